What follows belongs to an exercise in optimizing a design on an open flow for small area; a production flow would make more cautious choices.
At most, simulation tests tie the RTL to the original design; equivalence was not proved.
The runs stand in the order in which they began. Some may have run side by side, so a run need not build on the results above it, and the first need not be the original design.
The series may have gaps, and a smaller design here may also do less where the tests do not look.
No functional check of the RTL was part of runs 16 to 18 and 22.
The flow treats the clock pin as an ideal source. Dropping or thinning the clock tree relies on that and would not hold on a real chip.
Power figures rest on the tool's default switching activity, not on a simulated workload.

**flow/design.v**
```verilog
`timescale 1ns / 1ps
module adc_12bit #(
    parameter ADC_BITS = 12,
    parameter V_REF_MV = 2500,      
    parameter CONV_CYCLES = 12      
)(
    input  wire                    clk,
    input  wire                    rst_n,
    input  wire signed [15:0]      analog_in_mv,   
    input  wire                    start_conv,     
    output reg  signed [ADC_BITS-1:0] digital_out,
    output reg                        valid_out,
    output reg                        busy
);
    localparam MAX_CODE = (1 << ADC_BITS) - 1;   
    localparam HALF_RANGE = (1 << (ADC_BITS - 1));   
    reg [3:0] conv_counter;   
    reg [2:0] adc_state;
    reg signed [15:0] voltage_latched;
    localparam IDLE        = 3'b000;
    localparam SAMPLE      = 3'b001;
    localparam HOLD        = 3'b010;
    localparam CONVERT     = 3'b011;
    localparam QUANTIZE    = 3'b100;
    localparam OUTPUT      = 3'b101;
    always @(posedge clk or negedge rst_n) begin
        if (!rst_n) begin
            adc_state      <= IDLE;
            digital_out    <= {ADC_BITS{1'b0}};
            valid_out      <= 1'b0;
            busy           <= 1'b0;
            conv_counter   <= 4'b0;
            voltage_latched <= 16'b0;
        end else begin
            case (adc_state)
                IDLE: begin
                    valid_out    <= 1'b0;
                    busy         <= 1'b0;
                    conv_counter <= 4'b0;
                    if (start_conv) begin
                        busy      <= 1'b1;
                        adc_state <= SAMPLE;
                    end
                end
                SAMPLE: begin
                    voltage_latched <= analog_in_mv;
                    adc_state       <= HOLD;
                end
                HOLD: begin
                    adc_state <= CONVERT;
                end
                CONVERT: begin
                    if (conv_counter < CONV_CYCLES) begin
                        conv_counter <= conv_counter + 1'b1;
                    end else begin
                        adc_state    <= QUANTIZE;
                        conv_counter <= 4'b0;
                    end
                end
                QUANTIZE: begin
                    if (voltage_latched > V_REF_MV) begin
                        digital_out <= HALF_RANGE - 1;   
                    end else if (voltage_latched < -V_REF_MV) begin
                        digital_out <= -HALF_RANGE;      
                    end else begin
                        digital_out <= (voltage_latched * HALF_RANGE) / V_REF_MV;
                    end
                    adc_state <= OUTPUT;
                end
                OUTPUT: begin
                    valid_out <= 1'b1;
                    busy      <= 1'b0;
                    adc_state <= IDLE;
                end
                default: begin
                    adc_state <= IDLE;
                end
            endcase
        end
    end
endmodule
```
**flow/run.sh**
```bash
#!/bin/bash
# synth_recipe.tcl (not shown) runs the flow's synth.tcl, then flattens the netlist and writes it again
# the make line also repeats each setting of config.mk as NAME=value (left out here)
make -C /OpenROAD-flow-scripts/flow DESIGN_CONFIG=/design/flow/config.mk WORK_HOME=/design/flow/orfs CLKGATE_MAP_FILE= SYNTH_SCRIPT=/design/flow/synth_recipe.tcl finish
```
**flow/config.mk**
```make
export PLATFORM = sky130hd
export DESIGN_NAME = adc_12bit
export DESIGN_NICKNAME = adc_12bit
export VERILOG_FILES = /design/flow/design.v
export SDC_FILE = /design/flow/constraint.sdc
export NUM_CORES = 4
export LEC_CHECK = 0
export CAP_MARGIN = 20
export CORE_MARGIN = 2
export CORE_UTILIZATION = 40
export SLEW_MARGIN = 20
```
**flow/constraint.sdc**
```tcl
create_clock -name core_clock -period 20.0 [get_ports {clk}]
set_input_delay 4.0000 -clock core_clock [delete_from_list [all_inputs] [get_ports {clk}]]
set_output_delay 4.0000 -clock core_clock [all_outputs]
set_load 0.01 [all_outputs]
```
==> results of run 1 <==
-- sequential cells by signal (all words and copies together), names as in the netlist --
| register | count |
|---|---|
| voltage_latched | 16 |
| digital_out | 12 |
| conv_counter | 4 |
| adc_state | 3 |
| busy | 1 |
| valid_out | 1 |
-- layout make-up --
type / instances / area, sq um
tap: 330 / 413
sequential: 37 / 926
inverter: 28 / 110
clock buffer: 5 / 125
timing repair buffer: 126 / 1030
multi-input combinational: 1235 / 9210
fill: 2509 / 13200
clock inverter: 3 / 21.3
-- cell families after synthesis --
group | Yosys count
AOI/OAI and AO/OA | 575
and+or+nand+nor | 508
xor gates and xnor gates | 86
buffers and inverters | 84
muxes | 47
DFF | 37
adders and majority gates | 18
-- timing repair --
item,in CTS,in global routing
buffers inserted,4,23
endpoints found under the setup margin,9,12
cloned,0,1
pin swaps,2,20
gates resized for setup,9,66
-- cell usage in the layout, fill, tap and decap left out, types with 11 or more instances in the layout --
| cell type | instances |
|---|---|
| clkdlybuf4s50_1 | 31 |
| a21oi_1 | 83 |
| mux2_2 | 21 |
| a21o_1 | 22 |
| o211ai_1 | 28 |
| and3_1 | 14 |
| xnor2_1 | 57 |
| a211oi_1 | 21 |
| nand3_1 | 61 |
| nand2_1 | 112 |
| mux2i_1 | 20 |
| nor4_1 | 15 |
| or4_1 | 13 |
| o31ai_1 | 12 |
| o21ai_0 | 78 |
| a22oi_1 | 11 |
| nor2_1 | 98 |
| o22ai_1 | 15 |
| nor3_1 | 48 |
| xor2_1 | 17 |
| a31oi_1 | 34 |
| nand4_1 | 18 |
| and2_1 | 17 |
| or3_1 | 16 |
| ha_1 | 15 |
| inv_1 | 20 |
| buf_4 | 93 |
| dfrtp_1 | 37 |
| o21ai_1 | 26 |
-- through the flow --
stage	TNS (ns)	hold slack (ns)	utilization, %	instances
after floorplan	0	0.493	-	1355
after global placement	0	0.478	44.2	1728
after detailed placement	-2.32	0.510	44.2	1728
after CTS	0	0.522	45.1	1740
after global routing	-0.0934	0.534	47.3	1764
final	0	0.513	47.3	1764
-- worst paths after layout --
path,startpoint,endpoint,depth (start not counted)
min in group asynchronous,rst_n,valid_out,1
max in group asynchronous,rst_n,voltage_latched[2],1
worst max-delay path,voltage_latched[11],digital_out[10],82
worst min register to register,digital_out[1],digital_out[1],1
worst max register to register,voltage_latched[11],digital_out[10],82
worst min-delay path,digital_out[1],digital_out[1],1
-- metal layers --
metal | up-vias | part of all wire, %
met5 | - | 0
met4 | 0 | 1.9
met3 | 60 | 5.8
met2 | 502 | 47
met1 | 5671 | 45
li1 | 5597 | -
==> results by group, run 1 <==
Placed design
  • Placed cell areas: 11,100 sq um
  • Buffers on Ports: 32
  • Pre-CTS WS: -0.559 ns
  • HPWL after detailed placement: 27,500 um
  • Placer Congestion: 0.969

Cells and area
  • Finished Cell Area: 11,800 sq um
  • Ant. Diodes: 0
  • Layout net count: 1,469
  • Area Overhead vs Synth: 16.9%
  • Fraction of layout cells with a size suffix above 1: 20.4%

CTS
  • Num CTS Buffers: 5
  • Clock transition at path regs: 0.06 ns
  • H-tree depth: 2
  • TritonCTS clock tree: done
  • CTS sink count: 37
  • CTS root buffer: clkbuf_16
  • Cts hold-fix bufs: 0
  • Clock latency on the worst-skew pair: 0.28 ns
  • Clock Tree Buf Depth: 2

Route
  • DR vias/cell: 6.71
  • DR DRC count: 0
  • Vias: 11,800
  • WL/cell: 20.3 um
  • Final WL: 35,900 um
  • Antenna Violating Nets Remaining: 0
  • Initial DRC count: 1,335
  • Pre-antenna DRT Iters: 6

Global routing
  • Gr ovfl total: 0
  • GRT Util Overall: 25.6%
  • Global-route wire length before repair: 57,100 um
  • GR Util met2: 43.3%
  • Gr busiest metal: met2
  • Largest net degree at the start of global routing: 38
  • Met1 Track Usage GR: 35.9%
  • Met3 Track Usage GR: 1.22%
  • Number of global-route vias before repair: 10,700
  • Antenna violations before repair: 0

Floorplanning
  • Io pins: 33
  • Num rows: 58
  • Die width: 163 um
  • Die Y: 163 um
  • Starting density of the core: 40.5%
  • Die area: 26,600 sq um
  • CORE AREA: 25,000 sq um

Worst setup path
  • FF-to-FF setup slack: 1.04 ns
  • Critical path's largest stage delay: 0.64 ns
  • Worst Setup Start Kind: flop
  • Critical path arrival: 19.09 ns
  • Top delay family on crit path: compound AO/OA/AOI/OAI gates
  • Crit Path Category: reg -> reg
  • Crit end category: flop
  • WP buf/inv: 8
  • Crit-path most repeated cell: ha_1
  • Critical path data required time: 20.13 ns
  • Slowest CP cell: or4b_1
  • Crit path max fanout: 14

STA
  • Tmin final: 18.96 ns
  • Final hold vios: 0
  • F_max: 52.7 MHz
  • Max-slew violation count: 0
  • Fin crit share: 94.8%
  • Worst slew margin relative to its limit: 38.2%
  • Final setup fails: 0
  • Tightest Pin Transition: 0.921 ns
  • Worst Skew: 0.00727 ns
  • Setup ws final: 1.04 ns

Synth
  • Seq cells post-synth: 37
  • Area share of fa/ha/maj cells after synthesis: 2.20%
  • Sequential fraction of the synthesis area: 9.14%
  • XOR/XNOR Fraction of Synth Area: 7.87%
  • Synth Area in Simple Gates: 27.2%
  • Most frequent cells after synthesis: nand2_1, nor2_1, a21oi_1, o21ai_0, nand3_1
  • Largest family of logic cells by synthesized area: compound AO/OA/AOI/OAI gates
  • Synthesized area: 10,100 sq um
  • Number of synthesized flops with an enable pin: 0
  • Largest cells by area after synthesis: dfrtp_1, xnor2_1, a21oi_1
  • Syn Nets: 1,391
  • Yosys top cell by area: dfrtp_1
  • Yosys cell types: 141
  • Mux cell area share after synthesis: 4.98%
  • Async SR Flop Fraction: 100%
  • Mapped Cells: 1,355
  • YS warnings: 1
  • Avg Inst Size Synth: 7.48 sq um
  • Synth top area share: 9.14%
  • Top FF cell, synth: dfrtp_1
  • Most common cell in the netlist: nand2_1
  • Post-synthesis compound-gate area fraction: 44.3%

Job
  • Max-cap violation count: 0

Run status
  • Status: timing/DRC/antenna clean

Hold path
  • Tightest Hold Check Type: reg -> reg
Power of run 1 is not shown: default switching activity piles up to over one toggle a cycle in this logic, so the estimate is an artifact.
==> run 2: changes to the inputs <==
==> flow/design.v (replaced) <==
`timescale 1ns / 1ps
module adc_12bit #(
    parameter ADC_BITS = 12,
    parameter V_REF_MV = 2500,
    parameter CONV_CYCLES = 12
)(
    input  wire                    clk,
    input  wire                    rst_n,
    input  wire signed [15:0]      analog_in_mv,
    input  wire                    start_conv,
    output reg  signed [ADC_BITS-1:0] digital_out,
    output reg                        valid_out,
    output reg                        busy
);
    reg [4:0]  cnt;     
    reg [9:0]  rem;     
    reg [11:0] quo;     
    wire signed [15:0] v = analog_in_mv;
    wire pos_ovf = (v > 16'sd2500);
    wire neg_ovf = (v < -16'sd2500);
    wire neg     = v[15];
    wire [12:0] w = pos_ovf ? 13'd2499 :
                    neg_ovf ? 13'd2501 :
                    neg     ? (v[12:0] + 13'd5001) : v[12:0];
    wire [10:0] t  = {rem, quo[11]};
    wire [10:0] d  = t - 11'd625;
    wire        ge = ~d[10];
    wire load    = (cnt == 5'd0);
    wire quant   = (cnt == 5'd15);
    wire last    = (cnt == 5'd16);
    always @(posedge clk) begin
        cnt <= busy ? cnt + 5'd1 : 5'd0;
        if (load) begin
            rem <= {2'b00, w[12:5]};
            quo <= {w[4:0], 2'b00, neg, neg, neg, 2'b00};
        end else begin
            rem <= ge ? d[9:0] : t[9:0];
            quo <= {quo[10:0], ge};
        end
    end
    always @(posedge clk or negedge rst_n) begin
        if (!rst_n) begin
            digital_out <= {ADC_BITS{1'b0}};
            valid_out   <= 1'b0;
            busy        <= 1'b0;
        end else begin
            valid_out <= busy & last;
            busy      <= busy ? ~last : start_conv;
            if (busy & quant)
                digital_out <= quo;
        end
    end
endmodule
==> results by group, run 2 <==
Synth
  • Most common cell in the netlist: dfxtp_1
  • Seq cells post-synth: 41 (+11%)
  • Synth top area share: 26.7% (+18 points)
  • Yosys cell types: 50 (-65%)
  • Async SR Flop Fraction: 34.1% (-66 points)
  • Avg Inst Size Synth: 9.51 sq um (+27%)
  • Synthesized area: 2030 sq um (-80%)
  • Most frequent cells after synthesis: dfxtp_1, nand2_1, nor2_1, dfrtp_1
  • Sequential fraction of the synthesis area: 44.0% (+35 points)
  • Largest cells by area after synthesis: dfxtp_1, dfrtp_1, mux2_1
  • Mapped Cells: 213 (-84%)
  • Yosys top cell by area: dfxtp_1
  • Number of synthesized flops with an enable pin: 0 (unchanged)
  • Top FF cell, synth: dfxtp_1
  • YS warnings: 1 (unchanged)
  • Syn Nets: 238 (-83%)

Cells and area
  • Multi-input gate area: 1080 sq um (-88%)
  • Most common cell after layout, fill and taps aside: clkdlybuf4s50_1
  • Fraction of layout cells with a size suffix above 1: 6.88% (-14 points)
  • Layout net count: 271 (-82%)
  • Storage cell area: 891 sq um (-3.8%)
  • Largest regs: digital_out x12, quo x12, rem x10
  • Most frequent cells in the layout: clkdlybuf4s50_1, dfxtp_1, nand2_1
  • Area Overhead vs Synth: 23.3%
  • Ant. Diodes: 0 (unchanged)
  • Filler instances: 482 (-81%)

Worst setup path
  • Crit end category: flop
  • Critical path's largest stage delay: 0.55 ns (-0.09 ns)
  • Critical path data required time: 20.18 ns (+0.05 ns)
  • WP buf/inv: 1 (-7)
  • Crit Path Category: in -> reg
  • Reg-to-Reg Start: quo[11]
  • Worst Setup Start Kind: primary input
  • FF-to-FF End: rem[3]
  • FF-to-FF setup slack: 17.72 ns (+16.68 ns)
  • Crit path cell chain: clkdlybuf4s50_1 > or4_1 > o311a_1 > nor3_4 > o21ai_2 > o32a_2
  • Critical path arrival: 6.06 ns (-13.03 ns)
  • Crit path max fanout: 7 (-7)
  • Worst R2R Path Depth: 7 (-91%)
  • Slowest CP cell: or4_1
  • Top delay family on crit path: simple AND/OR/NAND/NOR gates

Floorplanning
  • Die area: 5650 sq um (-79%)
  • CORE AREA: 4820 sq um (-81%)
  • Die Y: 75.2 um (-54%)
  • Io pins: 33 (unchanged)
  • Die width: 75.2 um (-54%)
  • Num rows: 25 (-57%)
  • Starting density of the core: 42.1% (+1.6 points)

Route
  • Final WL: 4140 um (-88%)
  • Antenna Violating Nets Remaining: 0 (unchanged)
  • Vias: 1,615 (-86%)
  • Initial DRC count: 58 (-96%)
  • DR DRC count: 0 (unchanged)
  • Pre-antenna DRT Iters: 4 (-2)
  • WL/cell: 13.2 um (-35%)
  • DR vias/cell: 5.14 (-23%)

STA
  • Final hold vios: 0 (unchanged)
  • Post-Route Setup TNS: 0 ns (unchanged)
  • Tightest Pin Transition: 0.664 ns (-0.256 ns)
  • RSZ-0062 raised after global routing: no
  • Tmin final: 5.88 ns (-13.08 ns)
  • F_max: 170 MHz (+220%)
  • Worst slew margin relative to its limit: 55.5% (+17 points)
  • Setup ws final: 14.12 ns (+13.08 ns)
  • Max-slew violation count: 0 (unchanged)
  • Final setup fails: 0 (unchanged)
  • Fin crit share: 29.4% (-65 points)
  • Worst Skew: 0.00384 ns (-0.00342 ns)

Placed design
  • Pre-CTS WS: 13.80 ns (+14.36 ns)
  • Placer Congestion: 0.895 (-7.6%)
  • HPWL after detailed placement: 3090 um (-89%)
  • Buffers on Ports: 32 (unchanged)

Hold path
  • Hold Crit Depth: 2 (+1)
  • Tightest Hold Check Type: reg -> reg
  • Hold wc startpoint: quo[3]
  • Hold EP: quo[4]

Global routing
  • Global-route wire length before repair: 7030 um (-88%)
  • Gr ovfl total: 0 (unchanged)
  • GRT Util Overall: 16.6% (-9.0 points)
  • Antenna violations before repair: 0 (unchanged)
  • Largest net degree at the start of global routing: 18 (-53%)
  • Number of global-route vias before repair: 1,511 (-86%)

CTS
  • # resized after CTS: 0 (-9)
  • Clock latency on the worst-skew pair: 0.29 ns (about the same)
  • Num CTS Buffers: 5 (unchanged)
  • TritonCTS clock tree: done
  • Post-CTS setup buffer count: 0 (-4)
  • CTS sink count: 41 (+11%)
  • Cts hold-fix bufs: 0 (unchanged)
  • Clock Tree Buf Depth: 2 (unchanged)
  • Clock transition at path regs: 0.08 ns (+0.02 ns)
  • H-tree depth: 2 (unchanged)
  • CTS root buffer: clkbuf_8

Power
  • Power per standard cell area: 143 nW/um^2
  • Peak VDD IR: 58.5 uV
  • Leakage: 0.00103 uW

Run status
  • Status: timing/DRC/antenna clean

Job
  • Max-cap violation count: 0 (unchanged)
-- run 2: layout make-up --
type	instances	share of cell area, %
clock buffer	5	2.75
multi-input combinational	157	43.4
clock inverter	3	0.701
tap	67	3.36
inverter	9	1.35
timing repair buffer	32	12.8
sequential	41	35.7
-- run 2: kinds of logic after synthesis --
family,synth area share [%]
buf+inv,2.90
simple gates,21.9
compound gates,13.5
fa+ha+maj,3.71
mux,7.16
xor+xnor,6.92
flops,44.0
-- run 2: power by group --
| part | switching, uW | internal (uW) | leakage, uW |
|---|---|---|---|
| Sequential | 29.1 | 124 | 0.000405 |
| Combinational | 71.5 | 80.8 | 0.000579 |
| Clock | 28.7 | 24.1 | 0.0000439 |
| Total | 129 | 229 | 0.00103 |
-- run 2: through the flow --
| stage | util (%) | cell area [sq um] | instances | total power [uW] | hold slack, ns |
|---|---|---|---|---|---|
| after floorplan | - | 2030 | 213 | 255 | 0.417 |
| after global placement | 49.9 | 2400 | 306 | 304 | 0.436 |
| after detailed placement | 49.9 | 2400 | 306 | 307 | 0.434 |
| after CTS | 51.7 | 2490 | 314 | 361 | 0.446 |
| after global routing | 51.9 | 2500 | 314 | 390 | 0.462 |
| final | 51.9 | 2500 | 314 | 358 | 0.442 |
-- run 2: worst max path at each step --
| stage | start | end | slack [ns] | cells after the start |
|---|---|---|---|---|
| finish | analog_in_mv[10] | rem[3] | 14.12 | 6 |
| global placement | analog_in_mv[10] | rem[3] | 13.82 | 6 |
| floorplan | analog_in_mv[10] | rem[3] | 14.47 | 5 |
| global route | analog_in_mv[10] | rem[3] | 14.03 | 6 |
| detailed placement | analog_in_mv[10] | rem[3] | 13.80 | 6 |
| CTS | analog_in_mv[10] | rem[3] | 14.12 | 6 |
-- run 2: layer usage --
layer	share of wire, %	GRT usage (%)	vias to the layer above
li1	-	-	834
met1	49	23.3	732
met2	45	25.0	45
met3	4.4	4.02	4
met4	1.2	5.85	0
met5	0	0	-
-- run 2: worst register-to-register path, delay by kind of cell (launching register included) --
| kind | cells | cell delay (ns) |
|---|---|---|
| adder cells (fa/ha/maj) | 1 | 0.18 |
| flip-flops | 1 | 0.33 |
| buffers and inverters | 1 | 0.12 |
| AND/OR/NAND/NOR | 2 | 0.45 |
| XOR/XNOR | 1 | 0.55 |
| AO/OA/AOI/OAI | 2 | 0.55 |
==> run 3: changes to the inputs <==
--- a/flow/design.v
+++ b/flow/design.v
@@ -13,5 +13,5 @@
     output reg                        busy
 );
-    reg [4:0]  cnt;     
+    reg [4:0]  cnt;
     reg [9:0]  rem;     
     reg [11:0] quo;     
@@ -26,9 +26,9 @@
     wire [10:0] d  = t - 11'd625;
     wire        ge = ~d[10];
-    wire load    = (cnt == 5'd0);
-    wire quant   = (cnt == 5'd15);
-    wire last    = (cnt == 5'd16);
+    wire load    = ~cnt[0] & ~cnt[1] & ~cnt[2];    
+    wire quant   = ~cnt[1] &  cnt[2] &  cnt[4];    
+    wire last    = ~cnt[0] & ~cnt[2] &  cnt[3];    
     always @(posedge clk) begin
-        cnt <= busy ? cnt + 5'd1 : 5'd0;
+        cnt <= busy ? {cnt[3:0], ~(cnt[4] ^ cnt[1])} : 5'd0;
         if (load) begin
             rem <= {2'b00, w[12:5]};
--- a/flow/config.mk
+++ b/flow/config.mk
@@ -8,4 +8,5 @@
 export CAP_MARGIN = 20
 export CORE_MARGIN = 2
-export CORE_UTILIZATION = 40
+export CORE_UTILIZATION = 70
+export CTS_BUF_LIST = sky130_fd_sc_hd__clkbuf_4
 export SLEW_MARGIN = 20
==> results by group, run 3 <==
Floorplanning
  • Num rows: 19 (-24%)
  • Die area: 3190 sq um (-44%)
  • CORE AREA: 2690 sq um (-44%)
  • Die width: 56.5 um (-25%)
  • Starting density of the core: 71.7% (+30 points)
  • Io pins: 33 (unchanged)
  • Die Y: 56.5 um (-25%)

Power
  • Peak VDD IR: 134 uV (+130%)
  • Power per standard cell area: 155 nW/um^2 (+8.1%)
  • Clock power frac: 11.6% (-3.2 points)
  • Leakage: 0.000926 uW (-9.9%)
  • Net Sw Frac: 38.4% (+2.3 points)
  • Reg power frac: 43.7% (+1.0 points)
  • Gate power share: 44.7% (+2.2 points)
  • Design internal power: 220 uW (-3.5%)
  • Switching power: 137 uW (+6.3%)
  • Tot Pwr: 358 uW (about the same)

Cells and area
  • Largest regs: digital_out x12, quo x12, rem x10
  • Fraction of layout cells with a size suffix above 1: 4.78% (-2.1 points)
  • Most frequent cells in the layout: clkdlybuf4s50_1, dfxtp_1, nand2_1
  • Fin cells: 261 (-17%)
  • Area Overhead vs Synth: 20.0%
  • Most common cell after layout, fill and taps aside: clkdlybuf4s50_1
  • Ant. Diodes: 0 (unchanged)
  • Layout net count: 251 (-7.4%)

Route
  • Routed length on met3: 224 um (+22%)
  • WL/cell: 17.4 um (+32%)
  • Final WL: 4550 um (+10%)
  • Vias: 1,633 (+1.1%)
  • Top Metal Used: met4
  • DR DRC count: 0 (unchanged)
  • Pre-antenna DRT Iters: 5 (+1)
  • Post-Route M1 WL: 1850 um (-9.0%)
  • DR WL met2: 2350 um (+26%)
  • Antenna Violating Nets Remaining: 0 (unchanged)
  • DR vias/cell: 6.26 (+22%)
  • Initial DRC count: 110 (+90%)

Worst setup path
  • Crit end category: flop
  • Critical path arrival: 6.14 ns (+0.08 ns)
  • Setup crit end: rem[1]
  • Critical path's largest stage delay: 0.56 ns (about the same)
  • FF-to-FF setup slack: 17.34 ns (-0.38 ns)
  • Reg-to-Reg Start: quo[11]
  • Critical path data required time: 20.26 ns (+0.08 ns)
  • Critical path depth: 6 (unchanged)
  • Slowest CP cell: or4_1
  • Crit path max fanout: 10 (+3)
  • WP buf/inv: 1 (unchanged)
  • Top delay family on crit path: compound AO/OA/AOI/OAI gates
  • Worst Setup SP: analog_in_mv[10]
  • Crit path cell chain: clkdlybuf4s50_1 > or4_1 > o311a_1 > nor3_4 > a21oi_2 > o22a_1
  • Worst Setup Start Kind: primary input
  • FF-to-FF End: rem[3]
  • Crit Path Category: in -> reg
  • Worst R2R Path Depth: 7 (unchanged)

CTS
  • Clock transition at path regs: 0.12 ns (+0.04 ns)
  • Post-CTS setup buffer count: 0 (unchanged)
  • CTS sink count: 41 (unchanged)
  • # resized after CTS: 0 (unchanged)
  • H-tree depth: 2 (unchanged)
  • CTS root buffer: clkbuf_4
  • Clock latency on the worst-skew pair: 0.35 ns (+0.06 ns)
  • TritonCTS clock tree: done
  • Clock Tree Buf Depth: 2 (unchanged)
  • Cts hold-fix bufs: 0 (unchanged)
  • Num CTS Buffers: 5 (unchanged)

STA
  • Max-slew violation count: 0 (unchanged)
  • RSZ-0062 raised after global routing: no
  • Tightest Pin Transition: 1.07 ns (+0.403 ns)
  • Tmin final: 5.88 ns (-0.00140 ns)
  • Final hold vios: 0 (unchanged)
  • Post-Route Setup TNS: 0 ns (unchanged)
  • Final setup fails: 0 (unchanged)
  • Fin crit share: 29.4% (about the same)
  • Worst Skew: 0.0123 ns (+0.00842 ns)
  • F_max: 170 MHz (about the same)
  • Worst slew margin relative to its limit: 28.3% (-27 points)

Synth
  • Syn Nets: 220 (-7.6%)
  • Avg Inst Size Synth: 9.73 sq um (+2.3%)
  • Yosys top cell by area: dfxtp_1
  • Largest cells by area after synthesis: dfxtp_1, dfrtp_1, mux2_1
  • Yosys cell types: 43 (-14%)
  • Sequential fraction of the synthesis area: 46.2% (+2.3 points)
  • Async SR Flop Fraction: 34.1% (unchanged)
  • Most frequent cells after synthesis: dfxtp_1, nand2_1, dfrtp_1, xnor2_1, mux2_1
  • Synthesized area: 1930 sq um (-4.9%)
  • Number of synthesized flops with an enable pin: 0 (unchanged)
  • Mapped Cells: 198 (-7.0%)
  • Most common cell in the netlist: dfxtp_1
  • Top FF cell, synth: dfxtp_1
  • Synth top area share: 28.1% (+1.4 points)
  • Seq cells post-synth: 41 (unchanged)
  • YS warnings: 1 (unchanged)

Global routing
  • Global-route wire length before repair: 7400 um (+5.3%)
  • GRT Util Overall: 31.0% (+14 points)
  • Number of global-route vias before repair: 1,588 (+5.1%)
  • Gr ovfl total: 0 (unchanged)
  • Largest net degree at the start of global routing: 16 (-2)
  • Antenna violations before repair: 0 (unchanged)

Placed design
  • HPWL after detailed placement: 3440 um (+11%)
  • Buffers on Ports: 32 (unchanged)
  • # placed instances: 253 (-17%)
  • Placer Congestion: 0.857 (-4.2%)

Job
  • Max-cap violation count: 0 (unchanged)

Run status
  • Status: timing/DRC/antenna clean

Hold path
  • Tightest Hold Check Type: reg -> reg
  • Hold Crit Depth: 2 (unchanged)
run 3: logic make-up (layout without fill, tap and decap cells):
| group | count (synthesis) | after routing | share of synthesized area (%) |
|---|---|---|---|
| flip-flops | 41 | 41 | 46.2 |
| XOR/XNOR | 17 | 17 | 7.73 |
| adder cells (fa/ha/maj) | 3 | 3 | 1.95 |
| AND/OR/NAND/NOR | 65 | 65 | 18.7 |
| AO/OA/AOI/OAI | 45 | 45 | 15.5 |
| buffers and inverters | 15 | 47 | 2.92 |
| multiplexers | 12 | 12 | 6.95 |
run 3: cell type report:
type / instances / area [sq um]
Clock buffer: 7 / 52.6
Clock inverter: 1 / 3.75
Fill cell: 149 / 374
Inverter: 7 / 26.3
Multi-Input combinational cell: 142 / 980
Sequential cell: 41 / 891
Tap cell: 31 / 38.8
Timing Repair Buffer: 32 / 320
run 3: power by group through the flow:
stage	Clock [uW]	Sequential (uW)	Combinational, uW
6_report	41.6	156	160
5_1_grt	45.4	160	175
4_1_cts	42.8	155	159
3_5_place_dp	0	157	158
2_1_floorplan	0	152	103
3_3_place_gp	0	152	146
run 3: through the flow:
| step | utilization, % | area (sq um) | setup WS [ns] | hold WS (ns) |
|---|---|---|---|---|
| after floorplan | - | 1930 | 14.44 | 0.417 |
| after global placement | 84.0 | 2260 | 13.83 | 0.431 |
| after detailed placement | 84.0 | 2260 | 13.76 | 0.439 |
| after CTS | 86.1 | 2310 | 14.16 | 0.467 |
| after global routing | 86.1 | 2310 | 14.06 | 0.482 |
| final | 86.1 | 2310 | 14.12 | 0.469 |
run 3: per-layer routing:
layer  global-route usage [%]  vias to the layer above
met4                     15.0                        0
met5                        0                        -
met1                     36.2                      783
met2                     53.0                       63
li1                         -                      776
met3                     7.60                       11
run 3: worst min path at each step:
stage | end | startpoint | slack (ns)
2_1_floorplan | quo[2] | quo[1] | 0.42
3_3_place_gp | quo[3] | quo[2] | 0.43
3_5_place_dp | quo[3] | quo[2] | 0.44
4_1_cts | quo[4] | quo[3] | 0.47
5_1_grt | quo[10] | quo[9] | 0.48
6_report | quo[4] | quo[3] | 0.47
run 3: worst min-delay path, stage by stage, from the launching register on:
cell and delay, ns:
dfxtp_1 0.33, nand2_1 0.06, nand2_1 0.05
==> run 4: changes to the inputs <==
--- a/flow/config.mk
+++ b/flow/config.mk
@@ -8,5 +8,7 @@
 export CAP_MARGIN = 20
 export CORE_MARGIN = 2
-export CORE_UTILIZATION = 70
-export CTS_BUF_LIST = sky130_fd_sc_hd__clkbuf_4
+export CORE_UTILIZATION = 80
+export CTS_BUF_LIST = sky130_fd_sc_hd__clkbuf_8
+export CTS_CLUSTER_DIAMETER = 100
+export CTS_CLUSTER_SIZE = 50
 export SLEW_MARGIN = 20
==> results by group, run 4 <==
Floorplanning
  • Die Y: 53.1 um (-6.0%)
  • Io pins: 33 (unchanged)
  • Starting density of the core: 85.5% (+14 points)
  • Num rows: 17 (-2)
  • Die width: 53.1 um (-6.0%)

Placed design
  • Buffers on Ports: 32 (unchanged)

Synth
  • Avg Inst Size Synth: 9.73 sq um (unchanged)
  • Largest cells by area after synthesis: dfxtp_1, dfrtp_1, mux2_1
  • Seq cells post-synth: 41 (unchanged)
  • Sequential fraction of the synthesis area: 46.2% (unchanged)
  • Yosys cell types: 43 (unchanged)
  • Most frequent cells after synthesis: dfxtp_1, nand2_1, dfrtp_1, xnor2_1, mux2_1
  • Synthesized area: 1930 sq um (unchanged)
  • Yosys top cell by area: dfxtp_1
  • Most common cell in the netlist: dfxtp_1
  • Top FF cell, synth: dfxtp_1
  • Syn Nets: 220 (unchanged)
  • Async SR Flop Fraction: 34.1% (unchanged)
  • Number of synthesized flops with an enable pin: 0 (unchanged)
  • Mapped Cells: 198 (unchanged)
  • Synth top area share: 28.1% (unchanged)
  • YS warnings: 1 (unchanged)

Run status
  • Err: [ERROR GPL-0301] Utilization 108.109 % exceeds 100%.
  • Halt Stage: global placement (3_3_place_gp)
  • Status: aborted with a tool error
==> run 4: cell counts after synthesis <==
No cell type changed its count.
==> run 4: logic make-up after synthesis <==
kind of cell    Yosys count  synth area share (%)
simple gates             65                  18.7
compound gates           45                  15.5
flops                    41                  46.2
xor+xnor                 17                  7.73
buf+inv                  15                  2.92
mux                      12                  6.95
fa+ha+maj                 3                  1.95
==> run 5: changes to the inputs <==
==> flow/flow/run.sh (new file) <==
#!/bin/bash
set -euo pipefail
W=$(pwd)
F=$W/flow
cp standard.sh standard.sh.orig
# synthesis script: the standard flow's, with the ABC override sourced first
awk -v ov="$F/abc_override.tcl" 'NR==1{print; print "source " ov; next} {print}' synth_recipe.tcl > my_synth.tcl
sed "s#$W/synth_recipe.tcl#$W/my_synth.tcl#g" standard.sh > my_standard.sh
export MY_ABC_SCRIPT=$F/area.abc
export BUFFER_PORTS_ARGS="-buffer_cell sky130_fd_sc_hd__buf_1"
export CTS_ARGS="-sink_clustering_enable -repair_clock_nets -dont_use_dummy_load -buf_list sky130_fd_sc_hd__clkbuf_8 -sink_clustering_size 50 -sink_clustering_max_diameter 200"
bash my_standard.sh > make_flow.log 2>&1
==> flow/flow/abc_override.tcl (new file) <==
# Map the combinational logic with an area-oriented ABC script (flow/area.abc)
# instead of ORFS's speed script. Flip-flops are mapped before ABC runs, so the
# registers are the standard synthesis's.
proc abc {args} {
  set i [lsearch -exact $args -script]
  if {$i >= 0 && [info exists ::env(MY_ABC_SCRIPT)]} {
    lset args [expr {$i + 1}] $::env(MY_ABC_SCRIPT)
  }
  yosys abc {*}$args
}
==> flow/flow/area.abc (new file) <==
&get -n
&st
&syn2
&dch -f
&nf -R 1000 -p
&st
&syn2
&dch -f
&nf -R 1000 -p
&put
==> flow/standard.sh (new file) <==
#!/bin/bash
# synth_recipe.tcl (not shown) runs the flow's synth.tcl, then flattens the netlist and writes it again
# the make line also repeats each setting of config.mk as NAME=value (left out here)
make -C /OpenROAD-flow-scripts/flow DESIGN_CONFIG=/design/flow/config.mk WORK_HOME=/design/flow/orfs CLKGATE_MAP_FILE= SYNTH_SCRIPT=/design/flow/synth_recipe.tcl "${@:-finish}"
--- a/flow/config.mk
+++ b/flow/config.mk
@@ -8,7 +8,4 @@
 export CAP_MARGIN = 20
 export CORE_MARGIN = 2
-export CORE_UTILIZATION = 80
-export CTS_BUF_LIST = sky130_fd_sc_hd__clkbuf_8
-export CTS_CLUSTER_DIAMETER = 100
-export CTS_CLUSTER_SIZE = 50
+export CORE_UTILIZATION = 85
 export SLEW_MARGIN = 20
removed: flow/run.sh
==> results by group, run 5 <==
Run status
  • Status: aborted with a tool error
  • Halt Stage: global placement (3_3_place_gp)
  • Err: [ERROR GPL-0301] Utilization 104.359 % exceeds 100%.

Synth
  • Yosys top cell by area: dfxtp_1
  • Most frequent cells after synthesis: dfxtp_1, nand2_1, dfrtp_1
  • Most common cell in the netlist: dfxtp_1
  • Avg Inst Size Synth: 9.64 sq um (-0.94%)
  • Mapped Cells: 186 (-6.1%)
  • Async SR Flop Fraction: 34.1% (unchanged)
  • YS warnings: 1 (unchanged)
  • Number of synthesized flops with an enable pin: 0 (unchanged)
  • Top FF cell, synth: dfxtp_1
  • Synthesized area: 1790 sq um (-6.9%)
  • Largest cells by area after synthesis: dfxtp_1, dfrtp_1, mux2_1
  • Sequential fraction of the synthesis area: 49.7% (+3.5 points)
  • Yosys cell types: 30 (-30%)
  • Seq cells post-synth: 41 (unchanged)
  • Synth top area share: 30.1% (+2.1 points)
  • Syn Nets: 208 (-5.5%)

Floorplanning
  • Die width: 49.9 um (-5.9%)
  • Num rows: 16 (-1)
  • Io pins: 33 (unchanged)
  • Starting density of the core: 90.5% (+5.0 points)
  • Die Y: 49.9 um (-5.9%)

Placed design
  • Buffers on Ports: 32 (unchanged)
-- run 5: cell count changes after synthesis, sizes merged, moves of 3 or more --
cell / delta
xor2: +8
clkbuf: -7
inv: -7
xnor2: -7
clkinv: +6
nand2: +6
a31oi: -5
o211ai: -4
or3: -4
a21oi: +3
nand3: +3
-- run 5: cells by family after synthesis --
family,after synthesis,synth area share [%]
adder cells (fa/ha/maj),3,2.09
multiplexers,11,6.91
flip-flops,41,49.7
buffers and inverters,6,1.26
XOR/XNOR,18,8.79
AND/OR/NAND/NOR,68,18.3
AO/OA/AOI/OAI,39,13.0
==> run 6: changes to the inputs <==
--- a/flow/config.mk
+++ b/flow/config.mk
@@ -8,4 +8,4 @@
 export CAP_MARGIN = 20
 export CORE_MARGIN = 2
-export CORE_UTILIZATION = 85
+export CORE_UTILIZATION = 72
 export SLEW_MARGIN = 20
==> results by group, run 6 <==
Run status
  • Status: timing/DRC/antenna clean

Worst setup path
  • Critical path data required time: 20.14 ns
  • Crit Path Category: in -> reg
  • Crit end category: flop
  • Critical path arrival: 5.48 ns
  • Worst R2R Path Depth: 11
  • Crit path max fanout: 5
  • Worst Setup Start Kind: primary input

Floorplanning
  • CORE AREA: 2410 sq um
  • Starting density of the core: 74.4% (-16 points)
  • Num rows: 18 (+2)
  • Die width: 53.9 um (+8.0%)
  • Die Y: 53.9 um (+8.0%)
  • Die area: 2910 sq um
  • Io pins: 33 (unchanged)

CTS
  • Cts hold-fix bufs: 0
  • CTS root buffer: clkbuf_8
  • Clock latency on the worst-skew pair: 0.29 ns
  • Num CTS Buffers: 5
  • CTS sink count: 41
  • TritonCTS clock tree: done
  • Post-CTS setup buffer count: 0
  • Clock Tree Buf Depth: 2
  • H-tree depth: 2
  • # resized after CTS: 0
  • Clock transition at path regs: 0.07 ns

Synth
  • Synth Area in Simple Gates: 18.3% (unchanged)
  • Most common cell in the netlist: dfxtp_1
  • Seq cells post-synth: 41 (unchanged)
  • Mux cell area share after synthesis: 6.91% (unchanged)
  • Most frequent cells after synthesis: dfxtp_1, nand2_1, dfrtp_1
  • Mapped Cells: 186 (unchanged)
  • Yosys cell types: 30 (unchanged)
  • Synthesized area: 1790 sq um (unchanged)
  • YS warnings: 1 (unchanged)
  • Post-synthesis compound-gate area fraction: 13.0% (unchanged)
  • XOR/XNOR Fraction of Synth Area: 8.79% (unchanged)
  • Sequential fraction of the synthesis area: 49.7% (unchanged)
  • Avg Inst Size Synth: 9.64 sq um (unchanged)
  • Yosys top cell by area: dfxtp_1
  • Top FF cell, synth: dfxtp_1
  • Async SR Flop Fraction: 34.1% (unchanged)
  • Synth top area share: 30.1% (unchanged)
  • Largest family of logic cells by synthesized area: simple AND/OR/NAND/NOR gates
  • Largest cells by area after synthesis: dfxtp_1, dfrtp_1, mux2_1
  • Number of synthesized flops with an enable pin: 0 (unchanged)
  • Syn Nets: 208 (unchanged)
  • Area share of fa/ha/maj cells after synthesis: 2.09% (unchanged)

Cells and area
  • Finished Cell Area: 2030 sq um
  • Most frequent cells in the layout: buf_1, dfxtp_1, nand2_1
  • Ant. Diodes: 0
  • Filler instances: 151
  • Area Overhead vs Synth: 13.0%
  • Final Util: 84.1%
  • Most common cell after layout, fill and taps aside: buf_1
  • Layout net count: 248
  • Largest regs: digital_out x12, quo x12, rem x10
  • Fraction of layout cells with a size suffix above 1: 2.68%

Route
  • DR DRC count: 0
  • Final WL: 3650 um
  • Initial DRC count: 33
  • Antenna Violating Nets Remaining: 0
  • Vias: 1,490
  • DR vias/cell: 5.87
  • WL/cell: 14.4 um
  • Pre-antenna DRT Iters: 4

Global routing
  • GRT Util Overall: 28.7%
  • Number of global-route vias before repair: 1,358
  • Global-route wire length before repair: 5820 um
  • Largest net degree at the start of global routing: 18
  • Antenna violations before repair: 0
  • Gr ovfl total: 0

STA
  • RSZ-0062 raised after global routing: no
  • Fin crit share: 26.7%
  • Post-Route Setup TNS: 0 ns
  • Final hold vios: 0
  • Max-slew violation count: 0
  • Worst Skew: 0.00889 ns
  • Tightest Pin Transition: 0.746 ns
  • Tmin final: 5.33 ns
  • Final setup fails: 0
  • F_max: 188 MHz
  • Worst slew margin relative to its limit: 50.1%

Hold path
  • Tightest Hold Check Type: reg -> reg
  • Hold Crit Depth: 1

Placed design
  • HPWL after detailed placement: 2690 um
  • Buffers on Ports: 32 (unchanged)
  • Placed cell areas: 1960 sq um
  • Placer Congestion: 0.864

Power
  • Power per standard cell area: 162 nW/um^2
  • Peak VDD IR: 154 uV
  • Leakage: 0.000834 uW

Job
  • Max-cap violation count: 0
==> run 6: cell counts after synthesis <==
No cell type changed its count.
==> run 6: cells by family after synthesis <==
group                    count (synthesis)
multiplexers                            11
AND/OR/NAND/NOR                         68
flip-flops                              41
adder cells (fa/ha/maj)                  3
XOR/XNOR                                18
AO/OA/AOI/OAI                           39
buffers and inverters                    6
==> run 6: routing by layer <==
layer / global-route usage [%] / wire length (um) / vias up
met5: 0 / 0 / -
met1: 33.5 / 1520 / 700
met2: 50.4 / 1910 / 49
met4: 8.55 / 33 / 0
li1: - / - / 735
met3: 8.61 / 184 / 6
==> run 6: path summary, 6_finish.rpt <==
check,from,end,slack (ns)
max,analog_in_mv[0],rem[6],14.67
min,rem[8],rem[9],0.46
max reg2reg,quo[11],rem[6],17.30
min reg2reg,rem[8],rem[9],0.46
max in group asynchronous,rst_n,digital_out[7],15.79
min in group asynchronous,rst_n,digital_out[4],3.74
==> run 6: cell type report <==
class	instances	area (sq um)	share of cell area, %
Tap cell	30	37.5	1.85
Clock buffer	5	68.8	3.40
Multi-Input combinational cell	139	880	43.4
Sequential cell	41	891	44.0
Inverter	6	22.5	1.11
Timing Repair Buffer	33	128	6.30
==> run 6: power by group <==
part	internal, uW	switching [uW]
combinational	56.4	74.3
clock	22.4	24.2
sequential	124	27.0
total	203	126
==> run 6: worst max-delay path: stages <==
cell	delay, ns
buf_1	0.14
clkinv_1	0.08
ha_1	0.14
nand2b_1	0.09
a21oi_1	0.06
o31ai_1	0.22
a21o_1	0.17
nand2_1	0.09
a21oi_1	0.34
a22oi_1	0.14
==> run 6: through the flow <==
stage | setup slack, ns | std cells | total power, uW | hold WS, ns
after floorplan | 14.76 | 186 | 240 | 0.416
after global placement | 14.53 | 249 | 269 | 0.428
after detailed placement | 14.39 | 249 | 280 | 0.440
after CTS | 14.68 | 254 | 329 | 0.454
after global routing | 14.49 | 254 | 355 | 0.465
final | 14.67 | 254 | 328 | 0.455
==> run 7: changes to the inputs <==
--- a/flow/flow/run.sh
+++ b/flow/flow/run.sh
@@ -1,3 +1,7 @@
 #!/bin/bash
+# Own layout flow: the standard ORFS flow with three changes:
+#  - synthesis maps logic with an area-oriented ABC script (flow/area.abc),
+#  - port buffers are sky130_fd_sc_hd__buf_1 (one per input/output port, as usual),
+#  - the clock tree uses clkbuf_4 buffers and no dummy loads.
 set -euo pipefail
 W=$(pwd)
@@ -9,4 +13,4 @@
 export MY_ABC_SCRIPT=$F/area.abc
 export BUFFER_PORTS_ARGS="-buffer_cell sky130_fd_sc_hd__buf_1"
-export CTS_ARGS="-sink_clustering_enable -repair_clock_nets -dont_use_dummy_load -buf_list sky130_fd_sc_hd__clkbuf_8 -sink_clustering_size 50 -sink_clustering_max_diameter 200"
+export CTS_ARGS="-sink_clustering_enable -repair_clock_nets -dont_use_dummy_load -buf_list sky130_fd_sc_hd__clkbuf_4"
 bash my_standard.sh > make_flow.log 2>&1
--- a/flow/config.mk
+++ b/flow/config.mk
@@ -7,5 +7,5 @@
 export LEC_CHECK = 0
 export CAP_MARGIN = 20
-export CORE_MARGIN = 2
-export CORE_UTILIZATION = 72
+export CORE_AREA = 2 2 60 60
+export DIE_AREA = 0 0 62 62
 export SLEW_MARGIN = 20
==> results by group, run 7 <==
Run status
  • Status: timing/DRC/antenna clean

Cells and area
  • Final Util: 61.4% (-23 points)
  • Ant. Diodes: 0 (unchanged)
  • Largest regs: digital_out x12, quo x12, rem x10
  • Layout net count: 248 (unchanged)
  • Fraction of layout cells with a size suffix above 1: 2.68% (unchanged)
  • Fin cells: 270 (+6.3%)
  • Area Overhead vs Synth: 12.4%
  • Most frequent cells in the layout: buf_1, dfxtp_1, nand2_1
  • Most common cell after layout, fill and taps aside: buf_1

Synth
  • Syn Nets: 208 (unchanged)
  • Most common cell in the netlist: dfxtp_1
  • Number of synthesized flops with an enable pin: 0 (unchanged)
  • Seq cells post-synth: 41 (unchanged)
  • Async SR Flop Fraction: 34.1% (unchanged)
  • Most frequent cells after synthesis: dfxtp_1, nand2_1, dfrtp_1
  • Avg Inst Size Synth: 9.64 sq um (unchanged)
  • Sequential fraction of the synthesis area: 49.7% (unchanged)
  • Synthesized area: 1790 sq um (unchanged)
  • Top FF cell, synth: dfxtp_1
  • Largest cells by area after synthesis: dfxtp_1, dfrtp_1, mux2_1
  • YS warnings: 1 (unchanged)
  • Mapped Cells: 186 (unchanged)
  • Synth top area share: 30.1% (unchanged)
  • Yosys cell types: 30 (unchanged)
  • Yosys top cell by area: dfxtp_1

CTS
  • Clock latency on the worst-skew pair: 0.34 ns (+0.05 ns)
  • TritonCTS clock tree: done
  • Clock transition at path regs: 0.11 ns (+0.04 ns)
  • CTS sink count: 41 (unchanged)
  • Cts hold-fix bufs: 0 (unchanged)
  • Clock Tree Buf Depth: 2 (unchanged)
  • Post-CTS setup buffer count: 0 (unchanged)
  • Num CTS Buffers: 5 (unchanged)
  • H-tree depth: 2 (unchanged)
  • CTS root buffer: clkbuf_4
  • # resized after CTS: 0 (unchanged)

Hold path
  • Tightest Hold Check Type: reg -> reg
  • Hold wc startpoint: quo[0]

Route
  • Vias: 1,465 (-1.7%)
  • DR DRC count: 0 (unchanged)
  • Final WL: 3440 um (-5.8%)
  • Antenna Violating Nets Remaining: 0 (unchanged)
  • WL/cell: 12.7 um (-11%)
  • DR vias/cell: 5.43 (-7.5%)
  • Pre-antenna DRT Iters: 4 (unchanged)
  • Initial DRC count: 50 (+52%)

Worst setup path
  • Crit Path Category: in -> reg
  • Crit path cell chain: buf_1 > clkinv_1 > ha_1 > nand2b_1 > a21oi_1 > o31ai_1 > a21o_1 > nand2_1 > a21oi_1 > a22oi_1
  • Worst Setup Start Kind: primary input
  • Crit end category: flop
  • Worst Setup SP: analog_in_mv[0]
  • Critical path's largest stage delay: 0.33 ns (about the same)
  • FF-to-FF setup slack: 17.30 ns (about the same)
  • Crit path max fanout: 5 (unchanged)
  • Crit-path most repeated cell: a21oi_1
  • Critical path data required time: 20.20 ns (+0.06 ns)
  • Top delay family on crit path: compound AO/OA/AOI/OAI gates
  • Critical path arrival: 5.43 ns (-0.05 ns)
  • Slowest CP cell: a21oi_1
  • WP buf/inv: 2 (unchanged)
  • Reg-to-Reg Start: quo[11]

Placed design
  • Pre-CTS WS: 14.41 ns (+0.0263 ns)
  • # placed instances: 265 (+6.4%)
  • Placer Congestion: 0.808 (-6.5%)
  • HPWL after detailed placement: 2650 um (-1.5%)
  • Buffers on Ports: 32 (unchanged)

STA
  • Final setup fails: 0 (unchanged)
  • Setup ws final: 14.77 ns (+0.0971 ns)
  • Post-Route Setup TNS: 0 ns (unchanged)
  • Worst Skew: 0.0212 ns (+0.0123 ns)
  • Tightest Pin Transition: 0.736 ns (-0.00944 ns)
  • Worst slew margin relative to its limit: 50.7% (+0.63 points)
  • F_max: 191 MHz (+1.9%)
  • Max-slew violation count: 0 (unchanged)
  • Tmin final: 5.23 ns (-0.0971 ns)
  • Final hold vios: 0 (unchanged)
  • RSZ-0062 raised after global routing: no
  • Fin crit share: 26.2% (-0.49 points)

Global routing
  • GRT Util Overall: 19.9% (-8.9 points)
  • Largest net degree at the start of global routing: 18 (unchanged)
  • Met1 Track Usage GR: 23.8% (-9.7 points)
  • Number of global-route vias before repair: 1,281 (-5.7%)
  • Met3 Track Usage GR: 6.63% (-2.0 points)
  • GR Util met2: 33.2% (-17 points)
  • Gr busiest metal: met2
  • Gr ovfl total: 0 (unchanged)
  • Antenna violations before repair: 0 (unchanged)
  • Global-route wire length before repair: 5490 um (-5.8%)

Floorplanning
  • Die Y: 62 um (+15%)
  • Num rows: 21 (+3)
  • Starting density of the core: 54.6% (-20 points)
  • Io pins: 33 (unchanged)
  • Die width: 62 um (+15%)
  • CORE AREA: 3280 sq um (+36%)
  • Die area: 3840 sq um (+32%)

Power
  • Peak VDD IR: 76.4 uV (-50%)
  • Tot Pwr: 311 uW (-5.3%)
  • Leakage: 0.000821 uW (-1.6%)
  • Power per standard cell area: 154 nW/um^2 (-4.8%)

Job
  • Max-cap violation count: 0 (unchanged)
-- run 7: cell count changes in the layout (fill, tap and decap cells not counted) --
cell      change
clkbuf_4      +5
clkbuf_8      -5
-- run 7: path summary, 6_finish.rpt --
| check | cells after the start | endpoint |
|---|---|---|
| max | 10 | rem[6] |
| min | 1 | quo[1] |
| max reg2reg | 10 | rem[3] |
| min reg2reg | 1 | quo[1] |
| max in group asynchronous | 1 | digital_out[8] |
| min in group asynchronous | 1 | digital_out[4] |
-- run 7: per-layer routing --
metal / share of wire, % / vias to the layer above
li1: - / 736
met1: 45 / 668
met2: 47 / 53
met3: 6.1 / 8
met4: 2.1 / 0
met5: 0 / -
-- run 7: area by class of cell --
cell class,instances,area [sq um]
inverters,6,22.5
fillers,301,1270
repair buffers,33,128
well taps,46,57.6
flip-flops and latches,41,891
multi-input cells,139,880
clock buffers,5,37.5
-- run 7: stage by stage --
step | instance area [sq um] | hold slack [ns]
2_1_floorplan | 1790 | 0.416
3_5_place_dp | 1980 | 0.436
5_1_grt | 2020 | 0.479
4_1_cts | 2020 | 0.448
3_3_place_gp | 1980 | 0.427
6_report | 2020 | 0.438
-- run 7: kinds of logic (layout without fill, tap and decap cells) --
group                      count (synthesis)  after routing  synth area share, %
and+or+nand+nor                           68             68                 18.3
DFF                                       41             41                 49.7
AOI/OAI and AO/OA                         39             39                 13.0
xor gates and xnor gates                  18             18                 8.79
muxes                                     11             11                 6.91
buffers and inverters                      6             44                 1.26
adders and majority gates                  3              3                 2.09
-- run 7: power breakdown --
| group | leakage (uW) | internal, uW | switching (uW) |
|---|---|---|---|
| sequential | 0.000403 | 124 | 25.7 |
| combinational | 0.000395 | 56.3 | 70.8 |
| clock | 0.0000230 | 11.8 | 22.7 |
| total | 0.000821 | 192 | 119 |
==> run 8: changes to the inputs <==
--- a/flow/design.v
+++ b/flow/design.v
@@ -15,26 +15,27 @@
     reg [4:0]  cnt;
     reg [9:0]  rem;     
-    reg [11:0] quo;     
+    reg [10:0] quo;     
     wire signed [15:0] v = analog_in_mv;
     wire pos_ovf = (v > 16'sd2500);
     wire neg_ovf = (v < -16'sd2500);
     wire neg     = v[15];
-    wire [12:0] w = pos_ovf ? 13'd2499 :
-                    neg_ovf ? 13'd2501 :
-                    neg     ? (v[12:0] + 13'd5001) : v[12:0];
-    wire [10:0] t  = {rem, quo[11]};
-    wire [10:0] d  = t - 11'd625;
-    wire        ge = ~d[10];
+    wire [12:0] wn = v[12:0] + 13'd5000 + {12'd0, neg};
+    wire [12:0] w  = (pos_ovf | neg_ovf) ? {10'd937, neg, ~neg, ~neg} : wn;
     wire load    = ~cnt[0] & ~cnt[1] & ~cnt[2];    
     wire quant   = ~cnt[1] &  cnt[2] &  cnt[4];    
     wire last    = ~cnt[0] & ~cnt[2] &  cnt[3];    
+    wire late    =  cnt[2] &  cnt[3] &  cnt[4];    
+    wire        b  = quo[10] & ~late;
+    wire [10:0] t  = {rem, b};
+    wire [10:0] d  = t - 11'd625;
+    wire        ge = ~d[10];
     always @(posedge clk) begin
         cnt <= busy ? {cnt[3:0], ~(cnt[4] ^ cnt[1])} : 5'd0;
         if (load) begin
-            rem <= {2'b00, w[12:5]};
-            quo <= {w[4:0], 2'b00, neg, neg, neg, 2'b00};
+            rem <= {3'b000, w[12:6]};
+            quo <= {w[5:0], 2'b00, neg, neg, neg};
         end else begin
             rem <= ge ? d[9:0] : t[9:0];
-            quo <= {quo[10:0], ge};
+            quo <= {quo[9:0], ge};
         end
     end
@@ -48,5 +49,5 @@
             busy      <= busy ? ~last : start_conv;
             if (busy & quant)
-                digital_out <= quo;
+                digital_out <= {quo, ge};
         end
     end
==> flow/flow/run.sh (replaced) <==
#!/bin/bash
# Own layout flow: the standard ORFS flow with these changes:
#  - synthesis maps the logic with area-oriented ABC scripts (flow/abc_*.abc):
#    each is tried (synthesis only) and the one giving the smallest
#    synthesized area is used for the layout,
#  - port buffers are sky130_fd_sc_hd__buf_1 (one per input/output port, as usual),
#  - the clock tree uses clkbuf_4 buffers and no dummy loads.
set -euo pipefail
W=$(pwd)
F=$W/flow
# synthesis script: the standard flow's, with the ABC override sourced first
awk -v ov="$F/abc_override.tcl" 'NR==1{print; print "source " ov; next} {print}' synth_recipe.tcl > my_synth.tcl
sed "s#$W/synth_recipe.tcl#$W/my_synth.tcl#g" standard.sh > my_standard.sh
export BUFFER_PORTS_ARGS="-buffer_cell sky130_fd_sc_hd__buf_1"
export CTS_ARGS="-sink_clustering_enable -repair_clock_nets -dont_use_dummy_load -buf_list sky130_fd_sc_hd__clkbuf_4"

# try each ABC script, synthesis only, each in an ORFS work folder of its own
names=()
for s in "$F"/abc_*.abc; do
  n=$(basename "$s" .abc)
  names+=("$n")
  sed "s#WORK_HOME=$W/orfs #WORK_HOME=$W/try_$n #" my_standard.sh > "try_$n.sh"
  (MY_ABC_SCRIPT="$s" bash "try_$n.sh" synth > "try_$n.log" 2>&1 || true) &
done
wait
best=""
best_area=""
for n in "${names[@]}"; do
  f=$(ls "$W"/try_"$n"/reports/*/adc_12bit/base/synth_stat.txt 2>/dev/null | head -1 || true)
  [[ -n "$f" ]] || continue
  a=$(awk '/Chip area/ {print $NF}' "$f" | tail -1)
  echo "$n $a" >> synth_tries.txt
  if [[ -z "$best" ]] || awk -v a="$a" -v b="$best_area" 'BEGIN{exit !(a < b)}'; then
    best=$n
    best_area=$a
  fi
done
echo "chosen: $best $best_area" >> synth_tries.txt
export MY_ABC_SCRIPT=$F/$best.abc
bash my_standard.sh > make_flow.log 2>&1
==> flow/flow/abc_a.abc (new file) <==
&get -n
&st
&syn2
&dch 
&nf -R 1000 -p
&st
&syn2
&dch 
&nf -R 1000 -p
&put
==> flow/flow/abc_b.abc (new file) <==
&get -n
&st
&syn3
&dch -f
&nf -R 1000 -p
&st
&syn3
&dch -f
&nf -R 1000 -p
&put
==> flow/flow/abc_c.abc (new file) <==
&get -n
&st
&syn3
&dch -f
&nf -R 1000 -p
&st
&syn3
&dch -f
&nf -R 1000 -p
&st
&syn3
&dch -f
&nf -R 1000 -p
&put
--- a/flow/config.mk
+++ b/flow/config.mk
@@ -9,3 +9,4 @@
 export CORE_AREA = 2 2 60 60
 export DIE_AREA = 0 0 62 62
+export PLACE_DENSITY = 0.85
 export SLEW_MARGIN = 20
removed: flow/flow/area.abc
==> results by group, run 8 <==
Cells and area
  • Multi-input gate area: 831 sq um (-5.5%)
  • Largest register by flop count: digital_out
  • Fraction of layout cells with a size suffix above 1: 2.88% (+0.21 points)
  • Largest register FFs: 12
  • Most frequent cells in the layout: buf_1, dfxtp_1, nor2_1
  • Most common cell after layout, fill and taps aside: buf_1
  • Area Overhead vs Synth: 13.0%
  • Filler instances: 292 (-3.0%)
  • Storage cell area: 871 sq um (-2.2%)
  • Layout net count: 232 (-6.5%)
  • Largest regs: digital_out x12, quo x11, rem x10
  • Ant. Diodes: 0 (unchanged)

Route
  • WL/cell: 13.3 um (+4.6%)
  • Pre-antenna DRT Iters: 4 (unchanged)
  • DR DRC count: 0 (unchanged)
  • Antenna Violating Nets Remaining: 0 (unchanged)
  • Vias: 1,348 (-8.0%)
  • DR vias/cell: 5.31 (-2.2%)
  • Final WL: 3380 um (-1.6%)
  • Initial DRC count: 86 (+72%)

Global routing
  • Global-route wire length before repair: 5400 um (-1.5%)
  • Number of global-route vias before repair: 1,250 (-2.4%)
  • Gr ovfl total: 0 (unchanged)
  • Antenna violations before repair: 0 (unchanged)
  • GRT Util Overall: 19.8% (-0.11 points)
  • Largest net degree at the start of global routing: 16 (-2)

STA
  • Post-Route Setup TNS: 0 ns (unchanged)
  • Tmin final: 5.52 ns (+0.285 ns)
  • Final hold vios: 0 (unchanged)
  • Hold_ws: 0.461 ns (+0.0228 ns)
  • Worst Skew: 0.0299 ns (+0.00876 ns)
  • Final setup fails: 0 (unchanged)
  • RSZ-0062 raised after global routing: no
  • Worst slew margin relative to its limit: 43.5% (-7.2 points)
  • F_max: 181 MHz (-5.2%)
  • Tightest Pin Transition: 0.844 ns (+0.108 ns)
  • Max-slew violation count: 0 (unchanged)
  • Fin crit share: 27.6% (+1.4 points)

Synth
  • Number of synthesized flops with an enable pin: 0 (unchanged)
  • YS warnings: 1 (unchanged)
  • Largest cells by area after synthesis: dfxtp_1, dfrtp_1, mux2_1
  • Sequential fraction of the synthesis area: 51.0% (+1.3 points)
  • Synth top area share: 30.5% (+0.31 points)
  • Most common cell in the netlist: dfxtp_1
  • Async SR Flop Fraction: 35.0% (+0.85 points)
  • Yosys top cell by area: dfxtp_1
  • Avg Inst Size Synth: 10.1 sq um (+4.3%)
  • Synthesized area: 1710 sq um (-4.7%)
  • Most frequent cells after synthesis: dfxtp_1, nor2_1, dfrtp_1, nand2_1, xnor2_1
  • Syn Nets: 192 (-7.7%)
  • Top FF cell, synth: dfxtp_1
  • Yosys cell types: 31 (+3.3%)
  • Seq cells post-synth: 40 (-2.4%)
  • Mapped Cells: 170 (-8.6%)

CTS
  • Post-CTS setup buffer count: 0 (unchanged)
  • CTS root buffer: clkbuf_4
  • H-tree depth: 2 (unchanged)
  • Clock latency on the worst-skew pair: 0.35 ns (about the same)
  • # resized after CTS: 0 (unchanged)
  • Num CTS Buffers: 5 (unchanged)
  • Clock Tree Buf Depth: 2 (unchanged)
  • Cts hold-fix bufs: 0 (unchanged)
  • TritonCTS clock tree: done
  • CTS sink count: 40 (-2.4%)
  • Clock transition at path regs: 0.09 ns (-0.02 ns)

Worst setup path
  • Critical path arrival: 5.71 ns (+0.28 ns)
  • Critical path's largest stage delay: 0.25 ns (-0.08 ns)
  • Crit path max fanout: 4 (-1)
  • Critical path data required time: 20.19 ns (about the same)
  • Crit path cell chain: buf_1 > ha_1 > ha_1 > a21oi_1 > nor2_1 > a21oi_1 > nand2b_1 > o211ai_1 > xnor2_1 > a22oi_1
  • Slowest CP cell: a21oi_1
  • Top delay family on crit path: compound AO/OA/AOI/OAI gates
  • WP buf/inv: 1 (-1)
  • Crit end category: flop
  • Worst Setup Start Kind: primary input
  • Crit Path Category: in -> reg

Floorplanning
  • Die width: 62 um (unchanged)
  • Num rows: 21 (unchanged)
  • Die area: 3840 sq um (unchanged)
  • Starting density of the core: 52.0% (-2.6 points)
  • CORE AREA: 3280 sq um (unchanged)
  • Io pins: 33 (unchanged)
  • Die Y: 62 um (unchanged)

Placed design
  • HPWL after detailed placement: 2570 um (-3.4%)
  • Placer Congestion: 0.814 (+0.72%)
  • Buffers on Ports: 32 (unchanged)

Power
  • Peak VDD IR: 78.2 uV (+2.3%)
  • Power per standard cell area: 160 nW/um^2 (+3.7%)
  • Leakage: 0.000767 uW (-6.6%)

Run status
  • Status: timing/DRC/antenna clean

Job
  • Max-cap violation count: 0 (unchanged)

Hold path
  • Tightest Hold Check Type: reg -> reg
[run 8: logic make-up after synthesis]
kind of cell | synth area share [%]
AO/OA/AOI/OAI | 13.4
XOR/XNOR | 9.22
adder cells (fa/ha/maj) | 2.20
buffers and inverters | 0.439
flip-flops | 51.0
multiplexers | 7.25
AND/OR/NAND/NOR | 16.5
[run 8: worst paths after layout]
path	start	endpoint	slack [ns]	cells after the start
worst max-delay path	analog_in_mv[15]	rem[6]	14.48	10
worst min-delay path	rem[8]	rem[9]	0.46	1
worst max register to register	cnt[4]	rem[6]	17.38	10
worst min register to register	rem[8]	rem[9]	0.46	1
max in group asynchronous	rst_n	digital_out[0]	15.80	1
min in group asynchronous	rst_n	digital_out[10]	3.68	1
[run 8: where the power goes]
part	total, uW	switching (uW)	internal (uW)
logic	128	70.5	57.2
clock network	35.0	23.3	11.8
registers	146	24.7	122
total	309	118	191
[run 8: layout make-up]
cell class | instances | area share (%)
clock buffer | 5 | 1.94
sequential | 40 | 45.1
timing repair buffer | 33 | 6.61
inverter | 2 | 0.389
multi-input combinational | 128 | 43.0
tap | 46 | 2.98
[run 8: worst register-to-register path, delay by kind of cell, from the launching register on]
| family | cells | cell delay (ns) |
|---|---|---|
| xor gates and xnor gates | 2 | 0.88 |
| and+or+nand+nor | 3 | 0.41 |
| DFF | 1 | 0.39 |
| adders and majority gates | 1 | 0.21 |
| AOI/OAI and AO/OA | 4 | 0.58 |
[run 8: stage by stage]
step                      util [%]  cell area (sq um)  instances  power (uW)  setup slack, ns
final                         58.8               1930        254         309            14.48
after global routing          58.8               1930        254         337            14.27
after CTS                     58.8               1930        254         311            14.49
after detailed placement      57.7               1890        249         276            14.14
after global placement        57.7               1890        249         269            14.16
after floorplan                  -               1710        170         237            14.48
[run 8: layer usage]
| metal | vias to the layer above | wire length [um] | share of wire, % | track usage, % |
|---|---|---|---|---|
| li1 | 680 | - | - | - |
| met1 | 626 | 1540 | 46 | 24.3 |
| met2 | 36 | 1610 | 48 | 32.6 |
| met3 | 6 | 170 | 5.0 | 6.00 |
| met4 | 0 | 59 | 1.7 | 7.60 |
| met5 | - | 0 | 0 | 0 |
==> run 9: changes to the inputs <==
--- a/flow/flow/run.sh
+++ b/flow/flow/run.sh
@@ -5,5 +5,8 @@
 #    synthesized area is used for the layout,
 #  - port buffers are sky130_fd_sc_hd__buf_1 (one per input/output port, as usual),
-#  - the clock tree uses clkbuf_4 buffers and no dummy loads.
+#  - synthesis leaves adders to ABC (no ORFS adder cell mapping),
+#  - the clock tree uses clkbuf_4 buffers and no dummy loads; after CTS a clock
+#    buffer whose sinks see a slow edge is swapped for the next size up
+#    (flow/post_cts.tcl).
 set -euo pipefail
 W=$(pwd)
@@ -13,4 +16,7 @@
 sed "s#$W/synth_recipe.tcl#$W/my_synth.tcl#g" standard.sh > my_standard.sh
 export BUFFER_PORTS_ARGS="-buffer_cell sky130_fd_sc_hd__buf_1"
+export ADDER_MAP_FILE=
+export POST_CTS_TCL=$F/post_cts.tcl
+export CLK_SLEW_UPSIZE_NS=0.115
 export CTS_ARGS="-sink_clustering_enable -repair_clock_nets -dont_use_dummy_load -buf_list sky130_fd_sc_hd__clkbuf_4"
 
==> flow/flow/post_cts.tcl (new file) <==
estimate_parasitics -placement
set db_ [ord::get_db]
set swapped 0
foreach inst [[ord::get_db_block] getInsts] {
  set m [[$inst getMaster] getName]
  if {![regexp {^sky130_fd_sc_hd__clkbuf_([0-9]+)$} $m -> size]} { continue }
  if {$size >= 16} { continue }
  set worst 0.0
  set onet [[$inst findITerm X] getNet]
  if {$onet eq "NULL"} { continue }
  foreach it [$onet getITerms] {
    if {[$it isOutputSignal]} { continue }
    set pin [get_pins -quiet "[[$it getInst] getName]/[[$it getMTerm] getName]"]
    if {$pin eq ""} { continue }
    set s [get_property $pin slew_max]
    if {$s > $worst} { set worst $s }
  }
  if {$worst > $::env(CLK_SLEW_UPSIZE_NS)} {
    set new sky130_fd_sc_hd__clkbuf_[expr {$size * 2}]
    puts "post_cts: [$inst getName] $m -> $new (sink slew [format %.4f $worst] ns)"
    $inst swapMaster [$db_ findMaster $new]
    incr swapped
  }
}
if {$swapped} {
  detailed_placement
  check_placement -verbose
  estimate_parasitics -placement
}
==> results by group, run 9 <==
Cells and area
  • Most common cell after layout, fill and taps aside: buf_1
  • Finished Cell Area: 1880 sq um (-2.7%)
  • Most frequent cells in the layout: buf_1, dfxtp_1, nor2_1, o21ai_0, dfrtp_1
  • Area Overhead vs Synth: 13.4%
  • Fraction of layout cells with a size suffix above 1: 2.46% (-0.42 points)
  • Largest regs: digital_out x12, quo x11, rem x10
  • Largest register FFs: 12 (unchanged)
  • Layout net count: 224 (-3.4%)
  • Ant. Diodes: 0 (unchanged)
  • Largest register by flop count: digital_out

Synth
  • Synth top area share: 31.4% (+0.94 points)
  • Synthesized area: 1660 sq um (-3.0%)
  • Seq cells post-synth: 40 (unchanged)
  • Async SR Flop Fraction: 35.0% (unchanged)
  • Number of synthesized flops with an enable pin: 0 (unchanged)
  • Synth Area in Simple Gates: 18.9% (+2.4 points)
  • Most common cell in the netlist: dfxtp_1
  • Largest cells by area after synthesis: dfxtp_1, dfrtp_1, mux2_1
  • Sequential fraction of the synthesis area: 52.5% (+1.6 points)
  • Mapped Cells: 166 (-2.4%)
  • Largest family of logic cells by synthesized area: simple AND/OR/NAND/NOR gates
  • XOR/XNOR Fraction of Synth Area: 6.87% (-2.4 points)
  • Yosys top cell by area: dfxtp_1
  • Avg Inst Size Synth: 9.99 sq um (-0.66%)
  • Mux cell area share after synthesis: 6.79% (-0.45 points)
  • Yosys cell types: 31 (unchanged)
  • Post-synthesis compound-gate area fraction: 14.2% (+0.79 points)
  • Most frequent cells after synthesis: dfxtp_1, nor2_1, o21ai_0, dfrtp_1, nand2_1
  • YS warnings: 1 (unchanged)
  • Top FF cell, synth: dfxtp_1
  • Area share of fa/ha/maj cells after synthesis: 0% (-2.2 points)
  • Syn Nets: 185 (-3.6%)

Worst setup path
  • Worst R2R Path Depth: 11 (+1)
  • Critical path data required time: 20.21 ns (+0.02 ns)
  • Slowest CP cell: o21ai_0
  • Crit end category: flop
  • Crit path cell chain: buf_1 > and3_1 > and2_0 > o21ai_0 > nand2b_1 > nand2b_1 > nor2b_1 > nand2b_1 > o21ai_0 > nand2b_1 > xnor2_1 > a22oi_1
  • Critical path depth: 12 (+2)
  • Critical path arrival: 6.27 ns (+0.56 ns)
  • Crit Path Category: in -> reg
  • Worst Setup Start Kind: primary input
  • Crit path max fanout: 6 (+2)
  • Top delay family on crit path: simple AND/OR/NAND/NOR gates
  • Crit-path most repeated cell: nand2b_1
  • WP buf/inv: 1 (unchanged)
  • Critical path's largest stage delay: 0.30 ns (+0.05 ns)

Floorplanning
  • Die width: 62 um (unchanged)
  • Num rows: 21 (unchanged)
  • Die Y: 62 um (unchanged)
  • Starting density of the core: 50.5% (-1.6 points)
  • Io pins: 33 (unchanged)
  • Die area: 3840 sq um (unchanged)
  • CORE AREA: 3280 sq um (unchanged)

Global routing
  • Largest net degree at the start of global routing: 21 (+5)
  • Antenna violations before repair: 0 (unchanged)
  • GRT Util Overall: 18.8% (-0.97 points)
  • Gr ovfl total: 0 (unchanged)
  • Global-route wire length before repair: 5110 um (-5.4%)
  • Number of global-route vias before repair: 1,173 (-6.2%)

STA
  • Worst slew margin relative to its limit: 41.8% (-1.7 points)
  • Tightest Pin Transition: 0.866 ns (+0.0216 ns)
  • Tmin final: 6.06 ns (+0.545 ns)
  • Max-slew violation count: 0 (unchanged)
  • Final setup fails: 0 (unchanged)
  • Final hold vios: 0 (unchanged)
  • Worst Skew: 0.0248 ns (-0.00516 ns)
  • RSZ-0062 raised after global routing: no
  • Post-Route Setup TNS: 0 ns (unchanged)
  • Fin crit share: 30.3% (+2.7 points)
  • F_max: 165 MHz (-9.0%)

Run status
  • Status: timing/DRC/antenna clean

Power
  • Peak VDD IR: 61.4 uV (-22%)
  • Leakage: 0.000741 uW (-3.4%)
  • Power per standard cell area: 160 nW/um^2 (-0.22%)

CTS
  • Clock latency on the worst-skew pair: 0.34 ns (about the same)
  • TritonCTS clock tree: done
  • Clock transition at path regs: 0.10 ns (about the same)
  • CTS sink count: 40 (unchanged)

Placed design
  • Placer Congestion: 0.771 (-5.3%)
  • Buffers on Ports: 32 (unchanged)
  • HPWL after detailed placement: 2540 um (-1.1%)
  • Placed cell areas: 1840 sq um (-3.1%)

Route
  • Initial DRC count: 75 (-13%)
  • DR DRC count: 0 (unchanged)
  • Final WL: 3370 um (-0.21%)
  • Vias: 1,338 (-0.74%)
  • DR vias/cell: 5.37 (+1.3%)
  • Pre-antenna DRT Iters: 4 (unchanged)
  • Antenna Violating Nets Remaining: 0 (unchanged)
  • WL/cell: 13.6 um (+1.8%)

Job
  • Max-cap violation count: 0 (unchanged)

Hold path
  • Tightest Hold Check Type: reg -> reg
  • Hold Crit Depth: 1 (unchanged)
-- run 9: changes by cell type in the layout (fill, tap and decap cells not counted), sizes merged, moves of 2 or more --
| cell | change |
|---|---|
| o21ai | +4 |
| a22oi | -2 |
| nand2 | -2 |
| nand2b | +4 |
| nand4 | -2 |
| xnor2 | -6 |
| a32o | +2 |
| ha | -3 |
| or3 | +4 |
| nor2b | +3 |
| a21oi | -4 |
| a32oi | +2 |
-- run 9: metrics by stage --
step	hold WS, ns	total power [uW]	setup WS [ns]	utilization, %	instances
after floorplan	0.408	227	14.04	-	166
after global placement	0.438	256	13.75	55.9	244
after detailed placement	0.440	264	13.63	55.9	244
after global routing	0.481	325	13.75	57.2	249
final	0.457	300	13.94	57.2	249
-- run 9: cells by family after synthesis --
family	after synthesis
compound gates	38
xor+xnor	13
buf+inv	3
flops	40
mux	10
simple gates	62
-- run 9: power breakdown --
| group | internal, uW | leakage [uW] | switching, uW |
|---|---|---|---|
| clock | 13.9 | 0.0000256 | 23.9 |
| combinational | 51.3 | 0.000323 | 63.9 |
| sequential | 122 | 0.000392 | 25.0 |
| total | 187 | 0.000741 | 113 |
-- run 9: path summary, 6_finish.rpt --
kind,end,slack (ns),start
hold reg to reg,digital_out[2],0.46,quo[1]
setup reg to reg,rem[3],16.98,cnt[2]
min in group asynchronous,digital_out[7],3.69,rst_n
hold / removal,digital_out[2],0.46,quo[1]
max in group asynchronous,digital_out[8],15.82,rst_n
setup / recovery,rem[6],13.94,analog_in_mv[15]
-- run 9: worst reg2reg max path, delay by kind of cell (launching register included) --
family,cells,cell delay [ns]
flip-flops,1,0.40
XOR/XNOR,2,0.34
AO/OA/AOI/OAI,2,0.34
AND/OR/NAND/NOR,7,1.83
-- run 9: metal layers --
layer	vias up	GRT usage, %	wire length [um]
met4	0	7.60	70
met5	-	0	0
li1	663	-	-
met1	631	22.2	1470
met2	36	31.7	1680
met3	8	5.80	159
-- run 9: area by class of cell --
class                   instances  area, sq um
repair buffers                 32          120
well taps                      46         57.6
flip-flops and latches         40          871
multi-input cells             123          776
clock buffers                   5         43.8
inverters                       3         11.3
fillers                       310         1410
==> run 10: changes to the inputs <==
--- a/flow/flow/run.sh
+++ b/flow/flow/run.sh
@@ -6,7 +6,8 @@
 #  - port buffers are sky130_fd_sc_hd__buf_1 (one per input/output port, as usual),
 #  - synthesis leaves adders to ABC (no ORFS adder cell mapping),
-#  - the clock tree uses clkbuf_4 buffers and no dummy loads; after CTS a clock
-#    buffer whose sinks see a slow edge is swapped for the next size up
-#    (flow/post_cts.tcl).
+#  - after CTS, the clock tree is replaced by a flat one (flow/clock_tree.tcl):
+#    the clock port drives two clkbuf_8 buffers, each driving the flip-flops
+#    of one placement cluster; a buffer whose sinks see a slow edge is swapped
+#    for the next size up.
 set -euo pipefail
 W=$(pwd)
@@ -17,6 +18,8 @@
 export BUFFER_PORTS_ARGS="-buffer_cell sky130_fd_sc_hd__buf_1"
 export ADDER_MAP_FILE=
-export POST_CTS_TCL=$F/post_cts.tcl
-export CLK_SLEW_UPSIZE_NS=0.115
+export POST_CTS_TCL=$F/clock_tree.tcl
+export NCLK=2
+export CLKBUF=sky130_fd_sc_hd__clkbuf_8
+export CLK_SLEW_UPSIZE_NS=0.122
 export CTS_ARGS="-sink_clustering_enable -repair_clock_nets -dont_use_dummy_load -buf_list sky130_fd_sc_hd__clkbuf_4"
 
==> flow/flow/clock_tree.tcl (new file) <==
# Replaces the clock tree that CTS built with a flat one: the clock port
# drives NCLK buffers (cell CLKBUF) directly, each driving the flip-flops of one
# placement cluster (k-means on the flip-flops' positions). A buffer whose
# sinks see a slow edge (estimated from placement) is swapped for the next
# size up. Then the placement is legalized.
set block [ord::get_db_block]
set db_ [ord::get_db]
set clknet [$block findNet clk]
set kinds {}
# 1. undo CTS: every flip-flop clock pin back on the port's net, CTS cells removed
set cts_insts {}
foreach inst [$block getInsts] {
  set m [[$inst getMaster] getName]
  if {[regexp {^sky130_fd_sc_hd__clk(buf|inv)_} $m] && [regexp {^(clkbuf_|clkload)} [$inst getName]]} {
    lappend cts_insts $inst
  }
}
set cts_nets {}
foreach inst $cts_insts {
  foreach it [$inst getITerms] {
    set n [$it getNet]
    if {$n ne "NULL" && [$n getName] ne "clk" && [$n getSigType] eq "CLOCK" || ($n ne "NULL" && [string match clknet* [$n getName]])} {
      if {[lsearch -exact $cts_nets $n] < 0} { lappend cts_nets $n }
    }
  }
}
foreach n $cts_nets {
  foreach it [$n getITerms] {
    set inst [$it getInst]
    if {[lsearch -exact $cts_insts $inst] >= 0} { continue }
    $it disconnect
    $it connect $clknet
  }
}
foreach inst $cts_insts { puts "clock_tree: removing [$inst getName] ([[$inst getMaster] getName])"; odb::dbInst_destroy $inst }
foreach n $cts_nets { if {[llength [$n getITerms]] == 0} { odb::dbNet_destroy $n } }

# 2. cluster the sinks
set sinks {}
foreach it [$clknet getITerms] {
  if {[$it isInputSignal]} {
    set inst [$it getInst]
    lassign [$inst getLocation] x y
    set m [$inst getMaster]
    lappend sinks [list "[$inst getName]/[[$it getMTerm] getName]" [expr {$x + [$m getWidth]/2}] [expr {$y + [$m getHeight]/2}]]
  }
}
set k $::env(NCLK)
set sorted [lsort -integer -index 1 $sinks]
set n [llength $sorted]
set cents {}
for {set i 0} {$i < $k} {incr i} { set s [lindex $sorted [expr {int(($i + 0.5) * $n / $k)}]]; lappend cents [list [lindex $s 1] [lindex $s 2]] }
for {set iter 0} {$iter < 50} {incr iter} {
  set groups {}
  for {set i 0} {$i < $k} {incr i} { lappend groups {} }
  foreach s $sinks {
    set best 0; set bd -1
    for {set i 0} {$i < $k} {incr i} {
      lassign [lindex $cents $i] cx cy
      set d [expr {abs([lindex $s 1]-$cx) + abs([lindex $s 2]-$cy)}]
      if {$bd < 0 || $d < $bd} { set bd $d; set best $i }
    }
    lset groups $best [concat [lindex $groups $best] [list $s]]
  }
  set new {}
  for {set i 0} {$i < $k} {incr i} {
    set g [lindex $groups $i]
    if {[llength $g] == 0} { lappend new [lindex $cents $i]; continue }
    set sx 0; set sy 0
    foreach s $g { incr sx [lindex $s 1]; incr sy [lindex $s 2] }
    lappend new [list [expr {$sx / [llength $g]}] [expr {$sy / [llength $g]}]]
  }
  set cents $new
}
# 3. one buffer per cluster
set dbu [$block getDbUnitsPerMicron]
set bufs {}
for {set i 0} {$i < $k} {incr i} {
  set g [lindex $groups $i]
  if {[llength $g] == 0} { continue }
  set pins {}
  foreach s $g { lappend pins [get_pins [lindex $s 0]] }
  lassign [lindex $cents $i] cx cy
  puts "clock_tree: cluster $i: [llength $g] sinks around ([expr {$cx/double($dbu)}], [expr {$cy/double($dbu)}])"
  insert_buffer -buffer_cell $::env(CLKBUF) -net clk -load_pins $pins -location [list [expr {$cx/double($dbu)}] [expr {$cy/double($dbu)}]] -buffer_name clkbuf_leaf_$i -net_name clknet_leaf_$i
  # the new buffer drives the first sink of the cluster
  lassign [split [lindex $g 0 0] /] iname pname
  set lnet [[[$block findInst $iname] findITerm $pname] getNet]
  $lnet setSigType CLOCK
  # a leaf net gets no non-default rule (insert_buffer copies the clock port net's)
  $lnet setNonDefaultRule NULL
  foreach it [$lnet getITerms] { if {[$it isOutputSignal]} { lappend bufs [$it getInst] } }
}
$clknet setSigType CLOCK
detailed_placement
# 4. upsize a buffer whose sinks see a slow edge
estimate_parasitics -placement
set swapped 0
foreach inst $bufs {
  set m [[$inst getMaster] getName]
  regexp {_([0-9]+)$} $m -> size
  if {$size >= 16} { continue }
  set worst 0.0
  foreach it [[[$inst findITerm X] getNet] getITerms] {
    if {[$it isOutputSignal]} { continue }
    set s [get_property [get_pins "[[$it getInst] getName]/[[$it getMTerm] getName]"] slew_max]
    if {$s > $worst} { set worst $s }
  }
  puts "clock_tree: [$inst getName] $m drives [expr {[llength [[[$inst findITerm X] getNet] getITerms]] - 1}] sinks, worst sink slew [format %.4f $worst] ns"
  if {$worst > $::env(CLK_SLEW_UPSIZE_NS)} {
    set new sky130_fd_sc_hd__clkbuf_[expr {$size * 2}]
    puts "clock_tree: [$inst getName] $m -> $new"
    $inst swapMaster [$db_ findMaster $new]
    incr swapped
  }
}
if {$swapped} { detailed_placement }
check_placement -verbose
estimate_parasitics -placement
removed: flow/flow/post_cts.tcl
==> results by group, run 10 <==
Floorplanning
  • Io pins: 33 (unchanged)
  • Die width: 62 um (unchanged)
  • Die area: 3840 sq um (unchanged)
  • Num rows: 21 (unchanged)
  • Starting density of the core: 50.5% (unchanged)
  • CORE AREA: 3280 sq um (unchanged)
  • Die Y: 62 um (unchanged)

Cells and area
  • Fin cells: 246 (-1.2%)
  • Layout net count: 221 (-1.3%)
  • Most frequent cells in the layout: buf_1, dfxtp_1, nor2_1, o21ai_0, dfrtp_1
  • Multi-input gate area: 776 sq um (unchanged)
  • Largest regs: digital_out x12, quo x11, rem x10
  • Filler instances: 313 (+0.97%)
  • Storage cell area: 871 sq um (unchanged)
  • Largest register FFs: 12 (unchanged)
  • Ant. Diodes: 0 (unchanged)
  • Largest register by flop count: digital_out
  • Most common cell after layout, fill and taps aside: buf_1
  • Area Overhead vs Synth: 12.4%
  • Fraction of layout cells with a size suffix above 1: 1.00% (-1.5 points)

Global routing
  • Number of global-route vias before repair: 1,165 (-0.68%)
  • GRT Util Overall: 17.4% (-1.4 points)
  • Gr ovfl total: 0 (unchanged)
  • Antenna violations before repair: 0 (unchanged)
  • Global-route wire length before repair: 5000 um (-2.3%)
  • Largest net degree at the start of global routing: 22 (+4.8%)

STA
  • Final setup fails: 0 (unchanged)
  • Post-Route Setup TNS: 0 ns (unchanged)
  • Worst Skew: 0.00985 ns (-0.0149 ns)
  • RSZ-0062 raised after global routing: no
  • Final hold vios: 0 (unchanged)
  • Setup ws final: 13.79 ns (-0.141 ns)
  • Worst slew margin relative to its limit: 44.0% (+2.1 points)
  • Fin crit share: 31.0% (+0.71 points)
  • Max-slew violation count: 0 (unchanged)
  • F_max: 161 MHz (-2.3%)
  • Tightest Pin Transition: 0.834 ns (-0.0317 ns)
  • Tmin final: 6.21 ns (+0.141 ns)

Route
  • Pre-antenna DRT Iters: 4 (unchanged)
  • WL/cell: 13.2 um (-2.9%)
  • Initial DRC count: 56 (-25%)
  • Vias: 1,325 (-0.97%)
  • Post-Route M1 WL: 1410 um (-4.0%)
  • Routed length on met3: 114 um (-28%)
  • Top Metal Used: met4
  • Antenna Violating Nets Remaining: 0 (unchanged)
  • DR WL met2: 1700 um (+1.0%)
  • DR vias/cell: 5.39 (+0.24%)
  • Final WL: 3240 um (-4.1%)
  • DR DRC count: 0 (unchanged)

CTS
  • CTS sink count: 40 (unchanged)
  • Clock transition at path regs: 0.12 ns (+0.02 ns)
  • Clock latency on the worst-skew pair: 0.17 ns (-0.17 ns)

Power
  • Leakage: 0.000729 uW (-1.5%)
  • Peak VDD IR: 60.8 uV (-0.82%)
  • Power per standard cell area: 156 nW/um^2 (-2.5%)
  • Tot Pwr: 290 uW (-3.3%)

Synth
  • Syn Nets: 185 (unchanged)
  • Largest cells by area after synthesis: dfxtp_1, dfrtp_1, mux2_1
  • Synth top area share: 31.4% (unchanged)
  • Top FF cell, synth: dfxtp_1
  • Most common cell in the netlist: dfxtp_1
  • Sequential fraction of the synthesis area: 52.5% (unchanged)
  • Yosys cell types: 31 (unchanged)
  • Mapped Cells: 166 (unchanged)
  • YS warnings: 1 (unchanged)
  • Yosys top cell by area: dfxtp_1
  • Most frequent cells after synthesis: dfxtp_1, nor2_1, o21ai_0, dfrtp_1, nand2_1
  • Async SR Flop Fraction: 35.0% (unchanged)
  • Seq cells post-synth: 40 (unchanged)
  • Avg Inst Size Synth: 9.99 sq um (unchanged)
  • Synthesized area: 1660 sq um (unchanged)
  • Number of synthesized flops with an enable pin: 0 (unchanged)

Hold path
  • Tightest Hold Check Type: reg -> reg

Worst setup path
  • Critical path arrival: 6.24 ns (-0.03 ns)
  • Crit Path Category: in -> reg
  • Crit end category: flop
  • Crit path max fanout: 6 (unchanged)
  • Worst Setup Start Kind: primary input
  • Critical path data required time: 20.03 ns (-0.18 ns)

Placed design
  • # placed instances: 244 (unchanged)
  • HPWL after detailed placement: 2540 um (unchanged)
  • Pre-CTS WS: 13.63 ns (unchanged)
  • Placer Congestion: 0.771 (unchanged)
  • Buffers on Ports: 32 (unchanged)

Job
  • Max-cap violation count: 0 (unchanged)

Run status
  • Status: timing/DRC/antenna clean
-- run 10: cell types whose count changed in the layout (fill, tap and decap cells not counted) --
| cell | delta |
|---|---|
| clkbuf_4 | -4 |
| clkbuf_8 | +1 |
-- run 10: area by class of cell, without the clock buffers --
class / count / share of cell area, %
Sequential cell: 40 / 46.7
Timing Repair Buffer: 32 / 6.45
Tap cell: 46 / 3.09
Multi-Input combinational cell: 123 / 41.6
Inverter: 3 / 0.604
-- run 10: cell families (layout without fill, tap and decap cells) --
group | Yosys count | count (layout) | synth area share, %
xor gates and xnor gates | 13 | 13 | 6.87
AOI/OAI and AO/OA | 38 | 38 | 14.2
buffers and inverters | 3 | 37 | 0.679
DFF | 40 | 40 | 52.5
and+or+nand+nor | 62 | 62 | 18.9
muxes | 10 | 10 | 6.79
-- run 10: worst max-delay path, cell delays in order --
cell      delay [ns]
buf_1           0.15
and3_1          0.20
and2_0          0.21
o21ai_0         0.29
nand2b_1        0.21
nand2b_1        0.13
nor2b_1         0.24
nand2b_1        0.13
o21ai_0         0.30
nand2b_1        0.17
xnor2_1         0.11
a22oi_1         0.10
-- run 10: final timing paths --
kind / from / to / slack (ns) / cells past startpoint
max: analog_in_mv[15] / rem[6] / 13.79 / 12
min: quo[6] / quo[7] / 0.46 / 2
min in group asynchronous: rst_n / digital_out[7] / 3.85 / 1
max reg2reg: cnt[2] / rem[3] / 17.00 / 11
min reg2reg: quo[6] / quo[7] / 0.46 / 2
max in group asynchronous: rst_n / valid_out / 15.67 / 1
-- run 10: layer usage --
layer	vias to the layer above	track usage, %
met2	33	32.4
met3	2	2.07
met5	-	0
met4	0	3.04
li1	657	-
met1	633	21.7
-- run 10: power breakdown --
part | leakage [uW] | internal (uW) | switching [uW]
clock | 0.0000144 | 9.36 | 18.9
sequential | 0.000392 | 122 | 24.8
combinational | 0.000323 | 51.3 | 63.8
-- run 10: per-stage QoR --
stage | util, % | cell area, sq um | hold WS, ns
3_5_place_dp | 55.9 | 1840 | 0.440
2_1_floorplan | - | 1660 | 0.408
3_3_place_gp | 55.9 | 1840 | 0.438
5_1_grt | 56.7 | 1860 | 0.492
6_report | 56.7 | 1860 | 0.462
==> run 11: changes to the inputs <==
--- a/flow/flow/run.sh
+++ b/flow/flow/run.sh
@@ -1,7 +1,8 @@
 #!/bin/bash
 # Own layout flow: the standard ORFS flow with these changes:
-#  - synthesis maps the logic with area-oriented ABC scripts (flow/abc_*.abc):
-#    each is tried (synthesis only) and the one giving the smallest
-#    synthesized area is used for the layout,
+#  - synthesis maps the logic with area-oriented ABC scripts (flow/abc_*.abc:
+#    three fixed scripts and &deepsyn with twelve seeds): each is tried
+#    (synthesis only) and the one giving the smallest synthesized area is
+#    used for the layout,
 #  - port buffers are sky130_fd_sc_hd__buf_1 (one per input/output port, as usual),
 #  - synthesis leaves adders to ABC (no ORFS adder cell mapping),
@@ -24,13 +25,14 @@
 export CTS_ARGS="-sink_clustering_enable -repair_clock_nets -dont_use_dummy_load -buf_list sky130_fd_sc_hd__clkbuf_4"
 
-# try each ABC script, synthesis only, each in an ORFS work folder of its own
+# try each ABC script, synthesis only, each in an ORFS work folder of its own,
+# four at a time
 names=()
 for s in "$F"/abc_*.abc; do
   n=$(basename "$s" .abc)
+  n=${n#abc_}
   names+=("$n")
   sed "s#WORK_HOME=$W/orfs #WORK_HOME=$W/try_$n #" my_standard.sh > "try_$n.sh"
-  (MY_ABC_SCRIPT="$s" bash "try_$n.sh" synth > "try_$n.log" 2>&1 || true) &
 done
-wait
+printf '%s\n' "${names[@]}" | xargs -P 4 -I{} bash -c 'MY_ABC_SCRIPT="$1/abc_$2.abc" bash "try_$2.sh" synth > "try_$2.log" 2>&1 || true' _ "$F" {}
 best=""
 best_area=""
@@ -46,4 +48,4 @@
 done
 echo "chosen: $best $best_area" >> synth_tries.txt
-export MY_ABC_SCRIPT=$F/$best.abc
+export MY_ABC_SCRIPT=$F/abc_$best.abc
 bash my_standard.sh > make_flow.log 2>&1
==> flow/flow/abc_d0.abc (new file) <==
&get -n
&st
&deepsyn -J 200 -S 0
&nf -R 1000 -p
&put
==> flow/flow/abc_d1.abc (new file) <==
&get -n
&st
&deepsyn -J 200 -S 1
&nf -R 1000 -p
&put
==> flow/flow/abc_d10.abc (new file) <==
&get -n
&st
&deepsyn -J 200 -S 10
&nf -R 1000 -p
&put
==> flow/flow/abc_d11.abc (new file) <==
&get -n
&st
&deepsyn -J 200 -S 11
&nf -R 1000 -p
&put
==> flow/flow/abc_d2.abc (new file) <==
&get -n
&st
&deepsyn -J 200 -S 2
&nf -R 1000 -p
&put
==> flow/flow/abc_d3.abc (new file) <==
&get -n
&st
&deepsyn -J 200 -S 3
&nf -R 1000 -p
&put
==> flow/flow/abc_d4.abc (new file) <==
&get -n
&st
&deepsyn -J 200 -S 4
&nf -R 1000 -p
&put
==> flow/flow/abc_d5.abc (new file) <==
&get -n
&st
&deepsyn -J 200 -S 5
&nf -R 1000 -p
&put
==> flow/flow/abc_d6.abc (new file) <==
&get -n
&st
&deepsyn -J 200 -S 6
&nf -R 1000 -p
&put
==> flow/flow/abc_d7.abc (new file) <==
&get -n
&st
&deepsyn -J 200 -S 7
&nf -R 1000 -p
&put
==> flow/flow/abc_d8.abc (new file) <==
&get -n
&st
&deepsyn -J 200 -S 8
&nf -R 1000 -p
&put
==> flow/flow/abc_d9.abc (new file) <==
&get -n
&st
&deepsyn -J 200 -S 9
&nf -R 1000 -p
&put
==> results by group, run 11 <==
STA
  • Tmin final: 5.67 ns (-0.533 ns)
  • Hold_ws: 0.454 ns (-0.00752 ns)
  • Final setup fails: 0 (unchanged)
  • Fin crit share: 28.4% (-2.7 points)
  • RSZ-0062 raised after global routing: no
  • Worst Skew: 0.0169 ns (+0.00708 ns)
  • Final hold vios: 0 (unchanged)
  • Max-slew violation count: 0 (unchanged)
  • Post-Route Setup TNS: 0 ns (unchanged)
  • Worst slew margin relative to its limit: 49.4% (+5.5 points)
  • Tightest Pin Transition: 0.758 ns (-0.0757 ns)
  • F_max: 176 MHz (+9.4%)

Synth
  • Mux cell area share after synthesis: 6.89% (+0.099 points)
  • Largest cells by area after synthesis: dfxtp_1, dfrtp_1, mux2_1
  • Largest family of logic cells by synthesized area: simple AND/OR/NAND/NOR gates
  • Async SR Flop Fraction: 35.0% (unchanged)
  • Synth top area share: 31.9% (+0.46 points)
  • Mapped Cells: 165 (-0.60%)
  • Area share of fa/ha/maj cells after synthesis: 0% (unchanged)
  • YS warnings: 1 (unchanged)
  • Syn Nets: 184 (-0.54%)
  • Most frequent cells after synthesis: dfxtp_1, nand2_1, dfrtp_1, o21ai_0
  • Post-synthesis compound-gate area fraction: 15.5% (+1.3 points)
  • Avg Inst Size Synth: 9.90 sq um (-0.84%)
  • Yosys top cell by area: dfxtp_1
  • Synth Area in Simple Gates: 18.4% (-0.57 points)
  • Seq cells post-synth: 40 (unchanged)
  • Number of synthesized flops with an enable pin: 0 (unchanged)
  • XOR/XNOR Fraction of Synth Area: 4.82% (-2.0 points)
  • Yosys cell types: 34 (+9.7%)
  • Most common cell in the netlist: dfxtp_1
  • Sequential fraction of the synthesis area: 53.3% (+0.76 points)
  • Synthesized area: 1630 sq um (-1.4%)
  • Top FF cell, synth: dfxtp_1

Cells and area
  • Fin cells: 246 (unchanged)
  • Largest register by flop count: digital_out
  • Largest regs: digital_out x12, quo x11, rem x10
  • Ant. Diodes: 0 (unchanged)
  • Fraction of layout cells with a size suffix above 1: 1.50% (+0.50 points)
  • Most frequent cells in the layout: buf_1, dfxtp_1, nand2_1
  • Final Util: 56.2% (-0.50 points)
  • Layout net count: 221 (unchanged)
  • Largest register FFs: 12 (unchanged)
  • Area Overhead vs Synth: 13.0%
  • Most common cell after layout, fill and taps aside: buf_1
  • Filler instances: 299 (-4.5%)

Worst setup path
  • Critical path's largest stage delay: 0.50 ns (+0.20 ns)
  • FF-to-FF End: rem[3]
  • Crit path max fanout: 10 (+4)
  • Worst R2R Path Depth: 12 (+1)
  • Crit end category: flop
  • Worst Setup SP: analog_in_mv[5]
  • Setup crit end: rem[4]
  • Slowest CP cell: nor2b_1
  • Worst Setup Start Kind: primary input
  • Crit-path most repeated cell: a21oi_1
  • Reg-to-Reg Start: cnt[2]
  • Crit path cell chain: buf_1 > nor3_1 > a21oi_1 > o31ai_1 > nand2_1 > clkinv_1 > o21ai_0 > nor2b_1 > a21boi_0 > a21oi_1
  • WP buf/inv: 2 (+1)
  • Top delay family on crit path: simple AND/OR/NAND/NOR gates
  • Crit Path Category: in -> reg
  • Critical path data required time: 20.04 ns (about the same)
  • FF-to-FF setup slack: 16.93 ns (-0.07 ns)
  • Critical path depth: 10 (-2)
  • Critical path arrival: 5.71 ns (-0.53 ns)

Power
  • Tot Pwr: 281 uW (-3.3%)
  • Reg power frac: 50.9% (+0.4 points)
  • Gate power share: 39.2% (-0.5 points)
  • Design internal power: 178 uW (-2.5%)
  • Power per standard cell area: 152 nW/um^2 (-2.4%)
  • Switching power: 103 uW (-4.6%)
  • Clock power frac: 9.8% (about the same)
  • Net Sw Frac: 36.5% (-0.53 points)
  • Leakage: 0.000723 uW (-0.88%)
  • Peak VDD IR: 65.7 uV (+8.0%)

Floorplanning
  • Starting density of the core: 49.8% (-0.72 points)
  • CORE AREA: 3280 sq um (unchanged)
  • Die width: 62 um (unchanged)
  • Io pins: 33 (unchanged)
  • Die Y: 62 um (unchanged)
  • Die area: 3840 sq um (unchanged)
  • Num rows: 21 (unchanged)

Placed design
  • HPWL after detailed placement: 2300 um (-9.4%)
  • Placer Congestion: 0.773 (+0.26%)
  • Buffers on Ports: 32 (unchanged)
  • # placed instances: 244 (unchanged)

Global routing
  • Number of global-route vias before repair: 1,172 (+0.60%)
  • Global-route wire length before repair: 5060 um (+1.2%)
  • Gr ovfl total: 0 (unchanged)
  • Largest net degree at the start of global routing: 23 (+4.5%)
  • Antenna violations before repair: 0 (unchanged)
  • GRT Util Overall: 17.3% (-0.16 points)

Route
  • Final WL: 2980 um (-7.9%)
  • Vias: 1,279 (-3.5%)
  • Initial DRC count: 69 (+23%)
  • DR vias/cell: 5.20 (-3.5%)
  • Antenna Violating Nets Remaining: 0 (unchanged)
  • WL/cell: 12.1 um (-7.9%)
  • Pre-antenna DRT Iters: 4 (unchanged)
  • DR DRC count: 0 (unchanged)

CTS
  • Clock latency on the worst-skew pair: 0.17 ns (about the same)
  • CTS sink count: 40 (unchanged)
  • Clock transition at path regs: 0.12 ns (about the same)

Job
  • Max-cap violation count: 0 (unchanged)

Hold path
  • Tightest Hold Check Type: reg -> reg
  • Hold wc startpoint: quo[0]

Run status
  • Status: timing/DRC/antenna clean
[run 11: changes by cell type in the layout (fill, tap and decap cells not counted), sizes merged, moves of 3 or more]
cell,previous run,this run
nor2,15,11
xor2,6,3
a21oi,8,11
nand2,12,17
[run 11: worst reg2reg max path, stage by stage, from the launching register on]
cell	delay, ns
dfxtp_1	0.39
a31oi_1	0.15
nor4_1	0.39
nor2_1	0.12
and2_0	0.20
nor3_1	0.30
nor2_1	0.10
xnor2_1	0.27
or2_0	0.34
nor3_1	0.17
nor2_1	0.09
a222oi_1	0.36
clkinv_1	0.10
[run 11: cells by family (layout without fill, tap and decap cells)]
family | count (synthesis) | count (layout)
compound gates | 41 | 41
xor+xnor | 9 | 9
buf+inv | 5 | 40
flops | 40 | 40
mux | 10 | 10
simple gates | 60 | 60
[run 11: power by group through the flow]
stage / Sequential (uW) / Combinational [uW] / Clock, uW
final: 143 / 110 / 27.6
after global routing: 149 / 127 / 31.4
after detailed placement: 145 / 111 / 0
after global placement: 143 / 106 / 0
after floorplan: 145 / 74.9 / 0
[run 11: worst min path at each step]
stage / to / slack (ns) / depth (start not counted)
after detailed placement: rem[9] / 0.43 / 2
final: quo[1] / 0.45 / 2
after global routing: quo[1] / 0.47 / 2
after global placement: quo[1] / 0.43 / 2
after floorplan: quo[5] / 0.41 / 2
[run 11: stage by stage]
step	area (sq um)	worst slack (ns)
final	1850	14.33
after global routing	1850	14.09
after detailed placement	1820	14.17
after global placement	1820	14.15
after floorplan	1630	14.53
[run 11: per-layer routing]
metal,GRT usage [%],vias up,wire length (um)
li1,-,659,-
met1,24.2,587,1460
met2,28.3,33,1390
met3,3.31,0,135
met4,2.74,0,0
met5,0,-,0
[run 11: final cells by class, without the clock buffers]
class / instances / area [sq um] / area share [%]
Multi-Input combinational cell: 120 / 744 / 40.3
Tap cell: 46 / 57.6 / 3.12
Timing Repair Buffer: 33 / 128 / 6.91
Inverter: 5 / 18.8 / 1.02
Sequential cell: 40 / 871 / 47.2
==> run 12: changes to the inputs <==
--- a/flow/config.mk
+++ b/flow/config.mk
@@ -9,4 +9,5 @@
 export CORE_AREA = 2 2 60 60
 export DIE_AREA = 0 0 62 62
+export GPL_TIMING_DRIVEN = 0
 export PLACE_DENSITY = 0.85
 export SLEW_MARGIN = 20
==> results by group, run 12 <==
Global routing
  • Number of global-route vias before repair: 1,092 (-6.8%)
  • Global-route wire length before repair: 4860 um (-4.0%)
  • Largest net degree at the start of global routing: 22 (-4.3%)
  • Gr ovfl total: 0 (unchanged)
  • GRT Util Overall: 16.6% (-0.64 points)
  • Antenna violations before repair: 0 (unchanged)

CTS
  • Clock transition at path regs: 0.11 ns (about the same)
  • Clock latency on the worst-skew pair: 0.16 ns (about the same)
  • CTS sink count: 40 (unchanged)

Power
  • Tot Pwr: 280 uW (-0.25%)
  • Power per standard cell area: 152 nW/um^2 (-0.12%)
  • Leakage: 0.000719 uW (-0.56%)
  • Peak VDD IR: 48.3 uV (-26%)

Synth
  • Number of synthesized flops with an enable pin: 0 (unchanged)
  • Sequential fraction of the synthesis area: 53.3% (unchanged)
  • Synthesized area: 1630 sq um (unchanged)
  • Mapped Cells: 165 (unchanged)
  • Seq cells post-synth: 40 (unchanged)
  • Yosys top cell by area: dfxtp_1
  • Most frequent cells after synthesis: dfxtp_1, nand2_1, dfrtp_1, o21ai_0
  • Synth top area share: 31.9% (unchanged)
  • Largest cells by area after synthesis: dfxtp_1, dfrtp_1, mux2_1
  • Avg Inst Size Synth: 9.90 sq um (unchanged)
  • Most common cell in the netlist: dfxtp_1
  • Top FF cell, synth: dfxtp_1
  • YS warnings: 1 (unchanged)
  • Yosys cell types: 34 (unchanged)
  • Async SR Flop Fraction: 35.0% (unchanged)
  • Syn Nets: 184 (unchanged)

Worst setup path
  • Critical path arrival: 5.79 ns (+0.08 ns)
  • Crit path max fanout: 10 (unchanged)
  • Worst R2R Path Depth: 12 (unchanged)
  • Critical path's largest stage delay: 0.60 ns (+0.10 ns)
  • FF-to-FF setup slack: 16.92 ns (about the same)
  • Crit-path most repeated cell: a21oi_1
  • Crit Path Category: in -> reg
  • FF-to-FF End: rem[3]
  • Critical path data required time: 20.05 ns (about the same)
  • Crit end category: flop
  • Worst Setup Start Kind: primary input
  • Crit path cell chain: buf_1 > nor3_1 > a21oi_1 > o31ai_1 > nand2_1 > clkinv_1 > o21ai_0 > nor2b_1 > a21boi_0 > a21oi_1
  • Top delay family on crit path: simple AND/OR/NAND/NOR gates
  • Slowest CP cell: nor2b_1
  • Reg-to-Reg Start: cnt[2]
  • WP buf/inv: 2 (unchanged)

STA
  • RSZ-0062 raised after global routing: no
  • Tmin final: 5.74 ns (+0.0688 ns)
  • Worst slew margin relative to its limit: 48.4% (-1.0 points)
  • Final hold vios: 0 (unchanged)
  • F_max: 174 MHz (-1.2%)
  • Tightest Pin Transition: 0.769 ns (+0.0108 ns)
  • Post-Route Setup TNS: 0 ns (unchanged)
  • Hold_ws: 0.452 ns (-0.00222 ns)
  • Final setup fails: 0 (unchanged)
  • Max-slew violation count: 0 (unchanged)
  • Worst Skew: 0.00281 ns (-0.0141 ns)
  • Fin crit share: 28.7% (+0.34 points)

Hold path
  • Hold EP: rem[9]
  • Hold wc startpoint: rem[8]
  • Hold Crit Depth: 2 (unchanged)
  • Tightest Hold Check Type: reg -> reg

Cells and area
  • Largest register by flop count: digital_out
  • Finished Cell Area: 1840 sq um (-0.14%)
  • Area Overhead vs Synth: 12.9%
  • Most frequent cells in the layout: buf_1, dfxtp_1, nand2_1
  • Most common cell after layout, fill and taps aside: buf_1
  • Fraction of layout cells with a size suffix above 1: 1.51% (+0.0075 points)
  • Largest regs: digital_out x12, quo x11, rem x10
  • Largest register FFs: 12 (unchanged)
  • Filler instances: 299 (unchanged)
  • Ant. Diodes: 0 (unchanged)
  • Layout net count: 220 (-0.45%)

Route
  • Antenna Violating Nets Remaining: 0 (unchanged)
  • DR vias/cell: 5.27 (+1.4%)
  • WL/cell: 11.9 um (-1.7%)
  • Initial DRC count: 64 (-7.2%)
  • Final WL: 2920 um (-2.1%)
  • Pre-antenna DRT Iters: 4 (unchanged)
  • Vias: 1,292 (+1.0%)
  • DR DRC count: 0 (unchanged)

Job
  • Max-cap violation count: 0 (unchanged)

Placed design
  • HPWL after detailed placement: 2220 um (-3.5%)
  • Placer Congestion: 0.734 (-5.0%)
  • Buffers on Ports: 32 (unchanged)
  • Placed cell areas: 1820 sq um (-0.14%)

Floorplanning
  • Num rows: 21 (unchanged)
  • Starting density of the core: 49.8% (unchanged)
  • Die width: 62 um (unchanged)
  • Die area: 3840 sq um (unchanged)
  • Io pins: 33 (unchanged)
  • CORE AREA: 3280 sq um (unchanged)
  • Die Y: 62 um (unchanged)

Run status
  • Status: timing/DRC/antenna clean
## run 12: cell count changes in the layout (fill, tap and decap cells not counted)
cell / previous run / this run
buf_4: 1 / 0
nor3_1: 6 / 5
nor3_2: 0 / 1
## run 12: cell families (layout without fill, tap and decap cells)
kind of cell	Yosys count	in the layout	synth area share (%)
and+or+nand+nor	60	60	18.4
AOI/OAI and AO/OA	41	41	15.5
DFF	40	40	53.3
muxes	10	10	6.89
xor gates and xnor gates	9	9	4.82
buffers and inverters	5	39	1.15
## run 12: worst max path at each step
stage	from	end	slack, ns	cells past startpoint
final	analog_in_mv[4]	rem[4]	14.26	10
after floorplan	analog_in_mv[4]	rem[4]	14.53	9
after detailed placement	analog_in_mv[4]	rem[4]	14.10	10
after global placement	analog_in_mv[4]	rem[4]	14.10	10
after global routing	analog_in_mv[5]	rem[1]	14.04	10
## run 12: final cells by class, without the clock buffers
type	instances	area, sq um	share of cell area [%]
Inverter	5	18.8	1.02
Multi-Input combinational cell	120	749	40.6
Sequential cell	40	871	47.2
Tap cell	46	57.6	3.12
Timing Repair Buffer	32	120	6.51
## run 12: through the flow
stage	utilization [%]	instances	setup slack, ns
3_5_place_dp	55.3	243	14.10
3_3_place_gp	55.2	243	14.10
6_report	56.2	245	14.26
2_1_floorplan	-	165	14.53
5_1_grt	56.2	245	14.04
## run 12: report_power, final
| part | switching, uW | internal (uW) |
|---|---|---|
| sequential | 23.6 | 120 |
| combinational | 60.7 | 47.5 |
| clock | 18.5 | 9.35 |
## run 12: worst register-to-register path, cell delays in order (launching register included)
cell      delay, ns
dfxtp_1        0.42
a31oi_1        0.16
nor4_1         0.36
nor2_1         0.11
and2_0         0.20
nor3_1         0.29
nor2_1         0.09
xnor2_1        0.27
or2_0          0.34
nor3_1         0.16
nor2_1         0.08
a222oi_1       0.39
clkinv_1       0.10
## run 12: per-layer routing
layer / vias up / global-route usage, % / routed length [um]
li1: 664 / - / -
met1: 590 / 24.5 / 1510
met2: 36 / 26.5 / 1270
met3: 2 / 2.69 / 123
met4: 0 / 2.13 / 12
met5: - / 0 / 0
==> run 13: changes to the inputs <==
--- a/flow/config.mk
+++ b/flow/config.mk
@@ -6,8 +6,8 @@
 export NUM_CORES = 4
 export LEC_CHECK = 0
-export CAP_MARGIN = 20
+export CAP_MARGIN = 0
 export CORE_AREA = 2 2 60 60
 export DIE_AREA = 0 0 62 62
 export GPL_TIMING_DRIVEN = 0
 export PLACE_DENSITY = 0.85
-export SLEW_MARGIN = 20
+export SLEW_MARGIN = 0
==> results by group, run 13 <==
Run status
  • Status: timing/DRC/antenna clean

Power
  • Peak VDD IR: 54.8 uV (+13%)
  • Design internal power: 181 uW (+2.5%)
  • Reg power frac: 50.6% (-0.8 points)
  • Power per standard cell area: 153 nW/um^2 (+1.0%)
  • Net Sw Frac: 36.0% (-0.68 points)
  • Leakage: 0.000723 uW (+0.55%)
  • Gate power share: 37.8% (-0.8 points)
  • Switching power: 102 uW (-0.53%)
  • Clock power frac: 11.5% (+1.5 points)

Worst setup path
  • Top delay family on crit path: simple AND/OR/NAND/NOR gates
  • WP buf/inv: 2 (unchanged)
  • Crit-path most repeated cell: a21oi_1
  • Crit end category: flop
  • Critical path data required time: 20.04 ns (about the same)
  • Worst Setup Start Kind: primary input
  • Crit path max fanout: 10 (unchanged)
  • Worst R2R Path Depth: 12 (unchanged)
  • Critical path depth: 10 (unchanged)
  • Critical path arrival: 5.80 ns (about the same)
  • Critical path's largest stage delay: 0.60 ns (about the same)
  • Crit path cell chain: buf_1 > nor3_1 > a21oi_1 > o31ai_1 > nand2_1 > clkinv_1 > o21ai_0 > nor2b_1 > a21boi_0 > a21oi_1
  • Crit Path Category: in -> reg
  • Slowest CP cell: nor2b_1

STA
  • Max-slew violation count: 0 (unchanged)
  • Tmin final: 5.76 ns (+0.0206 ns)
  • Post-Route Setup TNS: 0 ns (unchanged)
  • Tightest Pin Transition: 1.26 ns (+0.488 ns)
  • Setup ws final: 14.24 ns (-0.0206 ns)
  • RSZ-0062 raised after global routing: no
  • Final setup fails: 0 (unchanged)
  • F_max: 174 MHz (-0.36%)
  • Worst Skew: 0.00681 ns (+0.00400 ns)
  • Worst slew margin relative to its limit: 15.6% (-33 points)
  • Final hold vios: 0 (unchanged)
  • Fin crit share: 28.8% (+0.10 points)

Synth
  • Sequential fraction of the synthesis area: 53.3% (unchanged)
  • YS warnings: 1 (unchanged)
  • Seq cells post-synth: 40 (unchanged)
  • Area share of fa/ha/maj cells after synthesis: 0% (unchanged)
  • Top FF cell, synth: dfxtp_1
  • Synth Area in Simple Gates: 18.4% (unchanged)
  • Synth top area share: 31.9% (unchanged)
  • Largest cells by area after synthesis: dfxtp_1, dfrtp_1, mux2_1
  • Syn Nets: 184 (unchanged)
  • Largest family of logic cells by synthesized area: simple AND/OR/NAND/NOR gates
  • Post-synthesis compound-gate area fraction: 15.5% (unchanged)
  • Yosys cell types: 34 (unchanged)
  • Async SR Flop Fraction: 35.0% (unchanged)
  • Yosys top cell by area: dfxtp_1
  • Mux cell area share after synthesis: 6.89% (unchanged)
  • Avg Inst Size Synth: 9.90 sq um (unchanged)
  • Synthesized area: 1630 sq um (unchanged)
  • Most common cell in the netlist: dfxtp_1
  • Mapped Cells: 165 (unchanged)
  • XOR/XNOR Fraction of Synth Area: 4.82% (unchanged)
  • Most frequent cells after synthesis: dfxtp_1, nand2_1, dfrtp_1, o21ai_0
  • Number of synthesized flops with an enable pin: 0 (unchanged)

Cells and area
  • Most common cell after layout, fill and taps aside: buf_1
  • Area Overhead vs Synth: 13.2%
  • Largest register by flop count: digital_out
  • Filler instances: 302 (+1.0%)
  • Largest register FFs: 12 (unchanged)
  • Multi-input gate area: 744 sq um (-0.67%)
  • Most frequent cells in the layout: buf_1, dfxtp_1, nand2_1
  • Fraction of layout cells with a size suffix above 1: 1.01% (-0.50 points)
  • Fin cells: 245 (unchanged)
  • Layout net count: 220 (unchanged)
  • Ant. Diodes: 0 (unchanged)
  • Largest regs: digital_out x12, quo x11, rem x10
  • Storage cell area: 871 sq um (unchanged)

Placed design
  • Pre-CTS WS: 14.08 ns (-0.0239 ns)
  • HPWL after detailed placement: 2210 um (-0.30%)
  • Buffers on Ports: 32 (unchanged)
  • Placer Congestion: 0.734 (unchanged)
  • # placed instances: 243 (unchanged)

Route
  • Vias: 1,286 (-0.46%)
  • Final WL: 2910 um (-0.34%)
  • WL/cell: 11.9 um (-0.34%)
  • Antenna Violating Nets Remaining: 0 (unchanged)
  • Initial DRC count: 53 (-17%)
  • DR vias/cell: 5.25 (-0.46%)
  • DR DRC count: 0 (unchanged)
  • Pre-antenna DRT Iters: 4 (unchanged)

Global routing
  • Antenna violations before repair: 0 (unchanged)
  • GRT Util Overall: 16.4% (-0.26 points)
  • Gr ovfl total: 0 (unchanged)
  • Global-route wire length before repair: 4760 um (-2.0%)
  • Number of global-route vias before repair: 1,068 (-2.2%)
  • Largest net degree at the start of global routing: 24 (+9.1%)

Floorplanning
  • CORE AREA: 3280 sq um (unchanged)
  • Die Y: 62 um (unchanged)
  • Num rows: 21 (unchanged)
  • Io pins: 33 (unchanged)
  • Die width: 62 um (unchanged)
  • Starting density of the core: 49.8% (unchanged)
  • Die area: 3840 sq um (unchanged)

CTS
  • CTS sink count: 40 (unchanged)
  • Clock transition at path regs: 0.10 ns (about the same)
  • Clock latency on the worst-skew pair: 0.15 ns (about the same)

Hold path
  • Tightest Hold Check Type: reg -> reg
  • Hold Crit Depth: 2 (unchanged)

Job
  • Max-cap violation count: 0 (unchanged)
-- run 13: cell count changes in the layout (fill, tap and decap cells not counted) --
cell	before	now
nor3_2	1	0
clkbuf_8	2	1
clkbuf_16	0	1
nor3_1	5	6
-- run 13: path summary, 6_finish.rpt --
| kind | from | to | slack (ns) |
|---|---|---|---|
| max in group asynchronous | rst_n | digital_out[5] | 15.65 |
| worst min register to register | rem[8] | rem[9] | 0.45 |
| worst min-delay path | rem[8] | rem[9] | 0.45 |
| worst max register to register | cnt[2] | rem[3] | 16.90 |
| min in group asynchronous | rst_n | digital_out[2] | 3.87 |
| worst max-delay path | analog_in_mv[5] | rem[4] | 14.24 |
-- run 13: per-stage QoR --
stage / instance area [sq um] / hold WS, ns / power (uW) / util (%)
final: 1850 / 0.451 / 284 / 56.3
after global routing: 1850 / 0.483 / 310 / 56.3
after detailed placement: 1810 / 0.436 / 253 / 55.2
after global placement: 1810 / 0.428 / 247 / 55.2
after floorplan: 1630 / 0.408 / 220 / -
-- run 13: logic make-up (layout without fill, tap and decap cells) --
family | count (synthesis) | in the layout
and+or+nand+nor | 60 | 60
AOI/OAI and AO/OA | 41 | 41
DFF | 40 | 40
muxes | 10 | 10
xor gates and xnor gates | 9 | 9
buffers and inverters | 5 | 39
-- run 13: per-layer routing --
layer	up-vias	GRT usage [%]	wire length [um]	share of wire (%)
li1	659	-	-	-
met1	590	25.0	1480	51
met2	35	25.3	1290	44
met4	0	3.65	21	0.72
met5	-	0	0	0
met3	2	1.24	115	4.0
-- run 13: final cells by class, without the clock buffers --
class | instances | share of cell area [%]
inverter | 5 | 1.01
tap | 46 | 3.11
timing repair buffer | 32 | 6.49
multi-input combinational | 120 | 40.2
sequential | 40 | 47.1
-- run 13: worst register-to-register path: cells and delay by family, from the launching register on --
family	cells	cell delay (ns)
AND/OR/NAND/NOR	8	1.64
AO/OA/AOI/OAI	2	0.58
flip-flops	1	0.40
XOR/XNOR	1	0.27
buffers and inverters	1	0.10
-- run 13: power by group through the flow --
stage	logic, uW	registers, uW	clock network [uW]
global route	125	149	36.0
finish	107	144	32.8
detailed placement	108	145	0
floorplan	74.9	145	0
global placement	104	143	0
==> run 14: changes to the inputs <==
--- a/flow/flow/clock_tree.tcl
+++ b/flow/flow/clock_tree.tcl
@@ -1,5 +1,5 @@
 # Replaces the clock tree that CTS built with a flat one: the clock port
 # drives NCLK buffers (cell CLKBUF) directly, each driving the flip-flops of one
-# placement cluster (k-means on the flip-flops' positions). A buffer whose
+# placement cluster (balanced bisection of the flip-flops' positions). A buffer whose
 # sinks see a slow edge (estimated from placement) is swapped for the next
 # size up. Then the placement is legalized.
@@ -46,30 +46,23 @@
   }
 }
-set k $::env(NCLK)
-set sorted [lsort -integer -index 1 $sinks]
-set n [llength $sorted]
+# recursive balanced bisection: split a group in two equal halves along its
+# longer side until there are NCLK groups
+proc bisect {g n} {
+  if {$n <= 1 || [llength $g] < 2} { return [list $g] }
+  set xs [lmap s $g {lindex $s 1}]; set ys [lmap s $g {lindex $s 2}]
+  set dx [expr {[tcl::mathfunc::max {*}$xs] - [tcl::mathfunc::min {*}$xs]}]
+  set dy [expr {[tcl::mathfunc::max {*}$ys] - [tcl::mathfunc::min {*}$ys]}]
+  set sorted [lsort -integer -index [expr {$dx >= $dy ? 1 : 2}] $g]
+  set n1 [expr {$n / 2}]
+  set cut [expr {int(round(double([llength $g]) * $n1 / $n))}]
+  return [concat [bisect [lrange $sorted 0 [expr {$cut - 1}]] $n1] [bisect [lrange $sorted $cut end] [expr {$n - $n1}]]]
+}
+set groups [bisect $sinks $::env(NCLK)]
+set k [llength $groups]
 set cents {}
-for {set i 0} {$i < $k} {incr i} { set s [lindex $sorted [expr {int(($i + 0.5) * $n / $k)}]]; lappend cents [list [lindex $s 1] [lindex $s 2]] }
-for {set iter 0} {$iter < 50} {incr iter} {
-  set groups {}
-  for {set i 0} {$i < $k} {incr i} { lappend groups {} }
-  foreach s $sinks {
-    set best 0; set bd -1
-    for {set i 0} {$i < $k} {incr i} {
-      lassign [lindex $cents $i] cx cy
-      set d [expr {abs([lindex $s 1]-$cx) + abs([lindex $s 2]-$cy)}]
-      if {$bd < 0 || $d < $bd} { set bd $d; set best $i }
-    }
-    lset groups $best [concat [lindex $groups $best] [list $s]]
-  }
-  set new {}
-  for {set i 0} {$i < $k} {incr i} {
-    set g [lindex $groups $i]
-    if {[llength $g] == 0} { lappend new [lindex $cents $i]; continue }
-    set sx 0; set sy 0
-    foreach s $g { incr sx [lindex $s 1]; incr sy [lindex $s 2] }
-    lappend new [list [expr {$sx / [llength $g]}] [expr {$sy / [llength $g]}]]
-  }
-  set cents $new
+foreach g $groups {
+  set sx 0; set sy 0
+  foreach s $g { incr sx [lindex $s 1]; incr sy [lindex $s 2] }
+  lappend cents [list [expr {$sx / [llength $g]}] [expr {$sy / [llength $g]}]]
 }
 # 3. one buffer per cluster
==> results by group, run 14 <==
Run status
  • Status: timing/DRC/antenna clean

Job
  • Max-cap violation count: 0 (unchanged)

Global routing
  • Antenna violations before repair: 0 (unchanged)
  • Gr ovfl total: 0 (unchanged)
  • Global-route wire length before repair: 4660 um (-2.0%)
  • GRT Util Overall: 16.1% (-0.29 points)
  • Number of global-route vias before repair: 1,060 (-0.75%)
  • Largest net degree at the start of global routing: 21 (-13%)

Placed design
  • Placer Congestion: 0.734 (unchanged)
  • Buffers on Ports: 32 (unchanged)
  • HPWL after detailed placement: 2210 um (unchanged)
  • Placed cell areas: 1810 sq um (unchanged)

Cells and area
  • Most frequent cells in the layout: buf_1, dfxtp_1, nand2_1
  • Fraction of layout cells with a size suffix above 1: 1.01% (unchanged)
  • Area Overhead vs Synth: 12.6%
  • Largest register FFs: 12 (unchanged)
  • Largest regs: digital_out x12, quo x11, rem x10
  • Most common cell after layout, fill and taps aside: buf_1
  • Multi-input gate area: 744 sq um (unchanged)
  • Layout net count: 220 (unchanged)
  • Filler instances: 303 (+0.33%)
  • Storage cell area: 871 sq um (unchanged)
  • Ant. Diodes: 0 (unchanged)
  • Largest register by flop count: digital_out
  • Finished Cell Area: 1840 sq um (-0.61%)

Synth
  • Yosys cell types: 34 (unchanged)
  • Avg Inst Size Synth: 9.90 sq um (unchanged)
  • Syn Nets: 184 (unchanged)
  • Largest cells by area after synthesis: dfxtp_1, dfrtp_1, mux2_1
  • Yosys top cell by area: dfxtp_1
  • Synthesized area: 1630 sq um (unchanged)
  • Async SR Flop Fraction: 35.0% (unchanged)
  • Synth top area share: 31.9% (unchanged)
  • Number of synthesized flops with an enable pin: 0 (unchanged)
  • Mapped Cells: 165 (unchanged)
  • YS warnings: 1 (unchanged)
  • Most frequent cells after synthesis: dfxtp_1, nand2_1, dfrtp_1, o21ai_0
  • Top FF cell, synth: dfxtp_1
  • Most common cell in the netlist: dfxtp_1
  • Sequential fraction of the synthesis area: 53.3% (unchanged)
  • Seq cells post-synth: 40 (unchanged)

Hold path
  • Hold wc startpoint: rem[8]
  • Hold Crit Depth: 2 (unchanged)
  • Tightest Hold Check Type: reg -> reg
  • Hold EP: rem[9]

Power
  • Design internal power: 177 uW (-2.5%)
  • Leakage: 0.000718 uW (-0.71%)
  • Peak VDD IR: 50.2 uV (-8.3%)
  • Clock power frac: 10.0% (-1.5 points)
  • Net Sw Frac: 36.7% (+0.65 points)
  • Gate power share: 38.7% (+0.9 points)
  • Power per standard cell area: 152 nW/um^2 (-0.88%)
  • Reg power frac: 51.3% (+0.7 points)
  • Switching power: 102 uW (+0.29%)

Route
  • Vias: 1,282 (-0.31%)
  • Initial DRC count: 70 (+32%)
  • Final WL: 2920 um (+0.55%)
  • DR DRC count: 0 (unchanged)
  • Antenna Violating Nets Remaining: 0 (unchanged)
  • Pre-antenna DRT Iters: 5 (+1)
  • DR vias/cell: 5.23 (-0.31%)
  • WL/cell: 11.9 um (+0.55%)

Worst setup path
  • Crit Path Category: in -> reg
  • Worst Setup SP: analog_in_mv[5]
  • Crit path cell chain: buf_1 > nor3_1 > a21oi_1 > o31ai_1 > nand2_1 > clkinv_1 > o21ai_0 > nor2b_1 > a21boi_0 > a21oi_1
  • Crit-path most repeated cell: a21oi_1
  • FF-to-FF setup slack: 16.92 ns (+0.02 ns)
  • FF-to-FF End: rem[3]
  • Critical path's largest stage delay: 0.60 ns (about the same)
  • Top delay family on crit path: simple AND/OR/NAND/NOR gates
  • Critical path data required time: 20.05 ns (about the same)
  • Slowest CP cell: nor2b_1
  • Critical path arrival: 5.80 ns (about the same)
  • Worst R2R Path Depth: 12 (unchanged)
  • Reg-to-Reg Start: cnt[4]
  • Crit path max fanout: 10 (unchanged)
  • Worst Setup Start Kind: primary input
  • Crit end category: flop
  • WP buf/inv: 2 (unchanged)

STA
  • Final setup fails: 0 (unchanged)
  • Tightest Pin Transition: 1.31 ns (+0.0529 ns)
  • Post-Route Setup TNS: 0 ns (unchanged)
  • Tmin final: 5.75 ns (-0.0154 ns)
  • Final hold vios: 0 (unchanged)
  • Hold_ws: 0.454 ns (+0.00275 ns)
  • F_max: 174 MHz (+0.27%)
  • Worst Skew: 0.00590 ns (-0.000907 ns)
  • Worst slew margin relative to its limit: 12.0% (-3.6 points)
  • Max-slew violation count: 0 (unchanged)
  • RSZ-0062 raised after global routing: no
  • Fin crit share: 28.7% (-0.077 points)

Floorplanning
  • CORE AREA: 3280 sq um (unchanged)
  • Die width: 62 um (unchanged)
  • Die Y: 62 um (unchanged)
  • Die area: 3840 sq um (unchanged)
  • Num rows: 21 (unchanged)
  • Starting density of the core: 49.8% (unchanged)
  • Io pins: 33 (unchanged)

CTS
  • Clock transition at path regs: 0.11 ns (about the same)
  • CTS sink count: 40 (unchanged)
  • Clock latency on the worst-skew pair: 0.17 ns (+0.02 ns)
-- run 14: stage by stage --
stage                     instances  util (%)  setup slack (ns)  power (uW)
final                           245      56.0             14.25         279
after global routing            245      56.0             14.02         305
after detailed placement        243      55.2             14.08         253
after global placement          243      55.2             14.10         247
after floorplan                 165         -             14.53         220
-- run 14: worst register-to-register path, cell delays in order, from the launching register on --
cell	delay, ns
dfxtp_1	0.40
a31oi_1	0.16
nor4_1	0.36
nor2_1	0.11
and2_0	0.20
nor3_1	0.29
nor2_1	0.09
xnor2_1	0.27
or2_0	0.34
nor3_1	0.16
nor2_1	0.08
a222oi_1	0.42
clkinv_1	0.10
-- run 14: power groups by stage --
stage | clock [uW] | combinational (uW) | sequential [uW]
after detailed placement | 0 | 108 | 145
after global routing | 31.7 | 124 | 149
final | 28.1 | 108 | 143
after global placement | 0 | 104 | 143
after floorplan | 0 | 74.9 | 145
-- run 14: how the worst max path moves through the flow --
stage	to	slack [ns]	cells past startpoint
3_5_place_dp	rem[4]	14.08	10
2_1_floorplan	rem[4]	14.53	9
3_3_place_gp	rem[4]	14.10	10
5_1_grt	rem[1]	14.02	10
6_report	rem[4]	14.25	10
-- run 14: layout make-up, without the clock buffers --
cell class | instances | area share [%]
repair buffers | 32 | 6.53
multi-input cells | 120 | 40.5
well taps | 46 | 3.13
inverters | 5 | 1.02
flip-flops and latches | 40 | 47.3
-- run 14: kinds of logic after synthesis --
| family | count (synthesis) | share of synthesized area, % |
|---|---|---|
| mux | 10 | 6.89 |
| flops | 40 | 53.3 |
| xor+xnor | 9 | 4.82 |
| simple gates | 60 | 18.4 |
| compound gates | 41 | 15.5 |
| buf+inv | 5 | 1.15 |
-- run 14: routing by layer --
metal,share of wire (%),vias to the layer above,global-route usage [%]
met4,0,0,3.65
li1,-,660,-
met1,51,587,24.2
met5,0,-,0
met2,46,35,25.1
met3,3.7,0,1.24
==> run 15: changes to the inputs <==
--- a/flow/flow/run.sh
+++ b/flow/flow/run.sh
@@ -1,6 +1,6 @@
 #!/bin/bash
 # Own layout flow: the standard ORFS flow with these changes:
-#  - synthesis maps the logic with area-oriented ABC scripts (flow/abc_*.abc:
-#    three fixed scripts and &deepsyn with twelve seeds): each is tried
+#  - synthesis maps the logic with area-oriented ABC scripts (flow/abc_*.abc,
+#    and &deepsyn with 28 seeds): each is tried
 #    (synthesis only) and the one giving the smallest synthesized area is
 #    used for the layout,
@@ -26,7 +26,12 @@
 
 # try each ABC script, synthesis only, each in an ORFS work folder of its own,
-# four at a time
+# four at a time: flow/abc_*.abc, and &deepsyn with seeds 0..27 (written here)
+mkdir -p abc
+cp "$F"/abc_*.abc abc/
+for sd in $(seq 0 27); do
+  printf '&get -n\n&st\n&deepsyn -J 200 -S %s\n&nf -R 1000 -p\n&put\n' "$sd" > "abc/abc_d$sd.abc"
+done
 names=()
-for s in "$F"/abc_*.abc; do
+for s in abc/abc_*.abc; do
   n=$(basename "$s" .abc)
   n=${n#abc_}
@@ -34,5 +39,5 @@
   sed "s#WORK_HOME=$W/orfs #WORK_HOME=$W/try_$n #" my_standard.sh > "try_$n.sh"
 done
-printf '%s\n' "${names[@]}" | xargs -P 4 -I{} bash -c 'MY_ABC_SCRIPT="$1/abc_$2.abc" bash "try_$2.sh" synth > "try_$2.log" 2>&1 || true' _ "$F" {}
+printf '%s\n' "${names[@]}" | xargs -P 4 -I{} bash -c 'MY_ABC_SCRIPT="$1/abc/abc_$2.abc" bash "try_$2.sh" synth > "try_$2.log" 2>&1 || true' _ "$W" {}
 best=""
 best_area=""
@@ -48,4 +53,4 @@
 done
 echo "chosen: $best $best_area" >> synth_tries.txt
-export MY_ABC_SCRIPT=$F/abc_$best.abc
+export MY_ABC_SCRIPT=$W/abc/abc_$best.abc
 bash my_standard.sh > make_flow.log 2>&1
removed: flow/flow/abc_d0.abc
removed: flow/flow/abc_d1.abc
removed: flow/flow/abc_d10.abc
removed: flow/flow/abc_d11.abc
removed: flow/flow/abc_d2.abc
removed: flow/flow/abc_d3.abc
removed: flow/flow/abc_d4.abc
removed: flow/flow/abc_d5.abc
removed: flow/flow/abc_d6.abc
removed: flow/flow/abc_d7.abc
removed: flow/flow/abc_d8.abc
removed: flow/flow/abc_d9.abc
==> results by group, run 15 <==
Run status
  • Status: timing/DRC/antenna clean

CTS
  • Clock transition at path regs: 0.11 ns (about the same)
  • Clock latency on the worst-skew pair: 0.17 ns (about the same)
  • CTS sink count: 40 (unchanged)

Synth
  • Number of synthesized flops with an enable pin: 0 (unchanged)
  • Top FF cell, synth: dfxtp_1
  • Mux cell area share after synthesis: 6.92% (+0.026 points)
  • Synthesized area: 1630 sq um (-0.38%)
  • Avg Inst Size Synth: 9.99 sq um (+0.84%)
  • Largest family of logic cells by synthesized area: simple AND/OR/NAND/NOR gates
  • Async SR Flop Fraction: 35.0% (unchanged)
  • Most frequent cells after synthesis: dfxtp_1, nand2_1, dfrtp_1, nor2_1, o21ai_0
  • Sequential fraction of the synthesis area: 53.5% (+0.20 points)
  • Post-synthesis compound-gate area fraction: 15.2% (-0.25 points)
  • Syn Nets: 182 (-1.1%)
  • Yosys cell types: 36 (+5.9%)
  • Synth top area share: 32.0% (+0.12 points)
  • Synth Area in Simple Gates: 19.1% (+0.76 points)
  • Seq cells post-synth: 40 (unchanged)
  • YS warnings: 1 (unchanged)
  • Mapped Cells: 163 (-1.2%)
  • Largest cells by area after synthesis: dfxtp_1, dfrtp_1, mux2_1
  • Most common cell in the netlist: dfxtp_1
  • Area share of fa/ha/maj cells after synthesis: 0% (unchanged)
  • Yosys top cell by area: dfxtp_1
  • XOR/XNOR Fraction of Synth Area: 4.30% (-0.52 points)

Cells and area
  • Most frequent cells in the layout: buf_1, dfxtp_1, nand2_1
  • Fin cells: 243 (-0.82%)
  • Largest register by flop count: digital_out
  • Ant. Diodes: 0 (unchanged)
  • Area Overhead vs Synth: 12.6% (about the same)
  • Fraction of layout cells with a size suffix above 1: 1.02% (+0.010 points)
  • Largest regs: digital_out x12, quo x11, rem x10
  • Largest register FFs: 12 (unchanged)
  • Final Util: 55.8% (-0.19 points)
  • Most common cell after layout, fill and taps aside: buf_1
  • Layout net count: 218 (-0.91%)

STA
  • Final hold vios: 0 (unchanged)
  • Tightest Pin Transition: 1.10 ns (-0.210 ns)
  • Worst Skew: 0.00222 ns (-0.00368 ns)
  • Tmin final: 6.03 ns (+0.284 ns)
  • F_max: 166 MHz (-4.7%)
  • Final setup fails: 0 (unchanged)
  • Worst slew margin relative to its limit: 26.1% (+14 points)
  • Post-Route Setup TNS: 0 ns (unchanged)
  • Max-slew violation count: 0 (unchanged)
  • Fin crit share: 30.2% (+1.4 points)
  • Hold_ws: 0.447 ns (-0.00707 ns)
  • RSZ-0062 raised after global routing: no

Power
  • Tot Pwr: 282 uW (+0.96%)
  • Leakage: 0.000713 uW (-0.71%)
  • Peak VDD IR: 65.0 uV (+29%)
  • Power per standard cell area: 154 nW/um^2 (+1.3%)

Route
  • Initial DRC count: 41 (-41%)
  • Final WL: 3080 um (+5.3%)
  • WL/cell: 12.7 um (+6.2%)
  • DR vias/cell: 5.26 (+0.51%)
  • Antenna Violating Nets Remaining: 0 (unchanged)
  • DR DRC count: 0 (unchanged)
  • Vias: 1,278 (-0.31%)
  • Pre-antenna DRT Iters: 4 (-1)

Global routing
  • Number of global-route vias before repair: 1,111 (+4.8%)
  • Global-route wire length before repair: 4760 um (+2.1%)
  • GRT Util Overall: 16.4% (+0.37 points)
  • Antenna violations before repair: 0 (unchanged)
  • Gr ovfl total: 0 (unchanged)
  • Largest net degree at the start of global routing: 21 (unchanged)

Job
  • Max-cap violation count: 0 (unchanged)

Hold path
  • Tightest Hold Check Type: reg -> reg
  • Hold wc startpoint: rem[8]
  • Hold Crit Depth: 2 (unchanged)
  • Hold EP: rem[9]

Worst setup path
  • Worst Setup Start Kind: primary input
  • Critical path arrival: 6.12 ns (+0.32 ns)
  • Crit Path Category: in -> reg
  • Worst R2R Path Depth: 11 (-1)
  • FF-to-FF setup slack: 17.04 ns (+0.12 ns)
  • Critical path data required time: 20.08 ns (+0.03 ns)
  • Crit end category: flop
  • Crit path max fanout: 5 (-5)
  • Reg-to-Reg Start: cnt[2]
  • FF-to-FF End: rem[3]

Placed design
  • # placed instances: 241 (-0.82%)
  • Placer Congestion: 0.823 (+12%)
  • Buffers on Ports: 32 (unchanged)
  • HPWL after detailed placement: 2370 um (+7.0%)

Floorplanning
  • Io pins: 33 (unchanged)
  • Die area: 3840 sq um (unchanged)
  • Die Y: 62 um (unchanged)
  • Die width: 62 um (unchanged)
  • CORE AREA: 3280 sq um (unchanged)
  • Num rows: 21 (unchanged)
  • Starting density of the core: 49.6% (-0.19 points)
run 15: cell families (layout without fill, tap and decap cells):
family	Yosys count	after routing
flip-flops	40	40
AO/OA/AOI/OAI	39	39
buffers and inverters	4	38
AND/OR/NAND/NOR	62	62
multiplexers	10	10
XOR/XNOR	8	8
run 15: through the flow:
| step | setup slack, ns | cell area [sq um] |
|---|---|---|
| after floorplan | 14.29 | 1630 |
| after global placement | 13.92 | 1810 |
| after detailed placement | 13.79 | 1810 |
| after global routing | 13.60 | 1830 |
| final | 13.97 | 1830 |
run 15: worst max-delay path by stage:
stage,start,endpoint,slack [ns],cells after the start
global placement,analog_in_mv[15],rem[6],13.92,11
floorplan,analog_in_mv[0],rem[6],14.29,10
finish,analog_in_mv[0],rem[6],13.97,11
global route,analog_in_mv[0],rem[6],13.60,11
detailed placement,analog_in_mv[1],rem[6],13.79,11
run 15: routing by layer:
layer	wire length [um]	vias to the layer above	global-route usage [%]	part of all wire [%]
met3	85	2	1.86	2.8
met4	24	0	3.04	0.78
met1	1470	598	21.7	48
met2	1500	22	29.2	49
met5	0	-	0	0
li1	-	656	-	-
run 15: worst max-delay path, stage by stage:
cell and delay (ns):
buf_1 0.12, nand4_1 0.17, clkinv_1 0.10, o21ai_0 0.39, nor2b_1 0.15, a21oi_1 0.24, nand2b_1 0.15, o21ai_0 0.25
or2_0 0.14, a32oi_1 0.11, a311oi_1 0.29
run 15: area by class of cell, without the clock buffers:
cell class	instances	area, sq um
Fill cell	314	1450
Inverter	4	15.0
Multi-Input combinational cell	119	742
Sequential cell	40	871
Tap cell	46	57.6
Timing Repair Buffer	32	120
run 15: report_power, final:
group | switching, uW | internal (uW)
registers | 23.2 | 121
logic | 62.0 | 47.5
clock network | 18.9 | 9.36
==> run 16: changes to the inputs <==
--- a/flow/design.v
+++ b/flow/design.v
@@ -20,11 +20,10 @@
     wire neg_ovf = (v < -16'sd2500);
     wire neg     = v[15];
-    wire [12:0] wn = v[12:0] + 13'd5000 + {12'd0, neg};
-    wire [12:0] w  = (pos_ovf | neg_ovf) ? {10'd937, neg, ~neg, ~neg} : wn;
+    wire [12:0] wn = v[12:0] + 13'd2500 + {12'd0, neg};
+    wire [12:0] w  = pos_ovf ? 13'd4999 : neg_ovf ? 13'd0 : wn;
     wire load    = ~cnt[0] & ~cnt[1] & ~cnt[2];    
     wire quant   = ~cnt[1] &  cnt[2] &  cnt[4];    
     wire last    = ~cnt[0] & ~cnt[2] &  cnt[3];    
-    wire late    =  cnt[2] &  cnt[3] &  cnt[4];    
-    wire        b  = quo[10] & ~late;
+    wire        b  = quo[10] & ~quant;
     wire [10:0] t  = {rem, b};
     wire [10:0] d  = t - 11'd625;
@@ -49,5 +48,5 @@
             busy      <= busy ? ~last : start_conv;
             if (busy & quant)
-                digital_out <= {quo, ge};
+                digital_out <= {~quo[10], quo[9:0], ge};
         end
     end
==> results by group, run 16 <==
Floorplanning
  • Die width: 62 um (unchanged)
  • Die area: 3840 sq um (unchanged)
  • CORE AREA: 3280 sq um (unchanged)
  • Num rows: 21 (unchanged)
  • Io pins: 33 (unchanged)
  • Die Y: 62 um (unchanged)
  • Starting density of the core: 49.8% (+0.23 points)

Worst setup path
  • Setup crit end: rem[6]
  • FF-to-FF setup slack: 17.40 ns (+0.36 ns)
  • Worst R2R Path Depth: 12 (+1)
  • Crit Path Category: in -> reg
  • Crit path max fanout: 6 (+1)
  • Critical path data required time: 20.07 ns (about the same)
  • Crit end category: flop
  • Reg-to-Reg Start: cnt[1]
  • FF-to-FF End: rem[3]
  • Worst Setup Start Kind: primary input
  • Worst Setup SP: analog_in_mv[15]
  • Critical path arrival: 5.77 ns (-0.35 ns)

Synth
  • Avg Inst Size Synth: 9.91 sq um (-0.76%)
  • Syn Nets: 184 (+1.1%)
  • Synthesized area: 1640 sq um (+0.46%)
  • Sequential fraction of the synthesis area: 53.3% (-0.25 points)
  • Async SR Flop Fraction: 35.0% (unchanged)
  • Mapped Cells: 165 (+1.2%)
  • Most frequent cells after synthesis: dfxtp_1, o21ai_0, a21oi_1, dfrtp_1, nand2_1
  • Synth top area share: 31.8% (-0.15 points)
  • Yosys cell types: 29 (-19%)
  • YS warnings: 1 (unchanged)
  • Most common cell in the netlist: dfxtp_1
  • Largest cells by area after synthesis: dfxtp_1, dfrtp_1, mux2_1
  • Number of synthesized flops with an enable pin: 0 (unchanged)
  • Seq cells post-synth: 40 (unchanged)
  • Yosys top cell by area: dfxtp_1
  • Top FF cell, synth: dfxtp_1

STA
  • Final setup fails: 0 (unchanged)
  • RSZ-0062 raised after global routing: no
  • Worst Skew: 0.00457 ns (+0.00235 ns)
  • Max-slew violation count: 0 (unchanged)
  • Final hold vios: 0 (unchanged)
  • Tightest Pin Transition: 0.931 ns (-0.168 ns)
  • Fin crit share: 28.5% (-1.7 points)
  • F_max: 175 MHz (+5.8%)
  • Tmin final: 5.70 ns (-0.332 ns)
  • Post-Route Setup TNS: 0 ns (unchanged)
  • Worst slew margin relative to its limit: 37.4% (+11 points)

Route
  • DR vias/cell: 5.24 (-0.27%)
  • DR DRC count: 0 (unchanged)
  • Pre-antenna DRT Iters: 4 (unchanged)
  • Final WL: 2930 um (-4.8%)
  • WL/cell: 12.0 um (-5.6%)
  • Vias: 1,285 (+0.55%)
  • Initial DRC count: 72 (+76%)
  • Antenna Violating Nets Remaining: 0 (unchanged)

Job
  • Max-cap violation count: 0 (unchanged)

Cells and area
  • Final Util: 56.0% (+0.23 points)
  • Layout net count: 220 (+0.92%)
  • Fraction of layout cells with a size suffix above 1: 1.01% (-0.010 points)
  • Most common cell after layout, fill and taps aside: buf_1
  • Largest regs: digital_out x12, quo x11, rem x10
  • Area Overhead vs Synth: 12.5% (about the same)
  • Ant. Diodes: 0 (unchanged)
  • Most frequent cells in the layout: buf_1, dfxtp_1, o21ai_0
  • Largest register by flop count: digital_out
  • Largest register FFs: 12 (unchanged)

Power
  • Switching power: 105 uW (+1.3%)
  • Clock power frac: 9.9% (about the same)
  • Gate power share: 39.0% (+0.2 points)
  • Tot Pwr: 286 uW (+1.4%)
  • Peak VDD IR: 44.7 uV (-31%)
  • Power per standard cell area: 155 nW/um^2 (+0.96%)
  • Leakage: 0.000705 uW (-0.99%)
  • Net Sw Frac: 36.8% (about the same)
  • Design internal power: 181 uW (+1.4%)
  • Reg power frac: 51.1% (about the same)

Hold path
  • Tightest Hold Check Type: reg -> reg

Global routing
  • Global-route wire length before repair: 4780 um (+0.42%)
  • Antenna violations before repair: 0 (unchanged)
  • Number of global-route vias before repair: 1,111 (unchanged)
  • GRT Util Overall: 16.8% (+0.35 points)
  • Gr ovfl total: 0 (unchanged)
  • Largest net degree at the start of global routing: 21 (unchanged)

Run status
  • Status: timing/DRC/antenna clean

Placed design
  • Buffers on Ports: 32 (unchanged)
  • Placer Congestion: 0.759 (-7.7%)
  • HPWL after detailed placement: 2270 um (-4.3%)

CTS
  • Clock transition at path regs: 0.11 ns (about the same)
  • CTS sink count: 40 (unchanged)
  • Clock latency on the worst-skew pair: 0.17 ns (about the same)
run 16: worst min-delay path by stage:
stage                 from      end  slack (ns)  cells past startpoint
finish              rem[8]   rem[9]        0.45                      2
global route        rem[8]   rem[9]        0.49                      2
floorplan           quo[9]  quo[10]        0.42                      2
global placement    rem[8]   rem[9]        0.43                      2
detailed placement  rem[8]   rem[9]        0.44                      2
run 16: cell families (layout without fill, tap and decap cells):
family / after synthesis / count (layout) / synth area share, %
and+or+nand+nor: 57 / 57 / 18.0
AOI/OAI and AO/OA: 47 / 47 / 16.6
DFF: 40 / 40 / 53.3
muxes: 10 / 10 / 6.89
xor gates and xnor gates: 9 / 9 / 4.82
buffers and inverters: 2 / 36 / 0.459
run 16: area by class of cell, without the clock buffers:
class                           instances  area [sq um]
Fill cell                             295          1440
Inverter                                2          7.51
Multi-Input combinational cell        123           757
Sequential cell                        40           871
Tap cell                               46          57.6
Timing Repair Buffer                   32           120
run 16: power groups by stage:
stage / Sequential (uW) / Clock, uW / Combinational, uW
floorplan: 148 / 0 / 77.4
global placement: 146 / 0 / 108
detailed placement: 148 / 0 / 112
global route: 151 / 32.0 / 128
finish: 146 / 28.3 / 112
run 16: routing by layer:
metal	track usage [%]	routed length, um	vias to the layer above
met1	22.1	1460	586
met4	4.56	36	0
li1	-	-	660
met2	28.3	1290	37
met3	3.11	140	2
met5	0	0	-
run 16: stage by stage:
| stage | cell area (sq um) | setup WS (ns) | cells | hold slack (ns) |
|---|---|---|---|---|
| floorplan | 1640 | 14.56 | 165 | 0.418 |
| global placement | 1810 | 14.17 | 243 | 0.429 |
| detailed placement | 1810 | 14.13 | 243 | 0.439 |
| global route | 1840 | 14.01 | 245 | 0.486 |
| finish | 1840 | 14.30 | 245 | 0.452 |
run 16: worst max-delay path, cell delays in order:
cell and delay (ns):
buf_1 0.22, a31oi_1 0.17, nor2b_1 0.28, a31oi_1 0.19, nand2b_1 0.13, or2_0 0.21
nand3_1 0.14, a21oi_1 0.15, o21ai_0 0.13, o211a_1 0.15
==> run 17: changes to the inputs <==
--- a/flow/design.v
+++ b/flow/design.v
@@ -20,15 +20,16 @@
     wire neg_ovf = (v < -16'sd2500);
     wire neg     = v[15];
-    wire [12:0] wn = v[12:0] + 13'd2500 + {12'd0, neg};
-    wire [12:0] w  = pos_ovf ? 13'd4999 : neg_ovf ? 13'd0 : wn;
-    wire load    = ~cnt[0] & ~cnt[1] & ~cnt[2];    
-    wire quant   = ~cnt[1] &  cnt[2] &  cnt[4];    
-    wire last    = ~cnt[0] & ~cnt[2] &  cnt[3];    
-    wire        b  = quo[10] & ~quant;
+    wire [12:0] wn = v[12:0] + 13'd5000 + {12'd0, neg};
+    wire [12:0] w  = (pos_ovf | neg_ovf) ? {10'd937, neg, ~neg, ~neg} : wn;
+    wire load    = cnt[0] & cnt[1] & cnt[2];    
+    wire quant   = cnt[1] & ~cnt[2] & ~cnt[4];    
+    wire last    = cnt[0] & cnt[2] & ~cnt[3];    
+    wire late    = ~cnt[2] & ~cnt[3] & ~cnt[4];    
+    wire        b  = quo[10] & ~late;
     wire [10:0] t  = {rem, b};
     wire [10:0] d  = t - 11'd625;
     wire        ge = ~d[10];
     always @(posedge clk) begin
-        cnt <= busy ? {cnt[3:0], ~(cnt[4] ^ cnt[1])} : 5'd0;
+        cnt <= busy ? {cnt[3:0], (cnt[4] ^ cnt[1])} : 5'd31;
         if (load) begin
             rem <= {3'b000, w[12:6]};
@@ -48,5 +49,5 @@
             busy      <= busy ? ~last : start_conv;
             if (busy & quant)
-                digital_out <= {~quo[10], quo[9:0], ge};
+                digital_out <= {quo, ge};
         end
     end
==> results by group, run 17 <==
Placed design
  • Pre-CTS WS: 13.96 ns (-0.168 ns)
  • HPWL after detailed placement: 2280 um (+0.48%)
  • Buffers on Ports: 32 (unchanged)
  • Placed cell areas: 1820 sq um (+0.34%)
  • Placer Congestion: 0.758 (-0.13%)

Floorplanning
  • CORE AREA: 3280 sq um (unchanged)
  • Die Y: 62 um (unchanged)
  • Io pins: 33 (unchanged)
  • Num rows: 21 (unchanged)
  • Die area: 3840 sq um (unchanged)
  • Starting density of the core: 50.0% (+0.19 points)
  • Die width: 62 um (unchanged)

Route
  • DR DRC count: 0 (unchanged)
  • Final WL: 2960 um (+0.99%)
  • Vias: 1,268 (-1.3%)
  • Antenna Violating Nets Remaining: 0 (unchanged)
  • WL/cell: 12.3 um (+2.7%)
  • DR vias/cell: 5.26 (+0.31%)
  • Initial DRC count: 34 (-53%)
  • Pre-antenna DRT Iters: 4 (unchanged)

Worst setup path
  • Crit Path Category: in -> reg
  • Crit path cell chain: buf_1 > nor3_1 > a21oi_1 > o31a_1 > nor4_1 > o21ai_0 > nor2b_1 > a21boi_0 > a21oi_1
  • Crit-path most repeated cell: a21oi_1
  • Reg-to-Reg Start: cnt[2]
  • Crit end category: flop
  • Slowest CP cell: nor2b_1
  • WP buf/inv: 1 (unchanged)
  • Critical path data required time: 20.05 ns (-0.02 ns)
  • FF-to-FF End: rem[5]
  • Worst R2R Path Depth: 10 (-2)
  • Crit path max fanout: 10 (+4)
  • Top delay family on crit path: simple AND/OR/NAND/NOR gates
  • FF-to-FF setup slack: 17.03 ns (-0.37 ns)
  • Critical path's largest stage delay: 0.57 ns (+0.29 ns)
  • Worst Setup Start Kind: primary input
  • Critical path arrival: 5.90 ns (+0.13 ns)

STA
  • Final setup fails: 0 (unchanged)
  • Worst slew margin relative to its limit: 41.7% (+4.3 points)
  • Tightest Pin Transition: 0.871 ns (-0.0605 ns)
  • RSZ-0062 raised after global routing: no
  • Post-Route Setup TNS: 0 ns (unchanged)
  • Final hold vios: 0 (unchanged)
  • Fin crit share: 29.3% (+0.77 points)
  • Setup ws final: 14.15 ns (-0.153 ns)
  • F_max: 171 MHz (-2.6%)
  • Worst Skew: 0.00945 ns (+0.00488 ns)
  • Tmin final: 5.85 ns (+0.153 ns)
  • Max-slew violation count: 0 (unchanged)

Synth
  • Synthesized area: 1640 sq um (+0.38%)
  • Yosys top cell by area: dfxtp_1
  • Avg Inst Size Synth: 10.2 sq um (+2.9%)
  • YS warnings: 1 (unchanged)
  • Top FF cell, synth: dfxtp_1
  • Seq cells post-synth: 40 (unchanged)
  • Number of synthesized flops with an enable pin: 0 (unchanged)
  • Sequential fraction of the synthesis area: 53.0% (-0.20 points)
  • Synth top area share: 31.7% (-0.12 points)
  • Most common cell in the netlist: dfxtp_1
  • Largest cells by area after synthesis: dfxtp_1, dfrtp_1, mux2_1
  • Async SR Flop Fraction: 35.0% (unchanged)
  • Most frequent cells after synthesis: dfxtp_1, dfrtp_1, nand2_1, nor2_1, mux2_1
  • Syn Nets: 180 (-2.2%)
  • Mapped Cells: 161 (-2.4%)
  • Yosys cell types: 32 (+10%)

Global routing
  • Largest net degree at the start of global routing: 21 (unchanged)
  • Gr ovfl total: 0 (unchanged)
  • Antenna violations before repair: 0 (unchanged)
  • GRT Util Overall: 17.0% (+0.23 points)
  • Number of global-route vias before repair: 1,148 (+3.3%)
  • Global-route wire length before repair: 4900 um (+2.5%)

Hold path
  • Hold wc startpoint: quo[1]
  • Tightest Hold Check Type: reg -> reg
  • Hold Crit Depth: 2 (unchanged)
  • Hold EP: quo[2]

Cells and area
  • Area Overhead vs Synth: 12.5% (about the same)
  • Layout net count: 216 (-1.8%)
  • Largest regs: digital_out x12, quo x11, rem x10
  • Most frequent cells in the layout: buf_1, dfxtp_1, nand2_1, dfrtp_1, nor2_1
  • Fraction of layout cells with a size suffix above 1: 1.03% (+0.021 points)
  • Largest register FFs: 12 (unchanged)
  • Ant. Diodes: 0 (unchanged)
  • Most common cell after layout, fill and taps aside: buf_1
  • Largest register by flop count: digital_out
  • Finished Cell Area: 1850 sq um (+0.34%)

CTS
  • Clock latency on the worst-skew pair: 0.17 ns (about the same)
  • Clock transition at path regs: 0.12 ns (about the same)
  • CTS sink count: 40 (unchanged)

Run status
  • Status: timing/DRC/antenna clean

Power
  • Power per standard cell area: 155 nW/um^2 (-0.47%)
  • Leakage: 0.000724 uW (+2.7%)
  • Peak VDD IR: 54.8 uV (+23%)

Job
  • Max-cap violation count: 0 (unchanged)
## run 17: changes by cell type after synthesis, moves of 3 or more
cell,change
a21oi_1,-9
xor2_1,-3
o21ai_0,-11
nor2_1,+3
nand2b_1,+5
and2_0,-5
xnor2_1,+3
or2_0,+3
## run 17: worst max-delay path by stage
| stage | start | end | slack (ns) | depth (start not counted) |
|---|---|---|---|---|
| final | analog_in_mv[5] | rem[4] | 14.15 | 9 |
| after global routing | analog_in_mv[0] | rem[4] | 13.86 | 9 |
| after detailed placement | analog_in_mv[5] | rem[4] | 13.96 | 9 |
| after global placement | analog_in_mv[5] | rem[4] | 13.98 | 9 |
| after floorplan | analog_in_mv[4] | rem[4] | 14.44 | 8 |
## run 17: through the flow
| step | util, % | power, uW | hold WS (ns) | cells |
|---|---|---|---|---|
| global placement | 55.4 | 254 | 0.432 | 239 |
| global route | 56.2 | 309 | 0.492 | 241 |
| finish | 56.2 | 286 | 0.458 | 241 |
| floorplan | - | 225 | 0.419 | 161 |
| detailed placement | 55.4 | 260 | 0.449 | 239 |
## run 17: layout make-up, without the clock buffers
| cell class | count | area [sq um] |
|---|---|---|
| Fill cell | 309 | 1440 |
| Multi-Input combinational cell | 121 | 771 |
| Sequential cell | 40 | 871 |
| Tap cell | 46 | 57.6 |
| Timing Repair Buffer | 32 | 120 |
## run 17: logic make-up after synthesis
| logic type | after synthesis | share of synthesized area (%) |
|---|---|---|
| xor+xnor | 9 | 4.80 |
| flops | 40 | 53.0 |
| mux | 11 | 7.55 |
| compound gates | 33 | 13.6 |
| simple gates | 68 | 21.0 |
## run 17: tightest hold or removal path, stage by stage (launching register included)
cell,delay [ns]
dfxtp_1,0.33
nand2_1,0.05
nand2_1,0.05
## run 17: power by group
group / switching (uW) / internal [uW] / total (uW) / leakage, uW
combinational: 61.6 / 50.7 / 112 / 0.000320
sequential: 24.0 / 121 / 145 / 0.000389
clock: 18.7 / 9.36 / 28.0 / 0.0000144
total: 104 / 181 / 286 / 0.000724
## run 17: metal layers
| metal | GRT usage (%) | wire (um) | up-vias |
|---|---|---|---|
| li1 | - | - | 655 |
| met1 | 22.1 | 1400 | 583 |
| met2 | 30.1 | 1420 | 27 |
| met3 | 1.24 | 96 | 3 |
| met4 | 5.47 | 48 | 0 |
| met5 | 0 | 0 | - |
==> run 18: changes to the inputs <==
--- a/flow/design.v
+++ b/flow/design.v
@@ -21,9 +21,9 @@
     wire neg     = v[15];
     wire [12:0] wn = v[12:0] + 13'd5000 + {12'd0, neg};
-    wire [12:0] w  = (pos_ovf | neg_ovf) ? {10'd937, neg, ~neg, ~neg} : wn;
-    wire load    = cnt[0] & cnt[1] & cnt[2];    
-    wire quant   = cnt[1] & ~cnt[2] & ~cnt[4];    
-    wire last    = cnt[0] & cnt[2] & ~cnt[3];    
-    wire late    = ~cnt[2] & ~cnt[3] & ~cnt[4];    
+    wire [12:0] w  = (pos_ovf | neg_ovf) ? {10'd312, neg, ~neg, ~neg} : wn;
+    wire load    = ~cnt[0] & ~cnt[1] & ~cnt[2];    
+    wire quant   = ~cnt[1] &  cnt[2] &  cnt[4];    
+    wire last    = ~cnt[0] & ~cnt[2] &  cnt[3];    
+    wire late    =  cnt[2] &  cnt[3] &  cnt[4];    
     wire        b  = quo[10] & ~late;
     wire [10:0] t  = {rem, b};
@@ -31,5 +31,5 @@
     wire        ge = ~d[10];
     always @(posedge clk) begin
-        cnt <= busy ? {cnt[3:0], (cnt[4] ^ cnt[1])} : 5'd31;
+        cnt <= busy ? {cnt[3:0], ~(cnt[4] ^ cnt[1])} : 5'd0;
         if (load) begin
             rem <= {3'b000, w[12:6]};
==> results by group, run 18 <==
Cells and area
  • Largest register by flop count: digital_out
  • Finished Cell Area: 1840 sq um (-0.61%)
  • Most frequent cells in the layout: buf_1, dfxtp_1, nand2_1
  • Largest regs: digital_out x12, quo x11, rem x10
  • Filler instances: 301 (-2.6%)
  • Ant. Diodes: 0 (unchanged)
  • Most common cell after layout, fill and taps aside: buf_1
  • Fin cells: 246 (+2.1%)
  • Largest register FFs: 12 (unchanged)
  • Layout net count: 221 (+2.3%)
  • Multi-input gate area: 741 sq um (-3.9%)
  • Fraction of layout cells with a size suffix above 1: 1.00% (-0.026 points)
  • Storage cell area: 871 sq um (unchanged)
  • Area Overhead vs Synth: 12.6% (about the same)

Synth
  • Most frequent cells after synthesis: dfxtp_1, nand2_1, o21ai_0, dfrtp_1
  • Mapped Cells: 166 (+3.1%)
  • Syn Nets: 185 (+2.8%)
  • Synthesized area: 1630 sq um (-0.69%)
  • Yosys top cell by area: dfxtp_1
  • Top FF cell, synth: dfxtp_1
  • Sequential fraction of the synthesis area: 53.4% (+0.37 points)
  • Async SR Flop Fraction: 35.0% (unchanged)
  • Seq cells post-synth: 40 (unchanged)
  • Largest cells by area after synthesis: dfxtp_1, dfrtp_1, mux2_1
  • Most common cell in the netlist: dfxtp_1
  • Number of synthesized flops with an enable pin: 0 (unchanged)
  • Avg Inst Size Synth: 9.82 sq um (-3.7%)
  • YS warnings: 1 (unchanged)
  • Yosys cell types: 32 (unchanged)
  • Synth top area share: 31.9% (+0.22 points)

STA
  • F_max: 168 MHz (-1.9%)
  • Post-Route Setup TNS: 0 ns (unchanged)
  • RSZ-0062 raised after global routing: no
  • Worst slew margin relative to its limit: 40.3% (-1.5 points)
  • Worst Skew: 0.0103 ns (+0.000824 ns)
  • Final hold vios: 0 (unchanged)
  • Fin crit share: 29.8% (+0.56 points)
  • Final setup fails: 0 (unchanged)
  • Tightest Pin Transition: 0.889 ns (+0.0183 ns)
  • Tmin final: 5.97 ns (+0.113 ns)
  • Max-slew violation count: 0 (unchanged)

Worst setup path
  • FF-to-FF End: rem[6]
  • Worst Setup Start Kind: primary input
  • Worst R2R Path Depth: 10 (unchanged)
  • Reg-to-Reg Start: cnt[2]
  • Critical path data required time: 20.06 ns (about the same)
  • Critical path arrival: 6.02 ns (+0.12 ns)
  • Crit Path Category: in -> reg
  • FF-to-FF setup slack: 16.76 ns (-0.27 ns)
  • Crit path max fanout: 5 (-5)
  • Crit end category: flop

Route
  • Antenna Violating Nets Remaining: 0 (unchanged)
  • Initial DRC count: 42 (+24%)
  • WL/cell: 12.9 um (+5.0%)
  • Final WL: 3170 um (+7.2%)
  • DR DRC count: 0 (unchanged)
  • Vias: 1,334 (+5.2%)
  • Pre-antenna DRT Iters: 4 (unchanged)
  • DR vias/cell: 5.42 (+3.1%)

Hold path
  • Hold Crit Depth: 2 (unchanged)
  • Tightest Hold Check Type: reg -> reg
  • Hold wc startpoint: quo[0]
  • Hold EP: quo[1]

CTS
  • CTS sink count: 40 (unchanged)
  • Clock transition at path regs: 0.11 ns (about the same)
  • Clock latency on the worst-skew pair: 0.17 ns (about the same)

Power
  • Design internal power: 177 uW (-2.6%)
  • Switching power: 105 uW (+0.28%)
  • Reg power frac: 51.3% (+0.4 points)
  • Leakage: 0.000733 uW (+1.2%)
  • Clock power frac: 10.0% (+0.2 points)
  • Power per standard cell area: 153 nW/um^2 (-0.95%)
  • Net Sw Frac: 37.2% (+0.68 points)
  • Gate power share: 38.7% (-0.6 points)
  • Tot Pwr: 281 uW (-1.6%)
  • Peak VDD IR: 98.0 uV (+79%)

Placed design
  • Buffers on Ports: 32 (unchanged)
  • Placed cell areas: 1810 sq um (-0.62%)
  • Placer Congestion: 0.827 (+9.1%)
  • # placed instances: 244 (+2.1%)
  • HPWL after detailed placement: 2440 um (+7.1%)

Floorplanning
  • Die Y: 62 um (unchanged)
  • Die width: 62 um (unchanged)
  • Starting density of the core: 49.6% (-0.34 points)
  • CORE AREA: 3280 sq um (unchanged)
  • Die area: 3840 sq um (unchanged)
  • Io pins: 33 (unchanged)
  • Num rows: 21 (unchanged)

Global routing
  • Antenna violations before repair: 0 (unchanged)
  • Largest net degree at the start of global routing: 21 (unchanged)
  • Gr ovfl total: 0 (unchanged)
  • Number of global-route vias before repair: 1,203 (+4.8%)
  • GRT Util Overall: 17.6% (+0.56 points)
  • Global-route wire length before repair: 5140 um (+4.9%)

Run status
  • Status: timing/DRC/antenna clean

Job
  • Max-cap violation count: 0 (unchanged)
==> run 18: worst max path at each step <==
stage / cells past startpoint / endpoint / start
6_report: 11 / rem[6] / analog_in_mv[0]
5_1_grt: 11 / rem[6] / analog_in_mv[0]
3_5_place_dp: 11 / rem[6] / analog_in_mv[0]
3_3_place_gp: 11 / rem[6] / analog_in_mv[2]
2_1_floorplan: 10 / rem[6] / analog_in_mv[0]
==> run 18: power by group through the flow <==
stage | logic (uW) | clock network, uW | registers [uW]
after global routing | 124 | 31.5 | 150
after detailed placement | 109 | 0 | 146
after floorplan | 74.8 | 0 | 146
final | 109 | 28.3 | 144
after global placement | 104 | 0 | 144
==> run 18: cell type report, without the clock buffers <==
class | instances | area share [%]
sequential | 40 | 47.4
multi-input combinational | 121 | 40.4
timing repair buffer | 32 | 6.54
tap | 46 | 3.14
inverter | 5 | 1.02
==> run 18: routing by layer <==
metal	global-route usage (%)	up-vias	part of all wire (%)
li1	-	665	-
met5	0	-	0
met1	23.6	633	47
met3	4.14	4	4.2
met4	2.43	0	0.85
met2	29.6	32	48
==> run 18: kinds of logic (layout without fill, tap and decap cells) <==
| logic type | count (synthesis) | count (layout) | share of synthesized area, % |
|---|---|---|---|
| buf+inv | 5 | 39 | 1.15 |
| compound gates | 40 | 40 | 14.7 |
| flops | 40 | 40 | 53.4 |
| mux | 11 | 11 | 7.52 |
| simple gates | 62 | 62 | 19.0 |
| xor+xnor | 8 | 8 | 4.30 |
==> run 18: per-stage QoR <==
step | hold WS (ns) | utilization, % | worst slack [ns]
global route | 0.475 | 55.9 | 13.85
finish | 0.447 | 55.9 | 14.03
detailed placement | 0.428 | 55.0 | 13.87
global placement | 0.426 | 55.0 | 13.94
floorplan | 0.417 | - | 14.23
==> run 18: critical path: stages <==
cell      delay (ns)
buf_1           0.13
nand4_1         0.15
nor2b_1         0.24
nor2b_1         0.11
nand3_1         0.13
clkinv_1        0.08
or3_1           0.35
or2_0           0.26
nand2_1         0.12
a21oi_1         0.08
or3_1           0.38
==> run 19: changes to the inputs <==
--- a/flow/design.v
+++ b/flow/design.v
@@ -21,5 +21,5 @@
     wire neg     = v[15];
     wire [12:0] wn = v[12:0] + 13'd5000 + {12'd0, neg};
-    wire [12:0] w  = (pos_ovf | neg_ovf) ? {10'd312, neg, ~neg, ~neg} : wn;
+    wire [12:0] w  = (pos_ovf | neg_ovf) ? {10'd937, neg, ~neg, ~neg} : wn;
     wire load    = ~cnt[0] & ~cnt[1] & ~cnt[2];    
     wire quant   = ~cnt[1] &  cnt[2] &  cnt[4];    
--- a/flow/flow/run.sh
+++ b/flow/flow/run.sh
@@ -5,4 +5,6 @@
 #    (synthesis only) and the one giving the smallest synthesized area is
 #    used for the layout,
+#  - after ABC, each mux2 becomes an a22o with a shared inverted select
+#    (flow/mux2_a22o.v), which is smaller,
 #  - port buffers are sky130_fd_sc_hd__buf_1 (one per input/output port, as usual),
 #  - synthesis leaves adders to ABC (no ORFS adder cell mapping),
@@ -19,4 +21,5 @@
 export BUFFER_PORTS_ARGS="-buffer_cell sky130_fd_sc_hd__buf_1"
 export ADDER_MAP_FILE=
+export MY_MUX_MAP=$F/mux2_a22o.v
 export POST_CTS_TCL=$F/clock_tree.tcl
 export NCLK=2
==> flow/flow/abc_override.tcl (replaced) <==
# Map the combinational logic with the ABC script named by MY_ABC_SCRIPT
# instead of ORFS's speed script. Flip-flops are mapped before ABC runs, so the
# registers are the standard synthesis's. Then, if MY_MUX_MAP names a map file,
# each mux2 cell is rebuilt as an a22o with an inverted select, and inverters
# of the same net are merged (one inverter per select net).
proc abc {args} {
  set i [lsearch -exact $args -script]
  if {$i >= 0 && [info exists ::env(MY_ABC_SCRIPT)]} {
    lset args [expr {$i + 1}] $::env(MY_ABC_SCRIPT)
  }
  yosys abc {*}$args
  if {[info exists ::env(MY_MUX_MAP)]} {
    yosys techmap -map $::env(MY_MUX_MAP)
    yosys opt_merge -share_all
    yosys opt_clean
  }
}
==> flow/flow/mux2_a22o.v (new file) <==
// mux2 as a22o with an inverted select (the inverters are merged per select net)
module \sky130_fd_sc_hd__mux2_1 (A0, A1, S, X);
  input A0, A1, S;
  output X;
  wire Sn;
  \sky130_fd_sc_hd__inv_1 _inv_ (.A(S), .Y(Sn));
  \sky130_fd_sc_hd__a22o_1 _ao_ (.A1(A1), .A2(S), .B1(A0), .B2(Sn), .X(X));
endmodule
==> results by group, run 19 <==
CTS
  • CTS sink count: 40 (unchanged)
  • Clock latency on the worst-skew pair: 0.17 ns (about the same)
  • Clock transition at path regs: 0.11 ns (about the same)

Floorplanning
  • Num rows: 21 (unchanged)
  • CORE AREA: 3280 sq um (unchanged)
  • Die Y: 62 um (unchanged)
  • Io pins: 33 (unchanged)
  • Die width: 62 um (unchanged)
  • Die area: 3840 sq um (unchanged)
  • Starting density of the core: 48.9% (-0.72 points)

Synth
  • Synth top area share: 32.4% (+0.47 points)
  • Most frequent cells after synthesis: dfxtp_1, nand2_1, dfrtp_1, nor2_1, o21ai_0
  • Seq cells post-synth: 40 (unchanged)
  • Syn Nets: 183 (-1.1%)
  • Sequential fraction of the synthesis area: 54.2% (+0.79 points)
  • Avg Inst Size Synth: 9.80 sq um (-0.26%)
  • Async SR Flop Fraction: 35.0% (unchanged)
  • Largest cells by area after synthesis: dfxtp_1, dfrtp_1, a22o_1
  • Yosys top cell by area: dfxtp_1
  • Mapped Cells: 164 (-1.2%)
  • Number of synthesized flops with an enable pin: 0 (unchanged)
  • Synthesized area: 1610 sq um (-1.5%)
  • Most common cell in the netlist: dfxtp_1
  • Yosys cell types: 36 (+13%)
  • Top FF cell, synth: dfxtp_1
  • YS warnings: 1 (unchanged)

STA
  • Post-Route Setup TNS: 0 ns (unchanged)
  • Final hold vios: 0 (unchanged)
  • Hold_ws: 0.452 ns (+0.00582 ns)
  • F_max: 166 MHz (-0.97%)
  • Worst Skew: 0.00788 ns (-0.00239 ns)
  • Max-slew violation count: 0 (unchanged)
  • RSZ-0062 raised after global routing: no
  • Fin crit share: 30.1% (+0.29 points)
  • Tightest Pin Transition: 1.05 ns (+0.161 ns)
  • Final setup fails: 0 (unchanged)
  • Tmin final: 6.02 ns (+0.0584 ns)
  • Worst slew margin relative to its limit: 29.4% (-11 points)

Worst setup path
  • Crit path cell chain: buf_1 > nand4_1 > clkinv_1 > o21ai_0 > nor2b_1 > a21oi_1 > nand2b_1 > o21ai_0 > or2_0 > a32oi_1 > a311oi_1
  • Critical path's largest stage delay: 0.37 ns (about the same)
  • Worst Setup Start Kind: primary input
  • Crit end category: flop
  • Critical path arrival: 6.11 ns (+0.09 ns)
  • Critical path data required time: 20.08 ns (+0.02 ns)
  • Crit path max fanout: 4 (-1)
  • Crit-path most repeated cell: o21ai_0
  • Slowest CP cell: o21ai_0
  • FF-to-FF setup slack: 17.03 ns (+0.27 ns)
  • Crit Path Category: in -> reg

Route
  • Vias: 1,344 (+0.75%)
  • DR DRC count: 0 (unchanged)
  • WL/cell: 13.3 um (+3.2%)
  • Antenna Violating Nets Remaining: 0 (unchanged)
  • Final WL: 3250 um (+2.3%)
  • DR vias/cell: 5.51 (+1.6%)
  • Initial DRC count: 44 (+4.8%)
  • Pre-antenna DRT Iters: 4 (unchanged)

Global routing
  • Global-route wire length before repair: 5330 um (+3.6%)
  • Number of global-route vias before repair: 1,235 (+2.7%)
  • Gr ovfl total: 0 (unchanged)
  • Largest net degree at the start of global routing: 21 (unchanged)
  • Antenna violations before repair: 0 (unchanged)
  • GRT Util Overall: 19.0% (+1.4 points)

Cells and area
  • Area Overhead vs Synth: 12.8%
  • Largest regs: digital_out x12, quo x11, rem x10
  • Fraction of layout cells with a size suffix above 1: 1.01% (+0.010 points)
  • Most frequent cells in the layout: buf_1, dfxtp_1, nand2_1
  • Largest register by flop count: digital_out
  • Final Util: 55.2% (-0.72 points)
  • Most common cell after layout, fill and taps aside: buf_1
  • Largest register FFs: 12 (unchanged)
  • Ant. Diodes: 0 (unchanged)
  • Layout net count: 219 (-0.90%)

Power
  • Peak VDD IR: 87.8 uV (-10%)
  • Leakage: 0.000707 uW (-3.5%)
  • Power per standard cell area: 158 nW/um^2 (+3.1%)
  • Tot Pwr: 286 uW (+1.7%)

Placed design
  • Buffers on Ports: 32 (unchanged)
  • HPWL after detailed placement: 2430 um (-0.41%)
  • Placer Congestion: 0.852 (+3.0%)

Hold path
  • Tightest Hold Check Type: reg -> reg

Run status
  • Status: timing/DRC/antenna clean

Job
  • Max-cap violation count: 0 (unchanged)
-- run 19: cell types whose count changed in the layout (fill, tap and decap cells not counted), moves of 4 or more --
| cell | delta |
|---|---|
| a22o_1 | +11 |
| mux2_1 | -10 |
| xnor2_1 | +4 |
| o21ai_0 | -4 |
| xor2_1 | -4 |
-- run 19: cells by family after synthesis --
kind of cell	after synthesis	share of synthesized area (%)
buf+inv	5	1.17
flops	40	54.2
xor+xnor	8	4.36
simple gates	62	19.4
compound gates	49	20.9
-- run 19: report_power, final --
part	internal, uW	switching (uW)	total (uW)	leakage [uW]
registers	121	24.1	145	0.000396
clock network	9.37	19.0	28.4	0.0000144
logic	49.1	63.6	113	0.000297
total	179	107	286	0.000707
-- run 19: metrics by stage --
stage,worst slack (ns),cell area [sq um],instances
floorplan,14.29,1610,164
global placement,13.92,1780,242
detailed placement,13.81,1780,242
global route,13.69,1810,244
finish,13.98,1810,244
-- run 19: cell type report, without the clock buffers --
| class | count | area [sq um] |
|---|---|---|
| tap | 46 | 57.6 |
| timing repair buffer | 32 | 120 |
| multi-input combinational | 119 | 717 |
| fill | 293 | 1470 |
| inverter | 5 | 18.8 |
| sequential | 40 | 871 |
-- run 19: final timing paths --
kind,startpoint,to,depth (start not counted)
max in group asynchronous,rst_n,digital_out[2],1
hold reg to reg,quo[0],quo[1],2
min in group asynchronous,rst_n,digital_out[11],1
setup / recovery,analog_in_mv[2],rem[6],11
hold / removal,quo[0],quo[1],2
setup reg to reg,cnt[2],rem[3],11
-- run 19: per-layer routing --
metal,wire length (um),up-vias,track usage (%)
li1,-,671,-
met1,1520,637,23.9
met2,1560,31,33.6
met3,125,5,3.11
met4,35,0,5.17
met5,0,-,0
-- run 19: critical path, delay by kind of cell --
| kind | cells | cell delay, ns |
|---|---|---|
| AO/OA/AOI/OAI | 5 | 1.25 |
| buffers and inverters | 2 | 0.22 |
| AND/OR/NAND/NOR | 4 | 0.62 |
==> run 20: changes to the inputs <==
--- a/flow/flow/run.sh
+++ b/flow/flow/run.sh
@@ -2,5 +2,5 @@
 # Own layout flow: the standard ORFS flow with these changes:
 #  - synthesis maps the logic with area-oriented ABC scripts (flow/abc_*.abc,
-#    and &deepsyn with 28 seeds): each is tried
+#    and &deepsyn with 28 seeds, each mapped two ways): each is tried
 #    (synthesis only) and the one giving the smallest synthesized area is
 #    used for the layout,
@@ -29,9 +29,11 @@
 
 # try each ABC script, synthesis only, each in an ORFS work folder of its own,
-# four at a time: flow/abc_*.abc, and &deepsyn with seeds 0..27 (written here)
+# four at a time: flow/abc_*.abc, and &deepsyn with seeds 0..27, mapped with
+# and without &dch (written here)
 mkdir -p abc
 cp "$F"/abc_*.abc abc/
 for sd in $(seq 0 27); do
   printf '&get -n\n&st\n&deepsyn -J 200 -S %s\n&nf -R 1000 -p\n&put\n' "$sd" > "abc/abc_d$sd.abc"
+  printf '&get -n\n&st\n&deepsyn -J 200 -S %s\n&dch -f\n&nf -R 1000 -p\n&put\n' "$sd" > "abc/abc_e$sd.abc"
 done
 names=()
==> results by group, run 20 <==
Placed design
  • Placer Congestion: 0.737 (-14%)
  • HPWL after detailed placement: 2220 um (-8.6%)
  • Buffers on Ports: 32 (unchanged)

Floorplanning
  • Die area: 3840 sq um (unchanged)
  • Die Y: 62 um (unchanged)
  • Die width: 62 um (unchanged)
  • CORE AREA: 3280 sq um (unchanged)
  • Num rows: 21 (unchanged)
  • Starting density of the core: 48.8% (-0.11 points)
  • Io pins: 33 (unchanged)

Power
  • Peak VDD IR: 55.3 uV (-37%)
  • Design internal power: 180 uW (+0.54%)
  • Clock power frac: 9.8% (about the same)
  • Switching power: 103 uW (-3.2%)
  • Power per standard cell area: 157 nW/um^2 (-0.63%)
  • Leakage: 0.000712 uW (+0.59%)
  • Reg power frac: 51.5% (+0.8 points)
  • Gate power share: 38.7% (-0.7 points)
  • Net Sw Frac: 36.4% (-0.87 points)

CTS
  • Clock transition at path regs: 0.11 ns (about the same)
  • Clock latency on the worst-skew pair: 0.16 ns (about the same)
  • CTS sink count: 40 (unchanged)

Global routing
  • Gr ovfl total: 0 (unchanged)
  • GRT Util Overall: 15.7% (-3.3 points)
  • Antenna violations before repair: 0 (unchanged)
  • Global-route wire length before repair: 4530 um (-15%)
  • Largest net degree at the start of global routing: 21 (unchanged)
  • Number of global-route vias before repair: 1,025 (-17%)

Hold path
  • Hold wc startpoint: quo[0]
  • Hold Crit Depth: 2 (unchanged)
  • Hold EP: quo[1]
  • Tightest Hold Check Type: reg -> reg

Route
  • Initial DRC count: 45 (+2.3%)
  • Antenna Violating Nets Remaining: 0 (unchanged)
  • DR WL met2: 1330 um (-15%)
  • DR DRC count: 0 (unchanged)
  • Pre-antenna DRT Iters: 4 (unchanged)
  • Final WL: 2960 um (-9.0%)
  • Vias: 1,272 (-5.4%)
  • Routed length on met3: 99 um (-21%)
  • WL/cell: 12.4 um (-7.1%)
  • DR vias/cell: 5.32 (-3.4%)
  • Top Metal Used: met4
  • Post-Route M1 WL: 1510 um (-1.2%)

Cells and area
  • Most common cell after layout, fill and taps aside: buf_1
  • Fraction of layout cells with a size suffix above 1: 1.04% (+0.026 points)
  • Largest register FFs: 12 (unchanged)
  • Storage cell area: 871 sq um (unchanged)
  • Final Util: 55.0% (-0.11 points)
  • Area Overhead vs Synth: 12.8% (about the same)
  • Largest regs: digital_out x12, quo x11, rem x10
  • Multi-input gate area: 717 sq um (unchanged)
  • Most frequent cells in the layout: buf_1, dfxtp_1, dfrtp_1
  • Filler instances: 302 (+3.1%)
  • Layout net count: 214 (-2.3%)
  • Ant. Diodes: 0 (unchanged)
  • Largest register by flop count: digital_out

Synth
  • YS warnings: 1 (unchanged)
  • Most common cell in the netlist: dfxtp_1
  • Async SR Flop Fraction: 35.0% (unchanged)
  • Yosys cell types: 35 (-2.8%)
  • Avg Inst Size Synth: 10.1 sq um (+2.9%)
  • Area share of fa/ha/maj cells after synthesis: 0% (unchanged)
  • Syn Nets: 178 (-2.7%)
  • Seq cells post-synth: 40 (unchanged)
  • Synthesized area: 1600 sq um (-0.23%)
  • Largest family of logic cells by synthesized area: compound AO/OA/AOI/OAI gates
  • XOR/XNOR Fraction of Synth Area: 5.46% (+1.1 points)
  • Number of synthesized flops with an enable pin: 0 (unchanged)
  • Yosys top cell by area: dfxtp_1
  • Synth top area share: 32.5% (+0.076 points)
  • Most frequent cells after synthesis: dfxtp_1, dfrtp_1, nand2_1, a22o_1, o21ai_0
  • Sequential fraction of the synthesis area: 54.3% (+0.13 points)
  • Synth Area in Simple Gates: 16.9% (-2.5 points)
  • Mapped Cells: 159 (-3.0%)
  • Post-synthesis compound-gate area fraction: 21.8% (+0.91 points)
  • Largest cells by area after synthesis: dfxtp_1, dfrtp_1, a22o_1
  • Mux cell area share after synthesis: 0.625% (+0.62 points)
  • Top FF cell, synth: dfxtp_1

Worst setup path
  • Critical path's largest stage delay: 0.67 ns (+0.30 ns)
  • Critical path data required time: 20.07 ns (about the same)
  • Reg-to-Reg Start: cnt[2]
  • Crit path cell chain: buf_1 > o21ai_0 > a21oi_1 > o31a_1 > nor4_1 > o21ai_0 > a21oi_1 > nand2_1 > o21a_1
  • FF-to-FF End: rem[3]
  • Top delay family on crit path: compound AO/OA/AOI/OAI gates
  • Slowest CP cell: a21oi_1
  • Critical path arrival: 6.19 ns (+0.08 ns)
  • WP buf/inv: 1 (-1)
  • Crit path max fanout: 10 (+6)
  • Crit end category: flop
  • Worst R2R Path Depth: 10 (-1)
  • Worst Setup SP: analog_in_mv[0]
  • FF-to-FF setup slack: 16.85 ns (-0.18 ns)
  • Worst Setup Start Kind: primary input
  • Crit Path Category: in -> reg

STA
  • Worst Skew: 0.00163 ns (-0.00626 ns)
  • F_max: 164 MHz (-1.4%)
  • Tightest Pin Transition: 1.34 ns (+0.285 ns)
  • Fin crit share: 30.6% (+0.44 points)
  • Tmin final: 6.11 ns (+0.0875 ns)
  • Post-Route Setup TNS: 0 ns (unchanged)
  • Final setup fails: 0 (unchanged)
  • Final hold vios: 0 (unchanged)
  • Worst slew margin relative to its limit: 10.3% (-19 points)
  • RSZ-0062 raised after global routing: no
  • Max-slew violation count: 0 (unchanged)

Run status
  • Status: timing/DRC/antenna clean

Job
  • Max-cap violation count: 0 (unchanged)
[run 20: how the worst max path moves through the flow]
stage | slack (ns) | cells after the start | end
6_report | 13.89 | 9 | rem[6]
5_1_grt | 13.65 | 9 | rem[6]
3_5_place_dp | 13.74 | 9 | rem[6]
3_3_place_gp | 13.78 | 9 | rem[6]
2_1_floorplan | 14.36 | 8 | rem[6]
[run 20: power by group through the flow]
stage	combinational (uW)	clock [uW]	sequential [uW]
global route	125	30.7	152
floorplan	76.9	0	148
finish	110	27.8	146
detailed placement	109	0	148
global placement	106	0	146
[run 20: layer usage]
layer	up-vias	track usage [%]
met2	35	25.0
met5	-	0
met3	2	1.86
li1	657	-
met4	0	3.65
met1	578	22.9
[run 20: cell type report, without the clock buffers]
type / instances / share of cell area, %
Sequential cell: 40 / 48.2
Multi-Input combinational cell: 115 / 39.7
Timing Repair Buffer: 32 / 6.64
Tap cell: 46 / 3.18
Inverter: 4 / 0.830
[run 20: kinds of logic (layout without fill, tap and decap cells)]
kind of cell	count (synthesis)	after routing
flip-flops	40	40
AO/OA/AOI/OAI	50	50
multiplexers	1	1
AND/OR/NAND/NOR	54	54
buffers and inverters	4	38
XOR/XNOR	10	10
[run 20: tightest hold or removal path: cells and delay by family, from the launching register on]
kind          cells  cell delay (ns)
simple gates      2             0.09
flops             1             0.33
[run 20: through the flow]
step | cell area [sq um] | hold slack (ns) | instances | setup slack, ns | total power, uW
after floorplan | 1600 | 0.420 | 159 | 14.36 | 224
after global placement | 1780 | 0.423 | 237 | 13.78 | 252
after detailed placement | 1780 | 0.435 | 237 | 13.74 | 257
after global routing | 1810 | 0.462 | 239 | 13.65 | 308
final | 1810 | 0.453 | 239 | 13.89 | 284
==> run 21: changes to the inputs <==
--- a/flow/design.v
+++ b/flow/design.v
@@ -20,5 +20,5 @@
     wire neg_ovf = (v < -16'sd2500);
     wire neg     = v[15];
-    wire [12:0] wn = v[12:0] + 13'd5000 + {12'd0, neg};
+    wire [12:0] wn = {neg, v[11:0]} + 13'd5000 + {12'd0, neg};    
     wire [12:0] w  = (pos_ovf | neg_ovf) ? {10'd937, neg, ~neg, ~neg} : wn;
     wire load    = ~cnt[0] & ~cnt[1] & ~cnt[2];    
==> results by group, run 21 <==
Job
  • Max-cap violation count: 0 (unchanged)

Worst setup path
  • Crit path max fanout: 5 (-5)
  • FF-to-FF setup slack: 16.87 ns (+0.02 ns)
  • Setup crit end: rem[6]
  • Worst Setup SP: analog_in_mv[0]
  • Reg-to-Reg Start: cnt[2]
  • Worst R2R Path Depth: 6 (-4)
  • Crit end category: flop
  • Critical path data required time: 20.07 ns (about the same)
  • Crit Path Category: in -> reg
  • FF-to-FF End: rem[4]
  • Critical path arrival: 5.93 ns (-0.26 ns)
  • Worst Setup Start Kind: primary input

Cells and area
  • Filler instances: 312 (+3.3%)
  • Fraction of layout cells with a size suffix above 1: 1.02% (-0.016 points)
  • Most frequent cells in the layout: buf_1, dfxtp_1, nor2_1
  • Layout net count: 217 (+1.4%)
  • Area Overhead vs Synth: 12.8% (about the same)
  • Largest register by flop count: digital_out
  • Largest regs: digital_out x12, quo x11, rem x10
  • Most common cell after layout, fill and taps aside: buf_1
  • Largest register FFs: 12 (unchanged)
  • Ant. Diodes: 0 (unchanged)

Route
  • Initial DRC count: 79 (+76%)
  • Pre-antenna DRT Iters: 4 (unchanged)
  • Final WL: 2890 um (-2.2%)
  • Top Metal Used: met4
  • Post-Route M1 WL: 1410 um (-6.6%)
  • DR WL met2: 1320 um (-0.15%)
  • Antenna Violating Nets Remaining: 0 (unchanged)
  • Vias: 1,300 (+2.2%)
  • WL/cell: 11.9 um (-3.4%)
  • Routed length on met3: 134 um (+35%)
  • DR vias/cell: 5.37 (+0.93%)
  • DR DRC count: 0 (unchanged)

Placed design
  • Buffers on Ports: 32 (unchanged)
  • HPWL after detailed placement: 2250 um (+1.2%)
  • Placer Congestion: 0.784 (+6.4%)

Floorplanning
  • Starting density of the core: 48.7% (-0.11 points)
  • CORE AREA: 3280 sq um (unchanged)
  • Die width: 62 um (unchanged)
  • Io pins: 33 (unchanged)
  • Die area: 3840 sq um (unchanged)
  • Die Y: 62 um (unchanged)
  • Num rows: 21 (unchanged)

STA
  • Tmin final: 5.87 ns (-0.243 ns)
  • Worst slew margin relative to its limit: 9.22% (-1.0 points)
  • Worst Skew: 0.00366 ns (+0.00204 ns)
  • Tightest Pin Transition: 1.35 ns (+0.0154 ns)
  • Final hold vios: 0 (unchanged)
  • Post-Route Setup TNS: 0 ns (unchanged)
  • Fin crit share: 29.3% (-1.2 points)
  • F_max: 170 MHz (+4.1%)
  • RSZ-0062 raised after global routing: no
  • Final setup fails: 0 (unchanged)
  • Max-slew violation count: 0 (unchanged)

Power
  • Tot Pwr: 283 uW (-0.41%)
  • Peak VDD IR: 42.4 uV (-23%)
  • Leakage: 0.000714 uW (+0.29%)
  • Power per standard cell area: 157 nW/um^2 (-0.20%)

Synth
  • Seq cells post-synth: 40 (unchanged)
  • Largest cells by area after synthesis: dfxtp_1, dfrtp_1, a22o_1
  • Number of synthesized flops with an enable pin: 0 (unchanged)
  • Most common cell in the netlist: dfxtp_1
  • Mapped Cells: 162 (+1.9%)
  • Async SR Flop Fraction: 35.0% (unchanged)
  • Avg Inst Size Synth: 9.87 sq um (-2.1%)
  • Syn Nets: 181 (+1.7%)
  • YS warnings: 1 (unchanged)
  • Yosys top cell by area: dfxtp_1
  • Synthesized area: 1600 sq um (-0.23%)
  • Sequential fraction of the synthesis area: 54.5% (+0.13 points)
  • Synth top area share: 32.6% (+0.076 points)
  • Most frequent cells after synthesis: dfxtp_1, nor2_1, a21oi_1, dfrtp_1, a22o_1
  • Yosys cell types: 34 (-2.9%)
  • Top FF cell, synth: dfxtp_1

CTS
  • Clock transition at path regs: 0.11 ns (about the same)
  • Clock latency on the worst-skew pair: 0.16 ns (about the same)
  • CTS sink count: 40 (unchanged)

Run status
  • Status: timing/DRC/antenna clean

Global routing
  • GRT Util Overall: 15.9% (+0.17 points)
  • Number of global-route vias before repair: 1,072 (+4.6%)
  • Largest net degree at the start of global routing: 21 (unchanged)
  • Gr ovfl total: 0 (unchanged)
  • Global-route wire length before repair: 4650 um (+2.7%)
  • Antenna violations before repair: 0 (unchanged)

Hold path
  • Tightest Hold Check Type: reg -> reg
[run 21: cell count changes in the layout (fill, tap and decap cells not counted), sizes merged, moves of 2 or more]
cell / previous run / this run
nor2: 10 / 15
and3: 0 / 2
a21oi: 10 / 14
nand2: 13 / 11
[run 21: layout make-up, without the clock buffers]
| cell class | count | area [sq um] | share of cell area, % |
|---|---|---|---|
| Inverter | 4 | 15.0 | 0.832 |
| Multi-Input combinational cell | 118 | 713 | 39.5 |
| Sequential cell | 40 | 871 | 48.3 |
| Tap cell | 46 | 57.6 | 3.19 |
| Timing Repair Buffer | 32 | 120 | 6.66 |
[run 21: how the worst min path moves through the flow]
stage                start  endpoint  slack (ns)  cells past startpoint
detailed placement  rem[8]    rem[9]        0.44                      2
floorplan           rem[8]    rem[9]        0.42                      2
global route        rem[8]    rem[9]        0.47                      2
finish              rem[8]    rem[9]        0.45                      2
global placement    rem[8]    rem[9]        0.42                      2
[run 21: cells by family after synthesis]
| group | after synthesis | synth area share (%) |
|---|---|---|
| buffers and inverters | 4 | 0.939 |
| XOR/XNOR | 9 | 4.93 |
| AND/OR/NAND/NOR | 58 | 17.9 |
| flip-flops | 40 | 54.5 |
| AO/OA/AOI/OAI | 51 | 21.8 |
[run 21: stage by stage]
step                instances  cell area [sq um]  utilization (%)  hold slack (ns)  worst slack (ns)
floorplan                 162               1600                -            0.420             14.22
global placement          240               1780             54.1            0.424             13.96
detailed placement        240               1780             54.1            0.437             13.96
global route              242               1800             54.9            0.467             13.99
finish                    242               1800             54.9            0.449             14.13
[run 21: metal layers]
layer / up-vias / track usage (%)
met5: - / 0
met4: 0 / 2.74
met3: 3 / 1.24
met2: 33 / 25.9
met1: 599 / 23.4
li1: 665 / -
[run 21: power breakdown]
| part | leakage (uW) | switching [uW] | internal [uW] |
|---|---|---|---|
| Sequential | 0.000396 | 25.7 | 121 |
| Clock | 0.0000144 | 18.0 | 9.34 |
| Combinational | 0.000303 | 58.9 | 49.7 |
[run 21: critical path: stages]
cell and delay [ns]:
buf_1 0.11, and3_1 0.22, a21oi_1 0.27, nor2b_1 0.11, nand3_1 0.13, clkinv_1 0.08
or3_1 0.37, o21ai_0 0.26, xor2_1 0.13, o31a_1 0.25
==> run 22: changes to the inputs <==
--- a/flow/design.v
+++ b/flow/design.v
@@ -20,11 +20,10 @@
     wire neg_ovf = (v < -16'sd2500);
     wire neg     = v[15];
-    wire [12:0] wn = {neg, v[11:0]} + 13'd5000 + {12'd0, neg};    
-    wire [12:0] w  = (pos_ovf | neg_ovf) ? {10'd937, neg, ~neg, ~neg} : wn;
+    wire [12:0] wn = {neg, v[11:0]} + 13'd2500 + {12'd0, neg};    
+    wire [12:0] w  = pos_ovf ? 13'd4999 : neg_ovf ? 13'd0 : wn;
     wire load    = ~cnt[0] & ~cnt[1] & ~cnt[2];    
     wire quant   = ~cnt[1] &  cnt[2] &  cnt[4];    
     wire last    = ~cnt[0] & ~cnt[2] &  cnt[3];    
-    wire late    =  cnt[2] &  cnt[3] &  cnt[4];    
-    wire        b  = quo[10] & ~late;
+    wire        b  = quo[10] & ~quant;
     wire [10:0] t  = {rem, b};
     wire [10:0] d  = t - 11'd625;
@@ -49,5 +48,5 @@
             busy      <= busy ? ~last : start_conv;
             if (busy & quant)
-                digital_out <= {quo, ge};
+                digital_out <= {~quo[10], quo[9:0], ge};
         end
     end
==> results by group, run 22 <==
Run status
  • Status: timing/DRC/antenna clean

Power
  • Clock power frac: 10.0% (+0.3 points)
  • Switching power: 101 uW (-1.1%)
  • Reg power frac: 51.9% (about the same)
  • Net Sw Frac: 36.6% (+0.24 points)
  • Design internal power: 176 uW (-2.2%)
  • Power per standard cell area: 153 nW/um^2 (-2.1%)
  • Leakage: 0.000727 uW (+1.8%)
  • Gate power share: 38.1% (-0.3 points)
  • Peak VDD IR: 49.9 uV (+18%)

STA
  • Post-Route Setup TNS: 0 ns (unchanged)
  • Tightest Pin Transition: 1.19 ns (-0.157 ns)
  • Worst slew margin relative to its limit: 19.7% (+11 points)
  • Final setup fails: 0 (unchanged)
  • Final hold vios: 0 (unchanged)
  • F_max: 157 MHz (-7.7%)
  • Tmin final: 6.36 ns (+0.489 ns)
  • Worst Skew: 0.00694 ns (+0.00328 ns)
  • RSZ-0062 raised after global routing: no
  • Max-slew violation count: 0 (unchanged)
  • Hold_ws: 0.448 ns (-0.00177 ns)
  • Fin crit share: 31.8% (+2.4 points)

Route
  • Vias: 1,286 (-1.1%)
  • Post-Route M1 WL: 1420 um (+0.71%)
  • Pre-antenna DRT Iters: 4 (unchanged)
  • Antenna Violating Nets Remaining: 0 (unchanged)
  • DR WL met2: 1300 um (-1.9%)
  • WL/cell: 11.5 um (-4.0%)
  • DR DRC count: 0 (unchanged)
  • DR vias/cell: 5.14 (-4.2%)
  • Initial DRC count: 40 (-49%)
  • Routed length on met3: 122 um (-9.0%)
  • Final WL: 2870 um (-0.80%)
  • Top Metal Used: met4

Synth
  • Synthesized area: 1610 sq um (+0.39%)
  • Yosys top cell by area: dfxtp_1
  • Largest cells by area after synthesis: dfxtp_1, dfrtp_1, a22o_1
  • Most common cell in the netlist: dfxtp_1
  • Synth top area share: 32.4% (-0.13 points)
  • YS warnings: 1 (unchanged)
  • Most frequent cells after synthesis: dfxtp_1, nand2_1, nor2_1, dfrtp_1, o21ai_0
  • Mapped Cells: 170 (+4.9%)
  • Yosys cell types: 31 (-8.8%)
  • Top FF cell, synth: dfxtp_1
  • Async SR Flop Fraction: 35.0% (unchanged)
  • Number of synthesized flops with an enable pin: 0 (unchanged)
  • Seq cells post-synth: 40 (unchanged)
  • Avg Inst Size Synth: 9.44 sq um (-4.3%)
  • Sequential fraction of the synthesis area: 54.2% (-0.21 points)
  • Syn Nets: 189 (+4.4%)

Worst setup path
  • Critical path's largest stage delay: 0.91 ns (+0.54 ns)
  • Critical path data required time: 20.06 ns (about the same)
  • WP buf/inv: 1 (-1)
  • Crit-path most repeated cell: a21oi_1
  • Slowest CP cell: o41ai_1
  • Crit Path Category: in -> reg
  • Critical path arrival: 6.42 ns (+0.49 ns)
  • Worst Setup Start Kind: primary input
  • Top delay family on crit path: compound AO/OA/AOI/OAI gates
  • Crit path cell chain: buf_1 > nor3_1 > a21oi_1 > o31a_1 > o41ai_1 > nand2_1 > a21oi_1 > o21ai_0 > nand2_1 > a21oi_1
  • Crit path max fanout: 7 (+2)
  • Crit end category: flop

Floorplanning
  • Starting density of the core: 48.9% (+0.19 points)
  • Io pins: 33 (unchanged)
  • Num rows: 21 (unchanged)
  • Die width: 62 um (unchanged)
  • Die area: 3840 sq um (unchanged)
  • Die Y: 62 um (unchanged)
  • CORE AREA: 3280 sq um (unchanged)

Cells and area
  • Finished Cell Area: 1810 sq um (+0.35%)
  • Most common cell after layout, fill and taps aside: buf_1
  • Fraction of layout cells with a size suffix above 1: 0.980% (-0.040 points)
  • Area Overhead vs Synth: 12.8% (about the same)
  • Layout net count: 225 (+3.7%)
  • Largest regs: digital_out x12, quo x11, rem x10
  • Largest register FFs: 12 (unchanged)
  • Most frequent cells in the layout: buf_1, dfxtp_1, nand2_1
  • Largest register by flop count: digital_out
  • Filler instances: 305 (-2.2%)
  • Ant. Diodes: 0 (unchanged)

Global routing
  • Gr ovfl total: 0 (unchanged)
  • Largest net degree at the start of global routing: 21 (unchanged)
  • Number of global-route vias before repair: 1,123 (+4.8%)
  • Antenna violations before repair: 0 (unchanged)
  • Global-route wire length before repair: 5100 um (+9.7%)
  • GRT Util Overall: 17.3% (+1.4 points)

Job
  • Max-cap violation count: 0 (unchanged)

CTS
  • Clock transition at path regs: 0.11 ns (about the same)
  • Clock latency on the worst-skew pair: 0.17 ns (about the same)
  • CTS sink count: 40 (unchanged)

Placed design
  • Placer Congestion: 0.761 (-2.9%)
  • HPWL after detailed placement: 2250 um (+0.31%)
  • Placed cell areas: 1780 sq um (+0.35%)
  • Buffers on Ports: 32 (unchanged)

Hold path
  • Tightest Hold Check Type: reg -> reg
## run 22: changes by cell type after synthesis, sizes merged, moves of 2 or more
cell    delta
a22o       -2
o211ai     +2
a21o       -2
o31ai      +2
a32oi      -2
o21a       +2
o21ai      +4
nand2     +10
nor2b      +2
xnor2      -3
a21oi      -2
and2       +2
## run 22: cell type report, without the clock buffers
| cell class | count | area (sq um) | area share [%] |
|---|---|---|---|
| inverters | 4 | 15.0 | 0.829 |
| multi-input cells | 126 | 719 | 39.7 |
| well taps | 46 | 57.6 | 3.18 |
| flip-flops and latches | 40 | 871 | 48.1 |
| repair buffers | 32 | 120 | 6.63 |
## run 22: worst register-to-register path: stages (launching register included)
cell and delay, ns:
dfxtp_1 0.37, nor2b_1 0.21, nand2_1 0.10, a2111oi_0 0.69
nor2_1 0.18, or3_1 0.40, nand2_1 0.11, xor2_1 0.40
nand2b_1 0.24, nor3_1 0.09, o21ai_0 0.18, o211ai_1 0.11
## run 22: stage by stage
stage | power (uW) | utilization (%) | worst slack [ns] | std cells
2_1_floorplan | 220 | - | 14.16 | 170
3_3_place_gp | 247 | 54.3 | 13.49 | 248
3_5_place_dp | 253 | 54.3 | 13.47 | 248
5_1_grt | 306 | 55.1 | 13.26 | 250
6_report | 277 | 55.1 | 13.64 | 250
## run 22: worst paths after layout
| path | from | to | slack [ns] | depth (start not counted) |
|---|---|---|---|---|
| setup / recovery | analog_in_mv[5] | rem[6] | 13.64 | 10 |
| hold / removal | rem[5] | rem[6] | 0.45 | 2 |
| setup reg to reg | cnt[1] | rem[3] | 16.76 | 11 |
| hold reg to reg | rem[5] | rem[6] | 0.45 | 2 |
| max in group asynchronous | rst_n | digital_out[11] | 15.70 | 1 |
| min in group asynchronous | rst_n | busy | 3.85 | 1 |
## run 22: per-layer routing
metal  vias up  global-route usage [%]
met5         -                       0
met4         0                    4.56
met3         3                    1.24
met2        32                    27.2
met1       568                    25.6
li1        683                       -
## run 22: kinds of logic (layout without fill, tap and decap cells)
| kind of cell | Yosys count | count (layout) | share of synthesized area (%) |
|---|---|---|---|
| compound gates | 51 | 51 | 20.7 |
| xor+xnor | 7 | 7 | 3.82 |
| buf+inv | 4 | 38 | 0.935 |
| flops | 40 | 40 | 54.2 |
| mux | 1 | 1 | 0.624 |
| simple gates | 67 | 67 | 19.6 |
## run 22: power groups by stage
stage	registers, uW	clock network, uW	logic [uW]
after detailed placement	146	0	107
after global placement	144	0	104
after global routing	150	32.2	124
after floorplan	146	0	74.4
final	144	27.8	106

-- separate check: timing with driven ports --
No port has a modelled driver above. Below, the same layouts with a new extraction and two added sets of constraints.
Step 1 sets driving cells, clkbuf_16 on the clock port and buf_2 on the other inputs (assumed; they add their load-dependent delay and slew).
Step 2 also shifts input and output timing later by t, the mid clock arrival at the registers, as if the neighbouring blocks saw the same clock.
Three values: ideal, step 1, step 2; two values: the first two.
run | t (ns) | setup slack, ns | clock arrival spread, ns | worst data-port slew with drivers (ns)
run 1 | 0.307 | 1.038 / 1.038 / 1.038 | 0.008 / 0.008 | 0.05
run 2 | 0.317 | 14.117 / 14.125 / 13.808 | 0.004 / 0.004 | 0.03
run 3 | 0.370 | 14.118 / 14.121 / 13.751 | 0.013 / 0.013 | 0.03
run 6 | 0.308 | 14.669 / 14.674 / 14.366 | 0.012 / 0.011 | 0.03
run 7 | 0.357 | 14.766 / 14.771 / 14.413 | 0.021 / 0.021 | 0.03
run 8 | 0.361 | 14.480 / 14.478 / 14.117 | 0.030 / 0.030 | 0.04
run 9 | 0.355 | 13.935 / 13.940 / 13.586 | 0.025 / 0.025 | 0.04
run 10 | 0.198 | 13.794 / 13.808 / 13.610 | 0.010 / 0.010 | 0.04
run 11 | 0.195 | 14.327 / 14.339 / 14.145 | 0.017 / 0.017 | 0.03
run 12 | 0.194 | 14.258 / 14.270 / 14.076 | 0.003 / 0.003 | 0.03
run 13 | 0.188 | 14.237 / 14.254 / 14.067 | 0.007 / 0.007 | 0.03
run 14 | 0.194 | 14.253 / 14.262 / 14.068 | 0.006 / 0.006 | 0.03
run 15 | 0.197 | 13.968 / 13.974 / 13.777 | 0.003 / 0.003 | 0.03
run 16 | 0.198 | 14.300 / 14.312 / 14.114 | 0.004 / 0.005 | 0.03
run 17 | 0.199 | 14.147 / 14.162 / 13.963 | 0.009 / 0.010 | 0.03
run 18 | 0.197 | 14.034 / 14.042 / 13.845 | 0.012 / 0.012 | 0.03
run 19 | 0.202 | 13.975 / 13.994 / 13.792 | 0.008 / 0.008 | 0.04
run 20 | 0.194 | 13.888 / 13.900 / 13.706 | 0.002 / 0.002 | 0.03
run 21 | 0.189 | 14.131 / 14.139 / 13.950 | 0.004 / 0.004 | 0.03
run 22 | 0.197 | 13.642 / 13.656 / 13.459 | 0.007 / 0.007 | 0.03
After both steps every run listed still meets setup and hold. For run 3, which loses most, drivers alone change the setup slack by +0.003 ns; drivers and shift together by -0.367 ns.
